This is an optimization exercise on Yosys and OpenROAD, whose aim is small area, a short achievable clock period and few clock cycles, not a production implementation.
In this exercise RTL edits were held to simulation tests only and were not proved equivalent to the original.
The runs stand in the order in which they began. Some may have run side by side, so a run need not build on the results above it, and the first need not be the original design.
The series may have gaps, and a smaller design here may also do less where the tests do not look.
Power is estimated from default activity; no workload was simulated.

==> flow/design.v <==
`timescale 1 ns/10 ps
module mips_core (clk, rst, iaddr, idata, daddr, dwr, ddout, ddin);
	input         clk;
	input         rst;
	output [9:0]  iaddr;
	input  [31:0] idata;
	output [7:0]  daddr;
	output [31:0] ddout;
	input  [31:0] ddin;
	output        dwr;
	localparam ALU_ADD  = 4'd0;
	localparam ALU_SUB  = 4'd1;
	localparam ALU_AND  = 4'd2;
	localparam ALU_OR   = 4'd3;
	localparam ALU_XOR  = 4'd4;
	localparam ALU_NOR  = 4'd5;
	localparam ALU_SLT  = 4'd6;
	localparam ALU_SLTU = 4'd7;
	localparam ALU_SLL  = 4'd8;
	localparam ALU_SRL  = 4'd9;
	localparam ALU_SRA  = 4'd10;
	localparam ALU_LUI  = 4'd11;
	localparam ALU_MUL  = 4'd12;
	localparam ALU_LINK = 4'd13;
	reg  [31:0] f_pc;
	wire [31:0] f_ir;
	reg  [31:0] d_pc;
	reg  [31:0] d_ir;
	reg         d_valid;
	wire [5:0]  d_op     = d_ir[31:26];
	wire [4:0]  d_rs     = d_ir[25:21];
	wire [4:0]  d_rt     = d_ir[20:16];
	wire [4:0]  d_rd     = d_ir[15:11];
	wire [4:0]  d_shamt  = d_ir[10:6];
	wire [5:0]  d_funct  = d_ir[5:0];
	wire [31:0] d_imm32  = {{16{d_ir[15]}}, d_ir[15:0]};
	reg         d_RegWrite;
	reg  [4:0]  d_regtoWrite;
	reg         d_MemRead;
	reg         d_MemWrite;
	reg  [3:0]  d_AluOp;
	reg         d_AluSrc;     
	reg         d_ShiftVar;   
	reg         d_useRs;
	reg         d_useRt;
	reg         d_Branch;
	reg  [2:0]  d_BrType;
	reg         d_jump;       
	reg         d_jumpReg;    
	reg         x_valid;
	reg  [31:0] x_pc;
	reg  [31:0] x_regA;
	reg  [31:0] x_regB;
	reg  [31:0] x_imm32;
	reg  [4:0]  x_rs;
	reg  [4:0]  x_rt;
	reg  [4:0]  x_shamt;
	reg  [3:0]  x_AluOp;
	reg         x_AluSrc;
	reg         x_ShiftVar;
	reg         x_RegWrite;
	reg  [4:0]  x_regtoWrite;
	reg         x_MemRead;
	reg         x_MemWrite;
	reg  [31:0] m_addr;
	reg  [31:0] m_din;
	reg         m_RegWrite;
	reg  [4:0]  m_regtoWrite;
	reg         m_MemRead;
	reg         m_MemWrite;
	reg  [31:0] w_mem_data;
	reg  [31:0] w_AluZ;
	reg         w_RegWrite;
	reg         w_MemtoReg;
	reg  [4:0]  w_regtoWrite;
	wire [31:0] WB = w_MemtoReg ? w_mem_data : w_AluZ;
	reg  [31:0] RegBank [1:31];
	assign iaddr = f_pc[9:0];
	assign f_ir  = idata;
	always @(*) begin
		d_RegWrite   = 1'b0;
		d_regtoWrite = d_rt;
		d_MemRead    = 1'b0;
		d_MemWrite   = 1'b0;
		d_AluOp      = ALU_ADD;
		d_AluSrc     = 1'b0;
		d_ShiftVar   = 1'b0;
		d_useRs      = 1'b0;
		d_useRt      = 1'b0;
		d_Branch     = 1'b0;
		d_BrType     = 3'd0;
		d_jump       = 1'b0;
		d_jumpReg    = 1'b0;
		case (d_op)
			6'b000000: begin  
				d_regtoWrite = d_rd;
				d_useRs = 1'b1;
				d_useRt = 1'b1;
				d_RegWrite = 1'b1;
				case (d_funct)
					6'b100000: d_AluOp = ALU_ADD;   
					6'b100001: d_AluOp = ALU_ADD;   
					6'b100010: d_AluOp = ALU_SUB;   
					6'b100011: d_AluOp = ALU_SUB;   
					6'b100100: d_AluOp = ALU_AND;   
					6'b100101: d_AluOp = ALU_OR;    
					6'b100110: d_AluOp = ALU_XOR;   
					6'b100111: d_AluOp = ALU_NOR;   
					6'b101010: d_AluOp = ALU_SLT;   
					6'b101011: d_AluOp = ALU_SLTU;  
					6'b000000: d_AluOp = ALU_SLL;   
					6'b000010: d_AluOp = ALU_SRL;   
					6'b000011: d_AluOp = ALU_SRA;   
					6'b000100: begin d_AluOp = ALU_SLL; d_ShiftVar = 1'b1; end  
					6'b000110: begin d_AluOp = ALU_SRL; d_ShiftVar = 1'b1; end  
					6'b000111: begin d_AluOp = ALU_SRA; d_ShiftVar = 1'b1; end  
					6'b001000: begin  
						d_RegWrite = 1'b0;
						d_useRt = 1'b0;
						d_jumpReg = 1'b1;
					end
					6'b001001: begin  
						d_useRt = 1'b0;
						d_jumpReg = 1'b1;
						d_AluOp = ALU_LINK;
						d_regtoWrite = 5'd31;
					end
					default: d_RegWrite = 1'b0;
				endcase
			end
			6'b011100: begin  
				d_regtoWrite = d_rd;
				d_useRs = 1'b1;
				d_useRt = 1'b1;
				d_AluOp = ALU_MUL;
				d_RegWrite = (d_funct == 6'b000010);
			end
			6'b000100, 6'b000101: begin  
				d_useRs = 1'b1;
				d_useRt = 1'b1;
				d_Branch = 1'b1;
				d_BrType = {2'b00, d_op[0]};
			end
			6'b000110, 6'b000111: begin  
				d_useRs = 1'b1;
				d_Branch = 1'b1;
				d_BrType = {2'b01, d_op[0]};
			end
			6'b000001: begin  
				d_useRs = 1'b1;
				if (d_rt[3:1] == 3'b000) begin
					d_Branch = 1'b1;
					d_BrType = {2'b10, d_rt[0]};
					d_RegWrite = d_rt[4];
					d_regtoWrite = 5'd31;
					d_AluOp = ALU_LINK;
				end
			end
			6'b000010: d_jump = 1'b1;  
			6'b000011: begin  
				d_jump = 1'b1;
				d_RegWrite = 1'b1;
				d_regtoWrite = 5'd31;
				d_AluOp = ALU_LINK;
			end
			6'b100011: begin  
				d_useRs = 1'b1;
				d_AluSrc = 1'b1;
				d_RegWrite = 1'b1;
				d_MemRead = 1'b1;
			end
			6'b101011: begin  
				d_useRs = 1'b1;
				d_useRt = 1'b1;
				d_AluSrc = 1'b1;
				d_MemWrite = 1'b1;
			end
			6'b001000, 6'b001001: begin  
				d_useRs = 1'b1;
				d_AluSrc = 1'b1;
				d_RegWrite = 1'b1;
			end
			6'b001010: begin  
				d_useRs = 1'b1;
				d_AluSrc = 1'b1;
				d_RegWrite = 1'b1;
				d_AluOp = ALU_SLT;
			end
			6'b001011: begin  
				d_useRs = 1'b1;
				d_AluSrc = 1'b1;
				d_RegWrite = 1'b1;
				d_AluOp = ALU_SLTU;
			end
			6'b001100: begin  
				d_useRs = 1'b1;
				d_AluSrc = 1'b1;
				d_RegWrite = 1'b1;
				d_AluOp = ALU_AND;
			end
			6'b001101: begin  
				d_useRs = 1'b1;
				d_AluSrc = 1'b1;
				d_RegWrite = 1'b1;
				d_AluOp = ALU_OR;
			end
			6'b001110: begin  
				d_useRs = 1'b1;
				d_AluSrc = 1'b1;
				d_RegWrite = 1'b1;
				d_AluOp = ALU_XOR;
			end
			6'b001111: begin  
				d_AluSrc = 1'b1;
				d_RegWrite = 1'b1;
				d_AluOp = ALU_LUI;
			end
			default: ;
		endcase
	end
	wire [31:0] rf_A = (d_rs == 5'd0) ? 32'd0 :
	                   (w_RegWrite && w_regtoWrite == d_rs) ? WB : RegBank[d_rs];
	wire [31:0] rf_B = (d_rt == 5'd0) ? 32'd0 :
	                   (w_RegWrite && w_regtoWrite == d_rt) ? WB : RegBank[d_rt];
	always @(posedge clk)
		if (w_RegWrite && w_regtoWrite != 5'd0)
			RegBank[w_regtoWrite] <= WB;
	wire x_hitRs = x_valid && x_RegWrite && x_regtoWrite != 5'd0 && x_regtoWrite == d_rs;
	wire x_hitRt = x_valid && x_RegWrite && x_regtoWrite != 5'd0 && x_regtoWrite == d_rt;
	wire m_hitRs = m_RegWrite && m_regtoWrite != 5'd0 && m_regtoWrite == d_rs;
	wire m_hitRt = m_RegWrite && m_regtoWrite != 5'd0 && m_regtoWrite == d_rt;
	wire d_ctrl  = d_Branch || d_jumpReg;
	wire stall_LW = d_valid && x_MemRead &&
	                ((d_useRs && x_hitRs) || (d_useRt && x_hitRt));
	wire stall_BR = d_valid && d_ctrl &&
	                ((d_useRs && (x_hitRs || (m_hitRs && m_MemRead))) ||
	                 (d_useRt && (x_hitRt || (m_hitRt && m_MemRead))));
	wire stall = stall_LW || stall_BR;
	wire [31:0] d_regA = m_hitRs ? m_addr : rf_A;
	wire [31:0] d_regB = m_hitRt ? m_addr : rf_B;
	reg equal;
	always @(*) begin
		case (d_BrType)
			3'b000: equal = (d_regA == d_regB);                           
			3'b001: equal = (d_regA != d_regB);                           
			3'b010: equal = d_regA[31] || (d_regA == 32'd0);              
			3'b011: equal = !d_regA[31] && (d_regA != 32'd0);             
			3'b100: equal = d_regA[31];                                   
			3'b101: equal = !d_regA[31];                                  
			default: equal = 1'b0;
		endcase
	end
	wire [31:0] branch_value = d_pc + d_imm32 + 32'd1;
	wire [31:0] jump_value   = {d_pc[31:26], d_ir[25:0]};
	wire PCSrc   = d_valid && !stall && d_Branch && equal;
	wire d_takeJ = d_valid && d_jump;
	wire d_takeR = d_valid && !stall && d_jumpReg;
	wire redirect = PCSrc || d_takeJ || d_takeR;
	wire [31:0] nextPC = d_takeJ ? jump_value :
	                     d_takeR ? d_regA :
	                     PCSrc   ? branch_value : f_pc + 32'd1;
	wire fwdA_m = m_RegWrite && m_regtoWrite != 5'd0 && m_regtoWrite == x_rs;
	wire fwdA_w = w_RegWrite && w_regtoWrite != 5'd0 && w_regtoWrite == x_rs;
	wire fwdB_m = m_RegWrite && m_regtoWrite != 5'd0 && m_regtoWrite == x_rt;
	wire fwdB_w = w_RegWrite && w_regtoWrite != 5'd0 && w_regtoWrite == x_rt;
	wire [31:0] x_A  = fwdA_m ? m_addr : fwdA_w ? WB : x_regA;
	wire [31:0] x_Bs = fwdB_m ? m_addr : fwdB_w ? WB : x_regB;
	wire [31:0] aluA = x_A;
	wire [31:0] aluB = x_AluSrc ? x_imm32 : x_Bs;
	wire [4:0]  shamt = x_ShiftVar ? x_A[4:0] : x_shamt;
	reg [31:0] aluZ;
	always @(*) begin
		case (x_AluOp)
			ALU_ADD:  aluZ = aluA + aluB;
			ALU_SUB:  aluZ = aluA - aluB;
			ALU_AND:  aluZ = aluA & aluB;
			ALU_OR:   aluZ = aluA | aluB;
			ALU_XOR:  aluZ = aluA ^ aluB;
			ALU_NOR:  aluZ = ~(aluA | aluB);
			ALU_SLT:  aluZ = {31'd0, $signed(aluA) < $signed(aluB)};
			ALU_SLTU: aluZ = {31'd0, aluA < aluB};
			ALU_SLL:  aluZ = aluB << shamt;
			ALU_SRL:  aluZ = aluB >> shamt;
			ALU_SRA:  aluZ = $signed(aluB) >>> shamt;
			ALU_LUI:  aluZ = {aluB[15:0], 16'h0000};
			ALU_MUL:  aluZ = aluA * aluB;
			ALU_LINK: aluZ = x_pc + 32'd1;
			default:  aluZ = 32'd0;
		endcase
	end
	always @(posedge clk) begin
		if (rst) begin
			f_pc       <= 32'd0;
			d_valid    <= 1'b0;
			x_valid    <= 1'b0;
			x_RegWrite <= 1'b0;
			x_MemRead  <= 1'b0;
			x_MemWrite <= 1'b0;
			m_RegWrite <= 1'b0;
			m_MemRead  <= 1'b0;
			m_MemWrite <= 1'b0;
			w_RegWrite <= 1'b0;
		end else begin
			if (!stall) begin
				f_pc    <= nextPC;
				d_pc    <= f_pc;
				d_ir    <= f_ir;
				d_valid <= !redirect;
			end
			x_valid      <= d_valid && !stall;
			x_RegWrite   <= d_valid && !stall && d_RegWrite;
			x_MemRead    <= d_valid && !stall && d_MemRead;
			x_MemWrite   <= d_valid && !stall && d_MemWrite;
			x_pc         <= d_pc;
			x_regA       <= rf_A;
			x_regB       <= rf_B;
			x_imm32      <= d_imm32;
			x_rs         <= d_rs;
			x_rt         <= d_rt;
			x_shamt      <= d_shamt;
			x_AluOp      <= d_AluOp;
			x_AluSrc     <= d_AluSrc;
			x_ShiftVar   <= d_ShiftVar;
			x_regtoWrite <= d_regtoWrite;
			m_RegWrite   <= x_RegWrite;
			m_MemRead    <= x_MemRead;
			m_MemWrite   <= x_MemWrite;
			m_addr       <= aluZ;
			m_din        <= x_Bs;
			m_regtoWrite <= x_regtoWrite;
			w_RegWrite   <= m_RegWrite;
			w_MemtoReg   <= m_MemRead;
			w_mem_data   <= ddin;
			w_AluZ       <= m_addr;
			w_regtoWrite <= m_regtoWrite;
		end
	end
	assign daddr = (m_MemRead || m_MemWrite) ? m_addr[7:0] : 8'd0;
	assign ddout = m_din;
	assign dwr   = m_MemWrite;
endmodule
==> flow/run.sh <==
#!/bin/bash
# synth_recipe.tcl (not shown) runs the flow's synth.tcl, then flattens the netlist and writes it again
# the make line also repeats each setting of config.mk as NAME=value (left out here)
make -C /OpenROAD-flow-scripts/flow DESIGN_CONFIG=/design/flow/config.mk WORK_HOME=/design/flow/orfs CLKGATE_MAP_FILE= SYNTH_SCRIPT=/design/flow/synth_recipe.tcl finish
==> flow/config.mk <==
export PLATFORM = sky130hd
export DESIGN_NAME = mips_core
export DESIGN_NICKNAME = mips_core
export VERILOG_FILES = /design/flow/design.v
export SDC_FILE = /design/flow/constraint.sdc
export NUM_CORES = 4
export LEC_CHECK = 0
export CAP_MARGIN = 20
export CORE_MARGIN = 2
export CORE_UTILIZATION = 40
export SLEW_MARGIN = 20
==> flow/constraint.sdc <==
create_clock -name core_clock -period 12.0 [get_ports {clk}]
set_input_delay 2.4000 -clock core_clock [delete_from_list [all_inputs] [get_ports {clk}]]
set_output_delay 2.4000 -clock core_clock [all_outputs]
set_load 0.01 [all_outputs]
==> results.txt, run 1 <==
* CP Capture Point: m_addr[30]
* Crit start category: flop
* Top_reg_cell synth: edfxtp_1
* Critical R2R Capture: m_addr[30]
* Die X at 481 um
* Status: timing/DRC/antenna clean
* HPWL Detailed at approximately 280 mm
* Die area at 232000 um2
* Crit-path most repeated cell: fa_1
* Postcts setup bufs at 0
* IO Port Bufs at 116
* H-tree depth at 4
* First-pass GRT wire length at ~560 mm
* Io pins at roughly 120
* Fin. Hold Viols at 0
* Count of different cell masters after synthesis at 102
* Initial Util at 40.2%
* Reg2reg setup slack at between 500 and 600 ps
* Drt wl/cell at 36.9 um
* Total Wirelength at 405 mm
* Largest net degree at the start of global routing at 105
* Average size of a mapped cell at 11.7 um2
* Sequential share of the synthesized area at 44.9%
* Hold Path Class: flop to flop
* Nets at 8566
* CP delay by family, top: adder cells
* FF-to-FF Start: w_regtoWrite[4]
* Register bit count reported by yosys at 1379
* Cell count after synthesis at 7795
* R2r worst-path depth at 27
* Minimum clock period at 11460 ps
* Root buffer cell: clkbuf_16
* CP max FO at 17
* Filler cells at between 20000 and 25000
* Num CTS Buffers at 155
* Post-synth EDFFs at 1328
* Layout cells sized above 1 at 13.9%
* Synth Cell Area at approximately 91000 um2
* Clock latency at the later pin of the worst-skew pair at 860 ps
* Slew Viols, Final at 0
* CTS clk-pin slew, worst paths at 80 ps
* Global route overflow at 0
* Ys async rst share at 0%
* CTS tree: yes
* Critical path endpoint category: flop
* Period utilization at 95.5%
* Gr usage total at between 30% and 40%
* Cts hold-fix bufs at 0
* Worst path arrival time at approximately 12000 ps
* Fmax at between 80 and 90 MHz
* RSZ-0062 raised after global routing: no
* Worst path slowest cell: a221o_1
* Synthesized Nets at 8523
* Vias in the first global route at between 70000 and 80000
* Maximum clock path buffer count at 3
* Clock sinks at 1379
* Relative slew slack at approximately 7.5%
* Antenna violations before repair at 33
* Die height at 481 um
* DR vias/cell at approximately 6.6
* Sequential Area at 40900 um2
* Delay of the slowest cell on the worst path at 870 ps
* Via count at 72100
* Crit Path Class: flop to flop
* Footprint of the multi-input gates at 46400 um2
* Worst slew pin tran at 1380 ps
* Ys Warns at 1
* Core outline area at 227000 um2
* Hold slack at roughly 440 ps
* 1st-iter DRT viols at 10700
* CP required at 12570 ps
* Max cap viols at 0
* Row count at ~180
* Final Setup Violations at 0
* Worst path bufs/invs at 5
* Final GP Congestion at 1.08
* DRT Pass-1 Iters at 8
* Area Overhead vs Synth at 11.8%
* Instance count on the critical path at 27
* Worst Skew at around 61 ps
* # DRC at 0
* Routed Antenna Nets at 0
* Crit path launch: w_regtoWrite[4]
## synthesized netlist by cell type, drive strengths merged (27+ instances only)
master	count	area share [%]
edfxtp	1328	44
nor2	770	3.2
nand2	631	2.6
inv	534	2.2
fa	411	9.0
mux2i	393	4.3
mux4	342	8.4
a21oi	334	1.8
o21ai	317	1.8
clkbuf	290	1.2
ha	251	3.4
buf	243	1.5
xnor2	159	1.5
a211oi	146	1.2
nand3	127	0.70
a22oi	121	1.0
nor3	108	0.60
xor2	104	1.0
o22ai	99	0.68
nand4	79	0.54
mux2	65	0.80
a221oi	62	0.63
and3	59	0.40
o211ai	58	0.49
dfxtp	51	1.1
nor2b	50	0.34
o221ai	47	0.45
a21o	46	0.38
a221o	43	0.47
nor4	42	0.29
a31oi	41	0.28
nand2b	37	0.25
o31ai	33	0.29
o21bai	27	0.22
## layout by cell type, fill, tap and decap left out, drive strengths merged, types with 65 or more instances in the layout
| cell | netlist | layout |
|---|---|---|
| nand4 | 79 | 79 |
| mux2 | 65 | 65 |
| edfxtp | 1328 | 1328 |
| o21ai | 317 | 317 |
| a22oi | 121 | 121 |
| fa | 411 | 411 |
| clkdlybuf4s50 | 0 | 115 |
| o22ai | 99 | 99 |
| buf | 243 | 304 |
| xor2 | 104 | 104 |
| clkinv | 14 | 86 |
| ha | 251 | 251 |
| nand3 | 127 | 127 |
| nor3 | 108 | 108 |
| a211oi | 146 | 146 |
| mux2i | 393 | 393 |
| mux4 | 342 | 342 |
| a21oi | 334 | 334 |
| nand2 | 631 | 631 |
| nor2 | 770 | 770 |
| inv | 534 | 535 |
| clkbuf | 290 | 186 |
| xnor2 | 159 | 159 |
## cell families (layout without fill, tap and decap cells)
kind of cell / after synthesis / after routing / synth area share, %
and+or+nand+nor: 2044 / 2044 / 10.1
other: 0 / 9 / 0
muxes: 800 / 800 / 13.6
xor gates and xnor gates: 264 / 264 / 2.55
AOI/OAI and AO/OA: 1565 / 1565 / 11.6
DFF: 1379 / 1379 / 44.9
adders and majority gates: 662 / 662 / 12.5
buffers and inverters: 1081 / 1247 / 4.92
## routing by layer
layer	share of wire (%)	wire, um	global-route usage [%]	vias to the layer above
li1	-	-	-	29100
met1	36	145000	42.8	36600
met2	44	177000	51.6	4991
met3	12	47100	9.41	1416
met4	9.0	36300	25.5	20
met5	0.038	156	0	-
## registers in the layout, indices dropped and copies added, names as in the netlist, 4 cells and up, named ones only
name and count:
m_din 32, w_AluZ 32, d_pc 32, x_AluOp 4, d_ir 32, x_pc 32
f_pc 32, x_regtoWrite 5, x_regA 32, x_regB 32, x_rt 5, x_imm32 16
w_regtoWrite 5, RegBank 992, m_regtoWrite 5, x_rs 5, m_addr 32, w_mem_data 32
## stage by stage
| stage | TNS, ps | utilization, % | std cells | worst slack [ps] | cell area, um2 |
|---|---|---|---|---|---|
| 2_1_floorplan | 0 | - | 7795 | 2800 | 91200 |
| 3_3_place_gp | -352 | 42.5 | 10700 | -352 | 96600 |
| 3_5_place_dp | 0 | 42.6 | 10700 | 307 | 96600 |
| 4_1_cts | 0 | 44.9 | 11000 | 353 | 102000 |
| 5_1_grt | 0 | 44.9 | 11000 | 321 | 102000 |
| 6_report | 0 | 44.9 | 11000 | 543 | 102000 |
## what timing repair did
action,in CTS,in global routing
endpoints found under the setup margin,0,1
resized for setup,0,1
endpoints found under the hold margin,0,0
## worst min path at each step
stage	startpoint	end	slack, ps	depth (start not counted)
floorplan	x_MemWrite	m_MemWrite	410	1
global placement	x_MemWrite	m_MemWrite	430	1
detailed placement	x_MemWrite	m_MemWrite	430	1
CTS	x_MemWrite	m_MemWrite	440	1
global route	x_MemWrite	m_MemWrite	460	1
finish	x_MemWrite	m_MemWrite	440	1
## cell type report
cell class                 instances  area share, %
antenna                            9         0.0221
clock buffer                     186           3.92
clock inverter                    94           1.22
inverter                         548           2.03
multi-input combinational       5335           45.5
sequential                      1379           40.1
tap                             3009           3.69
timing repair buffer             419           3.46
Testbench counts, summed over its fixed seeds: cycles 24,885.
Power of run 1 is not shown: the default activity estimate is doubtful for this run.
==> inputs of run 2 (changes only) <==
==> flow/design.v (replaced) <==
`timescale 1 ns/10 ps
module mips_core (clk, rst, iaddr, idata, daddr, dwr, ddout, ddin);
	input         clk;
	input         rst;
	output [9:0]  iaddr;
	input  [31:0] idata;
	output [7:0]  daddr;
	output [31:0] ddout;
	input  [31:0] ddin;
	output        dwr;
	reg  [9:0]  f_pc;
	wire        f_isJ = (idata[31:27] == 5'b00001);  
	reg  [9:0]  d_pc;
	reg  [31:0] d_ir;
	reg         d_valid;
	wire [5:0]  d_op     = d_ir[31:26];
	wire [4:0]  d_rs     = d_ir[25:21];
	wire [4:0]  d_rt     = d_ir[20:16];
	wire [4:0]  d_rd     = d_ir[15:11];
	wire [5:0]  d_funct  = d_ir[5:0];
	wire [31:0] d_imm32  = {{16{d_ir[15]}}, d_ir[15:0]};
	wire [10:0] d_link   = {1'b0, d_pc} + 11'd1;
	reg         d_RegWrite;
	reg  [4:0]  d_regtoWrite;
	reg         d_MemRead;
	reg         d_MemWrite;
	reg         d_Mul;
	reg  [1:0]  d_Res;        
	reg         d_Sub;
	reg  [1:0]  d_Logic;      
	reg  [1:0]  d_Shift;      
	reg         d_Unsigned;
	reg         d_AluSrc;     
	reg         d_ShiftVar;   
	reg         d_Lui;
	reg         d_Link;
	reg         d_useRs;
	reg         d_useRt;
	reg         d_Branch;
	reg  [2:0]  d_BrType;
	reg         d_jumpReg;    
	reg  [31:0] x_A;          
	reg  [31:0] x_B;          
	reg  [31:0] x_sd;         
	reg  [31:0] x_mA;         
	reg  [31:0] x_mB;
	reg  [4:0]  x_sh;         
	reg  [1:0]  x_Res;
	reg         x_Sub;
	reg  [1:0]  x_Logic;
	reg  [1:0]  x_Shift;
	reg         x_Unsigned;
	reg         x_RegWrite;
	reg  [4:0]  x_regtoWrite;
	reg         x_MemRead;
	reg         x_MemWrite;
	reg         x_Mul;
	reg  [31:0] m_addr;       
	reg  [31:0] m_din;
	reg  [31:0] m_mulS;
	reg  [31:0] m_mulC;
	reg         m_RegWrite;
	reg  [4:0]  m_regtoWrite;
	reg         m_MemRead;
	reg         m_MemWrite;
	reg         m_Mul;
	reg  [31:0] w_val;
	reg         w_RegWrite;
	reg  [4:0]  w_regtoWrite;
	reg  [31:0] RegBank [1:31];
	assign iaddr = f_pc;
	always @(*) begin
		d_RegWrite   = 1'b0;
		d_regtoWrite = d_rt;
		d_MemRead    = 1'b0;
		d_MemWrite   = 1'b0;
		d_Mul        = 1'b0;
		d_Res        = 2'd0;
		d_Sub        = 1'b0;
		d_Logic      = 2'd0;
		d_Shift      = 2'd0;
		d_Unsigned   = 1'b0;
		d_AluSrc     = 1'b0;
		d_ShiftVar   = 1'b0;
		d_Lui        = 1'b0;
		d_Link       = 1'b0;
		d_useRs      = 1'b0;
		d_useRt      = 1'b0;
		d_Branch     = 1'b0;
		d_BrType     = 3'd0;
		d_jumpReg    = 1'b0;
		case (d_op)
			6'b000000: begin  
				d_regtoWrite = d_rd;
				d_useRs = 1'b1;
				d_useRt = 1'b1;
				d_RegWrite = 1'b1;
				case (d_funct)
					6'b100000, 6'b100001: ;                                   
					6'b100010, 6'b100011: d_Sub = 1'b1;                       
					6'b100100: begin d_Res = 2'd1; d_Logic = 2'd0; end        
					6'b100101: begin d_Res = 2'd1; d_Logic = 2'd1; end        
					6'b100110: begin d_Res = 2'd1; d_Logic = 2'd2; end        
					6'b100111: begin d_Res = 2'd1; d_Logic = 2'd3; end        
					6'b101010: begin d_Res = 2'd3; d_Sub = 1'b1; end          
					6'b101011: begin d_Res = 2'd3; d_Sub = 1'b1; d_Unsigned = 1'b1; end  
					6'b000000: begin d_Res = 2'd2; d_Shift = 2'd0; d_useRs = 1'b0; end  
					6'b000010: begin d_Res = 2'd2; d_Shift = 2'd2; d_useRs = 1'b0; end  
					6'b000011: begin d_Res = 2'd2; d_Shift = 2'd3; d_useRs = 1'b0; end  
					6'b000100: begin d_Res = 2'd2; d_Shift = 2'd0; d_ShiftVar = 1'b1; end  
					6'b000110: begin d_Res = 2'd2; d_Shift = 2'd2; d_ShiftVar = 1'b1; end  
					6'b000111: begin d_Res = 2'd2; d_Shift = 2'd3; d_ShiftVar = 1'b1; end  
					6'b001000: begin  
						d_RegWrite = 1'b0;
						d_useRt = 1'b0;
						d_jumpReg = 1'b1;
					end
					6'b001001: begin  
						d_useRt = 1'b0;
						d_jumpReg = 1'b1;
						d_Link = 1'b1;
						d_regtoWrite = 5'd31;
					end
					default: d_RegWrite = 1'b0;
				endcase
			end
			6'b011100: begin  
				d_regtoWrite = d_rd;
				d_useRs = 1'b1;
				d_useRt = 1'b1;
				d_Mul = 1'b1;
				d_RegWrite = (d_funct == 6'b000010);
			end
			6'b000100, 6'b000101: begin  
				d_useRs = 1'b1;
				d_useRt = 1'b1;
				d_Branch = 1'b1;
				d_BrType = {2'b00, d_op[0]};
			end
			6'b000110, 6'b000111: begin  
				d_useRs = 1'b1;
				d_Branch = 1'b1;
				d_BrType = {2'b01, d_op[0]};
			end
			6'b000001: begin  
				d_useRs = 1'b1;
				if (d_rt[3:1] == 3'b000) begin
					d_Branch = 1'b1;
					d_BrType = {2'b10, d_rt[0]};
					d_RegWrite = d_rt[4];
					d_regtoWrite = 5'd31;
					d_Link = 1'b1;
				end
			end
			6'b000010: ;  
			6'b000011: begin  
				d_RegWrite = 1'b1;
				d_regtoWrite = 5'd31;
				d_Link = 1'b1;
			end
			6'b100011: begin  
				d_useRs = 1'b1;
				d_AluSrc = 1'b1;
				d_RegWrite = 1'b1;
				d_MemRead = 1'b1;
			end
			6'b101011: begin  
				d_useRs = 1'b1;
				d_useRt = 1'b1;
				d_AluSrc = 1'b1;
				d_MemWrite = 1'b1;
			end
			6'b001000, 6'b001001: begin  
				d_useRs = 1'b1;
				d_AluSrc = 1'b1;
				d_RegWrite = 1'b1;
			end
			6'b001010: begin  
				d_useRs = 1'b1;
				d_AluSrc = 1'b1;
				d_RegWrite = 1'b1;
				d_Res = 2'd3;
				d_Sub = 1'b1;
			end
			6'b001011: begin  
				d_useRs = 1'b1;
				d_AluSrc = 1'b1;
				d_RegWrite = 1'b1;
				d_Res = 2'd3;
				d_Sub = 1'b1;
				d_Unsigned = 1'b1;
			end
			6'b001100: begin  
				d_useRs = 1'b1;
				d_AluSrc = 1'b1;
				d_RegWrite = 1'b1;
				d_Res = 2'd1;
				d_Logic = 2'd0;
			end
			6'b001101: begin  
				d_useRs = 1'b1;
				d_AluSrc = 1'b1;
				d_RegWrite = 1'b1;
				d_Res = 2'd1;
				d_Logic = 2'd1;
			end
			6'b001110: begin  
				d_useRs = 1'b1;
				d_AluSrc = 1'b1;
				d_RegWrite = 1'b1;
				d_Res = 2'd1;
				d_Logic = 2'd2;
			end
			6'b001111: begin  
				d_AluSrc = 1'b1;
				d_RegWrite = 1'b1;
				d_Lui = 1'b1;
			end
			default: ;
		endcase
	end
	wire [31:0] rf_A = (d_rs == 5'd0) ? 32'd0 :
	                   (w_RegWrite && w_regtoWrite == d_rs) ? w_val : RegBank[d_rs];
	wire [31:0] rf_B = (d_rt == 5'd0) ? 32'd0 :
	                   (w_RegWrite && w_regtoWrite == d_rt) ? w_val : RegBank[d_rt];
	always @(posedge clk)
		if (w_RegWrite && w_regtoWrite != 5'd0)
			RegBank[w_regtoWrite] <= w_val;
	wire x_late  = x_MemRead || x_Mul;    
	wire m_late  = m_MemRead || m_Mul;
	wire x_hitRs = x_RegWrite && x_regtoWrite != 5'd0 && x_regtoWrite == d_rs;
	wire x_hitRt = x_RegWrite && x_regtoWrite != 5'd0 && x_regtoWrite == d_rt;
	wire m_hitRs = m_RegWrite && m_regtoWrite != 5'd0 && m_regtoWrite == d_rs;
	wire m_hitRt = m_RegWrite && m_regtoWrite != 5'd0 && m_regtoWrite == d_rt;
	wire d_ctrl  = d_Branch || d_jumpReg;
	wire stall_LW = d_valid && x_late &&
	                ((d_useRs && x_hitRs) || (d_useRt && x_hitRt));
	wire stall_BR = d_valid && d_ctrl &&
	                ((d_useRs && (x_hitRs || (m_hitRs && m_late))) ||
	                 (d_useRt && (x_hitRt || (m_hitRt && m_late))));
	wire stall = stall_LW || stall_BR;
	wire [31:0] d_regA = m_hitRs ? m_addr : rf_A;
	wire [31:0] d_regB = m_hitRt ? m_addr : rf_B;
	reg taken;
	always @(*) begin
		case (d_BrType)
			3'b000: taken = (d_regA == d_regB);                           
			3'b001: taken = (d_regA != d_regB);                           
			3'b010: taken = d_regA[31] || (d_regA == 32'd0);              
			3'b011: taken = !d_regA[31] && (d_regA != 32'd0);             
			3'b100: taken = d_regA[31];                                   
			3'b101: taken = !d_regA[31];                                  
			default: taken = 1'b0;
		endcase
	end
	wire [9:0] branch_value = d_pc + d_ir[9:0] + 10'd1;
	wire PCSrc   = d_valid && !stall && d_Branch && taken && (d_ir[15:0] != 16'd0);
	wire d_takeR = d_valid && !stall && d_jumpReg;
	wire redirect = PCSrc || d_takeR;
	wire [9:0] nextPC = d_takeR ? d_regA[9:0] :
	                    PCSrc   ? branch_value :
	                    f_isJ   ? idata[9:0] : f_pc + 10'd1;
	wire [31:0] bx = x_B ^ {32{x_Sub}};
	wire [33:0] sum = {1'b0, x_A, 1'b1} + {1'b0, bx, x_Sub};
	wire lt = x_Unsigned ? !sum[33] :
	          (x_A[31] ^ x_B[31]) ? x_A[31] : sum[32];
	reg [31:0] logicZ;
	always @(*) begin
		case (x_Logic)
			2'd0: logicZ = x_A & x_B;
			2'd1: logicZ = x_A | x_B;
			2'd2: logicZ = x_A ^ x_B;
			default: logicZ = ~(x_A | x_B);
		endcase
	end
	wire [63:0] shext = {{32{x_Shift[0] & x_B[31]}}, x_B};
	wire [31:0] sr    = shext >> x_sh;
	wire [31:0] sl    = x_B << x_sh;
	wire [31:0] shiftZ = x_Shift[1] ? sr : sl;
	reg [31:0] aluZ;
	always @(*) begin
		case (x_Res)
			2'd0: aluZ = sum[32:1];
			2'd1: aluZ = logicZ;
			2'd2: aluZ = shiftZ;
			default: aluZ = {31'd0, lt};
		endcase
	end
	wire [31:0] m_res = m_Mul ? m_mulS + m_mulC : m_addr;
	wire [31:0] m_val = m_MemRead ? ddin : m_res;
	wire d_zeroA = d_Lui || d_Link;
	wire [31:0] fw_A = x_hitRs ? aluZ : m_hitRs ? m_val : rf_A;
	wire [31:0] fw_B = x_hitRt ? aluZ : m_hitRt ? m_val : rf_B;
	wire [31:0] op_A = d_zeroA ? 32'd0 : fw_A;
	wire [31:0] op_B = d_Lui    ? {d_ir[15:0], 16'h0000} :
	                   d_Link   ? {21'd0, d_link} :
	                   d_AluSrc ? d_imm32 : fw_B;
	wire [31:0] mt_r0 = {32{x_mB[0]}} & (x_mA << 0);
	wire [31:0] mt_r1 = {32{x_mB[1]}} & (x_mA << 1);
	wire [31:0] mt_r2 = {32{x_mB[2]}} & (x_mA << 2);
	wire [31:0] mt_r3 = {32{x_mB[3]}} & (x_mA << 3);
	wire [31:0] mt_r4 = {32{x_mB[4]}} & (x_mA << 4);
	wire [31:0] mt_r5 = {32{x_mB[5]}} & (x_mA << 5);
	wire [31:0] mt_r6 = {32{x_mB[6]}} & (x_mA << 6);
	wire [31:0] mt_r7 = {32{x_mB[7]}} & (x_mA << 7);
	wire [31:0] mt_r8 = {32{x_mB[8]}} & (x_mA << 8);
	wire [31:0] mt_r9 = {32{x_mB[9]}} & (x_mA << 9);
	wire [31:0] mt_r10 = {32{x_mB[10]}} & (x_mA << 10);
	wire [31:0] mt_r11 = {32{x_mB[11]}} & (x_mA << 11);
	wire [31:0] mt_r12 = {32{x_mB[12]}} & (x_mA << 12);
	wire [31:0] mt_r13 = {32{x_mB[13]}} & (x_mA << 13);
	wire [31:0] mt_r14 = {32{x_mB[14]}} & (x_mA << 14);
	wire [31:0] mt_r15 = {32{x_mB[15]}} & (x_mA << 15);
	wire [31:0] mt_r16 = {32{x_mB[16]}} & (x_mA << 16);
	wire [31:0] mt_r17 = {32{x_mB[17]}} & (x_mA << 17);
	wire [31:0] mt_r18 = {32{x_mB[18]}} & (x_mA << 18);
	wire [31:0] mt_r19 = {32{x_mB[19]}} & (x_mA << 19);
	wire [31:0] mt_r20 = {32{x_mB[20]}} & (x_mA << 20);
	wire [31:0] mt_r21 = {32{x_mB[21]}} & (x_mA << 21);
	wire [31:0] mt_r22 = {32{x_mB[22]}} & (x_mA << 22);
	wire [31:0] mt_r23 = {32{x_mB[23]}} & (x_mA << 23);
	wire [31:0] mt_r24 = {32{x_mB[24]}} & (x_mA << 24);
	wire [31:0] mt_r25 = {32{x_mB[25]}} & (x_mA << 25);
	wire [31:0] mt_r26 = {32{x_mB[26]}} & (x_mA << 26);
	wire [31:0] mt_r27 = {32{x_mB[27]}} & (x_mA << 27);
	wire [31:0] mt_r28 = {32{x_mB[28]}} & (x_mA << 28);
	wire [31:0] mt_r29 = {32{x_mB[29]}} & (x_mA << 29);
	wire [31:0] mt_r30 = {32{x_mB[30]}} & (x_mA << 30);
	wire [31:0] mt_r31 = {32{x_mB[31]}} & (x_mA << 31);
	wire [31:0] mt_s1_0 = mt_r0 ^ mt_r1 ^ mt_r2;
	wire [31:0] mt_c1_0 = {((mt_r0 & mt_r1) | (mt_r0 & mt_r2) | (mt_r1 & mt_r2)), 1'b0};
	wire [31:0] mt_s1_1 = mt_r3 ^ mt_r4 ^ mt_r5;
	wire [31:0] mt_c1_1 = {((mt_r3 & mt_r4) | (mt_r3 & mt_r5) | (mt_r4 & mt_r5)), 1'b0};
	wire [31:0] mt_s1_2 = mt_r6 ^ mt_r7 ^ mt_r8;
	wire [31:0] mt_c1_2 = {((mt_r6 & mt_r7) | (mt_r6 & mt_r8) | (mt_r7 & mt_r8)), 1'b0};
	wire [31:0] mt_s1_3 = mt_r9 ^ mt_r10 ^ mt_r11;
	wire [31:0] mt_c1_3 = {((mt_r9 & mt_r10) | (mt_r9 & mt_r11) | (mt_r10 & mt_r11)), 1'b0};
	wire [31:0] mt_s1_4 = mt_r12 ^ mt_r13 ^ mt_r14;
	wire [31:0] mt_c1_4 = {((mt_r12 & mt_r13) | (mt_r12 & mt_r14) | (mt_r13 & mt_r14)), 1'b0};
	wire [31:0] mt_s1_5 = mt_r15 ^ mt_r16 ^ mt_r17;
	wire [31:0] mt_c1_5 = {((mt_r15 & mt_r16) | (mt_r15 & mt_r17) | (mt_r16 & mt_r17)), 1'b0};
	wire [31:0] mt_s1_6 = mt_r18 ^ mt_r19 ^ mt_r20;
	wire [31:0] mt_c1_6 = {((mt_r18 & mt_r19) | (mt_r18 & mt_r20) | (mt_r19 & mt_r20)), 1'b0};
	wire [31:0] mt_s1_7 = mt_r21 ^ mt_r22 ^ mt_r23;
	wire [31:0] mt_c1_7 = {((mt_r21 & mt_r22) | (mt_r21 & mt_r23) | (mt_r22 & mt_r23)), 1'b0};
	wire [31:0] mt_s1_8 = mt_r24 ^ mt_r25 ^ mt_r26;
	wire [31:0] mt_c1_8 = {((mt_r24 & mt_r25) | (mt_r24 & mt_r26) | (mt_r25 & mt_r26)), 1'b0};
	wire [31:0] mt_s1_9 = mt_r27 ^ mt_r28 ^ mt_r29;
	wire [31:0] mt_c1_9 = {((mt_r27 & mt_r28) | (mt_r27 & mt_r29) | (mt_r28 & mt_r29)), 1'b0};
	wire [31:0] mt_s2_0 = mt_s1_0 ^ mt_c1_0 ^ mt_s1_1;
	wire [31:0] mt_c2_0 = {((mt_s1_0 & mt_c1_0) | (mt_s1_0 & mt_s1_1) | (mt_c1_0 & mt_s1_1)), 1'b0};
	wire [31:0] mt_s2_1 = mt_c1_1 ^ mt_s1_2 ^ mt_c1_2;
	wire [31:0] mt_c2_1 = {((mt_c1_1 & mt_s1_2) | (mt_c1_1 & mt_c1_2) | (mt_s1_2 & mt_c1_2)), 1'b0};
	wire [31:0] mt_s2_2 = mt_s1_3 ^ mt_c1_3 ^ mt_s1_4;
	wire [31:0] mt_c2_2 = {((mt_s1_3 & mt_c1_3) | (mt_s1_3 & mt_s1_4) | (mt_c1_3 & mt_s1_4)), 1'b0};
	wire [31:0] mt_s2_3 = mt_c1_4 ^ mt_s1_5 ^ mt_c1_5;
	wire [31:0] mt_c2_3 = {((mt_c1_4 & mt_s1_5) | (mt_c1_4 & mt_c1_5) | (mt_s1_5 & mt_c1_5)), 1'b0};
	wire [31:0] mt_s2_4 = mt_s1_6 ^ mt_c1_6 ^ mt_s1_7;
	wire [31:0] mt_c2_4 = {((mt_s1_6 & mt_c1_6) | (mt_s1_6 & mt_s1_7) | (mt_c1_6 & mt_s1_7)), 1'b0};
	wire [31:0] mt_s2_5 = mt_c1_7 ^ mt_s1_8 ^ mt_c1_8;
	wire [31:0] mt_c2_5 = {((mt_c1_7 & mt_s1_8) | (mt_c1_7 & mt_c1_8) | (mt_s1_8 & mt_c1_8)), 1'b0};
	wire [31:0] mt_s2_6 = mt_s1_9 ^ mt_c1_9 ^ mt_r30;
	wire [31:0] mt_c2_6 = {((mt_s1_9 & mt_c1_9) | (mt_s1_9 & mt_r30) | (mt_c1_9 & mt_r30)), 1'b0};
	wire [31:0] mt_s3_0 = mt_s2_0 ^ mt_c2_0 ^ mt_s2_1;
	wire [31:0] mt_c3_0 = {((mt_s2_0 & mt_c2_0) | (mt_s2_0 & mt_s2_1) | (mt_c2_0 & mt_s2_1)), 1'b0};
	wire [31:0] mt_s3_1 = mt_c2_1 ^ mt_s2_2 ^ mt_c2_2;
	wire [31:0] mt_c3_1 = {((mt_c2_1 & mt_s2_2) | (mt_c2_1 & mt_c2_2) | (mt_s2_2 & mt_c2_2)), 1'b0};
	wire [31:0] mt_s3_2 = mt_s2_3 ^ mt_c2_3 ^ mt_s2_4;
	wire [31:0] mt_c3_2 = {((mt_s2_3 & mt_c2_3) | (mt_s2_3 & mt_s2_4) | (mt_c2_3 & mt_s2_4)), 1'b0};
	wire [31:0] mt_s3_3 = mt_c2_4 ^ mt_s2_5 ^ mt_c2_5;
	wire [31:0] mt_c3_3 = {((mt_c2_4 & mt_s2_5) | (mt_c2_4 & mt_c2_5) | (mt_s2_5 & mt_c2_5)), 1'b0};
	wire [31:0] mt_s3_4 = mt_s2_6 ^ mt_c2_6 ^ mt_r31;
	wire [31:0] mt_c3_4 = {((mt_s2_6 & mt_c2_6) | (mt_s2_6 & mt_r31) | (mt_c2_6 & mt_r31)), 1'b0};
	wire [31:0] mt_s4_0 = mt_s3_0 ^ mt_c3_0 ^ mt_s3_1;
	wire [31:0] mt_c4_0 = {((mt_s3_0 & mt_c3_0) | (mt_s3_0 & mt_s3_1) | (mt_c3_0 & mt_s3_1)), 1'b0};
	wire [31:0] mt_s4_1 = mt_c3_1 ^ mt_s3_2 ^ mt_c3_2;
	wire [31:0] mt_c4_1 = {((mt_c3_1 & mt_s3_2) | (mt_c3_1 & mt_c3_2) | (mt_s3_2 & mt_c3_2)), 1'b0};
	wire [31:0] mt_s4_2 = mt_s3_3 ^ mt_c3_3 ^ mt_s3_4;
	wire [31:0] mt_c4_2 = {((mt_s3_3 & mt_c3_3) | (mt_s3_3 & mt_s3_4) | (mt_c3_3 & mt_s3_4)), 1'b0};
	wire [31:0] mt_s5_0 = mt_s4_0 ^ mt_c4_0 ^ mt_s4_1;
	wire [31:0] mt_c5_0 = {((mt_s4_0 & mt_c4_0) | (mt_s4_0 & mt_s4_1) | (mt_c4_0 & mt_s4_1)), 1'b0};
	wire [31:0] mt_s5_1 = mt_c4_1 ^ mt_s4_2 ^ mt_c4_2;
	wire [31:0] mt_c5_1 = {((mt_c4_1 & mt_s4_2) | (mt_c4_1 & mt_c4_2) | (mt_s4_2 & mt_c4_2)), 1'b0};
	wire [31:0] mt_s6_0 = mt_s5_0 ^ mt_c5_0 ^ mt_s5_1;
	wire [31:0] mt_c6_0 = {((mt_s5_0 & mt_c5_0) | (mt_s5_0 & mt_s5_1) | (mt_c5_0 & mt_s5_1)), 1'b0};
	wire [31:0] mt_s7_0 = mt_s6_0 ^ mt_c6_0 ^ mt_c5_1;
	wire [31:0] mt_c7_0 = {((mt_s6_0 & mt_c6_0) | (mt_s6_0 & mt_c5_1) | (mt_c6_0 & mt_c5_1)), 1'b0};
	wire [31:0] mt_s8_0 = mt_s7_0 ^ mt_c7_0 ^ mt_c3_4;
	wire [31:0] mt_c8_0 = {((mt_s7_0 & mt_c7_0) | (mt_s7_0 & mt_c3_4) | (mt_c7_0 & mt_c3_4)), 1'b0};
	wire [31:0] mt_sum = mt_s8_0;
	wire [31:0] mt_car = mt_c8_0;
	always @(posedge clk) begin
		if (rst) begin
			f_pc       <= 10'd0;
			d_valid    <= 1'b0;
			x_RegWrite <= 1'b0;
			x_MemRead  <= 1'b0;
			x_MemWrite <= 1'b0;
			x_Mul      <= 1'b0;
			m_RegWrite <= 1'b0;
			m_MemRead  <= 1'b0;
			m_MemWrite <= 1'b0;
			m_Mul      <= 1'b0;
			w_RegWrite <= 1'b0;
		end else begin
			if (!stall) begin
				f_pc    <= nextPC;
				d_valid <= !redirect;
			end
			x_RegWrite   <= d_valid && !stall && d_RegWrite;
			x_MemRead    <= d_valid && !stall && d_MemRead;
			x_MemWrite   <= d_valid && !stall && d_MemWrite;
			x_Mul        <= d_valid && !stall && d_Mul;
			m_RegWrite   <= x_RegWrite;
			m_MemRead    <= x_MemRead;
			m_MemWrite   <= x_MemWrite;
			m_Mul        <= x_Mul;
			w_RegWrite   <= m_RegWrite;
		end
	end
	always @(posedge clk) begin
		if (!stall) begin
			d_pc <= f_pc;
			d_ir <= idata;
		end
		x_A          <= op_A;
		x_B          <= op_B;
		x_sd         <= fw_B;
		x_mA         <= fw_A;
		x_mB         <= fw_B;
		x_sh         <= d_ShiftVar ? fw_A[4:0] : d_ir[10:6];
		x_Res        <= d_Res;
		x_Sub        <= d_Sub;
		x_Logic      <= d_Logic;
		x_Shift      <= d_Shift;
		x_Unsigned   <= d_Unsigned;
		x_regtoWrite <= d_regtoWrite;
		m_addr       <= aluZ;
		m_din        <= x_sd;
		m_mulS       <= mt_sum;
		m_mulC       <= mt_car;
		m_regtoWrite <= x_regtoWrite;
		w_val        <= m_val;
		w_regtoWrite <= m_regtoWrite;
	end
	assign daddr = m_addr[7:0];
	assign ddout = m_din;
	assign dwr   = m_MemWrite;
endmodule
--- a/flow/config.mk
+++ b/flow/config.mk
@@ -7,2 +7,3 @@
 export LEC_CHECK = 0
+export ABC_CLOCK_PERIOD_IN_PS = 4500
 export CAP_MARGIN = 20
==> results.txt, run 2 <==
* Place WS at 5220 ps (+4910 ps)
* Final Setup Violations at 0 (unchanged)
* Fin. Hold Viols at 0 (unchanged)
* IO Port Bufs at 116 (unchanged)
* Synth Cell Area at 85500 um2 (-6.2%)
* Post-synth EDFFs at 1034 (-22%)
* Io pins at 117 (unchanged)
* Drt wl/cell at 33.0 um (-11%)
* Relative slew slack at 14.6% (+7.1 points)
* Clock latency at the later pin of the worst-skew pair at 850 ps (about the same)
* Top cell type's share of synthesized area at 36.3% (-7.4 points)
* Postcts setup bufs at 0 (unchanged)
* Cell breakdown of the critical path: buf_4 > mux2i_1 > a211oi_1 > nor2_1 > nand3_1 > o22ai_1 > o21ai_0 > a2111oi_0 > and4_1 > nand4_1 > o31ai_1 > and3_4 > nor2_1 > o311ai_0
* Status: timing/DRC/antenna clean
* Row count at 169 (-3.4%)
* Met3 WL at 37.8 mm (-20%)
* Global route overflow at 0 (unchanged)
* Cell count after synthesis at 7098 (-8.9%)
* DRT Pass-1 Iters at 6 (-2)
* Worst path slowest cell: mux2i_1
* Nets at 7781 (-9.2%)
* Vias in the first global route at 61700 (-12%)
* Max reg flops at 992 (unchanged)
* RSZ-0062 raised after global routing: no
* Layout cells sized above 1 at 13.2% (-0.68 points)
* Antenna violations before repair at 29 (-12%)
* Final GP Congestion at 1.02 (-5.5%)
* Routed Antenna Nets at 0 (unchanged)
* Critical path endpoint category: flop
* Period utilization at 58.2% (-37 points)
* Worst path bufs/invs at 1 (-4)
* Cts hold-fix bufs at 0 (unchanged)
* Peak supply drop at 0.487 mV
* Average size of a mapped cell at 12.0 um2 (+3.0%)
* Crit start category: flop
* Leading area contributor after synthesis: edfxtp_1
* Hold Path Class: flop to flop
* DR top layer: met5
* Worst path arrival time at 7710 ps (-4320 ps)
* CTS clk-pin slew, worst paths at 70 ps (about the same)
* Synthesized Nets at 7803 (-8.4%)
* Total Wirelength at 331 mm (-18%)
* Most frequent cells in the layout: edfxtp_1, nand2_1, inv_1
* Setup TNS at 0 ps (unchanged)
* CP delay by family, top: compound AO/OA/AOI/OAI gates
* Clock sinks at 1371 (-0.58%)
* Final Non-Filler Cells at 10000 (-8.7%)
* Register bit count reported by yosys at 1371 (-0.58%)
* Maximum clock path buffer count at 3 (unchanged)
* 1st-iter DRT viols at 8983 (-16%)
* First-pass GRT wire length at 467 mm (-16%)
* Core outline area at 212000 um2 (-6.5%)
* Ys Warns at 1 (unchanged)
* Crit Path Class: flop to flop
* Slew Viols, Final at 0 (unchanged)
* Die height at 466 um (-3.1%)
* Most common cell after layout, fill and taps aside: edfxtp_1
* Num CTS Buffers at 153 (-1.3%)
* Die area at 217000 um2 (-6.2%)
* Leak at about 0.035 uW
* Crit-path most repeated cell: nor2_1
* Largest net degree at the start of global routing at 107 (+1.9%)
* DR vias/cell at 6.31 (-3.9%)
* Placed Instances at 9740 (-8.9%)
* Most instantiated cells after synthesis: edfxtp_1, nand2_1, inv_1
* Top cells by area, synth: edfxtp_1, fa_1, mux4_2
* Die X at 466 um (-3.1%)
* Worst Skew at 58.9 ps (-2.49 ps)
* Pwr Density at 242 nW/um2
* Initial Util at 40.3% (+0.11 points)
* Gr usage total at 30.0% (-4.5 points)
* CTS resizes at 0 (unchanged)
* Area Overhead vs Synth at 10.7%
* Hold slack at 427 ps (-8.74 ps)
* # DRC at 0 (unchanged)
* Fmax at 143 MHz (+64%)
* Count of different cell masters after synthesis at 96 (-5.9%)
* Sequential share of the synthesized area at 44.2% (-0.64 points)
* Top_reg_cell synth: edfxtp_1
* Via count at 63200 (-12%)
* Root buffer cell: clkbuf_16
* Worst slew pin tran at 1280 ps (-95.9 ps)
* Count leader, synth: edfxtp_1
* CP required at 12720 ps (+150 ps)
* Largest reg by FF count: RegBank
* H-tree depth at 4 (unchanged)
* Delay of the slowest cell on the worst path at 860 ps (about the same)
* CP max FO at 37 (+20)
* CTS tree: yes
* Max cap viols at 0 (unchanged)
* Minimum clock period at 6990 ps (-4470 ps)
* HPWL Detailed at 223 mm (-21%)
* Ys async rst share at 0% (unchanged)
* DR WL met2 at 144 mm (-19%)
* Final setup margin at 5010 ps (+4470 ps)
* M1 WL at 128 mm (-12%)
[run 2: cell types whose count changed in the layout (fill, tap and decap cells not counted), sizes merged, moves of 37 or more]
cell and delta:
dfxtp +286, a21oi -37, edfxtp -294, and2 +326
inv -80, a211oi -47, nand4 -50, buf -107
nand2 -66, nor2 -346, o21ai -51, nor3 -46
[run 2: layer usage]
metal	vias to the layer above	track usage, %
li1	26000	-
met1	32300	40.2
met2	4052	44.8
met3	849	7.30
met4	18	16.1
met5	-	0
[run 2: logic make-up (layout without fill, tap and decap cells)]
| kind of cell | after synthesis | count (layout) | synth area share [%] |
|---|---|---|---|
| and+or+nand+nor | 1798 | 1798 | 10.2 |
| DFF | 1371 | 1371 | 44.2 |
| AOI/OAI and AO/OA | 1293 | 1293 | 10.0 |
| buffers and inverters | 935 | 1035 | 4.80 |
| muxes | 855 | 855 | 15.7 |
| adders and majority gates | 639 | 639 | 13.0 |
| xor gates and xnor gates | 207 | 207 | 2.12 |
| other | 0 | 7 | 0 |
[run 2: report_power, final]
part           internal, uW  switching (uW)  leakage [uW]
clock network          2660            2100       0.00243
registers              6130             710        0.0122
logic                  4860            6460        0.0203
[run 2: cell type report]
class	instances	area (um2)
Antenna cell	7	17.5
Clock buffer	203	4220
Clock inverter	74	777
Fill cell	19300	118000
Inverter	443	1660
Multi-Input combinational cell	4792	43900
Sequential cell	1371	37900
Tap cell	2821	3530
Timing Repair Buffer	315	2690
[run 2: path summary, 6_finish.rpt]
kind | start | endpoint | slack [ps] | cells past startpoint
setup / recovery | flop | f_pc[2] | 5010 | 14
hold / removal | m_regtoWrite[3] | w_regtoWrite[3] | 430 | 0
setup reg to reg | flop | f_pc[2] | 5010 | 14
hold reg to reg | m_regtoWrite[3] | w_regtoWrite[3] | 430 | 0
[run 2: metrics by stage]
| stage | util, % | power (uW) | cell area (um2) |
|---|---|---|---|
| after floorplan | - | 14200 | 85500 |
| after global placement | 42.2 | 18200 | 89600 |
| after detailed placement | 42.2 | 18400 | 89600 |
| after CTS | 44.6 | 23200 | 94600 |
| after global routing | 44.6 | 24900 | 94700 |
| final | 44.6 | 22900 | 94700 |
Testbench counts for the RTL of run 2, summed over its fixed seeds: cycles 24,336.
==> inputs of run 3 (changes only) <==
--- a/flow/design.v
+++ b/flow/design.v
@@ -44,4 +44,2 @@
 	reg  [31:0] x_sd;         
-	reg  [31:0] x_mA;         
-	reg  [31:0] x_mB;
 	reg  [4:0]  x_sh;         
@@ -57,6 +55,12 @@
 	reg         x_Mul;
+	reg         x_BrE;        
+	reg         x_jumpReg;
+	reg  [2:0]  x_BrType;
+	reg         x_pred;       
+	reg  [9:0]  x_alt;        
 	reg  [31:0] m_addr;       
 	reg  [31:0] m_din;
-	reg  [31:0] m_mulS;
-	reg  [31:0] m_mulC;
+	reg  [31:0] m_mul0;       
+	reg  [31:0] m_mul1;
+	reg  [31:0] m_mul2;
 	reg         m_RegWrite;
@@ -121,2 +125,3 @@
 						d_Link = 1'b1;
+						d_Res = 2'd2;
 						d_regtoWrite = 5'd31;
@@ -152,2 +157,3 @@
 					d_Link = 1'b1;
+					d_Res = 2'd2;
 				end
@@ -159,2 +165,3 @@
 				d_Link = 1'b1;
+				d_Res = 2'd2;
 			end
@@ -217,2 +224,3 @@
 				d_Lui = 1'b1;
+				d_Res = 2'd2;
 			end
@@ -234,9 +242,9 @@
 	wire m_hitRt = m_RegWrite && m_regtoWrite != 5'd0 && m_regtoWrite == d_rt;
-	wire d_ctrl  = d_Branch || d_jumpReg;
-	wire stall_LW = d_valid && x_late &&
-	                ((d_useRs && x_hitRs) || (d_useRt && x_hitRt));
-	wire stall_BR = d_valid && d_ctrl &&
-	                ((d_useRs && (x_hitRs || (m_hitRs && m_late))) ||
-	                 (d_useRt && (x_hitRt || (m_hitRt && m_late))));
-	wire stall = stall_LW || stall_BR;
+	wire stall = d_valid &&
+	             ((d_useRs && ((x_late && x_hitRs) || (m_Mul && m_hitRs))) ||
+	              (d_useRt && ((x_late && x_hitRt) || (m_Mul && m_hitRt))));
+	wire d_cond  = d_Branch && (d_ir[15:0] != 16'd0);
+	wire d_ctrl  = d_cond || d_jumpReg;
+	wire d_defer = (d_useRs && (x_hitRs || (m_hitRs && m_late))) ||
+	               (d_useRt && (x_hitRt || (m_hitRt && m_late)));
 	wire [31:0] d_regA = m_hitRs ? m_addr : rf_A;
@@ -255,9 +263,8 @@
 	end
-	wire [9:0] branch_value = d_pc + d_ir[9:0] + 10'd1;
-	wire PCSrc   = d_valid && !stall && d_Branch && taken && (d_ir[15:0] != 16'd0);
-	wire d_takeR = d_valid && !stall && d_jumpReg;
-	wire redirect = PCSrc || d_takeR;
-	wire [9:0] nextPC = d_takeR ? d_regA[9:0] :
-	                    PCSrc   ? branch_value :
-	                    f_isJ   ? idata[9:0] : f_pc + 10'd1;
+	wire [9:0] d_pc1        = d_pc + 10'd1;
+	wire [9:0] branch_value = d_pc1 + d_ir[9:0];
+	wire d_go     = d_valid && !stall;
+	wire d_pred   = d_ir[15];                  
+	wire d_takeB  = d_go && d_cond && (d_defer ? d_pred : taken);
+	wire d_takeR  = d_go && d_jumpReg && !d_defer;
 	wire [31:0] bx = x_B ^ {32{x_Sub}};
@@ -288,43 +295,126 @@
 	end
-	wire [31:0] m_res = m_Mul ? m_mulS + m_mulC : m_addr;
+	reg x_taken;
+	always @(*) begin
+		case (x_BrType)
+			3'b000: x_taken = (x_A == x_B);
+			3'b001: x_taken = (x_A != x_B);
+			3'b010: x_taken = x_A[31] || (x_A == 32'd0);
+			3'b011: x_taken = !x_A[31] && (x_A != 32'd0);
+			3'b100: x_taken = x_A[31];
+			3'b101: x_taken = !x_A[31];
+			default: x_taken = 1'b0;
+		endcase
+	end
+	wire x_redirect = x_BrE && (x_jumpReg || (x_taken != x_pred));
+	wire [9:0] x_target = x_jumpReg ? x_A[9:0] : x_alt;
+	wire redirect = d_takeB || d_takeR;
+	wire [9:0] nextPC = x_redirect ? x_target :
+	                    d_takeR    ? d_regA[9:0] :
+	                    d_takeB    ? branch_value :
+	                    f_isJ      ? idata[9:0] : f_pc + 10'd1;
+	wire [31:0] m_ms  = m_mul0 ^ m_mul1 ^ m_mul2;
+	wire [31:0] m_mc  = {((m_mul0 & m_mul1) | (m_mul0 & m_mul2) | (m_mul1 & m_mul2)), 1'b0};
+	wire [31:0] m_res = m_Mul ? m_ms + m_mc : m_addr;
 	wire [31:0] m_val = m_MemRead ? ddin : m_res;
-	wire d_zeroA = d_Lui || d_Link;
-	wire [31:0] fw_A = x_hitRs ? aluZ : m_hitRs ? m_val : rf_A;
-	wire [31:0] fw_B = x_hitRt ? aluZ : m_hitRt ? m_val : rf_B;
-	wire [31:0] op_A = d_zeroA ? 32'd0 : fw_A;
-	wire [31:0] op_B = d_Lui    ? {d_ir[15:0], 16'h0000} :
-	                   d_Link   ? {21'd0, d_link} :
-	                   d_AluSrc ? d_imm32 : fw_B;
-	wire [31:0] mt_r0 = {32{x_mB[0]}} & (x_mA << 0);
-	wire [31:0] mt_r1 = {32{x_mB[1]}} & (x_mA << 1);
-	wire [31:0] mt_r2 = {32{x_mB[2]}} & (x_mA << 2);
-	wire [31:0] mt_r3 = {32{x_mB[3]}} & (x_mA << 3);
-	wire [31:0] mt_r4 = {32{x_mB[4]}} & (x_mA << 4);
-	wire [31:0] mt_r5 = {32{x_mB[5]}} & (x_mA << 5);
-	wire [31:0] mt_r6 = {32{x_mB[6]}} & (x_mA << 6);
-	wire [31:0] mt_r7 = {32{x_mB[7]}} & (x_mA << 7);
-	wire [31:0] mt_r8 = {32{x_mB[8]}} & (x_mA << 8);
-	wire [31:0] mt_r9 = {32{x_mB[9]}} & (x_mA << 9);
-	wire [31:0] mt_r10 = {32{x_mB[10]}} & (x_mA << 10);
-	wire [31:0] mt_r11 = {32{x_mB[11]}} & (x_mA << 11);
-	wire [31:0] mt_r12 = {32{x_mB[12]}} & (x_mA << 12);
-	wire [31:0] mt_r13 = {32{x_mB[13]}} & (x_mA << 13);
-	wire [31:0] mt_r14 = {32{x_mB[14]}} & (x_mA << 14);
-	wire [31:0] mt_r15 = {32{x_mB[15]}} & (x_mA << 15);
-	wire [31:0] mt_r16 = {32{x_mB[16]}} & (x_mA << 16);
-	wire [31:0] mt_r17 = {32{x_mB[17]}} & (x_mA << 17);
-	wire [31:0] mt_r18 = {32{x_mB[18]}} & (x_mA << 18);
-	wire [31:0] mt_r19 = {32{x_mB[19]}} & (x_mA << 19);
-	wire [31:0] mt_r20 = {32{x_mB[20]}} & (x_mA << 20);
-	wire [31:0] mt_r21 = {32{x_mB[21]}} & (x_mA << 21);
-	wire [31:0] mt_r22 = {32{x_mB[22]}} & (x_mA << 22);
-	wire [31:0] mt_r23 = {32{x_mB[23]}} & (x_mA << 23);
-	wire [31:0] mt_r24 = {32{x_mB[24]}} & (x_mA << 24);
-	wire [31:0] mt_r25 = {32{x_mB[25]}} & (x_mA << 25);
-	wire [31:0] mt_r26 = {32{x_mB[26]}} & (x_mA << 26);
-	wire [31:0] mt_r27 = {32{x_mB[27]}} & (x_mA << 27);
-	wire [31:0] mt_r28 = {32{x_mB[28]}} & (x_mA << 28);
-	wire [31:0] mt_r29 = {32{x_mB[29]}} & (x_mA << 29);
-	wire [31:0] mt_r30 = {32{x_mB[30]}} & (x_mA << 30);
-	wire [31:0] mt_r31 = {32{x_mB[31]}} & (x_mA << 31);
+	wire sA_x  = x_hitRs;
+	wire sA_m  = !x_hitRs && m_hitRs && !m_MemRead;
+	wire sA_l  = !x_hitRs && m_hitRs && m_MemRead;
+	wire sA_r  = !x_hitRs && !m_hitRs;
+	wire sB_x  = x_hitRt;
+	wire sB_m  = !x_hitRt && m_hitRt && !m_MemRead;
+	wire sB_l  = !x_hitRt && m_hitRt && m_MemRead;
+	wire sB_r  = !x_hitRt && !m_hitRt;
+	wire [31:0] fw_A = ({32{sA_x}} & aluZ) | ({32{sA_m}} & m_addr) |
+	                   ({32{sA_r}} & rf_A) | ({32{sA_l}} & ddin);
+	wire [31:0] fw_B = ({32{sB_x}} & aluZ) | ({32{sB_m}} & m_addr) |
+	                   ({32{sB_r}} & rf_B) | ({32{sB_l}} & ddin);
+	wire d_immB = d_Lui || d_Link || d_AluSrc;
+	wire [31:0] d_kB  = d_Lui  ? {d_ir[15:0], 16'h0000} :
+	                    d_Link ? {21'd0, d_link} : d_imm32;
+	wire [31:0] op_B = ({32{d_immB}} & d_kB) |
+	                   ({32{!d_immB && sB_x}} & aluZ) | ({32{!d_immB && sB_m}} & m_addr) |
+	                   ({32{!d_immB && sB_r}} & rf_B) | ({32{!d_immB && sB_l}} & ddin);
+	wire [32:0] mt_b = {x_sd, 1'b0};
+	wire [32:0] mt_a = {x_A, 1'b0};    
+	wire mt_one0 = mt_b[1] ^ mt_b[0];
+	wire mt_two0 = (mt_b[2] & ~mt_b[1] & ~mt_b[0]) | (~mt_b[2] & mt_b[1] & mt_b[0]);
+	wire mt_neg0 = mt_b[2];
+	wire [31:0] mt_p0 = (({32{mt_one0}} & mt_a[32:1]) | ({32{mt_two0}} & mt_a[31:0])) ^ {32{mt_neg0}};
+	wire [31:0] mt_r0 = mt_p0;
+	wire mt_one1 = mt_b[3] ^ mt_b[2];
+	wire mt_two1 = (mt_b[4] & ~mt_b[3] & ~mt_b[2]) | (~mt_b[4] & mt_b[3] & mt_b[2]);
+	wire mt_neg1 = mt_b[4];
+	wire [29:0] mt_p1 = (({30{mt_one1}} & mt_a[30:1]) | ({30{mt_two1}} & mt_a[29:0])) ^ {30{mt_neg1}};
+	wire [31:0] mt_r1 = {mt_p1, 1'b0, mt_neg0};
+	wire mt_one2 = mt_b[5] ^ mt_b[4];
+	wire mt_two2 = (mt_b[6] & ~mt_b[5] & ~mt_b[4]) | (~mt_b[6] & mt_b[5] & mt_b[4]);
+	wire mt_neg2 = mt_b[6];
+	wire [27:0] mt_p2 = (({28{mt_one2}} & mt_a[28:1]) | ({28{mt_two2}} & mt_a[27:0])) ^ {28{mt_neg2}};
+	wire [31:0] mt_r2 = {mt_p2, 1'b0, mt_neg1, 2'd0};
+	wire mt_one3 = mt_b[7] ^ mt_b[6];
+	wire mt_two3 = (mt_b[8] & ~mt_b[7] & ~mt_b[6]) | (~mt_b[8] & mt_b[7] & mt_b[6]);
+	wire mt_neg3 = mt_b[8];
+	wire [25:0] mt_p3 = (({26{mt_one3}} & mt_a[26:1]) | ({26{mt_two3}} & mt_a[25:0])) ^ {26{mt_neg3}};
+	wire [31:0] mt_r3 = {mt_p3, 1'b0, mt_neg2, 4'd0};
+	wire mt_one4 = mt_b[9] ^ mt_b[8];
+	wire mt_two4 = (mt_b[10] & ~mt_b[9] & ~mt_b[8]) | (~mt_b[10] & mt_b[9] & mt_b[8]);
+	wire mt_neg4 = mt_b[10];
+	wire [23:0] mt_p4 = (({24{mt_one4}} & mt_a[24:1]) | ({24{mt_two4}} & mt_a[23:0])) ^ {24{mt_neg4}};
+	wire [31:0] mt_r4 = {mt_p4, 1'b0, mt_neg3, 6'd0};
+	wire mt_one5 = mt_b[11] ^ mt_b[10];
+	wire mt_two5 = (mt_b[12] & ~mt_b[11] & ~mt_b[10]) | (~mt_b[12] & mt_b[11] & mt_b[10]);
+	wire mt_neg5 = mt_b[12];
+	wire [21:0] mt_p5 = (({22{mt_one5}} & mt_a[22:1]) | ({22{mt_two5}} & mt_a[21:0])) ^ {22{mt_neg5}};
+	wire [31:0] mt_r5 = {mt_p5, 1'b0, mt_neg4, 8'd0};
+	wire mt_one6 = mt_b[13] ^ mt_b[12];
+	wire mt_two6 = (mt_b[14] & ~mt_b[13] & ~mt_b[12]) | (~mt_b[14] & mt_b[13] & mt_b[12]);
+	wire mt_neg6 = mt_b[14];
+	wire [19:0] mt_p6 = (({20{mt_one6}} & mt_a[20:1]) | ({20{mt_two6}} & mt_a[19:0])) ^ {20{mt_neg6}};
+	wire [31:0] mt_r6 = {mt_p6, 1'b0, mt_neg5, 10'd0};
+	wire mt_one7 = mt_b[15] ^ mt_b[14];
+	wire mt_two7 = (mt_b[16] & ~mt_b[15] & ~mt_b[14]) | (~mt_b[16] & mt_b[15] & mt_b[14]);
+	wire mt_neg7 = mt_b[16];
+	wire [17:0] mt_p7 = (({18{mt_one7}} & mt_a[18:1]) | ({18{mt_two7}} & mt_a[17:0])) ^ {18{mt_neg7}};
+	wire [31:0] mt_r7 = {mt_p7, 1'b0, mt_neg6, 12'd0};
+	wire mt_one8 = mt_b[17] ^ mt_b[16];
+	wire mt_two8 = (mt_b[18] & ~mt_b[17] & ~mt_b[16]) | (~mt_b[18] & mt_b[17] & mt_b[16]);
+	wire mt_neg8 = mt_b[18];
+	wire [15:0] mt_p8 = (({16{mt_one8}} & mt_a[16:1]) | ({16{mt_two8}} & mt_a[15:0])) ^ {16{mt_neg8}};
+	wire [31:0] mt_r8 = {mt_p8, 1'b0, mt_neg7, 14'd0};
+	wire mt_one9 = mt_b[19] ^ mt_b[18];
+	wire mt_two9 = (mt_b[20] & ~mt_b[19] & ~mt_b[18]) | (~mt_b[20] & mt_b[19] & mt_b[18]);
+	wire mt_neg9 = mt_b[20];
+	wire [13:0] mt_p9 = (({14{mt_one9}} & mt_a[14:1]) | ({14{mt_two9}} & mt_a[13:0])) ^ {14{mt_neg9}};
+	wire [31:0] mt_r9 = {mt_p9, 1'b0, mt_neg8, 16'd0};
+	wire mt_one10 = mt_b[21] ^ mt_b[20];
+	wire mt_two10 = (mt_b[22] & ~mt_b[21] & ~mt_b[20]) | (~mt_b[22] & mt_b[21] & mt_b[20]);
+	wire mt_neg10 = mt_b[22];
+	wire [11:0] mt_p10 = (({12{mt_one10}} & mt_a[12:1]) | ({12{mt_two10}} & mt_a[11:0])) ^ {12{mt_neg10}};
+	wire [31:0] mt_r10 = {mt_p10, 1'b0, mt_neg9, 18'd0};
+	wire mt_one11 = mt_b[23] ^ mt_b[22];
+	wire mt_two11 = (mt_b[24] & ~mt_b[23] & ~mt_b[22]) | (~mt_b[24] & mt_b[23] & mt_b[22]);
+	wire mt_neg11 = mt_b[24];
+	wire [9:0] mt_p11 = (({10{mt_one11}} & mt_a[10:1]) | ({10{mt_two11}} & mt_a[9:0])) ^ {10{mt_neg11}};
+	wire [31:0] mt_r11 = {mt_p11, 1'b0, mt_neg10, 20'd0};
+	wire mt_one12 = mt_b[25] ^ mt_b[24];
+	wire mt_two12 = (mt_b[26] & ~mt_b[25] & ~mt_b[24]) | (~mt_b[26] & mt_b[25] & mt_b[24]);
+	wire mt_neg12 = mt_b[26];
+	wire [7:0] mt_p12 = (({8{mt_one12}} & mt_a[8:1]) | ({8{mt_two12}} & mt_a[7:0])) ^ {8{mt_neg12}};
+	wire [31:0] mt_r12 = {mt_p12, 1'b0, mt_neg11, 22'd0};
+	wire mt_one13 = mt_b[27] ^ mt_b[26];
+	wire mt_two13 = (mt_b[28] & ~mt_b[27] & ~mt_b[26]) | (~mt_b[28] & mt_b[27] & mt_b[26]);
+	wire mt_neg13 = mt_b[28];
+	wire [5:0] mt_p13 = (({6{mt_one13}} & mt_a[6:1]) | ({6{mt_two13}} & mt_a[5:0])) ^ {6{mt_neg13}};
+	wire [31:0] mt_r13 = {mt_p13, 1'b0, mt_neg12, 24'd0};
+	wire mt_one14 = mt_b[29] ^ mt_b[28];
+	wire mt_two14 = (mt_b[30] & ~mt_b[29] & ~mt_b[28]) | (~mt_b[30] & mt_b[29] & mt_b[28]);
+	wire mt_neg14 = mt_b[30];
+	wire [3:0] mt_p14 = (({4{mt_one14}} & mt_a[4:1]) | ({4{mt_two14}} & mt_a[3:0])) ^ {4{mt_neg14}};
+	wire [31:0] mt_r14 = {mt_p14, 1'b0, mt_neg13, 26'd0};
+	wire mt_one15 = mt_b[31] ^ mt_b[30];
+	wire mt_two15 = (mt_b[32] & ~mt_b[31] & ~mt_b[30]) | (~mt_b[32] & mt_b[31] & mt_b[30]);
+	wire mt_neg15 = mt_b[32];
+	wire [1:0] mt_p15 = (({2{mt_one15}} & mt_a[2:1]) | ({2{mt_two15}} & mt_a[1:0])) ^ {2{mt_neg15}};
+	wire [31:0] mt_r15 = {mt_p15, 1'b0, mt_neg14, 28'd0};
+	wire [31:0] mt_r16 = {1'b0, mt_neg15, 30'd0};
 	wire [31:0] mt_s1_0 = mt_r0 ^ mt_r1 ^ mt_r2;
@@ -339,12 +429,2 @@
 	wire [31:0] mt_c1_4 = {((mt_r12 & mt_r13) | (mt_r12 & mt_r14) | (mt_r13 & mt_r14)), 1'b0};
-	wire [31:0] mt_s1_5 = mt_r15 ^ mt_r16 ^ mt_r17;
-	wire [31:0] mt_c1_5 = {((mt_r15 & mt_r16) | (mt_r15 & mt_r17) | (mt_r16 & mt_r17)), 1'b0};
-	wire [31:0] mt_s1_6 = mt_r18 ^ mt_r19 ^ mt_r20;
-	wire [31:0] mt_c1_6 = {((mt_r18 & mt_r19) | (mt_r18 & mt_r20) | (mt_r19 & mt_r20)), 1'b0};
-	wire [31:0] mt_s1_7 = mt_r21 ^ mt_r22 ^ mt_r23;
-	wire [31:0] mt_c1_7 = {((mt_r21 & mt_r22) | (mt_r21 & mt_r23) | (mt_r22 & mt_r23)), 1'b0};
-	wire [31:0] mt_s1_8 = mt_r24 ^ mt_r25 ^ mt_r26;
-	wire [31:0] mt_c1_8 = {((mt_r24 & mt_r25) | (mt_r24 & mt_r26) | (mt_r25 & mt_r26)), 1'b0};
-	wire [31:0] mt_s1_9 = mt_r27 ^ mt_r28 ^ mt_r29;
-	wire [31:0] mt_c1_9 = {((mt_r27 & mt_r28) | (mt_r27 & mt_r29) | (mt_r28 & mt_r29)), 1'b0};
 	wire [31:0] mt_s2_0 = mt_s1_0 ^ mt_c1_0 ^ mt_s1_1;
@@ -355,10 +435,4 @@
 	wire [31:0] mt_c2_2 = {((mt_s1_3 & mt_c1_3) | (mt_s1_3 & mt_s1_4) | (mt_c1_3 & mt_s1_4)), 1'b0};
-	wire [31:0] mt_s2_3 = mt_c1_4 ^ mt_s1_5 ^ mt_c1_5;
-	wire [31:0] mt_c2_3 = {((mt_c1_4 & mt_s1_5) | (mt_c1_4 & mt_c1_5) | (mt_s1_5 & mt_c1_5)), 1'b0};
-	wire [31:0] mt_s2_4 = mt_s1_6 ^ mt_c1_6 ^ mt_s1_7;
-	wire [31:0] mt_c2_4 = {((mt_s1_6 & mt_c1_6) | (mt_s1_6 & mt_s1_7) | (mt_c1_6 & mt_s1_7)), 1'b0};
-	wire [31:0] mt_s2_5 = mt_c1_7 ^ mt_s1_8 ^ mt_c1_8;
-	wire [31:0] mt_c2_5 = {((mt_c1_7 & mt_s1_8) | (mt_c1_7 & mt_c1_8) | (mt_s1_8 & mt_c1_8)), 1'b0};
-	wire [31:0] mt_s2_6 = mt_s1_9 ^ mt_c1_9 ^ mt_r30;
-	wire [31:0] mt_c2_6 = {((mt_s1_9 & mt_c1_9) | (mt_s1_9 & mt_r30) | (mt_c1_9 & mt_r30)), 1'b0};
+	wire [31:0] mt_s2_3 = mt_c1_4 ^ mt_r15 ^ mt_r16;
+	wire [31:0] mt_c2_3 = {((mt_c1_4 & mt_r15) | (mt_c1_4 & mt_r16) | (mt_r15 & mt_r16)), 1'b0};
 	wire [31:0] mt_s3_0 = mt_s2_0 ^ mt_c2_0 ^ mt_s2_1;
@@ -367,26 +441,12 @@
 	wire [31:0] mt_c3_1 = {((mt_c2_1 & mt_s2_2) | (mt_c2_1 & mt_c2_2) | (mt_s2_2 & mt_c2_2)), 1'b0};
-	wire [31:0] mt_s3_2 = mt_s2_3 ^ mt_c2_3 ^ mt_s2_4;
-	wire [31:0] mt_c3_2 = {((mt_s2_3 & mt_c2_3) | (mt_s2_3 & mt_s2_4) | (mt_c2_3 & mt_s2_4)), 1'b0};
-	wire [31:0] mt_s3_3 = mt_c2_4 ^ mt_s2_5 ^ mt_c2_5;
-	wire [31:0] mt_c3_3 = {((mt_c2_4 & mt_s2_5) | (mt_c2_4 & mt_c2_5) | (mt_s2_5 & mt_c2_5)), 1'b0};
-	wire [31:0] mt_s3_4 = mt_s2_6 ^ mt_c2_6 ^ mt_r31;
-	wire [31:0] mt_c3_4 = {((mt_s2_6 & mt_c2_6) | (mt_s2_6 & mt_r31) | (mt_c2_6 & mt_r31)), 1'b0};
 	wire [31:0] mt_s4_0 = mt_s3_0 ^ mt_c3_0 ^ mt_s3_1;
 	wire [31:0] mt_c4_0 = {((mt_s3_0 & mt_c3_0) | (mt_s3_0 & mt_s3_1) | (mt_c3_0 & mt_s3_1)), 1'b0};
-	wire [31:0] mt_s4_1 = mt_c3_1 ^ mt_s3_2 ^ mt_c3_2;
-	wire [31:0] mt_c4_1 = {((mt_c3_1 & mt_s3_2) | (mt_c3_1 & mt_c3_2) | (mt_s3_2 & mt_c3_2)), 1'b0};
-	wire [31:0] mt_s4_2 = mt_s3_3 ^ mt_c3_3 ^ mt_s3_4;
-	wire [31:0] mt_c4_2 = {((mt_s3_3 & mt_c3_3) | (mt_s3_3 & mt_s3_4) | (mt_c3_3 & mt_s3_4)), 1'b0};
+	wire [31:0] mt_s4_1 = mt_c3_1 ^ mt_s2_3 ^ mt_c2_3;
+	wire [31:0] mt_c4_1 = {((mt_c3_1 & mt_s2_3) | (mt_c3_1 & mt_c2_3) | (mt_s2_3 & mt_c2_3)), 1'b0};
 	wire [31:0] mt_s5_0 = mt_s4_0 ^ mt_c4_0 ^ mt_s4_1;
 	wire [31:0] mt_c5_0 = {((mt_s4_0 & mt_c4_0) | (mt_s4_0 & mt_s4_1) | (mt_c4_0 & mt_s4_1)), 1'b0};
-	wire [31:0] mt_s5_1 = mt_c4_1 ^ mt_s4_2 ^ mt_c4_2;
-	wire [31:0] mt_c5_1 = {((mt_c4_1 & mt_s4_2) | (mt_c4_1 & mt_c4_2) | (mt_s4_2 & mt_c4_2)), 1'b0};
-	wire [31:0] mt_s6_0 = mt_s5_0 ^ mt_c5_0 ^ mt_s5_1;
-	wire [31:0] mt_c6_0 = {((mt_s5_0 & mt_c5_0) | (mt_s5_0 & mt_s5_1) | (mt_c5_0 & mt_s5_1)), 1'b0};
-	wire [31:0] mt_s7_0 = mt_s6_0 ^ mt_c6_0 ^ mt_c5_1;
-	wire [31:0] mt_c7_0 = {((mt_s6_0 & mt_c6_0) | (mt_s6_0 & mt_c5_1) | (mt_c6_0 & mt_c5_1)), 1'b0};
-	wire [31:0] mt_s8_0 = mt_s7_0 ^ mt_c7_0 ^ mt_c3_4;
-	wire [31:0] mt_c8_0 = {((mt_s7_0 & mt_c7_0) | (mt_s7_0 & mt_c3_4) | (mt_c7_0 & mt_c3_4)), 1'b0};
-	wire [31:0] mt_sum = mt_s8_0;
-	wire [31:0] mt_car = mt_c8_0;
+	wire [31:0] mt_o0 = mt_s5_0;
+	wire [31:0] mt_o1 = mt_c5_0;
+	wire [31:0] mt_o2 = mt_c4_1;
+	wire d_issue = d_go && !x_redirect;
 	always @(posedge clk) begin
@@ -399,2 +459,3 @@
 			x_Mul      <= 1'b0;
+			x_BrE      <= 1'b0;
 			m_RegWrite <= 1'b0;
@@ -405,10 +466,11 @@
 		end else begin
-			if (!stall) begin
+			if (x_redirect || !stall) begin
 				f_pc    <= nextPC;
-				d_valid <= !redirect;
+				d_valid <= !x_redirect && !redirect;
 			end
-			x_RegWrite   <= d_valid && !stall && d_RegWrite;
-			x_MemRead    <= d_valid && !stall && d_MemRead;
-			x_MemWrite   <= d_valid && !stall && d_MemWrite;
-			x_Mul        <= d_valid && !stall && d_Mul;
+			x_RegWrite   <= d_issue && d_RegWrite;
+			x_MemRead    <= d_issue && d_MemRead;
+			x_MemWrite   <= d_issue && d_MemWrite;
+			x_Mul        <= d_issue && d_Mul;
+			x_BrE        <= d_issue && d_ctrl && d_defer;
 			m_RegWrite   <= x_RegWrite;
@@ -425,8 +487,6 @@
 		end
-		x_A          <= op_A;
+		x_A          <= fw_A;
 		x_B          <= op_B;
 		x_sd         <= fw_B;
-		x_mA         <= fw_A;
-		x_mB         <= fw_B;
-		x_sh         <= d_ShiftVar ? fw_A[4:0] : d_ir[10:6];
+		x_sh         <= d_ShiftVar ? fw_A[4:0] : (d_Lui || d_Link) ? 5'd0 : d_ir[10:6];
 		x_Res        <= d_Res;
@@ -437,6 +497,11 @@
 		x_regtoWrite <= d_regtoWrite;
+		x_jumpReg    <= d_jumpReg;
+		x_BrType     <= d_BrType;
+		x_pred       <= d_pred;
+		x_alt        <= d_pred ? d_pc1 : branch_value;
 		m_addr       <= aluZ;
 		m_din        <= x_sd;
-		m_mulS       <= mt_sum;
-		m_mulC       <= mt_car;
+		m_mul0       <= mt_o0;
+		m_mul1       <= mt_o1;
+		m_mul2       <= mt_o2;
 		m_regtoWrite <= x_regtoWrite;
==> flow/flow/run.sh (new file) <==
#!/bin/bash
export SETUP_SLACK_MARGIN=7.5
bash standard.sh > standard.log 2>&1
==> flow/standard.sh (new file) <==
#!/bin/bash
# synth_recipe.tcl (not shown) runs the flow's synth.tcl, then flattens the netlist and writes it again
# the make line also repeats each setting of config.mk as NAME=value (left out here)
make -C /OpenROAD-flow-scripts/flow DESIGN_CONFIG=/design/flow/config.mk WORK_HOME=/design/flow/orfs CLKGATE_MAP_FILE= SYNTH_SCRIPT=/design/flow/synth_recipe.tcl "${@:-finish}"
removed: flow/run.sh
==> results.txt, run 3 <==
* Top cell type's share of synthesized area at 36.7% (+0.41 points)
* Max cap viols at 0 (unchanged)
* Fin. Hold Viols at 0 (unchanged)
* Worst path arrival time at 5670 ps (-2040 ps)
* Relative slew slack at 21.5% (+6.9 points)
* Cell breakdown of the critical path: buf_16 > nand2_2 > buf_4 > nor2_1 > a2111o_1 > nand3_1 > o211ai_1 > xnor2_1 > nand2_1 > a32oi_1 > o2111ai_2 > nor4b_4 > xor2_1 > o211a_4 > mux2_4 > o211ai_1 > a21oi_1
* Num CTS Buffers at 152 (-0.65%)
* CP max FO at 40 (+8.1%)
* Minimum clock period at 4950 ps (-2030 ps)
* R2r worst-path depth at 17 (+3)
* Synthesized Nets at 7900 (+1.2%)
* CTS clk-pin slew, worst paths at 60 ps (about the same)
* Cell count after synthesis at 7430 (+4.7%)
* Largest reg by FF count: RegBank
* Die area at 215000 um2 (-1.1%)
* Footprint of the multi-input gates at 44600 um2 (+1.6%)
* Most common cell after layout, fill and taps aside: edfxtp_1
* Register bit count reported by yosys at 1363 (-0.58%)
* HPWL Detailed at 239 mm (+7.5%)
* Drt wl/cell at 36.7 um (+11%)
* Clock sinks at 1363 (-0.58%)
* Met2 Use GR at 52.0% (+7.2 points)
* Ys async rst share at 0% (unchanged)
* CP required at 12720 ps (about the same)
* Final GP Congestion at 1.00 (-1.5%)
* Hold depth at 0 (unchanged)
* Leading area contributor after synthesis: edfxtp_1
* Nets at 8066 (+3.7%)
* Largest net degree at the start of global routing at 99 (-7.5%)
* H-tree depth at 4 (unchanged)
* Final Util at 48.0% (+3.4 points)
* Instance count on the critical path at 17 (+3)
* Root buffer cell: clkbuf_16
* Count leader, synth: edfxtp_1
* Maximum clock path buffer count at 3 (unchanged)
* RSZ-0062 raised after global routing: yes
* Worst path slowest cell: dfxtp_4
* Crit-path most repeated cell: o211ai_1
* Initial Util at 40.3% (about the same)
* Delay of the slowest cell on the worst path at 420 ps (-440 ps)
* Leak at 0.0369 uW (+5.4%)
* CP delay by family, top: compound AO/OA/AOI/OAI gates
* Gr usage total at 34.7% (+4.7 points)
* Layout cells sized above 1 at 21.5% (+8.4 points)
* Critical path endpoint category: flop
* Hold Path Class: flop to flop
* Synth Cell Area at 84600 um2 (-1.1%)
* Die X at 464 um (-0.55%)
* M3 GR Usage at 9.65% (+2.4 points)
* DRT Pass-1 Iters at 7 (+1)
* Period utilization at 41.3% (-17 points)
* Sequential Area at 37800 um2 (about the same)
* Post-synth EDFFs at 1034 (unchanged)
* IO Port Bufs at 116 (unchanged)
* Gr busiest metal: met2
* Peak supply drop at 0.295 mV (-39%)
* Die height at 464 um (-0.55%)
* Routed Antenna Nets at 0 (unchanged)
* # DRC at 0 (unchanged)
* Via count at 71300 (+13%)
* First-pass GRT wire length at 530 mm (+13%)
* Worst path bufs/invs at 2 (+1)
* Total Wirelength at 387 mm (+17%)
* Most frequent cells in the layout: edfxtp_1, nor2_1, nand2_1
* Crit Path Class: flop to flop
* Pwr Density at 213 nW/um2 (-12%)
* Status: timing/DRC/antenna clean
* Ys Warns at 1 (unchanged)
* 1st-iter DRT viols at 12100 (+34%)
* Cts hold-fix bufs at 0 (unchanged)
* Core outline area at 210000 um2 (-1.2%)
* Average size of a mapped cell at 11.4 um2 (-5.5%)
* Clock latency at the later pin of the worst-skew pair at 880 ps (+30 ps)
* CTS tree: yes
* Area Overhead vs Synth at 19.1%
* Worst Skew at 60.7 ps (+1.80 ps)
* Vias in the first global route at 67000 (+8.6%)
* Filler cells at 18700 (-3.2%)
* Final Setup Violations at 0 (unchanged)
* Top_reg_cell synth: edfxtp_1
* Max reg flops at 992 (unchanged)
* Io pins at 117 (unchanged)
* Setup TNS at 0 ps (unchanged)
* DR vias/cell at 6.77 (+7.4%)
* Slew Viols, Final at 0 (unchanged)
* Worst slew pin tran at 1170 ps (-109 ps)
* GR Util met1 at 43.2% (+2.9 points)
* Top cells by area, synth: edfxtp_1, mux4_2, dfxtp_1
* Fmax at 202 MHz (+41%)
* Crit start category: flop
* Sequential share of the synthesized area at 44.5% (+0.30 points)
* Most instantiated cells after synthesis: edfxtp_1, nor2_1, nand2_1
* Global route overflow at 0 (unchanged)
* Row count at 168 (-0.59%)
* Count of different cell masters after synthesis at 105 (+9.4%)
* Antenna violations before repair at 22 (-24%)
## run 3: cell count changes after synthesis, moves of 105 or more
cell      delta
clkbuf_1   +129
inv_1      -105
and2_1     -303
nor2_1     +299
a22oi_1    +106
o21ai_0    +191
fa_1       -218
a211oi_1   +198
## run 3: per-stage QoR
stage                     cell area [um2]  instances  power (uW)  setup slack (ps)  hold slack (ps)
after CTS                           99200      10400       20900              7230              410
after floorplan                     84600       7430       11800              7500              329
after detailed placement            88400       9942       15300              5230              404
final                              101000      10500       21400              7050              410
after global routing               101000      10500       22400              7060              411
after global placement              88400       9940       15300              5350              397
## run 3: final cells by class
| class | instances | area share [%] |
|---|---|---|
| Antenna cell | 11 | 0.0273 |
| Clock buffer | 196 | 4.09 |
| Clock inverter | 79 | 1.07 |
| Inverter | 349 | 1.38 |
| Multi-Input combinational cell | 5075 | 44.3 |
| Sequential cell | 1363 | 37.6 |
| Tap cell | 2805 | 3.48 |
| Timing Repair Buffer | 655 | 8.10 |
## run 3: per-layer routing
metal | vias up | wire (um)
li1 | 28600 | -
met1 | 35200 | 133000
met2 | 6000 | 166000
met3 | 1492 | 51700
met4 | 12 | 35300
met5 | - | 84
## run 3: worst paths after layout
| path | from | endpoint | slack (ps) |
|---|---|---|---|
| setup / recovery | flop | f_pc[2] | 7050 |
| hold / removal | x_regtoWrite[0] | m_regtoWrite[0] | 410 |
| setup reg to reg | flop | f_pc[2] | 7050 |
| hold reg to reg | x_regtoWrite[0] | m_regtoWrite[0] | 410 |
## run 3: cell families (layout without fill, tap and decap cells)
| group | after synthesis | after routing | synth area share, % |
|---|---|---|---|
| multiplexers | 825 | 825 | 15.8 |
| adder cells (fa/ha/maj) | 404 | 404 | 7.73 |
| buffers and inverters | 993 | 1279 | 5.16 |
| AO/OA/AOI/OAI | 1968 | 1968 | 15.8 |
| other | 0 | 11 | 0 |
| AND/OR/NAND/NOR | 1651 | 1652 | 8.58 |
| flip-flops | 1363 | 1363 | 44.5 |
| XOR/XNOR | 226 | 226 | 2.34 |
## run 3: worst register-to-register path, stage by stage (launching register included)
cell       delay (ps)
dfxtp_4           420
buf_16            230
nand2_2           390
buf_4             420
nor2_1            120
a2111o_1          380
nand3_1           270
o211ai_1          310
xnor2_1           270
nand2_1            70
a32oi_1           310
o2111ai_2         220
nor4b_4           370
xor2_1            220
o211a_4           240
mux2_4            320
o211ai_1          170
a21oi_1            80
## run 3: what timing repair did
action                                  4_1_cts  5_1_grt
pin swaps                                    84       68
gates cloned                                 53        9
setup buffers                               176       67
resized for setup                           623      168
endpoints found under the setup margin      149      125
## run 3: where the power goes
group / leakage (uW) / total, uW / internal [uW] / switching, uW
registers: 0.0122 / 6740 / 6020 / 724
clock network: 0.00250 / 4940 / 2830 / 2110
logic: 0.0222 / 9740 / 3890 / 5850
total: 0.0369 / 21400 / 12700 / 8680
Testbench counts for the RTL of run 3, summed over its fixed seeds: cycles 23,936.
==> inputs of run 4 (changes only) <==
==> flow/flow/run.sh (replaced) <==
#!/bin/bash
export SETUP_SLACK_MARGIN=7.5
export TNS_END_PERCENT=10
bash standard.sh > standard.log 2>&1
==> results.txt, run 4 <==
* Maximum clock path buffer count at 3 (unchanged)
* Die height at 464 um (unchanged)
* Die area at 215000 um2 (unchanged)
* Num CTS Buffers at 152 (unchanged)
* Status: timing/DRC/antenna clean
* Synth Cell Area at 84600 um2 (unchanged)
* Antenna violations before repair at 16 (-27%)
* Via count at 71100 (-0.25%)
* Max cap viols at 0 (unchanged)
* Post-synth EDFFs at 1034 (unchanged)
* H-tree depth at 4 (unchanged)
* Ys async rst share at 0% (unchanged)
* Most common cell after layout, fill and taps aside: edfxtp_1
* Filler cells at 18700 (+0.11%)
* Layout cells sized above 1 at 20.8% (-0.68 points)
* Hold Path Class: flop to flop
* RSZ-0062 raised after global routing: yes
* Worst slew pin tran at 1160 ps (-7.84 ps)
* Die X at 464 um (unchanged)
* Largest reg by FF count: RegBank
* Vias in the first global route at 66300 (-0.92%)
* DR vias/cell at 6.76 (-0.12%)
* Top cells by area, synth: edfxtp_1, mux4_2, dfxtp_1
* Mux contribution to synthesized area at 15.8% (unchanged)
* Crit start category: flop
* Leading area contributor after synthesis: edfxtp_1
* Clock latency at the later pin of the worst-skew pair at 880 ps (about the same)
* 1st-iter DRT viols at 12100 (+0.70%)
* Placed Instances at 9942 (unchanged)
* Largest net degree at the start of global routing at 99 (unchanged)
* Sequential share of the synthesized area at 44.5% (unchanged)
* Ys Warns at 1 (unchanged)
* Slew Viols, Final at 0 (unchanged)
* CP max FO at 36 (-10%)
* CTS tree: yes
* Peak supply drop at 0.283 mV (-4.1%)
* Most instantiated cells after synthesis: edfxtp_1, nor2_1, nand2_1
* Row count at 168 (unchanged)
* Count of different cell masters after synthesis at 105 (unchanged)
* Fin. Hold Viols at 0 (unchanged)
* Pwr Density at 212 nW/um2 (-0.27%)
* First-pass GRT wire length at 522 mm (-1.5%)
* Nets at 8054 (-0.15%)
* Largest family of logic cells by synthesized area: compound AO/OA/AOI/OAI gates
* Relative slew slack at 21.7% (+0.17 points)
* Post-Synth XOR/XNOR Area at 2.34% (unchanged)
* Worst path arrival time at 5670 ps (about the same)
* Total Wirelength at 385 mm (-0.55%)
* Worst Skew at 55.8 ps (-4.90 ps)
* Synthesized Nets at 7900 (unchanged)
* Count leader, synth: edfxtp_1
* Routed Antenna Nets at 0 (unchanged)
* Leak at 0.0366 uW (-0.69%)
* Initial Util at 40.3% (unchanged)
* Minimum clock period at 4970 ps (+16.9 ps)
* Cell count after synthesis at 7430 (unchanged)
* Cts hold-fix bufs at 0 (unchanged)
* IO Port Bufs at 116 (unchanged)
* HPWL Detailed at 239 mm (unchanged)
* Period utilization at 41.4% (+0.14 points)
* Top_reg_cell synth: edfxtp_1
* Clock sinks at 1363 (unchanged)
* Gr usage total at 34.1% (-0.58 points)
* Setup TNS at 0 ps (unchanged)
* Drt wl/cell at 36.6 um (-0.42%)
* Area Overhead vs Synth at 18.6%
* Core outline area at 210000 um2 (unchanged)
* Most frequent cells in the layout: edfxtp_1, nor2_1, nand2_1
* Simple-gate share of the synthesized area at 8.58% (unchanged)
* DRT Pass-1 Iters at 8 (+1)
* Average size of a mapped cell at 11.4 um2 (unchanged)
* Final Setup Violations at 0 (unchanged)
* Post-synthesis compound-gate area fraction at 15.8% (unchanged)
* CP required at 12700 ps (-20 ps)
* Top cell type's share of synthesized area at 36.7% (unchanged)
* # DRC at 0 (unchanged)
* Hold slack at 414 ps (+3.49 ps)
* Global route overflow at 0 (unchanged)
* Fmax at 201 MHz (-0.34%)
* Root buffer cell: clkbuf_16
* Max reg flops at 992 (unchanged)
* Io pins at 117 (unchanged)
* Critical path endpoint category: flop
* Final Non-Filler Cells at 10500 (-0.13%)
* Post-Synth Adder-Cell Area at 7.73% (unchanged)
* Final GP Congestion at 1.00 (unchanged)
* Register bit count reported by yosys at 1363 (unchanged)
* CTS clk-pin slew, worst paths at 60 ps (about the same)
* Crit Path Class: flop to flop
-- run 4: kinds of logic (layout without fill, tap and decap cells) --
| kind of cell | count (synthesis) | count (layout) |
|---|---|---|
| AO/OA/AOI/OAI | 1968 | 1968 |
| adder cells (fa/ha/maj) | 404 | 404 |
| flip-flops | 1363 | 1363 |
| buffers and inverters | 993 | 1267 |
| multiplexers | 825 | 825 |
| AND/OR/NAND/NOR | 1651 | 1652 |
| XOR/XNOR | 226 | 226 |
| other | 0 | 9 |
-- run 4: worst paths after layout --
| kind | startpoint | to | slack [ps] | depth (start not counted) |
|---|---|---|---|---|
| setup / recovery | flop | f_pc[0] | 7030 | 17 |
| hold / removal | x_regtoWrite[0] | m_regtoWrite[0] | 410 | 0 |
| hold reg to reg | x_regtoWrite[0] | m_regtoWrite[0] | 410 | 0 |
| setup reg to reg | flop | f_pc[0] | 7030 | 17 |
-- run 4: timing repair --
item / in CTS / in global routing
pin swaps: 54 / 68
endpoints found under the hold margin: 0 / 0
cloned: 40 / 20
resized for setup: 454 / 276
buffers inserted: 118 / 115
setup endpoints to repair: 149 / 147
-- run 4: stage by stage --
stage	setup WS [ps]	total power, uW	cell area (um2)	util, %
2_1_floorplan	7500	11800	84600	-
3_3_place_gp	5350	15300	88400	42.1
3_5_place_dp	5230	15300	88400	42.1
4_1_cts	7230	20700	97800	46.6
5_1_grt	6970	22200	100000	47.8
6_report	7030	21300	100000	47.8
-- run 4: routing by layer --
layer | track usage, % | share of wire, %
met4 | 24.0 | 8.9
met3 | 9.30 | 13
met5 | 0 | 0.028
met1 | 42.7 | 35
met2 | 51.2 | 43
-- run 4: worst max-delay path, stage by stage, from the launching register on --
cell and delay, ps:
dfxtp_2 440, buf_12 270, buf_8 300, inv_1 90
buf_4 290, a311oi_1 430, a211o_1 370, o211ai_1 300
a21boi_0 240, a21oi_1 80, a21boi_1 250, o2111ai_2 220
nor4b_4 370, xor2_1 220, o211a_4 260, mux2_1 340
o21ai_1 120, a211oi_1 80
-- run 4: cell type report --
class | instances | area, um2 | area share [%]
multi-input combinational | 5075 | 44400 | 44.3
sequential | 1363 | 37800 | 37.7
timing repair buffer | 643 | 7890 | 7.87
clock buffer | 196 | 4120 | 4.11
tap | 2805 | 3510 | 3.50
inverter | 349 | 1380 | 1.38
clock inverter | 79 | 1070 | 1.07
antenna | 9 | 22.5 | 0.0225
-- run 4: power by group --
| part | switching, uW | internal (uW) | leakage (uW) |
|---|---|---|---|
| Combinational | 5760 | 3820 | 0.0219 |
| Sequential | 718 | 6020 | 0.0122 |
| Clock | 2120 | 2830 | 0.00250 |
| Total | 8600 | 12700 | 0.0366 |
==> inputs of run 5 (changes only) <==
--- a/flow/design.v
+++ b/flow/design.v
@@ -229,6 +229,14 @@
 	end
-	wire [31:0] rf_A = (d_rs == 5'd0) ? 32'd0 :
-	                   (w_RegWrite && w_regtoWrite == d_rs) ? w_val : RegBank[d_rs];
-	wire [31:0] rf_B = (d_rt == 5'd0) ? 32'd0 :
-	                   (w_RegWrite && w_regtoWrite == d_rt) ? w_val : RegBank[d_rt];
+	reg [31:0] rb_A, rb_B;
+	integer k;
+	always @(*) begin
+		rb_A = 32'd0;
+		rb_B = 32'd0;
+		for (k = 1; k < 32; k = k + 1) begin
+			rb_A = rb_A | ({32{d_rs == k}} & RegBank[k]);
+			rb_B = rb_B | ({32{d_rt == k}} & RegBank[k]);
+		end
+	end
+	wire [31:0] rf_A = (w_RegWrite && w_regtoWrite != 5'd0 && w_regtoWrite == d_rs) ? w_val : rb_A;
+	wire [31:0] rf_B = (w_RegWrite && w_regtoWrite != 5'd0 && w_regtoWrite == d_rt) ? w_val : rb_B;
 	always @(posedge clk)
@@ -247,6 +255,6 @@
 	wire d_ctrl  = d_cond || d_jumpReg;
-	wire d_defer = (d_useRs && (x_hitRs || (m_hitRs && m_late))) ||
-	               (d_useRt && (x_hitRt || (m_hitRt && m_late)));
-	wire [31:0] d_regA = m_hitRs ? m_addr : rf_A;
-	wire [31:0] d_regB = m_hitRt ? m_addr : rf_B;
+	wire d_defer = (d_useRs && (x_hitRs || m_hitRs)) ||
+	               (d_useRt && (x_hitRt || m_hitRt));
+	wire [31:0] d_regA = rf_A;
+	wire [31:0] d_regB = rf_B;
 	reg taken;
@@ -310,6 +318,6 @@
 	wire redirect = d_takeB || d_takeR;
-	wire [9:0] nextPC = x_redirect ? x_target :
-	                    d_takeR    ? d_regA[9:0] :
-	                    d_takeB    ? branch_value :
-	                    f_isJ      ? idata[9:0] : f_pc + 10'd1;
+	wire [9:0] nextPC0 = x_redirect ? x_target :
+	                     d_takeR    ? d_regA[9:0] :
+	                     f_isJ      ? idata[9:0] : f_pc + 10'd1;
+	wire [9:0] nextPC  = (d_takeB && !x_redirect) ? branch_value : nextPC0;
 	wire [31:0] m_ms  = m_mul0 ^ m_mul1 ^ m_mul2;
==> flow/flow/run.sh (replaced) <==
#!/bin/bash
export SETUP_SLACK_MARGIN=7.5
bash standard.sh > standard.log 2>&1
--- a/flow/config.mk
+++ b/flow/config.mk
@@ -7,6 +7,5 @@
 export LEC_CHECK = 0
-export ABC_CLOCK_PERIOD_IN_PS = 4500
 export CAP_MARGIN = 20
 export CORE_MARGIN = 2
-export CORE_UTILIZATION = 40
+export CORE_UTILIZATION = 65
 export SLEW_MARGIN = 20
==> results.txt, run 5 <==
* Error Message: [ERROR GRT-0232] Routing congestion too high. Check the congestion heatmap in the GUI.
* IO Port Bufs at 116 (unchanged)
* Ys Warns at 1 (unchanged)
* HPWL Detailed at 238 mm (-0.46%)
* Sequential share of the synthesized area at 44.7% (+0.21 points)
* Initial Util at 65.6% (+25 points)
* Most instantiated cells after synthesis: and3_1, edfxtp_1, nor2_1
* Count of different cell masters after synthesis at 104 (-0.95%)
* Global route overflow at 55
* Synthesized Nets at 8626 (+9.2%)
* Register bit count reported by yosys at 1353 (-0.73%)
* Worst endpoint type: register data pin
* Clock sinks at 1353 (-0.73%)
* H-tree depth at 4 (unchanged)
* Leading area contributor after synthesis: edfxtp_1
* Top cell type's share of synthesized area at 37.1% (+0.37 points)
* Gr usage total at 80.9%
* Die height at 363 um (-22%)
* Top_reg_cell synth: edfxtp_1
* Die X at 363 um (-22%)
* Largest net degree at the start of global routing at 77
* Io pins at 117 (unchanged)
* Cell count after synthesis at 8156 (+9.8%)
* Root buffer cell: clkbuf_16
* Synth Cell Area at 83700 um2 (-1.0%)
* Maximum clock path buffer count at 3 (unchanged)
* Average size of a mapped cell at 10.3 um2 (-9.8%)
* Num CTS Buffers at 142 (-6.6%)
* Row count at 131 (-22%)
* Place WS at 4990 ps (-236 ps)
* Final GP Congestion at 1.06 (+5.9%)
* Status: did not finish
* Top cells by area, synth: edfxtp_1, and3_1, dfxtp_1
* Cts hold-fix bufs at 0 (unchanged)
* Ys async rst share at 0% (unchanged)
* Post-synth EDFFs at 1034 (unchanged)
* Count leader, synth: and3_1
* Worst setup endpoint GRT: f_pc[0]$_SDFFE_PP0P_/D
* Halt Stage: global routing
## run 5: changes by cell type after synthesis, sizes merged, moves of 83 or more
| cell | before | now |
|---|---|---|
| nand2 | 472 | 314 |
| and4 | 8 | 91 |
| a2111oi | 13 | 332 |
| mux4 | 404 | 51 |
| and3 | 31 | 1131 |
| clkbuf | 423 | 566 |
| mux2i | 383 | 221 |
## run 5: through the flow
step | cells | cell area, um2
global placement | 9393 | 86100
detailed placement | 9393 | 86100
CTS | 10000 | 100000
floorplan | 8156 | 83700
## run 5: worst max path at each step
stage          cells past startpoint  slack, ps    endpoint      from
4_1_cts                           20       7300     f_pc[1]  d_ir[24]
3_3_place_gp                      16       5060     f_pc[1]  d_ir[24]
3_5_place_dp                      16       4990     f_pc[1]  d_ir[24]
2_1_floorplan                     20       7500  m_mul0[31]   x_sd[5]
## run 5: cells by family after synthesis
| group | synth area share, % |
|---|---|
| AND/OR/NAND/NOR | 18.5 |
| XOR/XNOR | 2.55 |
| flip-flops | 44.7 |
| buffers and inverters | 5.43 |
| AO/OA/AOI/OAI | 16.6 |
| multiplexers | 4.42 |
| adder cells (fa/ha/maj) | 7.81 |
## run 5: layer usage
layer / GRT usage (%) / GRT overflow
met3: 72.2 / 3
met4: 77.1 / 29
met1: 81.0 / 6
met2: 91.9 / 17
met5: 52.9 / 0
## run 5: repair_timing
item	4_1_cts
endpoints found under the setup margin	114
gates resized for setup	981
pin swaps	158
setup buffers	279
endpoints found under the hold margin	0
gates cloned	101
Testbench counts for the RTL of run 5, summed over its fixed seeds: cycles 23,973.
==> inputs of run 6 (changes only) <==
--- a/flow/design.v
+++ b/flow/design.v
@@ -11,3 +11,10 @@
 	reg  [9:0]  f_pc;
-	wire        f_isJ = (idata[31:27] == 5'b00001);  
+	reg  [9:0]  ras;          
+	reg         ras_v;
+	wire [9:0]  f_pc1 = f_pc + 10'd1;
+	wire        f_isJ  = (idata[31:27] == 5'b00001);  
+	wire        f_isRet = ras_v && idata[31:26] == 6'b000000 &&
+	                      idata[25:21] == 5'd31 && idata[5:0] == 6'b001000;  
+	wire        f_pred = f_isJ || f_isRet;
+	wire [9:0]  f_target = f_isJ ? idata[9:0] : ras;
 	reg  [9:0]  d_pc;
@@ -15,2 +22,3 @@
 	reg         d_valid;
+	reg         d_fp;         
 	wire [5:0]  d_op     = d_ir[31:26];
@@ -276,3 +284,4 @@
 	wire d_takeB  = d_go && d_cond && (d_defer ? d_pred : taken);
-	wire d_takeR  = d_go && d_jumpReg && !d_defer;
+	wire d_takeR  = d_go && d_jumpReg && !d_defer &&
+	                (!d_fp || d_regA[9:0] != f_pc);
 	wire [31:0] bx = x_B ^ {32{x_Sub}};
@@ -315,3 +324,4 @@
 	end
-	wire x_redirect = x_BrE && (x_jumpReg || (x_taken != x_pred));
+	wire x_redirect = x_BrE && (x_jumpReg ? (!x_pred || x_A[9:0] != x_alt) :
+	                                        (x_taken != x_pred));
 	wire [9:0] x_target = x_jumpReg ? x_A[9:0] : x_alt;
@@ -319,5 +329,5 @@
 	wire [9:0] nextPC0 = x_redirect ? x_target :
-	                     d_takeR    ? d_regA[9:0] :
-	                     f_isJ      ? idata[9:0] : f_pc + 10'd1;
-	wire [9:0] nextPC  = (d_takeB && !x_redirect) ? branch_value : nextPC0;
+	                     f_pred     ? f_target : f_pc1;
+	wire [9:0] nextPC  = ((d_takeB || d_takeR) && !x_redirect) ?
+	                     (d_takeR ? d_regA[9:0] : branch_value) : nextPC0;
 	wire [31:0] m_ms  = m_mul0 ^ m_mul1 ^ m_mul2;
@@ -462,2 +472,3 @@
 			f_pc       <= 10'd0;
+			ras_v      <= 1'b0;
 			d_valid    <= 1'b0;
@@ -478,2 +489,4 @@
 			end
+			if (d_issue && d_Link && (d_op == 6'b000011 || d_jumpReg))
+				ras_v    <= 1'b1;
 			x_RegWrite   <= d_issue && d_RegWrite;
@@ -494,3 +507,6 @@
 			d_ir <= idata;
+			d_fp <= f_pred;
 		end
+		if (d_issue && d_Link && (d_op == 6'b000011 || d_jumpReg))
+			ras <= d_pc1;
 		x_A          <= fw_A;
@@ -507,4 +523,4 @@
 		x_BrType     <= d_BrType;
-		x_pred       <= d_pred;
-		x_alt        <= d_pred ? d_pc1 : branch_value;
+		x_pred       <= d_jumpReg ? d_fp : d_pred;
+		x_alt        <= d_jumpReg ? f_pc : d_pred ? d_pc1 : branch_value;
 		m_addr       <= aluZ;
==> flow/flow/run.sh (replaced) <==
#!/bin/bash
export SETUP_SLACK_MARGIN=7.5
export TNS_END_PERCENT=10
bash standard.sh > standard.log 2>&1
--- a/flow/config.mk
+++ b/flow/config.mk
@@ -9,3 +9,3 @@
 export CORE_MARGIN = 2
-export CORE_UTILIZATION = 65
+export CORE_UTILIZATION = 40
 export SLEW_MARGIN = 20
==> results.txt, run 6 <==
* Final GP Congestion at 1.08 (+1.2%)
* Slew Viols, Final at 0
* FF-to-FF Start: d_ir[23]
* Internal Pwr Total at 13000 uW
* Register bit count reported by yosys at 1365 (+0.89%)
* Max cap viols at 0
* Nets at just under 9000
* DRT Pass-1 Iters at 15
* Hold Path Class: flop to flop
* Worst Skew at between 70 and 80 ps
* Psw at approximately 9600 uW
* Num CTS Buffers at 155 (+9.2%)
* # DRC at 0
* Leading area contributor after synthesis: edfxtp_1
* Crit Path Class: flop to flop
* Gr usage total at 41.0%
* Setup TNS at 0 ps
* Row count at 168 (+28%)
* Die area at approximately 210000 um2
* Crit start category: flop
* Sequential Area at 37900 um2
* RSZ-0062 raised after global routing: yes
* Critical path endpoint category: flop
* Die X at 463 um (+28%)
* Hold depth at 0
* Synthesized Nets at 8675 (+0.57%)
* Top_reg_cell synth: edfxtp_1
* Post-synth EDFFs at 1045 (+1.1%)
* Area Overhead vs Synth at 19.5%
* CP required at 12680 ps
* First-pass GRT wire length at 618 mm
* Leak at 0.0396 uW
* Sequential share of the synthesized area at 44.9% (+0.15 points)
* Io pins at 117 (unchanged)
* IO Port Bufs at 116 (unchanged)
* Fin. Hold Viols at 0
* CTS tree: yes
* Clock latency at the later pin of the worst-skew pair at 880 ps
* HPWL Detailed at 284 mm (+19%)
* DR vias/cell at approximately 7.4
* Most common cell after layout, fill and taps aside: edfxtp_1
* Root buffer cell: clkbuf_16
* Ys Warns at 1 (unchanged)
* Logic pwr share at 47.6%
* Initial Util at 40.2% (-25 points)
* Status: timing/DRC/antenna clean
* Worst slew pin tran at 1320 ps
* Cell count after synthesis at 8205 (+0.60%)
* Largest reg by FF count: RegBank
* Relative slew slack at under 10%
* Fmax at 196 MHz
* Most instantiated cells after synthesis: edfxtp_1, and3_1, nor2_1
* Maximum clock path buffer count at 3 (unchanged)
* Via count at 83900
* Global route overflow at 0
* Design area at ~100000 um2
* Sw Share at 42.3%
* CTS clk-pin slew, worst paths at 60 ps
* Critical R2R Capture: f_pc[3]
* Routed Antenna Nets at 0
* Drt wl/cell at 42.0 um
* Cts hold-fix bufs at 0 (unchanged)
* Count of different cell masters after synthesis at 100 (-3.8%)
* H-tree depth at 4 (unchanged)
* Synth Cell Area at 84200 um2 (+0.59%)
* Die height at 463 um (+28%)
* Pwr Density at 224 nW/um2
* Minimum clock period at 5110 ps
* Layout cells sized above 1 at 16.4%
* Most frequent cells in the layout: edfxtp_1, and3_1, nor2_1
* Average size of a mapped cell at 10.3 um2 (about the same)
* Core outline area at between 200000 and 250000 um2
* Final Util at 48.1%
* Largest net degree at the start of global routing at 135
* 1st-iter DRT viols at around 17000
* Seq pwr share at between 20% and 30%
* Peak supply drop at 0.384 mV
* Top cell type's share of synthesized area at 37.3% (+0.17 points)
* Period utilization at 42.6%
* Reg2reg setup slack at approximately 7000 ps
* CP max FO at 33
* Vias in the first global route at between 70000 and 80000
* Top cells by area, synth: edfxtp_1, and3_1, dfxtp_1
* Antenna violations before repair at 69
* Max reg flops at 992
* Filler cells at 19000
* Final Setup Violations at 0
* DP Area at 88600 um2 (+2.9%)
* Clock power share at 22.5%
* Clock sinks at 1365 (+0.89%)
* Hold endpoint: w_regtoWrite[1]
* Footprint of the multi-input gates at 44700 um2
* Hold Startpoint: m_regtoWrite[1]
* Ys async rst share at 0% (unchanged)
* Count leader, synth: edfxtp_1
* Worst path arrival time at roughly 5800 ps
* R2r worst-path depth at 18
* Total Wirelength at 474 mm
-- run 6: cell count changes after synthesis, sizes merged, moves of 23 or more --
| cell | previous run | this run |
|---|---|---|
| nor2 | 692 | 730 |
| a22oi | 189 | 258 |
| buf | 218 | 170 |
| a2111oi | 332 | 309 |
| and3 | 1131 | 1035 |
| nor2b | 62 | 31 |
| clkbuf | 566 | 615 |
| nand4 | 53 | 92 |
-- run 6: worst max-delay path by stage --
| stage | from | endpoint | slack (ps) | cells after the start |
|---|---|---|---|---|
| after global routing | d_ir[17] | f_pc[7] | 7070 | 20 |
| after global placement | d_ir[25] | f_pc[6] | 5120 | 16 |
| after CTS | m_mul0[8] | w_val[29] | 7160 | 15 |
| final | d_ir[23] | f_pc[3] | 6890 | 18 |
| after detailed placement | d_ir[25] | f_pc[9] | 5170 | 16 |
| after floorplan | x_sd[11] | m_mul0[31] | 7500 | 19 |
-- run 6: timing repair --
action,CTS,global route
gates cloned,23,35
pin swaps,47,80
buffers inserted,95,90
setup endpoints to repair,149,131
gates resized for setup,348,507
-- run 6: metal layers --
layer  GRT usage, %  up-vias  part of all wire (%)
li1               -    31400                     -
met1           49.2    40400                    33
met2           56.2     9162                    39
met3           18.9     2847                    17
met4           32.3       54                    11
met5          0.847        -                  0.23
-- run 6: stage by stage --
| step | total power, uW | worst slack (ps) | hold slack (ps) | std cells |
|---|---|---|---|---|
| 2_1_floorplan | 12500 | 7500 | 329 | 8205 |
| 3_3_place_gp | 16300 | 5120 | 400 | 10700 |
| 3_5_place_dp | 16600 | 5170 | 395 | 10700 |
| 4_1_cts | 21900 | 7160 | 413 | 11100 |
| 5_1_grt | 23600 | 7070 | 420 | 11200 |
| 6_report | 22600 | 6890 | 417 | 11300 |
-- run 6: critical path: stages (launching register included) --
cell and delay, ps:
edfxtp_1 410, buf_12 200, nor3b_2 220, buf_6 220
buf_8 250, a32o_1 320, a221oi_2 310, and4_2 350
a31oi_4 160, nor4_4 660, nand4_1 170, buf_4 200
o21a_1 200, nor3_2 260, a31oi_4 180, o21bai_4 220
clkbuf_16 190, mux2i_1 180, o21ai_1 80
-- run 6: power by group through the flow --
stage	clock network, uW	registers, uW	logic [uW]
final	5080	6760	10700
after global routing	5250	6780	11600
after CTS	5050	6690	10100
after detailed placement	0	6780	9840
after global placement	0	6770	9570
after floorplan	0	6560	5950
-- run 6: cell families (layout without fill, tap and decap cells) --
logic type                 after synthesis  count (layout)  synth area share [%]
other                                    0              90                     0
AOI/OAI and AO/OA                     1960            1960                  16.9
DFF                                   1365            1365                  44.9
adders and majority gates              404             404                  7.76
buffers and inverters                 1111            1283                  5.32
and+or+nand+nor                       2806            2816                  18.2
muxes                                  297             297                  4.29
xor gates and xnor gates               262             262                  2.73
-- run 6: layout make-up --
class                      instances  area share [%]
clock buffer                     190            4.12
inverter                         326            1.27
clock inverter                    98            1.19
sequential                      1365            37.7
multi-input combinational       5739            44.4
tap                             2805            3.49
timing repair buffer             669            7.65
antenna                           90           0.224
Testbench counts for the RTL of run 6, summed over its fixed seeds: cycles 23,332.
==> inputs of run 7 (changes only) <==
--- a/flow/design.v
+++ b/flow/design.v
@@ -17,4 +17,8 @@
 	                      idata[25:21] == 5'd31 && idata[5:0] == 6'b001000;  
-	wire        f_pred = f_isJ || f_isRet;
-	wire [9:0]  f_target = f_isJ ? idata[9:0] : ras;
+	reg  [9:0]  btb_pc;       
+	reg  [9:0]  btb_tgt;
+	reg         btb_v;
+	wire        f_btb  = btb_v && f_pc == btb_pc;
+	wire        f_pred = f_btb || f_isJ || f_isRet;
+	wire [9:0]  f_target = f_btb ? btb_tgt : f_isJ ? idata[9:0] : ras;
 	reg  [9:0]  d_pc;
@@ -22,3 +26,8 @@
 	reg         d_valid;
+	reg  [31:1] d_selA;       
+	reg  [31:1] d_selB;
+	reg         d_wA;         
+	reg         d_wB;
 	reg         d_fp;         
+	reg         d_fb;         
 	wire [5:0]  d_op     = d_ir[31:26];
@@ -237,14 +246,2 @@
 	end
-	reg [31:0] rb_A, rb_B;
-	integer k;
-	always @(*) begin
-		rb_A = 32'd0;
-		rb_B = 32'd0;
-		for (k = 1; k < 32; k = k + 1) begin
-			rb_A = rb_A | ({32{d_rs == k}} & RegBank[k]);
-			rb_B = rb_B | ({32{d_rt == k}} & RegBank[k]);
-		end
-	end
-	wire [31:0] rf_A = (w_RegWrite && w_regtoWrite != 5'd0 && w_regtoWrite == d_rs) ? w_val : rb_A;
-	wire [31:0] rf_B = (w_RegWrite && w_regtoWrite != 5'd0 && w_regtoWrite == d_rt) ? w_val : rb_B;
 	always @(posedge clk)
@@ -261,2 +258,19 @@
 	              (d_useRt && ((x_late && x_hitRt) || (m_Mul && m_hitRt))));
+	wire [4:0] n_rs = stall ? d_rs : idata[25:21];    
+	wire [4:0] n_rt = stall ? d_rt : idata[20:16];
+	wire n_wA = m_RegWrite && m_regtoWrite != 5'd0 && m_regtoWrite == n_rs;
+	wire n_wB = m_RegWrite && m_regtoWrite != 5'd0 && m_regtoWrite == n_rt;
+	reg [31:0] rf_A, rf_B;
+	reg [31:1] n_selA, n_selB;
+	integer k;
+	always @(*) begin
+		rf_A = {32{d_wA}} & w_val;
+		rf_B = {32{d_wB}} & w_val;
+		for (k = 1; k < 32; k = k + 1) begin
+			n_selA[k] = (n_rs == k) && !n_wA;
+			n_selB[k] = (n_rt == k) && !n_wB;
+			rf_A = rf_A | ({32{d_selA[k]}} & RegBank[k]);
+			rf_B = rf_B | ({32{d_selB[k]}} & RegBank[k]);
+		end
+	end
 	wire d_cond  = d_Branch && (d_ir[15:0] != 16'd0);
@@ -283,5 +297,2 @@
 	wire d_pred   = d_ir[15];                  
-	wire d_takeB  = d_go && d_cond && (d_defer ? d_pred : taken);
-	wire d_takeR  = d_go && d_jumpReg && !d_defer &&
-	                (!d_fp || d_regA[9:0] != f_pc);
 	wire [31:0] bx = x_B ^ {32{x_Sub}};
@@ -327,7 +338,17 @@
 	wire [9:0] x_target = x_jumpReg ? x_A[9:0] : x_alt;
-	wire redirect = d_takeB || d_takeR;
-	wire [9:0] nextPC0 = x_redirect ? x_target :
-	                     f_pred     ? f_target : f_pc1;
-	wire [9:0] nextPC  = ((d_takeB || d_takeR) && !x_redirect) ?
-	                     (d_takeR ? d_regA[9:0] : branch_value) : nextPC0;
+	wire [9:0] nextF  = f_pred ? f_target : f_pc1;   
+	wire d_early  = !rst && !x_redirect && d_go;
+	wire mBR      = d_early && d_cond && !d_defer;   
+	wire mJR      = d_early && d_jumpReg && !d_defer;  
+	wire jr_go    = !d_fp || d_regA[9:0] != f_pc;
+	wire e_take   = d_go && d_cond && d_defer && !d_fb && d_pred;
+	wire e_untake = d_go && d_fb && !d_cond;       
+	wire [9:0] pcE = rst ? 10'd0 : x_redirect ? x_target : stall ? f_pc :
+	                 e_take ? branch_value : e_untake ? d_pc1 : nextF;
+	wire vE       = !rst && !x_redirect && (stall ? d_valid : !(e_take || e_untake));
+	wire [9:0] pcT = d_fb ? nextF : branch_value;   
+	wire [9:0] pcN = d_fb ? d_pc1 : nextF;          
+	wire [9:0] f_pc_next = mBR ? (taken ? pcT : pcN) :
+	                       mJR ? (jr_go ? d_regA[9:0] : nextF) : pcE;
+	wire d_valid_next = mBR ? (taken == d_fb) : mJR ? !jr_go : vE;
 	wire [31:0] m_ms  = m_mul0 ^ m_mul1 ^ m_mul2;
@@ -470,6 +491,9 @@
 	always @(posedge clk) begin
+		f_pc    <= f_pc_next;     
+		d_valid <= d_valid_next;
+	end
+	always @(posedge clk) begin
 		if (rst) begin
-			f_pc       <= 10'd0;
 			ras_v      <= 1'b0;
-			d_valid    <= 1'b0;
+			btb_v      <= 1'b0;
 			x_RegWrite <= 1'b0;
@@ -485,8 +509,6 @@
 		end else begin
-			if (x_redirect || !stall) begin
-				f_pc    <= nextPC;
-				d_valid <= !x_redirect && !redirect;
-			end
 			if (d_issue && d_Link && (d_op == 6'b000011 || d_jumpReg))
 				ras_v    <= 1'b1;
+			if (d_issue && d_cond && d_pred)
+				btb_v    <= 1'b1;
 			x_RegWrite   <= d_issue && d_RegWrite;
@@ -508,2 +530,3 @@
 			d_fp <= f_pred;
+			d_fb <= f_btb;
 		end
@@ -511,2 +534,10 @@
 			ras <= d_pc1;
+		if (d_issue && d_cond && d_pred) begin
+			btb_pc  <= d_pc;
+			btb_tgt <= branch_value;
+		end
+		d_selA <= n_selA;
+		d_selB <= n_selB;
+		d_wA   <= n_wA;
+		d_wB   <= n_wB;
 		x_A          <= fw_A;
==> flow/flow/run.sh (replaced) <==
#!/bin/bash
export SETUP_SLACK_MARGIN=8
export TNS_END_PERCENT=10
bash standard.sh > standard.log 2>&1
==> results.txt, run 7 <==
* Hold Path Class: flop to flop
* Routed Antenna Nets at 0 (unchanged)
* Count leader, synth: a22oi_1
* Largest reg by FF count: RegBank
* Largest net degree at the start of global routing at 77 (-43%)
* Nets at 8060 (-7.6%)
* Leak at 0.0344 uW (-13%)
* Synth Cell Area at 81700 um2 (-3.0%)
* First-pass GRT wire length at 566 mm (-8.4%)
* Maximum clock path buffer count at 3 (unchanged)
* Period utilization at 37.6% (-5.0 points)
* DR vias/cell at 7.23 (-2.8%)
* Most frequent cells in the layout: a22oi_1, edfxtp_1, nor2_1
* # DRC at 0 (unchanged)
* Layout cells sized above 1 at 17.1% (+0.63 points)
* Total Wirelength at 418 mm (-12%)
* Core outline area at 203000 um2 (-3.3%)
* CTS clk-pin slew, worst paths at 60 ps (about the same)
* Top cells by area, synth: edfxtp_1, a22oi_1, dfxtp_1
* Slew Viols, Final at 0 (unchanged)
* Root buffer cell: clkbuf_16
* Num CTS Buffers at 156 (+0.65%)
* Top cell type's share of synthesized area at 39.6% (+2.3 points)
* Minimum clock period at 4510 ps (-603 ps)
* Area Overhead vs Synth at 19.2%
* Peak supply drop at 0.439 mV (+14%)
* Max cap viols at 0 (unchanged)
* Logic pwr share at 46.3% (-1.3 points)
* Average size of a mapped cell at 10.9 um2 (+6.6%)
* Fmax at 222 MHz (+13%)
* Seq pwr share at 31.1% (+1.2 points)
* Sequential share of the synthesized area at 48.7% (+3.9 points)
* Met3 WL at 64.6 mm (-19%)
* Via count at 75200 (-10%)
* DR top layer: met5
* Post-synth EDFFs at 1076 (+3.0%)
* Die X at 456 um (-1.5%)
* Clock sinks at 1451 (+6.3%)
* Final Setup Violations at 0 (unchanged)
* Ys Warns at 1 (unchanged)
* Final Util at 48.1% (about the same)
* Antenna violations before repair at 24 (-65%)
* Leading area contributor after synthesis: edfxtp_1
* 1st-iter DRT viols at 15100 (-13%)
* Cts hold-fix bufs at 0 (unchanged)
* Most instantiated cells after synthesis: a22oi_1, edfxtp_1, nor2_1
* Top_reg_cell synth: edfxtp_1
* Pwr Density at 236 nW/um2 (+5.2%)
* HPWL Detailed at 239 mm (-16%)
* Io pins at 117 (unchanged)
* H-tree depth at 4 (unchanged)
* Design area at 97400 um2 (-3.2%)
* DRT Pass-1 Iters at 14 (-1)
* Row count at 165 (-1.8%)
* DR WL met2 at 171 mm (-7.1%)
* Final GP Congestion at 1.01 (-6.3%)
* RSZ-0062 raised after global routing: yes
* Die height at 456 um (-1.5%)
* Gr usage total at 38.5% (-2.5 points)
* CTS tree: yes
* Relative slew slack at 11.9% (+2.7 points)
* Sw Share at 41.0% (-1.3 points)
* Clock latency at the later pin of the worst-skew pair at 840 ps (-40 ps)
* Crit start category: flop
* Status: timing/DRC/antenna clean
* Ys async rst share at 0% (unchanged)
* Die area at 208000 um2 (-3.0%)
* CP required at 12730 ps (+50 ps)
* Worst slew pin tran at 1310 ps (-16.2 ps)
* Internal Pwr Total at 13600 uW (+4.0%)
* Crit Path Class: flop to flop
* Initial Util at 40.3% (+0.12 points)
* Global route overflow at 0 (unchanged)
* Synthesized Nets at 7936 (-8.5%)
* Fin. Hold Viols at 0 (unchanged)
* Worst Skew at 63.5 ps (-15.3 ps)
* Vias in the first global route at 70400 (-5.6%)
* Max reg flops at 992 (unchanged)
* Clock power share at 22.6% (about the same)
* M1 WL at 135 mm (-14%)
* Worst path arrival time at 5230 ps (-560 ps)
* CP max FO at 11 (-67%)
* Count of different cell masters after synthesis at 90 (-10%)
* Psw at 9420 uW (-1.3%)
* IO Port Bufs at 116 (unchanged)
* Most common cell after layout, fill and taps aside: a22oi_1
* Setup TNS at 0 ps (unchanged)
* Cell count after synthesis at 7466 (-9.0%)
* Drt wl/cell at 40.1 um (-4.4%)
* Critical path endpoint category: flop
* Register bit count reported by yosys at 1451 (+6.3%)
* DP Area at 85900 um2 (-3.1%)
==> run 7: cells by family after synthesis <==
kind of cell    synth area share, %
compound gates                 20.5
simple gates                   9.90
flops                          48.7
buf+inv                        4.83
fa+ha+maj                      8.00
mux                            5.02
xor+xnor                       2.96
==> run 7: power groups by stage <==
stage	Clock [uW]	Combinational (uW)	Sequential [uW]
floorplan	0	5920	6880
global placement	0	9550	7180
global route	5400	11500	7170
CTS	5190	10400	7090
detailed placement	0	9710	7190
finish	5200	10600	7150
==> run 7: layer usage <==
metal,track usage (%),vias to the layer above
met5,0.482,-
met4,32.0,16
met3,15.7,2546
met2,55.8,7578
met1,44.4,36100
li1,-,29000
==> run 7: layout make-up <==
| class | instances | area, um2 |
|---|---|---|
| antenna | 16 | 40.0 |
| clock buffer | 209 | 4330 |
| timing repair buffer | 622 | 7230 |
| clock inverter | 81 | 1200 |
| multi-input combinational | 5020 | 39800 |
| inverter | 339 | 1310 |
| sequential | 1451 | 40100 |
| tap | 2672 | 3340 |
| fill | 17900 | 105000 |
==> run 7: critical path, stage by stage (launching register included) <==
cell	delay [ps]
dfxtp_1	800
xor2_1	140
ha_1	400
o21ai_0	120
a21oi_1	360
a31oi_2	200
o21ai_2	350
a31o_2	240
xnor2_1	140
nor2_1	60
a21oi_1	310
o21ai_0	430
mux2_2	540
a221o_1	350
==> run 7: repair_timing <==
| action | in CTS | in global routing |
|---|---|---|
| gates resized for setup | 718 | 38 |
| gates cloned | 42 | 6 |
| pin swaps | 93 | 17 |
| endpoints found under the setup margin | 341 | 326 |
| buffers inserted | 197 | 10 |
==> run 7: metrics by stage <==
stage	hold WS (ps)	setup WS, ps	total power, uW	std cells
final	411	7490	23000	10400
after CTS	406	7690	22700	10400
after global routing	418	7480	24100	10400
after floorplan	329	7440	12800	7466
after global placement	397	6360	16700	9847
after detailed placement	405	6410	16900	9847
==> run 7: worst paths after layout <==
path	start	endpoint	slack, ps	cells after the start
max	x_B[3]	x_B[24]	7490	13
min reg2reg	x_regtoWrite[1]	m_regtoWrite[1]	410	0
min	x_regtoWrite[1]	m_regtoWrite[1]	410	0
max reg2reg	x_B[3]	x_B[24]	7490	13
Testbench counts for the RTL of run 7, summed over its fixed seeds: cycles 22,972.
==> inputs of run 8 (changes only) <==
==> flow/flow/run.sh (replaced) <==
#!/bin/bash
export SETUP_SLACK_MARGIN=8
export TNS_END_PERCENT=10
export CTS_CLUSTER_SIZE=22
export CTS_CLUSTER_DIAMETER=80
export CTS_BUF_LIST="sky130_fd_sc_hd__clkbuf_8 sky130_fd_sc_hd__clkbuf_16"
bash standard.sh > standard.log 2>&1
==> results.txt, run 8 <==
* Sw Share at 43.1% (+2.1 points)
* Peak supply drop at 0.412 mV (-6.1%)
* CP required at 12630 ps (-100 ps)
* DR top layer: met5
* Cell count after synthesis at 7466 (unchanged)
* Most frequent cells in the layout: a22oi_1, edfxtp_1, nor2_1
* RSZ-0062 raised after global routing: yes
* Synthesized Nets at 7936 (unchanged)
* Io pins at 117 (unchanged)
* Top cell type's share of synthesized area at 39.6% (unchanged)
* Largest net degree at the start of global routing at 77 (unchanged)
* Fin. Hold Viols at 0 (unchanged)
* Final Util at 47.0% (-1.0 points)
* Count leader, synth: a22oi_1
* Antenna violations before repair at 24 (unchanged)
* Average size of a mapped cell at 10.9 um2 (unchanged)
* HPWL Detailed at 239 mm (unchanged)
* Global route overflow at 0 (unchanged)
* Vias in the first global route at 69500 (-1.3%)
* Core outline area at 203000 um2 (unchanged)
* Delay of the slowest cell on the worst path at 720 ps (-80 ps)
* Worst path slowest cell: o21ai_0
* Drt wl/cell at 40.2 um (+0.15%)
* Status: timing/DRC/antenna clean
* Critical path endpoint category: flop
* DRT Pass-1 Iters at 10 (-4)
* Gr usage total at 38.2% (-0.32 points)
* FF-to-FF Start: x_B[1]
* Final Setup Violations at 0 (unchanged)
* Final GP Congestion at 1.01 (unchanged)
* Post-synth EDFFs at 1076 (unchanged)
* Logic pwr share at 50.6% (+4.3 points)
* Internal Pwr Total at 12100 uW (-11%)
* Row count at 165 (unchanged)
* Count of different cell masters after synthesis at 90 (unchanged)
* Cell breakdown of the critical path: xor2_1 > ha_1 > o21ai_0 > o211ai_1 > buf_4 > nand2_1 > xor2_1 > o21ai_1 > a22oi_1 > o21ai_0 > nor2_1 > o32ai_1
* Minimum clock period at 4440 ps (-61.8 ps)
* Setup TNS at 0 ps (unchanged)
* Largest reg by FF count: RegBank
* Relative slew slack at 14.3% (+2.4 points)
* Top_reg_cell synth: edfxtp_1
* Via count at 74400 (-1.1%)
* 1st-iter DRT viols at 14500 (-4.6%)
* CTS clk-pin slew, worst paths at 90 ps (+30 ps)
* Worst path arrival time at 5080 ps (-150 ps)
* Slew Viols, Final at 0 (unchanged)
* Leak at 0.0334 uW (-2.8%)
* Crit path launch: x_B[1]
* Crit Path Class: flop to flop
* Psw at 9160 uW (-2.8%)
* Die area at 208000 um2 (unchanged)
* Nets at 8011 (-0.61%)
* Num CTS Buffers at 88 (-44%)
* Clock latency at the later pin of the worst-skew pair at 840 ps (about the same)
* CP max FO at 8 (-3)
* Maximum clock path buffer count at 3 (unchanged)
* Layout cells sized above 1 at 16.4% (-0.67 points)
* Max reg flops at 992 (unchanged)
* Top cells by area, synth: edfxtp_1, a22oi_1, dfxtp_1
* Most instantiated cells after synthesis: a22oi_1, edfxtp_1, nor2_1
* CTS tree: yes
* Synth Cell Area at 81700 um2 (unchanged)
* Max cap viols at 0 (unchanged)
* Die height at 456 um (unchanged)
* DR vias/cell at 7.23 (about the same)
* Fmax at 225 MHz (+1.4%)
* Initial Util at 40.3% (unchanged)
* First-pass GRT wire length at 561 mm (-0.78%)
* Routed Antenna Nets at 0 (unchanged)
* # DRC at 0 (unchanged)
* H-tree depth at 3 (-1)
* Filler cells at 18100 (+1.3%)
* Ys async rst share at 0% (unchanged)
* Hold Path Class: flop to flop
* Most common cell after layout, fill and taps aside: a22oi_1
* Sequential share of the synthesized area at 48.7% (unchanged)
* Clock sinks at 1451 (unchanged)
* Period utilization at 37.0% (-0.52 points)
* Root buffer cell: clkbuf_16
* Hold Startpoint: x_regtoWrite[1]
* Hold slack at 417 ps (+5.60 ps)
* Clock power share at 15.8% (-6.8 points)
* Worst slew pin tran at 1270 ps (-38.4 ps)
* Register bit count reported by yosys at 1451 (unchanged)
* Ys Warns at 1 (unchanged)
* Worst Skew at 98.8 ps (+35.3 ps)
* Total Wirelength at 414 mm (-0.89%)
* DR WL met2 at 170 mm (-0.82%)
* Met3 WL at 64.4 mm (-0.30%)
* Crit start category: flop
* Die X at 456 um (unchanged)
* IO Port Bufs at 116 (unchanged)
* Seq pwr share at 33.5% (+2.4 points)
* Pwr Density at 223 nW/um2 (-5.4%)
* Leading area contributor after synthesis: edfxtp_1
* M1 WL at 133 mm (-1.4%)
* Area Overhead vs Synth at 16.6%
-- run 8: cell counts after synthesis --
No cell type changed its count.
-- run 8: logic make-up (layout without fill, tap and decap cells) --
kind of cell,Yosys count,in the layout,synth area share (%)
adder cells (fa/ha/maj),404,404,8.00
XOR/XNOR,276,276,2.96
AO/OA/AOI/OAI,2359,2359,20.5
other,0,13,0
multiplexers,335,335,5.02
AND/OR/NAND/NOR,1638,1645,9.90
buffers and inverters,1003,1146,4.83
flip-flops,1451,1451,48.7
-- run 8: what timing repair did --
action | CTS | global route
pin swaps | 105 | 39
gates cloned | 41 | 5
endpoints found under the setup margin | 344 | 318
setup buffers | 210 | 20
gates resized for setup | 744 | 103
hold buffers | 0 | 0
-- run 8: worst max-delay path, delay by kind of cell, from the launching register on --
family | cells | cell delay (ps)
buffers and inverters | 1 | 200
xor gates and xnor gates | 2 | 290
adders and majority gates | 1 | 360
and+or+nand+nor | 2 | 130
DFF | 1 | 670
AOI/OAI and AO/OA | 6 | 2640
-- run 8: layout make-up --
| cell class | instances | area (um2) | share of cell area, % |
|---|---|---|---|
| clock inverter | 75 | 686 | 0.720 |
| inverter | 339 | 1310 | 1.38 |
| antenna | 13 | 32.5 | 0.0341 |
| timing repair buffer | 642 | 7520 | 7.89 |
| tap | 2672 | 3340 | 3.51 |
| sequential | 1451 | 40200 | 42.1 |
| multi-input combinational | 5019 | 40000 | 42.0 |
| clock buffer | 90 | 2230 | 2.34 |
-- run 8: final timing paths --
kind	endpoint	slack (ps)	depth (start not counted)
max	x_B[6]	7560	12
min	m_regtoWrite[1]	420	0
max reg2reg	x_B[6]	7560	12
min reg2reg	m_regtoWrite[1]	420	0
-- run 8: power by group through the flow --
| stage | Combinational, uW | Sequential (uW) | Clock, uW |
|---|---|---|---|
| after floorplan | 5920 | 6880 | 0 |
| final | 10800 | 7130 | 3370 |
| after detailed placement | 9710 | 7190 | 0 |
| after CTS | 10500 | 7080 | 3360 |
| after global routing | 11700 | 7160 | 3540 |
| after global placement | 9550 | 7180 | 0 |
-- run 8: metal layers --
layer  GRT usage, %  vias to the layer above
li1               -                    28900
met1           44.1                    35600
met2           55.7                     7421
met3           15.2                     2471
met4           31.7                       14
met5              0                        -
-- run 8: through the flow --
| stage | setup WS, ps | instance area (um2) | cells | power [uW] |
|---|---|---|---|---|
| after floorplan | 7440 | 81700 | 7466 | 12800 |
| after global placement | 6360 | 85900 | 9847 | 16700 |
| after detailed placement | 6410 | 85900 | 9847 | 16900 |
| after CTS | 7660 | 94600 | 10300 | 20900 |
| after global routing | 7510 | 95300 | 10300 | 22400 |
| final | 7560 | 95300 | 10300 | 21300 |
==> inputs of run 9 (changes only) <==
--- a/flow/design.v
+++ b/flow/design.v
@@ -61,3 +61,4 @@
 	reg  [31:0] x_sd;         
-	reg  [4:0]  x_sh;         
+	reg  [4:0]  x_shL;        
+	reg  [4:0]  x_shR;
 	reg  [1:0]  x_Res;
@@ -311,4 +312,4 @@
 	wire [63:0] shext = {{32{x_Shift[0] & x_B[31]}}, x_B};
-	wire [31:0] sr    = shext >> x_sh;
-	wire [31:0] sl    = x_B << x_sh;
+	wire [31:0] sr    = shext >> x_shR;
+	wire [31:0] sl    = x_B << x_shL;
 	wire [31:0] shiftZ = x_Shift[1] ? sr : sl;
@@ -545,3 +546,6 @@
 		x_sd         <= fw_B;
-		x_sh         <= d_ShiftVar ? fw_A[4:0] : (d_Lui || d_Link) ? 5'd0 : d_ir[10:6];
+		if (d_Res == 2'd2 && !d_Shift[1])
+			x_shL    <= d_ShiftVar ? fw_A[4:0] : (d_Lui || d_Link) ? 5'd0 : d_ir[10:6];
+		if (d_Res == 2'd2 && d_Shift[1])
+			x_shR    <= d_ShiftVar ? fw_A[4:0] : d_ir[10:6];
 		x_Res        <= d_Res;
==> results.txt, run 9 <==
* Worst Skew at 68.2 ps (-30.6 ps)
* Cell count after synthesis at 7515 (+0.66%)
* Layout cells sized above 1 at 18.0% (+1.6 points)
* Filler cells at 18100 (+0.22%)
* Minimum clock period at 4530 ps (+84.7 ps)
* Final setup margin at 7470 ps (-84.7 ps)
* Max cap viols at 0 (unchanged)
* HPWL Detailed at 245 mm (+2.3%)
* Hold endpoint: m_din[30]
* Die X at 458 um (+0.39%)
* R2r worst-path depth at 10 (-2)
* Register bit count reported by yosys at 1456 (+0.34%)
* Most frequent cells in the layout: a22oi_1, edfxtp_1, nor2_1
* Average size of a mapped cell at 11.0 um2 (+0.13%)
* Area Overhead vs Synth at 18.2%
* Final GP Congestion at 1.02 (+1.3%)
* Hold Startpoint: x_sd[30]
* Hold depth at 0 (unchanged)
* Slew Viols, Final at 0 (unchanged)
* Reg2reg setup slack at 7470 ps (-80 ps)
* Worst slew pin tran at 1290 ps (+20.8 ps)
* Worst path slowest cell: a21oi_1
* Worst path bufs/invs at 0 (-1)
* Peak supply drop at 0.369 mV (-10%)
* Most common cell after layout, fill and taps aside: a22oi_1
* CTS clk-pin slew, worst paths at 90 ps (about the same)
* 1st-iter DRT viols at 17200 (+19%)
* Delay of the slowest cell on the worst path at 1010 ps (+290 ps)
* Hold Path Class: flop to flop
* Io pins at 117 (unchanged)
* Row count at 166 (+0.61%)
* Place WS at 6490 ps (+79.5 ps)
* DR vias/cell at 7.39 (+2.3%)
* RSZ-0062 raised after global routing: yes
* Drt wl/cell at 40.9 um (+1.9%)
* Count of different cell masters after synthesis at 106 (+18%)
* Cts hold-fix bufs at 0 (unchanged)
* CTS tree: yes
* Post-synth EDFFs at 1086 (+0.93%)
* Critical R2R Capture: x_B[18]
* First-pass GRT wire length at 577 mm (+2.7%)
* DP Area at 86400 um2 (+0.61%)
* DRT Pass-1 Iters at 30 (+20)
* Routed Antenna Nets at 0 (unchanged)
* Vias in the first global route at 71400 (+2.7%)
* Synth Cell Area at 82300 um2 (+0.78%)
* Cell breakdown of the critical path: and2_1 > mux2i_1 > o21ai_0 > mux2i_1 > nor2_1 > nor2_1 > nor3_1 > mux2i_1 > a21oi_1 > a221o_1
* Status: timing/DRC/antenna clean
* Largest net degree at the start of global routing at 67 (-13%)
* Max reg flops at 992 (unchanged)
* Die area at 209000 um2 (+0.78%)
* Final Setup Violations at 0 (unchanged)
* Core outline area at 205000 um2 (+1.0%)
* Most instantiated cells after synthesis: a22oi_1, edfxtp_1, nor2_1
* H-tree depth at 3 (unchanged)
* Worst path arrival time at 5260 ps (+180 ps)
* Fmax at 221 MHz (-1.9%)
* FF-to-FF Start: x_B[31]
* Setup TNS at 0 ps (unchanged)
* Clock latency at the later pin of the worst-skew pair at 820 ps (-20 ps)
* Total Wirelength at 430 mm (+3.9%)
* Via count at 77700 (+4.3%)
* Top_reg_cell synth: edfxtp_1
* CP required at 12730 ps (+100 ps)
* Global route overflow at 0 (unchanged)
* IO Port Bufs at 116 (unchanged)
* Gr usage total at 39.4% (+1.2 points)
* Design area at 97300 um2 (+2.1%)
* Maximum clock path buffer count at 3 (unchanged)
* Ys Warns at 1 (unchanged)
* Crit-path most repeated cell: mux2i_1
* Pwr Density at 220 nW/um2 (-1.3%)
* Critical path endpoint category: flop
* Nets at 8173 (+2.0%)
* Period utilization at 37.7% (+0.71 points)
* Top cell type's share of synthesized area at 39.6% (+0.057 points)
* Top cells by area, synth: edfxtp_1, a22oi_1, dfxtp_1
* Clock sinks at 1456 (+0.34%)
* Largest reg by FF count: RegBank
* Num CTS Buffers at 89 (+1.1%)
* Sequential share of the synthesized area at 48.6% (-0.14 points)
* Leak at 0.0345 uW (+3.2%)
* Synthesized Nets at 7985 (+0.62%)
* Leading area contributor after synthesis: edfxtp_1
* Ys async rst share at 0% (unchanged)
* Antenna violations before repair at 33 (+38%)
* Root buffer cell: clkbuf_16
* Final Util at 47.6% (+0.51 points)
* Crit Path Class: flop to flop
* CP max FO at 11 (+3)
* Fin. Hold Viols at 0 (unchanged)
* Crit start category: flop
* CP delay by family, top: compound AO/OA/AOI/OAI gates
* Initial Util at 40.2% (-0.093 points)
* Die height at 458 um (+0.39%)
* Relative slew slack at 13.8% (-0.52 points)
* Count leader, synth: a22oi_1
* # DRC at 0 (unchanged)
[run 9: cell count changes after synthesis, moves of 26 or more]
| cell | change |
|---|---|
| a221oi_1 | -26 |
| a22oi_1 | +42 |
| buf_2 | +46 |
| buf_4 | +48 |
| buf_6 | +28 |
| clkbuf_1 | -131 |
| inv_1 | +27 |
| nand2_1 | +59 |
| nor2_1 | -41 |
| nor2b_1 | +48 |
| nor4_1 | +33 |
| xnor2_1 | -43 |
| xor2_1 | +37 |
[run 9: per-layer routing]
| layer | global-route usage, % | vias up | wire [um] |
|---|---|---|---|
| met5 | 1.24 | - | 594 |
| met4 | 29.4 | 35 | 45500 |
| met1 | 48.9 | 37100 | 145000 |
| met3 | 19.5 | 2747 | 77400 |
| met2 | 51.8 | 8581 | 161000 |
| li1 | - | 29200 | - |
[run 9: what timing repair did]
item | 4_1_cts | 5_1_grt
cloned | 56 | 6
setup buffers | 255 | 53
gates resized for setup | 744 | 138
pin swaps | 98 | 50
endpoints found under the setup margin | 309 | 293
[run 9: cell type report]
type	instances	area (um2)	share of cell area, %
sequential	1456	40400	41.5
multi-input combinational	5039	40000	41.2
timing repair buffer	752	8940	9.19
tap	2688	3360	3.46
clock buffer	95	2350	2.42
inverter	365	1460	1.50
clock inverter	73	656	0.674
antenna	37	92.6	0.0952
[run 9: per-stage QoR]
stage               hold WS, ps  power, uW  cells
detailed placement          400      16600   9927
global placement            402      16600   9925
finish                      412      21400  10500
floorplan                   326      12800   7515
CTS                         412      20800  10400
global route                417      22400  10500
[run 9: cell families after synthesis]
| group | after synthesis | synth area share (%) |
|---|---|---|
| mux | 334 | 4.91 |
| xor+xnor | 271 | 2.89 |
| flops | 1456 | 48.6 |
| simple gates | 1691 | 10.0 |
| compound gates | 2331 | 20.2 |
| fa+ha+maj | 405 | 7.95 |
| buf+inv | 1027 | 5.45 |
[run 9: power by group]
group	internal (uW)	switching (uW)
sequential	6410	712
combinational	4300	6560
clock	1530	1920
total	12200	9190
[run 9: worst max-delay path by stage]
| stage | start | end | slack [ps] | cells past startpoint |
|---|---|---|---|---|
| finish | x_B[31] | x_B[18] | 7470 | 10 |
| global route | x_sd[23] | m_mul0[31] | 7420 | 18 |
| CTS | x_sd[1] | m_mul0[31] | 7580 | 18 |
| detailed placement | idata[24] | f_pc[6] | 6490 | 12 |
| global placement | idata[24] | f_pc[6] | 6520 | 12 |
| floorplan | idata[31] | f_pc[2] | 7450 | 10 |
Testbench counts for the RTL of run 9, summed over its fixed seeds: cycles 22,972.
==> inputs of run 10 (changes only) <==
--- a/flow/design.v
+++ b/flow/design.v
@@ -61,4 +61,3 @@
 	reg  [31:0] x_sd;         
-	reg  [4:0]  x_shL;        
-	reg  [4:0]  x_shR;
+	reg  [4:0]  x_sh;         
 	reg  [1:0]  x_Res;
@@ -312,4 +311,4 @@
 	wire [63:0] shext = {{32{x_Shift[0] & x_B[31]}}, x_B};
-	wire [31:0] sr    = shext >> x_shR;
-	wire [31:0] sl    = x_B << x_shL;
+	wire [31:0] sr    = shext >> x_sh;
+	wire [31:0] sl    = x_B << x_sh;
 	wire [31:0] shiftZ = x_Shift[1] ? sr : sl;
@@ -546,6 +545,3 @@
 		x_sd         <= fw_B;
-		if (d_Res == 2'd2 && !d_Shift[1])
-			x_shL    <= d_ShiftVar ? fw_A[4:0] : (d_Lui || d_Link) ? 5'd0 : d_ir[10:6];
-		if (d_Res == 2'd2 && d_Shift[1])
-			x_shR    <= d_ShiftVar ? fw_A[4:0] : d_ir[10:6];
+		x_sh         <= d_ShiftVar ? fw_A[4:0] : (d_Lui || d_Link) ? 5'd0 : d_ir[10:6];
 		x_Res        <= d_Res;
==> flow/flow/run.sh (replaced) <==
#!/bin/bash
export SETUP_SLACK_MARGIN=8
export TNS_END_PERCENT=10
export CTS_CLUSTER_SIZE=28
export CTS_CLUSTER_DIAMETER=100
export CTS_BUF_LIST="sky130_fd_sc_hd__clkbuf_4 sky130_fd_sc_hd__clkbuf_8 sky130_fd_sc_hd__clkbuf_16"
bash standard.sh > standard.log 2>&1
==> results.txt, run 10 <==
* Total Wirelength at 415 mm (-3.4%)
* Leading area contributor after synthesis: edfxtp_1
* Worst slew pin tran at 1310 ps (+22.0 ps)
* Most frequent cells in the layout: a22oi_1, edfxtp_1, nor2_1
* Ys async rst share at 0% (unchanged)
* Ys Warns at 1 (unchanged)
* Synth Cell Area at 81700 um2 (-0.78%)
* Post-Synth Adder-Cell Area at 8.00% (+0.050 points)
* Most instantiated cells after synthesis: a22oi_1, edfxtp_1, nor2_1
* Top_reg_cell synth: edfxtp_1
* Die X at 456 um (-0.39%)
* M1 WL at 135 mm (-7.5%)
* Post-synthesis compound-gate area fraction at 20.5% (+0.38 points)
* Core outline area at 203000 um2 (-1.0%)
* Final GP Congestion at 1.01 (-1.3%)
* Area Overhead vs Synth at 15.9%
* Pwr Density at 220 nW/um2 (-0.22%)
* Die area at 208000 um2 (-0.77%)
* 1st-iter DRT viols at 15000 (-13%)
* IO Port Bufs at 116 (unchanged)
* DRT Pass-1 Iters at 10 (-67%)
* Cts hold-fix bufs at 0 (unchanged)
* CTS clk-pin slew, worst paths at 110 ps (+20 ps)
* Mux contribution to synthesized area at 5.02% (+0.11 points)
* Status: timing/DRC/antenna clean
* CP max FO at 11 (unchanged)
* DR vias/cell at 7.25 (-2.0%)
* Peak supply drop at 0.437 mV (+18%)
* Max cap viols at 0 (unchanged)
* Cell count after synthesis at 7466 (-0.65%)
* Layout cells sized above 1 at 16.2% (-1.7 points)
* Design area at 94700 um2 (-2.7%)
* Simple-gate share of the synthesized area at 9.90% (-0.12 points)
* DR WL met2 at 171 mm (+6.4%)
* Crit Path Class: flop to flop
* FF-to-FF Start: x_B[7]
* Post-Synth XOR/XNOR Area at 2.96% (+0.067 points)
* Clock sinks at 1451 (-0.34%)
* Met3 WL at 63.3 mm (-18%)
* DP Area at 85900 um2 (-0.61%)
* Worst Skew at 84.0 ps (+15.9 ps)
* Delay of the slowest cell on the worst path at 850 ps (-160 ps)
* Fin. Hold Viols at 0 (unchanged)
* Post-synth EDFFs at 1076 (-0.92%)
* Worst path slowest cell: dfxtp_1
* R2r worst-path depth at 14 (+4)
* Instance count on the critical path at 14 (+4)
* Root buffer cell: clkbuf_16
* Clock latency at the later pin of the worst-skew pair at 810 ps (about the same)
* Top cells by area, synth: edfxtp_1, a22oi_1, dfxtp_1
* Via count at 74400 (-4.3%)
* CTS tree: yes
* H-tree depth at 3 (unchanged)
* Num CTS Buffers at 68 (-24%)
* Vias in the first global route at 69300 (-3.0%)
* Row count at 165 (-0.60%)
* Minimum clock period at 4480 ps (-46.6 ps)
* Count of different cell masters after synthesis at 90 (-15%)
* Maximum clock path buffer count at 3 (unchanged)
* First-pass GRT wire length at 561 mm (-2.7%)
* Crit start category: flop
* Register bit count reported by yosys at 1451 (-0.34%)
* CP delay by family, top: compound AO/OA/AOI/OAI gates
* Nets at 7992 (-2.2%)
* DR top layer: met5
* Worst path bufs/invs at 1 (+1)
* Gr usage total at 38.2% (-1.2 points)
* Critical R2R Capture: x_A[19]
* Antenna violations before repair at 27 (-18%)
* Final Setup Violations at 0 (unchanged)
* Hold Path Class: flop to flop
* Relative slew slack at 11.4% (-2.4 points)
* Reg2reg setup slack at 7520 ps (+50 ps)
* CP required at 12720 ps (about the same)
* Io pins at 117 (unchanged)
* Slew Viols, Final at 0 (unchanged)
* Synthesized Nets at 7936 (-0.61%)
* Largest family of logic cells by synthesized area: compound AO/OA/AOI/OAI gates
* Initial Util at 40.3% (+0.093 points)
* Worst path arrival time at 5200 ps (-60 ps)
* Most common cell after layout, fill and taps aside: a22oi_1
* Average size of a mapped cell at 10.9 um2 (-0.13%)
* Count leader, synth: a22oi_1
* Fmax at 223 MHz (+1.0%)
* CP Capture Point: x_A[19]
* HPWL Detailed at 239 mm (-2.3%)
* RSZ-0062 raised after global routing: yes
* Sequential share of the synthesized area at 48.7% (+0.14 points)
* Die height at 456 um (-0.39%)
* Top cell type's share of synthesized area at 39.6% (-0.057 points)
* # DRC at 0 (unchanged)
* Critical path endpoint category: flop
* Largest net degree at the start of global routing at 77 (+15%)
* Leak at 0.0331 uW (-4.2%)
* Global route overflow at 0 (unchanged)
* Crit path launch: x_B[7]
* Max reg flops at 992 (unchanged)
* Routed Antenna Nets at 0 (unchanged)
* Period utilization at 37.4% (-0.39 points)
* Cell breakdown of the critical path: xor2_1 > ha_1 > o21a_1 > o21ai_0 > a21oi_1 > o21ai_1 > nand2_1 > a21o_1 > a21oi_1 > xor2_1 > o211ai_1 > a21boi_0 > buf_4 > mux2_2
* Setup TNS at 0 ps (unchanged)
* Largest reg by FF count: RegBank
* Drt wl/cell at 40.5 um (-1.1%)
==> run 10: changes by cell type in the layout (fill, tap and decap cells not counted), sizes merged, moves of 42 or more <==
| cell | before | now |
|---|---|---|
| a22oi | 1165 | 1123 |
| buf | 592 | 489 |
| inv | 402 | 339 |
| nand2 | 363 | 297 |
| nor2b | 76 | 28 |
| xnor2 | 116 | 159 |
==> run 10: routing by layer <==
layer	GRT usage, %	vias up
met1	44.1	35700
met2	55.9	7382
met4	31.5	10
li1	-	28800
met3	15.0	2429
met5	0.230	-
==> run 10: how the worst min path moves through the flow <==
| stage | start | to | slack (ps) | depth (start not counted) |
|---|---|---|---|---|
| finish | x_regtoWrite[1] | m_regtoWrite[1] | 420 | 0 |
| global route | x_sd[26] | m_din[26] | 430 | 0 |
| CTS | x_sd[26] | m_din[26] | 420 | 0 |
| detailed placement | x_regtoWrite[1] | m_regtoWrite[1] | 410 | 0 |
| global placement | x_sd[30] | m_din[30] | 400 | 0 |
| floorplan | x_sd[0] | m_din[0] | 330 | 0 |
==> run 10: final cells by class <==
class / count / area [um2]
Sequential cell: 1451 / 40200
Clock buffer: 93 / 1910
Tap cell: 2672 / 3340
Inverter: 339 / 1310
Clock inverter: 28 / 474
Antenna cell: 12 / 30.0
Multi-Input combinational cell: 5020 / 40000
Timing Repair Buffer: 642 / 7490
Fill cell: 18100 / 108000
==> run 10: cell families (layout without fill, tap and decap cells) <==
kind of cell,count (synthesis),count (layout)
AOI/OAI and AO/OA,2359,2359
xor gates and xnor gates,276,276
adders and majority gates,404,404
buffers and inverters,1003,1102
DFF,1451,1451
muxes,335,335
other,0,12
and+or+nand+nor,1638,1646
==> run 10: worst reg2reg max path, cell delays in order, from the launching register on <==
cell and delay (ps):
dfxtp_1 850, xor2_1 150, ha_1 380, o21a_1 120, o21ai_0 250, a21oi_1 110
o21ai_1 200, nand2_1 210, a21o_1 220, a21oi_1 160, xor2_1 200, o211ai_1 520
a21boi_0 570, buf_4 280, mux2_2 220
==> run 10: power breakdown <==
group,switching (uW),internal [uW]
logic,6400,4200
clock network,1820,1260
registers,737,6400
total,8950,11900
==> run 10: repair_timing <==
action / 4_1_cts / 5_1_grt
pin swaps: 92 / 26
cloned: 41 / 11
buffers inserted: 207 / 18
gates resized for setup: 727 / 78
endpoints found under the setup margin: 349 / 333
==> run 10: metrics by stage <==
step           setup slack, ps  std cells  util, %  power [uW]  hold slack, ps
6_report                  7520      10300     46.8       20800             420
3_3_place_gp              6360       9847     42.4       16700             397
2_1_floorplan             7440       7466        -       12800             329
3_5_place_dp              6410       9847     42.4       16900             405
4_1_cts                   7640      10200     46.4       20500             419
5_1_grt                   7510      10200     46.7       21900             426
Testbench counts for the RTL of run 10, summed over its fixed seeds: cycles 22,972.
==> inputs of run 11 (changes only) <==
--- a/flow/design.v
+++ b/flow/design.v
@@ -279,2 +279,5 @@
 	               (d_useRt && (x_hitRt || m_hitRt));
+	wire d_deferJ = d_fp ? (x_hitRs || m_hitRs) :
+	                ((x_hitRs && (x_late || x_Res == 2'd3)) ||
+	                 (!x_hitRs && m_hitRs && m_MemRead));
 	wire [31:0] d_regA = rf_A;
@@ -339,5 +342,6 @@
 	wire [9:0] nextF  = f_pred ? f_target : f_pc1;   
+	wire [9:0] jr_tgt = x_hitRs ? aluZ[9:0] : m_hitRs ? m_addr[9:0] : d_regA[9:0];
 	wire d_early  = !rst && !x_redirect && d_go;
 	wire mBR      = d_early && d_cond && !d_defer;   
-	wire mJR      = d_early && d_jumpReg && !d_defer;  
+	wire mJR      = d_early && d_jumpReg && !d_deferJ;  
 	wire jr_go    = !d_fp || d_regA[9:0] != f_pc;
@@ -351,3 +355,3 @@
 	wire [9:0] f_pc_next = mBR ? (taken ? pcT : pcN) :
-	                       mJR ? (jr_go ? d_regA[9:0] : nextF) : pcE;
+	                       mJR ? (jr_go ? jr_tgt : nextF) : pcE;
 	wire d_valid_next = mBR ? (taken == d_fb) : mJR ? !jr_go : vE;
@@ -517,3 +521,3 @@
 			x_Mul        <= d_issue && d_Mul;
-			x_BrE        <= d_issue && d_ctrl && d_defer;
+			x_BrE        <= d_issue && ((d_cond && d_defer) || (d_jumpReg && d_deferJ));
 			m_RegWrite   <= x_RegWrite;
==> flow/flow/run.sh (replaced) <==
#!/bin/bash
export SETUP_SLACK_MARGIN=8
export TNS_END_PERCENT=0
export CTS_CLUSTER_SIZE=22
export CTS_CLUSTER_DIAMETER=80
export CTS_BUF_LIST="sky130_fd_sc_hd__clkbuf_8 sky130_fd_sc_hd__clkbuf_16"
bash standard.sh > standard.log 2>&1
==> results.txt, run 11 <==
* Placed Instances at 9957 (+1.1%)
* Crit start category: flop
* Logic pwr share at 50.6% (-0.3 points)
* CP max FO at 32 (+21)
* Die X at 456 um (about the same)
* Count leader, synth: a22oi_1
* Most instantiated cells after synthesis: a22oi_1, edfxtp_1, nor2_1
* Drt wl/cell at 40.3 um (-0.36%)
* Worst path slowest cell: buf_4
* Synth Cell Area at 81700 um2 (about the same)
* Die height at 456 um (about the same)
* Final Util at 46.9% (+0.13 points)
* Most common cell after layout, fill and taps aside: a22oi_1
* Core outline area at 203000 um2 (unchanged)
* Cts hold-fix bufs at 0 (unchanged)
* Nets at 8111 (+1.5%)
* First-pass GRT wire length at 567 mm (+1.1%)
* Design area at 95000 um2 (+0.28%)
* Psw at 9320 uW (+4.1%)
* Relative slew slack at 14.0% (+2.5 points)
* Status: timing/DRC/antenna clean
* DP Area at 86200 um2 (+0.37%)
* Clock sinks at 1451 (unchanged)
* H-tree depth at 3 (unchanged)
* Final Non-Filler Cells at 10400 (+1.4%)
* Internal Pwr Total at 12300 uW (+3.4%)
* Register bit count reported by yosys at 1451 (unchanged)
* Fmax at 220 MHz (-1.5%)
* Seq pwr share at 33.2% (-1.1 points)
* Cell breakdown of the critical path: buf_4 > a22oi_1 > nand4_1 > nor4_4 > buf_4 > xnor2_1 > nand4_1 > or4_1 > or4_1 > o211ai_1 > buf_4 > buf_6 > buf_4 > mux2i_1 > mux2i_1 > a22oi_1
* Io pins at 117 (unchanged)
* Die area at 208000 um2 (about the same)
* Sequential share of the synthesized area at 48.7% (about the same)
* Antenna violations before repair at 23 (-15%)
* Top_reg_cell synth: edfxtp_1
* Gr usage total at 38.6% (+0.42 points)
* Final Setup Violations at 0 (unchanged)
* Area Overhead vs Synth at 16.2%
* Num CTS Buffers at 92 (+35%)
* Worst Skew at 100 ps (+16.4 ps)
* Maximum clock path buffer count at 3 (unchanged)
* Crit Path Class: flop to flop
* HPWL Detailed at 250 mm (+4.5%)
* DRT Pass-1 Iters at 8 (-2)
* 1st-iter DRT viols at 15500 (+3.2%)
* Delay of the slowest cell on the worst path at 740 ps (-110 ps)
* Clock power share at 16.2% (+1.4 points)
* CTS clk-pin slew, worst paths at 90 ps (-20 ps)
* Global route overflow at 0 (unchanged)
* Layout cells sized above 1 at 15.9% (-0.37 points)
* Initial Util at 40.3% (about the same)
* Pwr Density at 227 nW/um2 (+3.4%)
* Worst path arrival time at 5190 ps (about the same)
* Count of different cell masters after synthesis at 88 (-2.2%)
* Row count at 165 (unchanged)
* Slew Viols, Final at 0 (unchanged)
* Most frequent cells in the layout: a22oi_1, edfxtp_1, nor2_1
* DR vias/cell at 7.24 (-0.11%)
* Filler cells at 18200 (+0.38%)
* Crit-path most repeated cell: buf_4
* Average size of a mapped cell at 10.8 um2 (-1.2%)
* Largest net degree at the start of global routing at 86 (+12%)
* Period utilization at 37.9% (+0.56 points)
* Post-synth EDFFs at 1076 (unchanged)
* Crit path launch: d_selB[17]
* Ys async rst share at 0% (unchanged)
* Root buffer cell: clkbuf_16
* RSZ-0062 raised after global routing: yes
* CTS tree: yes
* Ys Warns at 1 (unchanged)
* CP required at 12640 ps (-80 ps)
* Footprint of the multi-input gates at 39800 um2 (-0.32%)
* Setup TNS at 0 ps (unchanged)
* Max reg flops at 992 (unchanged)
* Top cell type's share of synthesized area at 39.5% (about the same)
* Largest reg by FF count: RegBank
* Hold Startpoint: x_sd[30]
* Minimum clock period at 4550 ps (+67.7 ps)
* Worst path bufs/invs at 5 (+4)
* CP delay by family, top: buffers and inverters
* Via count at 75300 (+1.3%)
* Cell count after synthesis at 7558 (+1.2%)
* Hold Path Class: flop to flop
* # DRC at 0 (unchanged)
* Leak at 0.0337 uW (+1.9%)
* Sw Share at 43.2% (+0.18 points)
* Total power at 21600 uW (+3.7%)
* Clock latency at the later pin of the worst-skew pair at 830 ps (+20 ps)
* Peak supply drop at 0.438 mV (+0.30%)
* Sequential Area at 40200 um2 (about the same)
* Routed Antenna Nets at 0 (unchanged)
* Max cap viols at 0 (unchanged)
* Leading area contributor after synthesis: edfxtp_1
* Vias in the first global route at 70300 (+1.4%)
* Fin. Hold Viols at 0 (unchanged)
* Top cells by area, synth: edfxtp_1, a22oi_1, dfxtp_1
* Worst slew pin tran at 1270 ps (-37.6 ps)
* Final GP Congestion at 1.01 (-0.32%)
* Critical path endpoint category: flop
* Synthesized Nets at 8028 (+1.2%)
* Total Wirelength at 420 mm (+1.0%)
* IO Port Bufs at 116 (unchanged)
* FF-to-FF Start: d_selB[17]
## run 11: what timing repair did
item	in CTS	in global routing
endpoints found under the setup margin	342	310
gates resized for setup	614	63
cloned	41	6
buffers inserted	172	42
pin swaps	74	33
## run 11: stage by stage
step,setup WS [ps],hold WS (ps)
global placement,6080,398
finish,7450,416
detailed placement,6110,396
floorplan,7300,326
global route,7400,428
CTS,7690,415
## run 11: area by class of cell
class                      count  share of cell area, %
sequential                  1451                   42.3
timing repair inverter         1                0.00527
clock inverter                73                  0.694
timing repair buffer         649                   7.57
clock buffer                  97                   2.53
multi-input combinational   5107                   42.0
tap                         2672                   3.52
inverter                     339                   1.39
antenna                       13                 0.0343
## run 11: worst paths after layout
| check | cells after the start | end | slack, ps |
|---|---|---|---|
| setup reg to reg | 16 | f_pc[5] | 7450 |
| hold reg to reg | 0 | m_din[30] | 420 |
| setup / recovery | 16 | f_pc[5] | 7450 |
| hold / removal | 0 | m_din[30] | 420 |
## run 11: worst reg2reg max path, delay by kind of cell (launching register included)
kind	cells	cell delay [ps]
flip-flops	1	320
multiplexers	2	280
XOR/XNOR	1	300
AO/OA/AOI/OAI	3	700
buffers and inverters	5	1440
AND/OR/NAND/NOR	5	1330
## run 11: kinds of logic (layout without fill, tap and decap cells)
logic type | count (synthesis) | in the layout | share of synthesized area, %
fa+ha+maj | 404 | 404 | 8.00
simple gates | 1775 | 1781 | 10.4
buf+inv | 1006 | 1159 | 4.83
other cells | 0 | 13 | 0
flops | 1451 | 1451 | 48.7
mux | 293 | 293 | 4.75
compound gates | 2355 | 2355 | 20.4
xor+xnor | 274 | 274 | 2.94
## run 11: metal layers
layer | global-route usage [%] | share of wire, % | routed length, um
met5 | 0 | 0.047 | 196
met4 | 30.4 | 11 | 44200
met3 | 13.7 | 15 | 62700
met2 | 56.6 | 42 | 174000
met1 | 46.0 | 33 | 138000
## run 11: power by group through the flow
| stage | combinational, uW | sequential [uW] | clock, uW |
|---|---|---|---|
| after floorplan | 5960 | 6900 | 0 |
| after global placement | 9790 | 7210 | 0 |
| after detailed placement | 9910 | 7230 | 0 |
| after CTS | 10600 | 7120 | 3480 |
| after global routing | 11800 | 7200 | 3650 |
| final | 10900 | 7170 | 3500 |
Testbench counts for the RTL of run 11, summed over its fixed seeds: cycles 22,658.
==> inputs of run 12 (changes only) <==
--- a/flow/flow/run.sh
+++ b/flow/flow/run.sh
@@ -2,3 +2,3 @@
 export SETUP_SLACK_MARGIN=8
-export TNS_END_PERCENT=0
+export TNS_END_PERCENT=10
 export CTS_CLUSTER_SIZE=22
==> results.txt, run 12 <==
* Register bit count reported by yosys at 1451 (unchanged)
* Minimum clock period at 4590 ps (+43.9 ps)
* Most common cell after layout, fill and taps aside: a22oi_1
* CTS clk-pin slew, worst paths at 90 ps (about the same)
* Final setup margin at 7410 ps (-43.9 ps)
* Setup TNS at 0 ps (unchanged)
* First-pass GRT wire length at 587 mm (+3.6%)
* Filler cells at 17700 (-2.4%)
* Die area at 208000 um2 (unchanged)
* Final Setup Violations at 0 (unchanged)
* Clock latency at the later pin of the worst-skew pair at 850 ps (+20 ps)
* Num CTS Buffers at 92 (unchanged)
* Top_reg_cell synth: edfxtp_1
* Gr usage total at 40.3% (+1.7 points)
* Critical path endpoint category: flop
* Post-synth EDFFs at 1076 (unchanged)
* Worst Skew at 117 ps (+16.3 ps)
* Total power at 22000 uW (+1.9%)
* Most instantiated cells after synthesis: a22oi_1, edfxtp_1, nor2_1
* Layout cells sized above 1 at 21.4% (+5.5 points)
* DR vias/cell at 7.34 (+1.3%)
* Count leader, synth: a22oi_1
* Period utilization at 38.3% (+0.37 points)
* Cell count after synthesis at 7558 (unchanged)
* Root buffer cell: clkbuf_16
* Sequential share of the synthesized area at 48.7% (unchanged)
* Seq pwr share at 32.4% (-0.8 points)
* Internal Pwr Total at 12500 uW (+1.7%)
* Worst slew pin tran at 1300 ps (+20.7 ps)
* Sw Share at 43.3% (+0.12 points)
* Core outline area at 203000 um2 (unchanged)
* 1st-iter DRT viols at 16400 (+6.4%)
* Count of different cell masters after synthesis at 88 (unchanged)
* Max cap viols at 0 (unchanged)
* Maximum clock path buffer count at 3 (unchanged)
* H-tree depth at 3 (unchanged)
* Pwr Density at 219 nW/um2 (-3.4%)
* Synth Cell Area at 81700 um2 (unchanged)
* Row count at 165 (unchanged)
* Largest net degree at the start of global routing at 96 (+12%)
* Relative slew slack at 12.6% (-1.4 points)
* Nets at 8409 (+3.7%)
* Clock sinks at 1451 (unchanged)
* R2r worst-path depth at 16 (unchanged)
* Crit Path Class: flop to flop
* Most frequent cells in the layout: a22oi_1, edfxtp_1, nor2_1
* Antenna violations before repair at 39 (+70%)
* Vias in the first global route at 71500 (+1.8%)
* Place WS at 6270 ps (+159 ps)
* CP required at 12580 ps (-60 ps)
* Max reg flops at 992 (unchanged)
* Peak supply drop at 0.381 mV (-13%)
* Psw at 9530 uW (+2.2%)
* Leading area contributor after synthesis: edfxtp_1
* Final GP Congestion at 1.00 (-0.36%)
* RSZ-0062 raised after global routing: yes
* CP max FO at 21 (-34%)
* Average size of a mapped cell at 10.8 um2 (unchanged)
* Io pins at 117 (unchanged)
* Hold slack at 418 ps (+2.20 ps)
* Status: timing/DRC/antenna clean
* Drt wl/cell at 41.4 um (+2.6%)
* DRT Pass-1 Iters at 12 (+4)
* Die X at 456 um (unchanged)
* Synthesized Nets at 8028 (unchanged)
* # DRC at 0 (unchanged)
* CTS tree: yes
* Hold Path Class: flop to flop
* IO Port Bufs at 116 (unchanged)
* Slew Viols, Final at 0 (unchanged)
* Largest reg by FF count: RegBank
* Hold depth at 0 (unchanged)
* Ys Warns at 1 (unchanged)
* Via count at 78700 (+4.4%)
* Routed Antenna Nets at 0 (unchanged)
* Logic pwr share at 51.3% (+0.7 points)
* Top cell type's share of synthesized area at 39.5% (unchanged)
* Global route overflow at 0 (unchanged)
* Area Overhead vs Synth at 22.7%
* Initial Util at 40.3% (unchanged)
* Fin. Hold Viols at 0 (unchanged)
* Cts hold-fix bufs at 0 (unchanged)
* HPWL Detailed at 252 mm (+0.93%)
* Leak at 0.0359 uW (+6.5%)
* Clock power share at 16.3% (about the same)
* Fmax at 218 MHz (-0.96%)
* Top cells by area, synth: edfxtp_1, a22oi_1, dfxtp_1
* Crit start category: flop
* Die height at 456 um (unchanged)
* Total Wirelength at 444 mm (+5.7%)
* Ys async rst share at 0% (unchanged)
* Worst path arrival time at 5180 ps (about the same)
==> run 12: cell count changes in the layout (fill, tap and decap cells not counted), moves of 18 or more <==
cell	before	now
o21ai_1	31	49
buf_4	354	526
a22oi_2	10	69
buf_16	3	41
o21ai_0	283	256
buf_12	55	127
a22oi_1	1149	1090
nor4_1	48	30
inv_1	357	336
==> run 12: stage by stage <==
stage	area, um2	instances	util [%]
detailed placement	86500	9987	42.7
global placement	86500	9985	42.7
CTS	96900	10500	47.9
finish	100000	10700	49.5
floorplan	81900	7558	-
global route	100000	10700	49.5
==> run 12: path summary, 6_finish.rpt <==
kind	startpoint	end	slack, ps
setup / recovery	d_selB[23]	f_pc[6]	7410
setup reg to reg	d_selB[23]	f_pc[6]	7410
hold reg to reg	x_sd[30]	m_din[30]	420
hold / removal	x_sd[30]	m_din[30]	420
==> run 12: layout make-up <==
cell class / count / area, um2 / share of cell area, %
sequential: 1451 / 40200 / 40.1
clock buffer: 96 / 2390 / 2.39
clock inverter: 75 / 717 / 0.715
multi-input combinational: 5107 / 40900 / 40.8
tap: 2672 / 3340 / 3.34
timing repair inverter: 1 / 5.00 / 0.00499
inverter: 339 / 1320 / 1.32
antenna: 30 / 75.1 / 0.0749
timing repair buffer: 947 / 11300 / 11.3
==> run 12: kinds of logic (layout without fill, tap and decap cells) <==
kind of cell,after synthesis,count (layout),synth area share (%)
AO/OA/AOI/OAI,2355,2355,20.4
AND/OR/NAND/NOR,1775,1781,10.4
flip-flops,1451,1451,48.7
buffers and inverters,1006,1458,4.83
adder cells (fa/ha/maj),404,404,8.00
multiplexers,293,293,4.75
XOR/XNOR,274,274,2.94
other,0,30,0
==> run 12: what timing repair did <==
| action | in CTS | in global routing |
|---|---|---|
| resized for setup | 871 | 307 |
| hold endpoints to repair | 0 | 0 |
| gates cloned | 61 | 17 |
| endpoints found under the setup margin | 354 | 283 |
| pin swaps | 125 | 122 |
| setup buffers | 282 | 169 |
==> run 12: metal layers <==
| metal | up-vias | routed length, um | global-route usage [%] |
|---|---|---|---|
| li1 | 29800 | - | - |
| met1 | 37600 | 144000 | 48.6 |
| met2 | 8480 | 177000 | 56.9 |
| met3 | 2754 | 73400 | 16.5 |
| met4 | 28 | 48100 | 31.3 |
| met5 | - | 366 | 0.230 |
==> run 12: critical path, stage by stage (launching register included) <==
cell and delay [ps]:
dfxtp_2 330, buf_12 170, buf_12 220, a22oi_2 190, nand4_1 140, nor4_2 360
buf_4 200, xnor2_1 120, o211ai_1 430, or4_1 640, or4_4 420, o211ai_1 160
clkbuf_16 230, buf_16 170, mux2i_1 190, mux2i_1 100, o22a_1 210
==> run 12: power by group through the flow <==
stage / logic, uW / registers [uW] / clock network, uW
2_1_floorplan: 5990 / 6900 / 0
3_3_place_gp: 9780 / 7180 / 0
3_5_place_dp: 9920 / 7200 / 0
4_1_cts: 10900 / 7080 / 3530
5_1_grt: 12100 / 7160 / 3700
6_report: 11300 / 7130 / 3580
==> inputs of run 13 (changes only) <==
--- a/flow/design.v
+++ b/flow/design.v
@@ -279,5 +279,2 @@
 	               (d_useRt && (x_hitRt || m_hitRt));
-	wire d_deferJ = d_fp ? (x_hitRs || m_hitRs) :
-	                ((x_hitRs && (x_late || x_Res == 2'd3)) ||
-	                 (!x_hitRs && m_hitRs && m_MemRead));
 	wire [31:0] d_regA = rf_A;
@@ -342,6 +339,5 @@
 	wire [9:0] nextF  = f_pred ? f_target : f_pc1;   
-	wire [9:0] jr_tgt = x_hitRs ? aluZ[9:0] : m_hitRs ? m_addr[9:0] : d_regA[9:0];
 	wire d_early  = !rst && !x_redirect && d_go;
 	wire mBR      = d_early && d_cond && !d_defer;   
-	wire mJR      = d_early && d_jumpReg && !d_deferJ;  
+	wire mJR      = d_early && d_jumpReg && !d_defer;  
 	wire jr_go    = !d_fp || d_regA[9:0] != f_pc;
@@ -355,3 +351,3 @@
 	wire [9:0] f_pc_next = mBR ? (taken ? pcT : pcN) :
-	                       mJR ? (jr_go ? jr_tgt : nextF) : pcE;
+	                       mJR ? (jr_go ? d_regA[9:0] : nextF) : pcE;
 	wire d_valid_next = mBR ? (taken == d_fb) : mJR ? !jr_go : vE;
@@ -521,3 +517,3 @@
 			x_Mul        <= d_issue && d_Mul;
-			x_BrE        <= d_issue && ((d_cond && d_defer) || (d_jumpReg && d_deferJ));
+			x_BrE        <= d_issue && d_ctrl && d_defer;
 			m_RegWrite   <= x_RegWrite;
--- a/flow/flow/run.sh
+++ b/flow/flow/run.sh
@@ -2,3 +2,3 @@
 export SETUP_SLACK_MARGIN=8
-export TNS_END_PERCENT=10
+export TNS_END_PERCENT=0
 export CTS_CLUSTER_SIZE=22
==> results.txt, run 13 <==
* DRT Pass-1 Iters at 15 (+3)
* Core outline area at 203000 um2 (unchanged)
* Largest net degree at the start of global routing at 66 (-31%)
* HPWL Detailed at 245 mm (-3.0%)
* # DRC at 0 (unchanged)
* Nets at 7955 (-5.4%)
* Io pins at 117 (unchanged)
* Global route overflow at 0 (unchanged)
* Total Wirelength at 409 mm (-7.8%)
* Ys Warns at 1 (unchanged)
* Synthesized Nets at 7936 (-1.1%)
* Pwr Density at 229 nW/um2 (+4.4%)
* Gr usage total at 37.8% (-2.5 points)
* Hold Path Class: flop to flop
* Final Setup Violations at 0 (unchanged)
* Fin. Hold Viols at 0 (unchanged)
* Clock sinks at 1451 (unchanged)
* Worst slew pin tran at 1310 ps (+18.1 ps)
* Leading area contributor after synthesis: edfxtp_1
* Sequential share of the synthesized area at 48.7% (about the same)
* Root buffer cell: clkbuf_16
* Clock latency at the later pin of the worst-skew pair at 850 ps (about the same)
* Hold Startpoint: x_sd[26]
* Design area at 93600 um2 (-6.6%)
* Crit start category: flop
* Count leader, synth: a22oi_1
* Leak at 0.0329 uW (-8.3%)
* Most frequent cells in the layout: a22oi_1, edfxtp_1, nor2_1
* Status: timing/DRC/antenna clean
* Period utilization at 37.2% (-1.1 points)
* Cell count after synthesis at 7466 (-1.2%)
* Setup TNS at 0 ps (unchanged)
* Average size of a mapped cell at 10.9 um2 (+1.2%)
* Most common cell after layout, fill and taps aside: a22oi_1
* Peak supply drop at 0.385 mV (+0.99%)
* First-pass GRT wire length at 558 mm (-4.9%)
* Ys async rst share at 0% (unchanged)
* Largest reg by FF count: RegBank
* 1st-iter DRT viols at 15000 (-8.6%)
* Worst Skew at 110 ps (-6.74 ps)
* CP required at 12500 ps (-80 ps)
* Top cells by area, synth: edfxtp_1, a22oi_1, dfxtp_1
* Area Overhead vs Synth at 14.6%
* CTS clk-pin slew, worst paths at 90 ps (about the same)
* DP Area at 86100 um2 (-0.47%)
* Synth Cell Area at 81700 um2 (about the same)
* Worst path arrival time at 4960 ps (-220 ps)
* H-tree depth at 3 (unchanged)
* Die height at 456 um (about the same)
* Max cap viols at 0 (unchanged)
* DR vias/cell at 7.25 (-1.3%)
* Antenna violations before repair at 18 (-54%)
* Drt wl/cell at 39.9 um (-3.6%)
* Vias in the first global route at 69700 (-2.5%)
* Maximum clock path buffer count at 3 (unchanged)
* Row count at 165 (unchanged)
* IO Port Bufs at 116 (unchanged)
* Final GP Congestion at 1.03 (+2.7%)
* Layout cells sized above 1 at 14.5% (-6.9 points)
* Crit path launch: d_selA[18]
* Crit Path Class: flop to flop
* Count of different cell masters after synthesis at 90 (+2.3%)
* Critical path endpoint category: flop
* Fmax at 224 MHz (+3.0%)
* Relative slew slack at 11.9% (-0.70 points)
* Most instantiated cells after synthesis: a22oi_1, edfxtp_1, nor2_1
* Register bit count reported by yosys at 1451 (unchanged)
* Via count at 74300 (-5.6%)
* Num CTS Buffers at 93 (+1.1%)
* Initial Util at 40.3% (about the same)
* Routed Antenna Nets at 0 (unchanged)
* CTS tree: yes
* Die area at 208000 um2 (about the same)
* FF-to-FF Start: d_selA[18]
* RSZ-0062 raised after global routing: yes
* CP max FO at 28 (+33%)
* Minimum clock period at 4460 ps (-132 ps)
* Top cell type's share of synthesized area at 39.6% (about the same)
* Max reg flops at 992 (unchanged)
* Die X at 456 um (about the same)
* Top_reg_cell synth: edfxtp_1
* Post-synth EDFFs at 1076 (unchanged)
* Slew Viols, Final at 0 (unchanged)
==> run 13: cell types whose count changed after synthesis, sizes merged, moves of 22 or more <==
| cell | change |
|---|---|
| nor2b | -50 |
| a21oi | -43 |
| xor2 | -22 |
| nor2 | -50 |
| a22oi | -36 |
| xnor2 | +24 |
| o211ai | +29 |
| mux2i | +59 |
| nand2 | -55 |
==> run 13: area by class of cell <==
| class | instances | area [um2] |
|---|---|---|
| tap | 2672 | 3340 |
| clock inverter | 76 | 716 |
| sequential | 1451 | 40100 |
| inverter | 339 | 1310 |
| timing repair buffer | 583 | 6340 |
| antenna | 17 | 42.5 |
| clock buffer | 95 | 2370 |
| fill | 18200 | 109000 |
| multi-input combinational | 5017 | 39400 |
==> run 13: metal layers <==
metal  GRT usage (%)  vias up  wire length, um
met3            13.7     2417            61300
met2            55.1     7490           169000
met4            30.7       12            44100
met1            44.7    35600           134000
met5               0        -               86
li1                -    28700                -
==> run 13: what timing repair did <==
item                                    in CTS  in global routing
endpoints found under the setup margin     336                352
pin swaps                                   70                 22
setup buffers                              138                 16
endpoints found under the hold margin        0                  0
gates resized for setup                    450                 84
hold buffers                                 0                  0
cloned                                      36                  3
==> run 13: worst max-delay path: stages, from the launching register on <==
cell and delay [ps]:
dfxtp_2 480, buf_4 740, a22oi_1 210, nand4_1 170, nor4_4 60, buf_4 210
xnor2_1 430, nand4_1 150, nor4_1 280, nand4_1 110, buf_4 200, o41ai_4 320
buf_4 190, or2_4 260, mux2i_1 210, o221ai_1 130
==> run 13: cells by family (layout without fill, tap and decap cells) <==
| kind of cell | Yosys count | after routing | share of synthesized area [%] |
|---|---|---|---|
| AOI/OAI and AO/OA | 2359 | 2359 | 20.5 |
| and+or+nand+nor | 1638 | 1643 | 9.90 |
| DFF | 1451 | 1451 | 48.7 |
| buffers and inverters | 1003 | 1093 | 4.83 |
| adders and majority gates | 404 | 404 | 8.00 |
| muxes | 335 | 335 | 5.02 |
| xor gates and xnor gates | 276 | 276 | 2.96 |
| other | 0 | 17 | 0 |
==> run 13: through the flow <==
stage	instances	util, %	total power (uW)	setup slack [ps]	hold WS [ps]
after floorplan	7466	-	12800	7440	329
after global placement	9866	42.5	16800	6310	406
after detailed placement	9868	42.5	17000	6430	402
after CTS	10200	45.9	21000	7690	420
after global routing	10200	46.2	22500	7490	430
final	10300	46.2	21400	7540	421
==> run 13: worst paths after layout <==
kind / end / slack (ps) / cells past startpoint
setup / recovery: f_pc[8] / 7540 / 15
hold / removal: m_din[26] / 420 / 0
setup reg to reg: f_pc[8] / 7540 / 15
hold reg to reg: m_din[26] / 420 / 0
==> run 13: power breakdown <==
part	internal, uW	leakage [uW]	total, uW	switching (uW)
sequential	6400	0.0130	7090	694
combinational	4280	0.0183	10900	6570
clock	1540	0.00161	3490	1950
Testbench counts for the RTL of run 13, summed over its fixed seeds: cycles 22,972.
==> inputs of run 14 (changes only) <==
--- a/flow/design.v
+++ b/flow/design.v
@@ -279,2 +279,5 @@
 	               (d_useRt && (x_hitRt || m_hitRt));
+	wire d_deferJ = d_fp ? (x_hitRs || m_hitRs) :
+	                ((x_hitRs && (x_late || x_Res == 2'd3)) ||
+	                 (!x_hitRs && m_hitRs && m_MemRead));
 	wire [31:0] d_regA = rf_A;
@@ -339,5 +342,6 @@
 	wire [9:0] nextF  = f_pred ? f_target : f_pc1;   
+	wire [9:0] jr_tgt = x_hitRs ? aluZ[9:0] : m_hitRs ? m_addr[9:0] : d_regA[9:0];
 	wire d_early  = !rst && !x_redirect && d_go;
 	wire mBR      = d_early && d_cond && !d_defer;   
-	wire mJR      = d_early && d_jumpReg && !d_defer;  
+	wire mJR      = d_early && d_jumpReg && !d_deferJ;  
 	wire jr_go    = !d_fp || d_regA[9:0] != f_pc;
@@ -351,3 +355,3 @@
 	wire [9:0] f_pc_next = mBR ? (taken ? pcT : pcN) :
-	                       mJR ? (jr_go ? d_regA[9:0] : nextF) : pcE;
+	                       mJR ? (jr_go ? jr_tgt : nextF) : pcE;
 	wire d_valid_next = mBR ? (taken == d_fb) : mJR ? !jr_go : vE;
@@ -517,3 +521,3 @@
 			x_Mul        <= d_issue && d_Mul;
-			x_BrE        <= d_issue && d_ctrl && d_defer;
+			x_BrE        <= d_issue && ((d_cond && d_defer) || (d_jumpReg && d_deferJ));
 			m_RegWrite   <= x_RegWrite;
--- a/flow/flow/run.sh
+++ b/flow/flow/run.sh
@@ -1,3 +1,3 @@
 #!/bin/bash
-export SETUP_SLACK_MARGIN=8
+export SETUP_SLACK_MARGIN=8.3
 export TNS_END_PERCENT=0
==> results.txt, run 14 <==
* Maximum clock path buffer count at 3 (unchanged)
* Sw Share at 43.2% (+0.21 points)
* Max cap viols at 0 (unchanged)
* Seq pwr share at 33.2% (about the same)
* H-tree depth at 3 (unchanged)
* HPWL Detailed at 250 mm (+2.1%)
* Register bit count reported by yosys at 1451 (unchanged)
* Clock latency at the later pin of the worst-skew pair at 830 ps (-20 ps)
* Worst path arrival time at 5190 ps (+230 ps)
* Clock sinks at 1451 (unchanged)
* Final GP Congestion at 1.01 (-2.3%)
* Period utilization at 37.9% (+0.74 points)
* DRT Pass-1 Iters at 8 (-7)
* Max reg flops at 992 (unchanged)
* Global route overflow at 0 (unchanged)
* Status: timing/DRC/antenna clean
* Die X at 456 um (about the same)
* Root buffer cell: clkbuf_16
* Area Overhead vs Synth at 16.2%
* Ys Warns at 1 (unchanged)
* Crit start category: flop
* Leading area contributor after synthesis: edfxtp_1
* Placed Instances at 9957 (+0.90%)
* Top cell type's share of synthesized area at 39.5% (about the same)
* Most common cell after layout, fill and taps aside: a22oi_1
* Worst Skew at 100 ps (-9.54 ps)
* Post-synth EDFFs at 1076 (unchanged)
* Row count at 165 (unchanged)
* Io pins at 117 (unchanged)
* CP delay by family, top: buffers and inverters
* Relative slew slack at 14.0% (+2.1 points)
* Die height at 456 um (about the same)
* Internal Pwr Total at 12300 uW (+0.28%)
* RSZ-0062 raised after global routing: yes
* Hold depth at 0 (unchanged)
* Initial Util at 40.3% (about the same)
* R2r worst-path depth at 16 (+1)
* Average size of a mapped cell at 10.8 um2 (-1.2%)
* Pwr Density at 227 nW/um2 (-0.79%)
* Fin. Hold Viols at 0 (unchanged)
* Most instantiated cells after synthesis: a22oi_1, edfxtp_1, nor2_1
* CP max FO at 32 (+14%)
* Drt wl/cell at 40.3 um (+1.1%)
* Sequential share of the synthesized area at 48.7% (about the same)
* Hold endpoint: m_din[30]
* Count of different cell masters after synthesis at 88 (-2.2%)
* First-pass GRT wire length at 567 mm (+1.6%)
* Synth Cell Area at 81700 um2 (about the same)
* Hold slack at 416 ps (-5.18 ps)
* Crit-path most repeated cell: buf_4
* Largest reg by FF count: RegBank
* Psw at 9320 uW (+1.2%)
* Worst path bufs/invs at 5 (+1)
* Total Wirelength at 420 mm (+2.6%)
* Critical R2R Capture: f_pc[5]
* Ys async rst share at 0% (unchanged)
* Worst path slowest cell: buf_4
* Cell count after synthesis at 7558 (+1.2%)
* Core outline area at 203000 um2 (unchanged)
* Peak supply drop at 0.438 mV (+14%)
* Leak at 0.0337 uW (+2.4%)
* Via count at 75300 (+1.4%)
* CTS tree: yes
* Count leader, synth: a22oi_1
* Minimum clock period at 4550 ps (+88.4 ps)
* Die area at 208000 um2 (about the same)
* Final Setup Violations at 0 (unchanged)
* Vias in the first global route at 70300 (+0.78%)
* Final Util at 46.9% (+0.68 points)
* Num CTS Buffers at 92 (-1.1%)
* Top_reg_cell synth: edfxtp_1
* Clock power share at 16.2% (about the same)
* Top cells by area, synth: edfxtp_1, a22oi_1, dfxtp_1
* 1st-iter DRT viols at 15500 (+2.9%)
* Logic pwr share at 50.6% (about the same)
* IO Port Bufs at 116 (unchanged)
* Reg2reg setup slack at 7450 ps (-90 ps)
* Slew Viols, Final at 0 (unchanged)
* Worst slew pin tran at 1270 ps (-38.8 ps)
* Hold Startpoint: x_sd[30]
* Final Non-Filler Cells at 10400 (+1.5%)
* # DRC at 0 (unchanged)
* Hold Path Class: flop to flop
* Largest net degree at the start of global routing at 86 (+30%)
* CP required at 12640 ps (+140 ps)
* CTS clk-pin slew, worst paths at 90 ps (about the same)
* Antenna violations before repair at 23 (+5)
* Layout cells sized above 1 at 15.9% (+1.4 points)
* Filler cells at 18200 (-0.27%)
* Routed Antenna Nets at 0 (unchanged)
* Final setup margin at 7450 ps (-88.4 ps)
* Setup TNS at 0 ps (unchanged)
* Synthesized Nets at 8028 (+1.2%)
* Fmax at 220 MHz (-1.9%)
* Critical path endpoint category: flop
* FF-to-FF Start: d_selB[17]
* Most frequent cells in the layout: a22oi_1, edfxtp_1, nor2_1
* Nets at 8111 (+2.0%)
* Cell breakdown of the critical path: buf_4 > a22oi_1 > nand4_1 > nor4_4 > buf_4 > xnor2_1 > nand4_1 > or4_1 > or4_1 > o211ai_1 > buf_4 > buf_6 > buf_4 > mux2i_1 > mux2i_1 > a22oi_1
* Delay of the slowest cell on the worst path at 740 ps (about the same)
* DR vias/cell at 7.24 (about the same)
* Place WS at 6110 ps (-323 ps)
* Gr usage total at 38.6% (+0.81 points)
* Crit Path Class: flop to flop
* Cts hold-fix bufs at 0 (unchanged)
[run 14: cell types whose count changed in the layout (fill, tap and decap cells not counted), moves of 35 or more]
| cell | previous run | this run |
|---|---|---|
| mux2i_1 | 236 | 181 |
| a22oi_1 | 1114 | 1149 |
| nor2b_1 | 27 | 77 |
| buf_4 | 317 | 354 |
| nor2_1 | 604 | 650 |
| nand2_1 | 281 | 335 |
| a21oi_1 | 175 | 211 |
[run 14: layer usage]
metal,up-vias,wire length [um],track usage [%]
li1,29100,-,-
met1,36200,138000,46.0
met2,7654,174000,56.6
met3,2361,62700,13.7
met4,23,44200,30.4
met5,-,196,0
[run 14: cells by family (layout without fill, tap and decap cells)]
group | Yosys count | in the layout | share of synthesized area (%)
multiplexers | 293 | 293 | 4.75
buffers and inverters | 1006 | 1159 | 4.83
AO/OA/AOI/OAI | 2355 | 2355 | 20.4
adder cells (fa/ha/maj) | 404 | 404 | 8.00
AND/OR/NAND/NOR | 1775 | 1781 | 10.4
XOR/XNOR | 274 | 274 | 2.94
flip-flops | 1451 | 1451 | 48.7
other | 0 | 13 | 0
[run 14: final cells by class]
cell class | count | area [um2] | area share [%]
Clock inverter | 73 | 659 | 0.694
Timing Repair inverter | 1 | 5.00 | 0.00527
Antenna cell | 13 | 32.5 | 0.0343
Tap cell | 2672 | 3340 | 3.52
Multi-Input combinational cell | 5107 | 39800 | 42.0
Clock buffer | 97 | 2400 | 2.53
Sequential cell | 1451 | 40200 | 42.3
Inverter | 339 | 1320 | 1.39
Timing Repair Buffer | 649 | 7190 | 7.57
[run 14: timing repair]
item                                    4_1_cts  5_1_grt
pin swaps                                    74       33
endpoints found under the setup margin      374      365
buffers inserted                            172       42
cloned                                       41        6
gates resized for setup                     614       63
hold endpoints to repair                      0        0
[run 14: worst max-delay path by stage]
stage | cells after the start | start | to
4_1_cts | 18 | x_sd[5] | m_mul0[31]
3_3_place_gp | 12 | idata[23] | f_pc[0]
6_report | 16 | d_selB[17] | f_pc[5]
2_1_floorplan | 12 | idata[26] | f_pc[7]
3_5_place_dp | 12 | idata[25] | f_pc[0]
5_1_grt | 15 | w_val[3] | f_pc[1]
[run 14: power groups by stage]
stage,Combinational [uW],Sequential [uW],Clock [uW]
floorplan,5960,6900,0
global placement,9790,7210,0
detailed placement,9910,7230,0
CTS,10600,7120,3480
global route,11800,7200,3650
finish,10900,7170,3500
[run 14: metrics by stage]
step / area (um2) / total power, uW
final: 95000 / 21600
after global routing: 94900 / 22600
after CTS: 94200 / 21300
after detailed placement: 86200 / 17100
after global placement: 86200 / 17000
after floorplan: 81700 / 12900
Testbench counts for the RTL of run 14, summed over its fixed seeds: cycles 22,658.

## re-timing with driven ports
The flow's constraints put no driver on any port. The routed layouts listed below were extracted and timed again, unchanged, in two steps. Step 1, drivers: a clkbuf_16 drives clk and a buf_2 each remaining input, both assumed. Step 2 also shifts input and output timing later by t, the mid clock arrival at the registers, as if the neighbouring blocks saw the same clock. Three values: ideal, step 1, step 2; two values: the first two.
run | t, ns | slack for setup (ns) | worst setup path after step 2 | worst data-port slew with drivers (ns)
run 1 | 0.918 | 0.543 / 0.543 / 0.543 | register to register | 0.14
run 2 | 0.905 | 5.013 / 5.013 / 5.013 | register to register | 0.11
run 3 | 0.935 | 7.045 / 7.045 / 6.780 | input to register | 0.07
run 4 | 0.932 | 7.028 / 7.028 / 6.830 | input to register | 0.07
run 6 | 0.933 | 6.891 / 6.891 / 6.433 | input to register | 0.11
run 7 | 0.913 | 7.493 / 7.493 / 7.027 | input to register | 0.13
run 8 | 0.873 | 7.555 / 7.555 / 7.051 | input to register | 0.12
run 9 | 0.884 | 7.471 / 7.471 / 6.978 | input to register | 0.08
run 10 | 0.857 | 7.517 / 7.517 / 7.068 | input to register | 0.12
run 11 | 0.879 | 7.450 / 7.450 / 6.868 | input to register | 0.15
run 12 | 0.888 | 7.406 / 7.406 / 6.952 | input to register | 0.15
run 13 | 0.883 | 7.538 / 7.538 / 6.784 | input to register | 0.12
run 14 | 0.879 | 7.450 / 7.450 / 6.868 | input to register | 0.15
After both steps every run listed still meets setup and hold. The setup slack of run 13, which loses most, moves by 0.000 ns with the drivers and by -0.754 ns with both steps.
